Source: an optimization exercise on an open RTL-to-GDS flow (aim: small area). Production flows keep margins and buffers that such runs may drop. The RTL was checked by simulation tests, not by an equivalence proof against the original design. Order is by start time. A run may have started before the one above it ended, and the first run may already hold edits. Some runs may be left out. An edit can pass the tests and still lose a function that they never use.

File: flow/constraint.sdc
create_clock -name core_clock -period 10.0 [get_ports {CLK}]
set_input_delay 2.0000 -clock core_clock [delete_from_list [all_inputs] [get_ports {CLK}]]
set_output_delay 2.0000 -clock core_clock [all_outputs]
set_load 0.01 [all_outputs]
File: flow/config.mk
export PLATFORM = sky130hd
export DESIGN_NAME = Controller_FIR
export DESIGN_NICKNAME = Controller_FIR
export VERILOG_FILES = /design/flow/design.v
export SDC_FILE = /design/flow/constraint.sdc
export NUM_CORES = 4
export LEC_CHECK = 0
export CAP_MARGIN = 20
export CORE_MARGIN = 2
export CORE_UTILIZATION = 40
export SLEW_MARGIN = 20
File: flow/design.v
module Controller(Vppg, Find_Setting, CLK, rst_n, DC_Comp, PGA_Gain, CLK_Filter, LED_IR, LED_RED, IR_ADC_Value, RED_ADC_Value, LED_Drive);
input 		CLK;							 
input 		rst_n;							 
input 		Find_Setting;					 
input[7:0] 	Vppg;							 
output reg 			LED_IR;					 
output reg 			LED_RED;				 
output reg			CLK_Filter;				 
output reg  [3:0] 	LED_Drive;				 
output reg  [3:0] 	PGA_Gain;				 
output reg  [6:0] 	DC_Comp;				 
output reg  [7:0]   IR_ADC_Value;			 
output reg  [7:0]   RED_ADC_Value;			 
parameter 		 MAX_RAND_VOLTAGE = 250;
parameter 		 MIN_RAND_VOLTAGE = 5;
parameter		 MITTEL_VOLTAGE   = 127;
localparam[2:0]  INITIAL 			    = 3'b001;  
localparam[2:0]  IDLE         		    = 3'b010;  
localparam[2:0]  FIND_SETTING			= 3'b000;
localparam[2:0]  SWEEP_DC_COMP  		= 3'b011;  
localparam[2:0]  INCREASE_PGA_GAIN      = 3'b100;  
localparam[2:0]  OSCILLATE   	     	= 3'b101;  
localparam[2:0]  FIRST_DC_COMP   		= 3'b110;  
reg [9:0]  	counter;						 
reg [3:0] 	gaintemp;						
reg [3:0] 	PGA_Gain_IR;					 
reg [3:0] 	PGA_Gain_RED;					 
reg [2:0]   currentState, nextState;		 
reg [7:0]   DC_left, DC_right, DC_Comp_temp;  
reg [6:0]   DC_Comp_IR;						 
reg [6:0]   DC_Comp_RED; 				     
reg [1:0]	red_on_flag; 					 
reg [9:0]   min_index;						 
reg [9:0]   max_index;						 
reg [7:0]  	temp_min;						 
reg [7:0]  	temp_max;						 
reg [3:0]   gaintemp_max;
reg [3:0]   gaintemp_min;
reg 		start;
always@(posedge CLK or negedge rst_n) begin
	if(~rst_n)begin
		currentState  <= INITIAL;	
	end
    else begin 
		currentState  <= nextState;
	end
end
always@(posedge CLK) begin
	if(counter == 999) begin
			counter <= 0;
		end
		else if(counter >= 0) begin
		counter <= counter + 1;
		end
	 case(currentState)
		INITIAL: begin  
			nextState          <= FIND_SETTING;
			counter		       <= 0;
			PGA_Gain_RED 	   <= 0;
			PGA_Gain_IR		   <= 0;
			DC_Comp_temp	   <= 0;
			DC_Comp_IR 	       <= 0;
			DC_Comp_RED        <= 0; 
			red_on_flag        <= 1;  
			temp_min		   <= 255;
			temp_max           <= 0;
			min_index		   <= 0;
			max_index 		   <= 0;
			LED_IR			   <= 0;
			LED_RED			   <= 1;
			PGA_Gain		   <= 4'd0;
			gaintemp  		   <= 15;
			LED_Drive 	       <= 8;
			CLK_Filter         <= 0;
			gaintemp_max       <= 0;
			gaintemp_min       <= 0;
			start <= 0;
			DC_Comp            <= 0;
			IR_ADC_Value       <= 0;
			RED_ADC_Value      <= 0;
		end
		FIND_SETTING: begin  
		if(Find_Setting) begin
			nextState <= IDLE;
			end
		end
		IDLE: begin  
			DC_left	  <= 0;
			DC_right  <= MITTEL_VOLTAGE; 
            case(red_on_flag)   
                0: begin   
					nextState <= FIRST_DC_COMP;
		   		    LED_IR    <= 1;
		            LED_RED   <= 0;
                    DC_Comp   <= 0;
					temp_min  <= 255;
					temp_max  <= 0;
				end
				1: begin   
					nextState <= FIRST_DC_COMP;
		   			LED_IR    <= 0;
		   		    LED_RED   <= 1;
                    DC_Comp   <= 0; 	
					temp_min  <= 255;
					temp_max  <= 0;
				end 
				2: begin   
					if (Vppg < temp_min && LED_RED == 1) begin
		 				temp_min  <= Vppg;
		 				min_index <= counter;  
		 				nextState <= IDLE;
					end
					if (Vppg > temp_max && LED_RED == 1) begin
		 				temp_max  <= Vppg;
		 				max_index <= counter;  
						nextState <= IDLE;
					end
					if (counter == 999 && LED_RED == 1)begin  
						nextState <= SWEEP_DC_COMP;  
					end	
					if(LED_IR == 1) begin
						nextState <= SWEEP_DC_COMP;
					end				    
				end
                default:;
            endcase
		end 
		FIRST_DC_COMP:begin	 
			if ((DC_right - DC_left) > 1)begin 
				if(Vppg < MITTEL_VOLTAGE)begin
					DC_right 	    <= 	DC_Comp;
					DC_Comp_temp	<=  DC_Comp + DC_left;
					DC_Comp  		<=  DC_Comp_temp >>1;
				end else if(Vppg > MITTEL_VOLTAGE)begin
					DC_left 	    <=	DC_Comp;
					DC_Comp_temp 	<=  DC_Comp + DC_right;
					DC_Comp 	    <=  DC_Comp_temp >> 1;
				end else begin
					DC_left			<=	DC_Comp;
					DC_right		<=	DC_Comp;
				end	
			end else begin
				red_on_flag     	<=	 2;
				nextState			<= 	IDLE;					
			end
	    end
		SWEEP_DC_COMP: begin   
				if (counter < (((min_index +max_index) >> 1) + 7) && counter >= (((min_index + max_index) >> 1) - 7))begin 
					if(Vppg < MITTEL_VOLTAGE)begin
						DC_right 	    <= 	DC_Comp;
						DC_Comp_temp	<=  DC_Comp + DC_left;
						DC_Comp  		<=  DC_Comp_temp >>1;
					end else if(Vppg > MITTEL_VOLTAGE)begin
						DC_left 	    <=	DC_Comp;
						DC_Comp_temp    <=  DC_Comp + DC_right;
						DC_Comp 	    <=  DC_Comp_temp >> 1;
					end else begin
						DC_left			<=	DC_Comp;
						DC_right		<=	DC_Comp;
						nextState 		<= INCREASE_PGA_GAIN;
					end	
				end else if (counter >= (((min_index +max_index) >> 1) + 7)) begin 
					nextState	    <= INCREASE_PGA_GAIN;
				end         
		end
		INCREASE_PGA_GAIN: begin  
			if((counter >= max_index) && counter <= (max_index + 4'd15)) begin  
				if(Vppg < MAX_RAND_VOLTAGE) begin
					PGA_Gain <= PGA_Gain + 4'd1;
				end
				else begin
					gaintemp_max <= PGA_Gain;   
				end
				if(counter == (max_index + 4'd15)) begin   
					PGA_Gain <= 4'd0;
					start <= 1;
				end
			end
			if(start) begin
				start <= 0;
				if(2000 < gaintemp_max) begin
					red_on_flag    <= 0 ;
					counter    	   <= 0;  
					if(LED_IR) begin					 
						DC_Comp_IR    <= DC_Comp;		 
						PGA_Gain_IR   <= gaintemp_min; 	 
						nextState     <= OSCILLATE;
						PGA_Gain      <= 4'd0;  
						gaintemp      <= 15;
						gaintemp_max  <= 0;
						gaintemp_min  <= 0;
					end
					if(LED_RED) begin
						DC_Comp_RED   <= DC_Comp;		 
						PGA_Gain_RED  <= gaintemp_min;   
						nextState  	  <= IDLE; 			 
						PGA_Gain   	  <= 4'd0; 			 
						gaintemp      <= 15;
						gaintemp_max  <= 0;
						gaintemp_min  <= 0;
						LED_RED	      <= 0;
						LED_IR	      <= 1;
					end
				end
				else begin	
					red_on_flag 	  <= 0 ;
					counter    	      <= 0;  
					if(LED_IR) begin
						DC_Comp_IR    <= DC_Comp;		     
						PGA_Gain_IR   <= gaintemp_max; 		 
						nextState     <= OSCILLATE;			 
						PGA_Gain      <= 4'd0;  
						gaintemp      <= 15;
						gaintemp_max  <= 0;
						gaintemp_min  <= 0;
						LED_RED	      <= 1;
						LED_IR	      <= 0;
					end
					if(LED_RED) begin
						DC_Comp_RED   <= DC_Comp;			 
						PGA_Gain_RED  <= gaintemp_max;		 
						nextState     <= IDLE; 				 
						PGA_Gain      <= 4'd0; 				 
						gaintemp      <= 15;
						gaintemp_max  <= 0;
						gaintemp_min  <= 0;
						LED_RED	  	  <= 0;
						LED_IR	      <= 1;
					end
				end
			end
		end 
		OSCILLATE: begin  
			CLK_Filter <=~CLK_Filter;  
			if(counter == 9) begin	  
				LED_RED <= ~LED_RED; 
				LED_IR  <= ~LED_IR;
				counter <= 0;  
				if(LED_IR) begin
					DC_Comp  	  <= DC_Comp_RED;
					PGA_Gain 	  <= PGA_Gain_RED;
					IR_ADC_Value  <= Vppg;  
				end
				if(LED_RED) begin
					DC_Comp 	  <= DC_Comp_IR;
					PGA_Gain 	  <= PGA_Gain_IR;
					RED_ADC_Value <= Vppg;  
				end
			end	
		end
		default: nextState <= IDLE;
	endcase
end
endmodule
module FIR_Filter(
    input wire CLK,                  
    input wire CLK_Filter,           
    input wire [7:0] input_data,     
    input wire rst_n,                
    output reg [19:0] output_data    
);
parameter NUM_SHI_REGS = 22;	 
parameter NUM_ADD_REGS = 11;     
reg     [7:0]   shift_regs   [NUM_SHI_REGS-1:0];   
reg     [8:0]   add_regs     [NUM_ADD_REGS-1:0];   
reg 	[16:0]  order[NUM_ADD_REGS-1:0];  
wire    [7:0]   COEFFICIENTS [NUM_ADD_REGS-1:0];   
assign COEFFICIENTS[0]  =    8'd2;
assign COEFFICIENTS[1]  =    8'd10;
assign COEFFICIENTS[2]  =    8'd16;
assign COEFFICIENTS[3]  =    8'd28;
assign COEFFICIENTS[4]  =    8'd43;
assign COEFFICIENTS[5]  =    8'd60;
assign COEFFICIENTS[6]  =    8'd78;
assign COEFFICIENTS[7]  =    8'd95;
assign COEFFICIENTS[8]  =    8'd111;
assign COEFFICIENTS[9]  =    8'd122;
assign COEFFICIENTS[10] =    8'd128;
always @(posedge CLK or negedge rst_n) begin
    if (!rst_n) begin
        shift_regs[0]  <= 8'b0;
        shift_regs[1]  <= 8'b0;
        shift_regs[2]  <= 8'b0;
        shift_regs[3]  <= 8'b0;
        shift_regs[4]  <= 8'b0;
        shift_regs[5]  <= 8'b0;
        shift_regs[6]  <= 8'b0;
        shift_regs[7]  <= 8'b0;
        shift_regs[8]  <= 8'b0;
        shift_regs[9]  <= 8'b0;
        shift_regs[10] <= 8'b0;
        shift_regs[11] <= 8'b0;
        shift_regs[12] <= 8'b0;
        shift_regs[13] <= 8'b0;
        shift_regs[14] <= 8'b0;
        shift_regs[15] <= 8'b0;
        shift_regs[16] <= 8'b0;
        shift_regs[17] <= 8'b0;
        shift_regs[18] <= 8'b0;
        shift_regs[19] <= 8'b0;
        shift_regs[20] <= 8'b0;
        shift_regs[21] <= 8'b0;
        add_regs[0]  <= 9'b0;
        add_regs[1]  <= 9'b0;
        add_regs[2]  <= 9'b0;
        add_regs[3]  <= 9'b0;
        add_regs[4]  <= 9'b0;
        add_regs[5]  <= 9'b0;
        add_regs[6]  <= 9'b0;
        add_regs[7]  <= 9'b0;
        add_regs[8]  <= 9'b0;
        add_regs[9]  <= 9'b0;
        add_regs[10] <= 9'b0;
        order[0]  <= 17'b0;
        order[1]  <= 17'b0;
        order[2]  <= 17'b0;
        order[3]  <= 17'b0;
        order[4]  <= 17'b0;
        order[5]  <= 17'b0;
        order[6]  <= 17'b0;
        order[7]  <= 17'b0;
        order[8]  <= 17'b0;
        order[9]  <= 17'b0;
        order[10] <= 17'b0;
        output_data <= 20'd0;
    end else if (CLK_Filter) begin
        shift_regs[0]  <= input_data;
        shift_regs[1]  <= shift_regs[0];
        shift_regs[2]  <= shift_regs[1];
        shift_regs[3]  <= shift_regs[2];
        shift_regs[4]  <= shift_regs[3];
        shift_regs[5]  <= shift_regs[4];
        shift_regs[6]  <= shift_regs[5];
        shift_regs[7]  <= shift_regs[6];
        shift_regs[8]  <= shift_regs[7];
        shift_regs[9]  <= shift_regs[8];
        shift_regs[10] <= shift_regs[9];
        shift_regs[11] <= shift_regs[10];
        shift_regs[12] <= shift_regs[11];
        shift_regs[13] <= shift_regs[12];
        shift_regs[14] <= shift_regs[13];
        shift_regs[15] <= shift_regs[14];
        shift_regs[16] <= shift_regs[15];
        shift_regs[17] <= shift_regs[16];
        shift_regs[18] <= shift_regs[17];
        shift_regs[19] <= shift_regs[18];
        shift_regs[20] <= shift_regs[19];
        shift_regs[21] <= shift_regs[20];
        add_regs[0]     <= shift_regs[0] + shift_regs[21];
        add_regs[1]     <= shift_regs[1] + shift_regs[20];
        add_regs[2]     <= shift_regs[2] + shift_regs[19];
        add_regs[3]     <= shift_regs[3] + shift_regs[18];
        add_regs[4]     <= shift_regs[4] + shift_regs[17];
        add_regs[5]     <= shift_regs[5] + shift_regs[16];
        add_regs[6]     <= shift_regs[6] + shift_regs[15];
        add_regs[7]     <= shift_regs[7] + shift_regs[14];
        add_regs[8]     <= shift_regs[8] + shift_regs[13];
        add_regs[9]     <= shift_regs[9] + shift_regs[12];
        add_regs[10]    <= shift_regs[10] + shift_regs[11];
        order[0]    <= COEFFICIENTS[0] * add_regs[0];
        order[1]    <= COEFFICIENTS[1] * add_regs[1];
        order[2]    <= COEFFICIENTS[2] * add_regs[2];
        order[3]    <= COEFFICIENTS[3] * add_regs[3];
        order[4]    <= COEFFICIENTS[4] * add_regs[4];
        order[5]    <= COEFFICIENTS[5] * add_regs[5];
        order[6]    <= COEFFICIENTS[6] * add_regs[6];
        order[7]    <= COEFFICIENTS[7] * add_regs[7];
        order[8]    <= COEFFICIENTS[8] * add_regs[8];
        order[9]    <= COEFFICIENTS[9] * add_regs[9];
        order[10]   <= COEFFICIENTS[10] * add_regs[10];
	    output_data <=   order[0] + order[1] + order[2] + order[3] 
                       + order[4] + order[5] + order[6] + order[7] 
                       + order[8] + order[9] + order[10];
    end
end
endmodule
module Controller_FIR (
	input	[7:0] 	VPPG,             
	input 		  	Find_Setting,     
	input 		  	CLK,              
	input 		  	rst_n,            
	output 	[6:0] 	DC_Comp,          
	output 	[3:0] 	pga_Gain,         
	output 		  	LED_IR,           
	output 		  	LED_RED,          
	output  [19:0] 	Out_RED_Filtered, 
	output  [19:0] 	Out_IR_Filtered,  
	output  [3:0] 	LED_Drive         
);
	wire [7:0] IR_ADC_Value, RED_ADC_Value;
	wire 	   CLK_Filter;
	reg        CLK_Filter_q;    
	wire       Filter_En;       
	always @(posedge CLK or negedge rst_n) begin
		if (!rst_n) CLK_Filter_q <= 1'b0;
		else        CLK_Filter_q <= CLK_Filter;
	end
	assign Filter_En = CLK_Filter & ~CLK_Filter_q;
    Controller ct(  .Vppg(VPPG), 
                    .Find_Setting(Find_Setting), 
                    .CLK(CLK), 
                    .rst_n(rst_n), 
                    .DC_Comp(DC_Comp), 
                    .PGA_Gain(pga_Gain), 
                    .CLK_Filter(CLK_Filter), 
                    .LED_IR(LED_IR), 
                    .LED_RED(LED_RED),
                    .IR_ADC_Value(IR_ADC_Value), 
                    .RED_ADC_Value(RED_ADC_Value), 
                    .LED_Drive(LED_Drive)); 
	FIR_Filter red( .CLK(CLK),
                    .CLK_Filter(Filter_En), 
                    .input_data(RED_ADC_Value),
                    .rst_n(rst_n),  
                    .output_data(Out_RED_Filtered));
	FIR_Filter ir(  .CLK(CLK),
                    .CLK_Filter(Filter_En), 
                    .input_data(IR_ADC_Value),
                    .rst_n(rst_n),  
                    .output_data(Out_IR_Filtered));
endmodule
File: flow/run.sh
#!/bin/bash
# synth_recipe.tcl (not shown) runs the flow's synth.tcl, then flattens the netlist and writes it again
# the make line also repeats each setting of config.mk as NAME=value (left out here)
make -C /OpenROAD-flow-scripts/flow DESIGN_CONFIG=/design/flow/config.mk WORK_HOME=/design/flow/orfs CLKGATE_MAP_FILE= SYNTH_SCRIPT=/design/flow/synth_recipe.tcl finish
==> reports/qor.csv, run 1 <==
stage;metric;value;unit
run_status;status;timing/DRC/antenna clean;
yosys;synth-edff-count;121;
grt;antenna_found_initial;1;
final_layout;drive_gt1_frac;0.03756;
cts;clock_sinks;1007;
critical_path;cp.required;10620;ps
grt;track_usage;0.1869;
critical_path;crit_path_top_delay_cell;o41ai_1;
drt;first_pass_iters;5;
critical_path;r2r_end;red.output_data[18]$_DFFE_PN0P_;
cts;cts_hold_buf;0;
hold_path;whs_path_depth;0;
job;maxCapViolCount;0;
yosys;netlist_area;0.06798;sq mm
timing;relSlewSlack;0.2870;
hold_path;hp-start;ct.nextState[2]$_DFFE_PP_;
drt;wl_met3;5916;microns
floorplanning;pin_count;68;
yosys;syn_inst;7069;
yosys;synth_common_cells;nand2_1, dfrtp_1, inv_1, ha_1, o21ai_0;
grt;grt_pass1_vias;47163;
final_layout;syn_to_final_growth;10.31;%
drt;drc;0;
critical_path;crit_path_max_incr_delay;560;ps
yosys;yosysMostFrequentCell;nand2_1;
yosys;synth_flop_cell;dfrtp_1;
timing;skew;53.68;ps
timing;slew_viol_final;0;
floorplanning;initial_core_util;0.4020;
placed_design;dp_cells;9164;
yosys;synth_area_leaders;dfrtp_1, fa_1, ha_1, nand2_1, edfxtp_1;
floorplanning;core_area;0.1691;sq mm
timing;rsz0062_at_grt;false;
final_layout;antenna-diode-count;0;
critical_path;reg2reg_setup_slack;3090;ps
timing;fin_crit;6912;ps
hold_path;worstHoldEndpoint;ct.currentState[2]$_DFF_PN0_;
critical_path;crit_family;adder cells;
placed_design;io_buffer_count;63;
floorplanning;rows;151;
cts;clk_latency;770;ps
yosys;ys_ff_latch;1007;
critical_path;cp.buffers_inverters;5;
drt;route.detailed.wl_per_inst;16.79;microns
placed_design;place.gp.congestion;0.8717;
drt;num_vias;46248;
critical_path;critPathArrivalTime;7540;ps
critical_path;critPathKind;reg2reg;
critical_path;path_depth;30;
cts;post_cts_resized;0;
critical_path;crit_path_start_kind;flop;
grt;grt_max_degree;239;
timing;final_hold_viol_count;0;
timing;fmax;0.1447;GHz
yosys;yosysSeqAreaShare;0.3789;
cts;cts_buffers;116;
drt;viasPerCell;4.931;
yosys;synth_top_area_share;0.3221;
timing;tightest_slew;1062;ps
critical_path;r2r_start;red.order[1][1]$_DFFE_PN0P_;
floorplanning;fp.dieH;416.3;microns
cts;clockRootBuffer;clkbuf_16;
cts;clkTransAtPathRegs;60;ps
timing;fin_setup_tns;0;ps
critical_path;endpoint_kind;flop;
drt;dr_wl_met2;69860;microns
timing;setup_viol;0;
grt;grt_pass1_wl;260200;microns
yosys;async_flop_share;0.8699;
hold_path;hold_path.class;reg2reg;
cts;cts_tree;yes;
drt;ant_nets;0;
grt;gr-total-overflow;0;
drt;routedLengthMet1;78970;microns
floorplanning;fp.dieW;416.3;microns
timing;post-route-period-util;0.6912;
placed_design;dp_hpwl;119600;microns
drt;dr.max_layer_used;met5;
drt;wirelength;157500;microns
yosys;yosysTopAreaCell;dfrtp_1;
cts;h-tree-depth;3;
critical_path;crit_top_cell;fa_1;
yosys;netlist-cell-type-count;80;
critical_path;crit_fanout;3;
cts;clock_path_buffers;3;
yosys;yosys_warnings;6;
final_layout;fin_cells;9379;
yosys;syn_avg_cell_area;9.617;sq um
final_layout;nets;8298;
cts;post_cts_buffers;0;
drt;drt_iter0_drc;2434;
critical_path;reg2regPathDepth;30;
floorplanning;die_area;0.1733;sq mm
[area by class of cell]
class                      count  area (sq um)
multi-input combinational   5001         38260
clock buffer                 159          3267
inverter                     843          3164
timing repair buffer          95         950.9
fill                       16068         94100
clock inverter                56         812.0
sequential                  1007         25760
tap                         2218          2775
[placed cells by master (no fill, tap or decap), types with 19 or more instances in the layout]
cell	count
a21oi_1	315
and3_1	21
nand2_1	1810
a21o_1	113
o21bai_1	144
clkdlybuf4s50_1	62
nand2b_1	25
clkinv_2	19
ha_1	751
nor3_1	33
buf_4	26
mux2i_1	21
fa_1	472
dfrtp_1	875
clkbuf_16	118
clkbuf_1	25
xor2_1	131
nand3_1	31
nor2_1	111
o21ai_0	502
nor2b_1	29
edfxtp_1	121
and2_1	36
inv_1	843
xnor2_1	232
[registers in the layout, summed over array words and instances (netlist names), 8 cells and up]
register,count
red.shift_regs,176
ct.temp_max,8
ct.min_index,10
red.order,141
ir.add_regs,99
ct.IR_ADC_Value,8
red.output_data,20
red.add_regs,99
ct.counter,10
ir.output_data,20
ir.shift_regs,176
ct.RED_ADC_Value,8
ct.DC_right,8
ct.max_index,10
ct.temp_min,8
ir.order,141
ct.DC_left,8
[how the worst max path moves through the flow]
stage | startpoint | end | slack [ps]
final | red.order[1][1]$_DFFE_PN0P_ | red.output_data[18]$_DFFE_PN0P_ | 3090
after floorplan | red.order[1][1]$_DFFE_PN0P_ | red.output_data[18]$_DFFE_PN0P_ | 3710
after global routing | red.order[1][1]$_DFFE_PN0P_ | red.output_data[18]$_DFFE_PN0P_ | 2530
after detailed placement | red.order[1][1]$_DFFE_PN0P_ | red.output_data[18]$_DFFE_PN0P_ | 3110
after CTS | red.order[1][1]$_DFFE_PN0P_ | red.output_data[18]$_DFFE_PN0P_ | 3100
after global placement | red.order[1][1]$_DFFE_PN0P_ | red.output_data[18]$_DFFE_PN0P_ | 3120
[cell families after synthesis]
| kind of cell | synth area share |
|---|---|
| AOI/OAI and AO/OA | 0.1059 |
| xor gates and xnor gates | 0.04725 |
| adders and majority gates | 0.2772 |
| buffers and inverters | 0.05892 |
| DFF | 0.3789 |
| muxes | 0.003755 |
| other | 0.0001105 |
| and+or+nand+nor | 0.1280 |
[through the flow]
step / area [sq um] / util / setup slack, ps / hold slack [ps]
3_3_place_gp: 70890 / 0.4193 / 3121 / 333.8
2_1_floorplan: 67990 / - / 3714 / 330.6
4_1_cts: 74980 / 0.4434 / 3099 / 346.1
6_report: 74990 / 0.4435 / 3088 / 345.8
5_1_grt: 74990 / 0.4435 / 2534 / 359.7
3_5_place_dp: 70900 / 0.4193 / 3106 / 337.4
[layer usage]
layer  vias to the layer above  GRT usage
met5                         -          0
met4                         2    0.04197
met3                       196    0.02582
met2                       596     0.2885
met1                     22592     0.2782
li1                      22862          -
Power of run 1 is not shown: default switching activity piles up to over one toggle a cycle in this logic, so the estimate is an artifact.
==> inputs of run 2 (changes only) <==
==> flow/design.v (replaced) <==
module Controller(Vppg, Find_Setting, CLK, rst_n, DC_Comp, PGA_Gain, LED_RED, osc, cnt);
input        CLK;
input        rst_n;
input        Find_Setting;
input  [7:0] Vppg;
output reg       LED_RED;        
output reg [3:0] PGA_Gain;
output reg [6:0] DC_Comp;
output           osc;            
output     [3:0] cnt;            
localparam [2:0] INITIAL           = 3'b001;
localparam [2:0] IDLE              = 3'b010;
localparam [2:0] FIND_SETTING      = 3'b000;
localparam [2:0] SWEEP_DC_COMP     = 3'b011;
localparam [2:0] INCREASE_PGA_GAIN = 3'b100;
localparam [2:0] OSCILLATE         = 3'b101;
localparam [2:0] FIRST_DC_COMP     = 3'b110;
reg [9:0] counter;
reg [3:0] PGA_Gain_IR, PGA_Gain_RED;
reg [2:0] currentState, nextState;
reg [6:0] DC_left, DC_right;
reg [6:0] DC_half;               
reg [6:0] DC_Comp_IR, DC_Comp_RED;
reg [1:0] red_on_flag;
reg [9:0] min_index, max_index;
reg [7:0] temp_min, temp_max;
reg [3:0] gaintemp_max;
reg       start;
wire LED_IR = ~LED_RED;
assign osc = (currentState == OSCILLATE);
assign cnt = counter[3:0];
always @(posedge CLK or negedge rst_n) begin
    if (~rst_n) currentState <= INITIAL;
    else        currentState <= nextState;
end
wire [9:0]  idx_s;
wire        idx_co;
rc_add #(10) add_mid(.a(min_index), .b(max_index), .ci(1'b0), .s(idx_s), .co(idx_co));
wire [9:0]  mid = {idx_co, idx_s[9:1]};
wire [9:0]  e_s;
wire        e_co;
rc_add #(10) sub_e(.a(counter), .b(~mid), .ci(1'b1), .s(e_s), .co(e_co));
wire [10:0] e = {~e_co, e_s};
wire        e_ge7  = ~e[10] & ((|e[9:3]) | (&e[2:0]));
wire        e_gem7 = ~e[10] | ((&e[9:3]) & (|e[2:0]));
wire        mid_ge7 = (|mid[9:3]) | (&mid[2:0]);
wire        sw_in   = ~e_ge7 & e_gem7 & mid_ge7;
wire        sw_past = e_ge7;
wire [9:0]  f_s;
wire        f_co;
rc_add #(10) sub_f(.a(counter), .b(~max_index), .ci(1'b1), .s(f_s), .co(f_co));
wire        pg_in  = f_co & ~(|f_s[9:4]);
wire        pg_end = pg_in & (&f_s[3:0]);
wire [6:0]  dd_s;
wire        dd_co;
rc_add #(7) sub_dd(.a(DC_right), .b(~DC_left), .ci(1'b1), .s(dd_s), .co(dd_co));
wire        dc_go = ~dd_co | (|dd_s[6:1]);
wire        v_hi  = Vppg[7];
wire        v_lo  = ~Vppg[7] & ~(&Vppg[6:0]);
wire [6:0]  dcs_s;
wire        dcs_co;
rc_add #(7) add_dcs(.a(DC_Comp), .b(v_lo ? DC_left : DC_right), .ci(1'b0), .s(dcs_s), .co(dcs_co));
wire [7:0]  dc_sum = {dcs_co, dcs_s};
wire [7:0]  tmin_s, tmax_s;
wire        tmin_co, tmax_co;
rc_add #(8) cmp_min(.a(Vppg), .b(~temp_min), .ci(1'b1), .s(tmin_s), .co(tmin_co));   
rc_add #(8) cmp_max(.a(temp_max), .b(~Vppg), .ci(1'b1), .s(tmax_s), .co(tmax_co));   
wire        lt_min = ~tmin_co;
wire        gt_max = ~tmax_co;
wire [9:0]  cnt_inc;
wire        cnt_co;
rc_add #(10) inc_cnt(.a(counter), .b(10'd0), .ci(1'b1), .s(cnt_inc), .co(cnt_co));
wire [3:0]  pga_inc;
wire        pga_co;
rc_add #(4) inc_pga(.a(PGA_Gain), .b(4'd0), .ci(1'b1), .s(pga_inc), .co(pga_co));
wire        v_lt250 = ~(&Vppg[7:3] & (Vppg[2:1] != 2'b00));
always @(posedge CLK) begin
    if (counter == 10'd999) counter <= 10'd0;
    else                    counter <= cnt_inc;
    case (currentState)
    INITIAL: begin
        nextState    <= FIND_SETTING;
        counter      <= 10'd0;
        PGA_Gain_RED <= 4'd0;
        PGA_Gain_IR  <= 4'd0;
        DC_half      <= 7'd0;
        DC_Comp_IR   <= 7'd0;
        DC_Comp_RED  <= 7'd0;
        red_on_flag  <= 2'd1;
        temp_min     <= 8'd255;
        temp_max     <= 8'd0;
        min_index    <= 10'd0;
        max_index    <= 10'd0;
        LED_RED      <= 1'b1;
        PGA_Gain     <= 4'd0;
        gaintemp_max <= 4'd0;
        start        <= 1'b0;
        DC_Comp      <= 7'd0;
    end
    FIND_SETTING: begin
        if (Find_Setting) nextState <= IDLE;
    end
    IDLE: begin
        DC_left  <= 7'd0;
        DC_right <= 7'd127;
        case (red_on_flag)
        2'd0: begin
            nextState <= FIRST_DC_COMP;
            LED_RED   <= 1'b0;
            DC_Comp   <= 7'd0;
            temp_min  <= 8'd255;
            temp_max  <= 8'd0;
        end
        2'd1: begin
            nextState <= FIRST_DC_COMP;
            LED_RED   <= 1'b1;
            DC_Comp   <= 7'd0;
            temp_min  <= 8'd255;
            temp_max  <= 8'd0;
        end
        2'd2: begin
            if (lt_min && LED_RED) begin
                temp_min  <= Vppg;
                min_index <= counter;
                nextState <= IDLE;
            end
            if (gt_max && LED_RED) begin
                temp_max  <= Vppg;
                max_index <= counter;
                nextState <= IDLE;
            end
            if (counter == 10'd999 && LED_RED) nextState <= SWEEP_DC_COMP;
            if (LED_IR) nextState <= SWEEP_DC_COMP;
        end
        default: ;
        endcase
    end
    FIRST_DC_COMP: begin
        if (dc_go) begin
            if (v_lo) begin
                DC_right <= DC_Comp;
                DC_half  <= dc_sum[7:1];
                DC_Comp  <= DC_half;
            end else if (v_hi) begin
                DC_left  <= DC_Comp;
                DC_half  <= dc_sum[7:1];
                DC_Comp  <= DC_half;
            end else begin
                DC_left  <= DC_Comp;
                DC_right <= DC_Comp;
            end
        end else begin
            red_on_flag <= 2'd2;
            nextState   <= IDLE;
        end
    end
    SWEEP_DC_COMP: begin
        if (sw_in) begin
            if (v_lo) begin
                DC_right <= DC_Comp;
                DC_half  <= dc_sum[7:1];
                DC_Comp  <= DC_half;
            end else if (v_hi) begin
                DC_left  <= DC_Comp;
                DC_half  <= dc_sum[7:1];
                DC_Comp  <= DC_half;
            end else begin
                DC_left   <= DC_Comp;
                DC_right  <= DC_Comp;
                nextState <= INCREASE_PGA_GAIN;
            end
        end else if (sw_past) begin
            nextState <= INCREASE_PGA_GAIN;
        end
    end
    INCREASE_PGA_GAIN: begin
        if (pg_in) begin
            if (v_lt250) PGA_Gain <= pga_inc;
            else               gaintemp_max <= PGA_Gain;
            if (pg_end) begin
                PGA_Gain <= 4'd0;
                start    <= 1'b1;
            end
        end
        if (start) begin
            start        <= 1'b0;
            red_on_flag  <= 2'd0;
            counter      <= 10'd0;
            PGA_Gain     <= 4'd0;
            gaintemp_max <= 4'd0;
            if (LED_IR) begin
                DC_Comp_IR  <= DC_Comp;
                PGA_Gain_IR <= gaintemp_max;
                nextState   <= OSCILLATE;
                LED_RED     <= 1'b1;
            end else begin
                DC_Comp_RED  <= DC_Comp;
                PGA_Gain_RED <= gaintemp_max;
                nextState    <= IDLE;
                LED_RED      <= 1'b0;
            end
        end
    end
    OSCILLATE: begin
        if (counter == 10'd9) begin
            LED_RED <= ~LED_RED;
            counter <= 10'd0;
            if (LED_IR) begin
                DC_Comp  <= DC_Comp_RED;
                PGA_Gain <= PGA_Gain_RED;
            end else begin
                DC_Comp  <= DC_Comp_IR;
                PGA_Gain <= PGA_Gain_IR;
            end
        end
    end
    default: nextState <= IDLE;
    endcase
end
endmodule
module rc_add #(parameter W = 8) (
    input  [W-1:0] a,
    input  [W-1:0] b,
    input          ci,
    output [W-1:0] s,
    output         co
);
    wire [W:0] c;
    assign c[0] = ci;
    genvar i;
    generate
        for (i = 0; i < W; i = i + 1) begin : bit_
            assign s[i]   = a[i] ^ b[i] ^ c[i];
            assign c[i+1] = (a[i] & b[i]) | (c[i] & (a[i] ^ b[i]));
        end
    endgenerate
    assign co = c[W];
endmodule
module FIR_Filter(CLK, rst_n, osc, own, cnt, vin, out);
input         CLK;
input         rst_n;
input         osc;      
input         own;      
input  [3:0]  cnt;      
input  [7:0]  vin;      
output [19:0] out;
reg [18:0] y;
reg [15:0] dl;         
reg [7:0]  R;          
reg [8:0]  a, b, c;    
wire latch = osc & own & (cnt == 4'd9);
wire odd   = cnt[0];
wire       u_b = ~own & ~cnt[3] & ~(cnt[2] & cnt[1]);    
wire       v_b = own | cnt[3];                           
wire [9:0] u   = u_b ? {b[8], b} : {a[8], a};
wire [9:0] v   = v_b ? {b[8], b} : {c[8], c};
wire [9:0] w;
wire       w_co;
rc_add #(10) sub_w(.a(u), .b(~v), .ci(1'b1), .s(w), .co(w_co));
wire [15:0] w1  = {{6{w[9]}}, w};
wire [15:0] w2  = {{5{w[9]}}, w, 1'b0};
wire [15:0] w4  = {{4{w[9]}}, w, 2'b0};
wire [15:0] w8  = {{3{w[9]}}, w, 3'b0};
wire [15:0] w16 = {{2{w[9]}}, w, 4'b0};
wire [15:0] a1  = {{7{a[8]}}, a};
wire [15:0] a2  = {{6{a[8]}}, a, 1'b0};
wire [15:0] b1  = {{7{b[8]}}, b};
wire [15:0] c1  = {{7{c[8]}}, c};
wire [15:0] c2  = {{6{c[8]}}, c, 1'b0};
reg [15:0] X, Y;
reg        neg;
always @* begin
    X = 16'd0; Y = 16'd0; neg = 1'b0;
    case ({own, cnt})
    5'h10: begin X = w8;  Y = w4; end
    5'h12: begin X = w16;         end
    5'h14: begin X = w16; Y = w1; end
    5'h16: begin X = w16; Y = w2; end
    5'h18: begin X = w16; Y = w1; end
    5'h00: begin X = w16;         end
    5'h02: begin X = w8;  Y = w4; end
    5'h04: begin X = w4;  Y = w2; end
    5'h06: begin X = w8;          end
    5'h08: begin X = w4;  Y = w2; end
    5'h11: begin X = b1;            end
    5'h13: begin X = ~a1; neg = 1'b1; end
    5'h01: begin X = c1;            end
    5'h03: begin X = ~b1; neg = 1'b1; end
    5'h05: begin X = a2;            end
    5'h09: begin X = ~c2; neg = 1'b1; end
    default: ;
    endcase
end
wire [15:0] cs_s = dl ^ X ^ Y;
wire [15:0] cs_c = (dl & X) | (dl & Y) | (X & Y);
wire [15:0] dl_n;
wire        dl_co;
rc_add #(16) add_dl(.a(cs_s), .b({cs_c[14:0], neg}), .ci(1'b0), .s(dl_n), .co(dl_co));
wire [18:0] yin = odd ? 19'd0 : {{3{dl[15]}}, dl};
wire [18:0] y_n;
wire        y_co;
rc_add #(19) add_y(.a(y), .b(yin), .ci(1'b0), .s(y_n), .co(y_co));
wire [8:0] d_n;
wire       d_co;
rc_add #(9) sub_d(.a({1'b0, vin}), .b(~{1'b0, R}), .ci(1'b1), .s(d_n), .co(d_co));
always @(posedge CLK or negedge rst_n) begin
    if (!rst_n) begin
        y  <= 19'd0;
        dl <= 16'd0;
        R  <= 8'd0;
        a  <= 9'd0;
        b  <= 9'd0;
        c  <= 9'd0;
    end else begin
        y  <= y_n;
        dl <= dl_n;
        if (latch) begin
            R <= vin;
            a <= d_n;
            b <= a;
            c <= b;
        end
    end
end
assign out = {1'b0, y};
endmodule
module Controller_FIR (
    input  [7:0]  VPPG,
    input         Find_Setting,
    input         CLK,
    input         rst_n,
    output [6:0]  DC_Comp,
    output [3:0]  pga_Gain,
    output        LED_IR,
    output        LED_RED,
    output [19:0] Out_RED_Filtered,
    output [19:0] Out_IR_Filtered,
    output [3:0]  LED_Drive
);
    wire       osc;
    wire [3:0] cnt;
    assign LED_IR    = ~LED_RED;
    assign LED_Drive = 4'd8;
    Controller ct(.Vppg(VPPG), .Find_Setting(Find_Setting), .CLK(CLK), .rst_n(rst_n),
                  .DC_Comp(DC_Comp), .PGA_Gain(pga_Gain), .LED_RED(LED_RED),
                  .osc(osc), .cnt(cnt));
    FIR_Filter red(.CLK(CLK), .rst_n(rst_n), .osc(osc), .own(LED_RED), .cnt(cnt),
                   .vin(VPPG), .out(Out_RED_Filtered));
    FIR_Filter ir (.CLK(CLK), .rst_n(rst_n), .osc(osc), .own(LED_IR), .cnt(cnt),
                   .vin(VPPG), .out(Out_IR_Filtered));
endmodule
==> reports/qor.csv, run 2 <==
stage;metric;value;unit;change
run_status;status;timing/DRC/antenna clean;;
grt;track_usage;0.1705;;-0.01642
timing;fin_setup_tns;0;ps;unchanged
critical_path;critPathKind;reg2reg;;
timing;relSlewSlack;0.3272;;+0.04015
timing;setup_viol;0;;unchanged
yosys;yosysSeqAreaShare;0.4263;;+0.04742
timing;post-route-period-util;0.9407;;+0.2495
final_layout;syn_to_final_growth;13.92;%;
timing;slew_viol_final;0;;unchanged
timing;finalWorstSetupSlack;593.0;ps;-2495 ps
final_layout;antenna-diode-count;0;;unchanged
drt;wirelength;34220;microns;-78%
timing;rsz0062_at_grt;false;;
cts;post_cts_buffers;0;;unchanged
hold_path;whs_path_depth;0;;unchanged
floorplanning;core_area;0.03955;sq mm;-77%
drt;route.detailed.wl_per_inst;17.13;microns;+2.0%
critical_path;cp.buffers_inverters;5;;unchanged
grt;grt_max_degree;74;;-69%
critical_path;crit_path_top_delay_cell;fa_1;;
yosys;syn_inst;1395;;-80%
final_layout;reg_top3;ir.y: 19 flops, red.y: 19 flops;;
yosys;synth_common_cells;inv_1, fa_1, dfrtp_1, nor2_1, edfxtp_1;;
grt;grt_pass1_vias;10444;;-78%
yosys;syn_avg_cell_area;11.46;sq um;+19%
yosys;async_flop_share;0.5630;;-0.3069
hold_path;hold_path.class;reg2reg;;
drt;ant_nets;0;;unchanged
floorplanning;pin_count;68;;unchanged
hold_path;hp-start;ct.nextState[0]$_DFFE_PP_;;
critical_path;crit_fanout;20;;+17
timing;fin_crit;9407;ps;+2495 ps
critical_path;endpoint_kind;flop;;
drt;num_vias;10261;;-78%
cts;h-tree-depth;1;;-2
cts;clockRootBuffer;clkbuf_16;;
critical_path;reg2regPathDepth;30;;unchanged
cts;clkTransAtPathRegs;60;ps;about the same
grt;antenna_found_initial;0;;-1
critical_path;crit_path_start_kind;flop;;
drt;drc;0;;unchanged
final_layout;drive_gt1_frac;0.08152;;+0.04396
drt;first_pass_iters;5;;unchanged
floorplanning;initial_core_util;0.4041;;+0.002066
critical_path;r2r_end;ir.dl[15]$_DFF_PN0_;;
floorplanning;fp.dieH;203.9;microns;-51%
critical_path;crit_path_max_incr_delay;510;ps;-50 ps
critical_path;crit_top_cell;fa_1;;
placed_design;place.gp.congestion;0.8789;;+0.83%
cts;cts_hold_buf;0;;unchanged
cts;cts_buffers;29;;-75%
yosys;synth_top_area_share;0.2223;;-0.09975
yosys;yosysMostFrequentCell;inv_1;;
yosys;synth_area_leaders;dfrtp_1, fa_1, edfxtp_1, inv_1, mux2_1;;
cts;cts_tree;yes;;
cts;post_cts_resized;0;;unchanged
job;maxCapViolCount;0;;unchanged
critical_path;reg2reg_setup_slack;590;ps;-2490 ps
yosys;ys_ff_latch;254;;-75%
final_layout;nets;1660;;-80%
drt;viasPerCell;5.138;;+4.2%
cts;clock_path_buffers;3;;unchanged
final_layout;layout_commonest_cell;inv_1;;
final_layout;multi_input_area;0.008202;sq mm;-79%
grt;gr-total-overflow;0;;unchanged
yosys;yosys_warnings;2;;-4
yosys;synth_flop_cell;dfrtp_1;;
floorplanning;die_area;0.04157;sq mm;-76%
cts;clk_latency;580;ps;-190 ps
placed_design;dp_hpwl;25720;microns;-78%
cts;clock_sinks;254;;-75%
floorplanning;fp.dieW;203.9;microns;-51%
yosys;yosysTopAreaCell;dfrtp_1;;
timing;fmax;0.1063;GHz;-27%
final_layout;final_cell_mix;inv_1, fa_1, dfrtp_1, nor2_1, edfxtp_1;;
hold_path;worstHoldEndpoint;ct.currentState[0]$_DFF_PN1_;;
yosys;synth-edff-count;101;;-17%
drt;drt_iter0_drc;756;;-69%
grt;grt_pass1_wl;56150;microns;-78%
timing;skew;9.810;ps;-43.87 ps
critical_path;cp.required;10490;ps;-130 ps
yosys;netlist-cell-type-count;85;;+6.3%
final_layout;nFillCells;3664;;-77%
critical_path;r2r_start;ct.LED_RED$_DFFE_PP_;;
floorplanning;rows;73;;-52%
critical_path;crit_family;adder cells;;
timing;final_hold_viol_count;0;;unchanged
yosys;netlist_area;0.01598;sq mm;-76%
final_layout;regArea;0.006813;sq mm;-74%
critical_path;critPathArrivalTime;9900;ps;+2360 ps
timing;tightest_slew;983.8;ps;-78.53 ps
placed_design;dp_slack;607.6;ps;-2499 ps
placed_design;io_buffer_count;61;;-3.2%
[run 2: routing by layer]
metal	vias up	routed length, microns	GRT usage
met4	0	1014	0.04692
met2	236	16330	0.2849
met3	61	1433	0.02392
li1	4850	-	-
met5	-	0	0
met1	5114	15440	0.2330
[run 2: logic make-up (layout without fill, tap and decap cells)]
kind of cell,after synthesis,after routing,synth area share
AND/OR/NAND/NOR,363,363,0.1106
flip-flops,254,254,0.4263
buffers and inverters,242,315,0.06255
AO/OA/AOI/OAI,213,213,0.08831
adder cells (fa/ha/maj),198,198,0.2306
multiplexers,111,111,0.07453
XOR/XNOR,12,12,0.006577
other,2,6,0.0004699
[run 2: how the worst max path moves through the flow]
stage	startpoint	to	slack [ps]	cells past startpoint
final	ct.LED_RED$_DFFE_PP_	ir.dl[15]$_DFF_PN0_	590	30
after global placement	ct.LED_RED$_DFFE_PP_	ir.dl[15]$_DFF_PN0_	700	30
after floorplan	ct.LED_RED$_DFFE_PP_	red.dl[15]$_DFF_PN0_	960	29
after CTS	ct.LED_RED$_DFFE_PP_	ir.dl[15]$_DFF_PN0_	580	30
after detailed placement	ct.LED_RED$_DFFE_PP_	ir.dl[15]$_DFF_PN0_	610	30
after global routing	ct.LED_RED$_DFFE_PP_	ir.dl[15]$_DFF_PN0_	180	30
[run 2: cell type report]
type	count	share of cell area
clock inverters	20	0.01725
repair buffers	88	0.04543
inverters	175	0.03608
flip-flops and latches	254	0.3742
multi-input cells	903	0.4505
well taps	525	0.03608
clock buffers	32	0.04048
[run 2: per-stage QoR]
step,utilization,instance area (sq um),std cells,hold WS [ps]
after floorplan,-,16000,1399,330.6
after global placement,0.4331,17130,1944,333.5
after detailed placement,0.4331,17130,1944,336.8
after CTS,0.4597,18180,1996,352.4
after global routing,0.4603,18210,1997,350.7
final,0.4603,18210,1997,350.4
Power of run 2 is not shown: the default activity estimate is doubtful for this run.
==> inputs of run 3 (changes only) <==
--- a/flow/design.v
+++ b/flow/design.v
@@ -236,93 +236,99 @@
     endgenerate
     assign co = c[W];
 endmodule
-module FIR_Filter(CLK, rst_n, osc, own, cnt, vin, out);
+module FIR_Filter(CLK, rst_n, osc, led_red, cnt, vin, out_red, out_ir);
 input         CLK;
 input         rst_n;
-input         osc;      
-input         own;      
-input  [3:0]  cnt;      
-input  [7:0]  vin;      
-output [19:0] out;
-reg [18:0] y;
-reg [15:0] dl;         
-reg [7:0]  R;          
-reg [8:0]  a, b, c;    
-wire latch = osc & own & (cnt == 4'd9);
+input         osc;       
+input         led_red;   
+input  [3:0]  cnt;       
+input  [7:0]  vin;       
+output [19:0] out_red;
+output [19:0] out_ir;
+reg [18:0] y_red, y_ir;
+reg [15:0] d0, d1;                
+reg [7:0]  s1, s2;
+reg [8:0]  a1, a2, b1, b2, c0;    
+wire latch = osc & (cnt == 4'd9);
 wire odd   = cnt[0];
-wire       u_b = ~own & ~cnt[3] & ~(cnt[2] & cnt[1]);    
-wire       v_b = own | cnt[3];                           
-wire [9:0] u   = u_b ? {b[8], b} : {a[8], a};
-wire [9:0] v   = v_b ? {b[8], b} : {c[8], c};
+wire own   = led_red ^ odd;       
+wire [2:0] p = cnt[3:1];
+wire [8:0] u = own ? a2 : ((p[2] | (p[1] & p[0])) ? a1 : b1);
+wire [8:0] v = own ? b2 : ((p == 3'd4) ? b1 : c0);
 wire [9:0] w;
 wire       w_co;
-rc_add #(10) sub_w(.a(u), .b(~v), .ci(1'b1), .s(w), .co(w_co));
+rc_add #(10) sub_w(.a({u[8], u}), .b(~{v[8], v}), .ci(1'b1), .s(w), .co(w_co));
 wire [15:0] w1  = {{6{w[9]}}, w};
 wire [15:0] w2  = {{5{w[9]}}, w, 1'b0};
 wire [15:0] w4  = {{4{w[9]}}, w, 2'b0};
 wire [15:0] w8  = {{3{w[9]}}, w, 3'b0};
 wire [15:0] w16 = {{2{w[9]}}, w, 4'b0};
-wire [15:0] a1  = {{7{a[8]}}, a};
-wire [15:0] a2  = {{6{a[8]}}, a, 1'b0};
-wire [15:0] b1  = {{7{b[8]}}, b};
-wire [15:0] c1  = {{7{c[8]}}, c};
-wire [15:0] c2  = {{6{c[8]}}, c, 1'b0};
-reg [15:0] X, Y;
+reg [15:0] X, Y, Z;
 reg        neg;
 always @* begin
-    X = 16'd0; Y = 16'd0; neg = 1'b0;
-    case ({own, cnt})
-    5'h10: begin X = w8;  Y = w4; end
-    5'h12: begin X = w16;         end
-    5'h14: begin X = w16; Y = w1; end
-    5'h16: begin X = w16; Y = w2; end
-    5'h18: begin X = w16; Y = w1; end
-    5'h00: begin X = w16;         end
-    5'h02: begin X = w8;  Y = w4; end
-    5'h04: begin X = w4;  Y = w2; end
-    5'h06: begin X = w8;          end
-    5'h08: begin X = w4;  Y = w2; end
-    5'h11: begin X = b1;            end
-    5'h13: begin X = ~a1; neg = 1'b1; end
-    5'h01: begin X = c1;            end
-    5'h03: begin X = ~b1; neg = 1'b1; end
-    5'h05: begin X = a2;            end
-    5'h09: begin X = ~c2; neg = 1'b1; end
+    X = 16'd0; Y = 16'd0; Z = 16'd0; neg = 1'b0;
+    case ({own, p})
+    4'b1_000: begin X = w8;  Y = w4; Z = {{7{b2[8]}}, b2}; end
+    4'b1_001: begin X = w16;         Z = ~{{7{a2[8]}}, a2}; neg = 1'b1; end
+    4'b1_010: begin X = w16; Y = w1; end
+    4'b1_011: begin X = w16; Y = w2; end
+    4'b1_100: begin X = w16; Y = w1; end
+    4'b0_000: begin X = w16;         Z = {{7{c0[8]}}, c0}; end
+    4'b0_001: begin X = w8;  Y = w4; Z = ~{{7{b1[8]}}, b1}; neg = 1'b1; end
+    4'b0_010: begin X = w4;  Y = w2; Z = {{6{a1[8]}}, a1, 1'b0}; end
+    4'b0_011: begin X = w8;          end
+    4'b0_100: begin X = w4;  Y = w2; Z = ~{{6{c0[8]}}, c0, 1'b0}; neg = 1'b1; end
     default: ;
     endcase
 end
-wire [15:0] cs_s = dl ^ X ^ Y;
-wire [15:0] cs_c = (dl & X) | (dl & Y) | (X & Y);
-wire [15:0] dl_n;
-wire        dl_co;
-rc_add #(16) add_dl(.a(cs_s), .b({cs_c[14:0], neg}), .ci(1'b0), .s(dl_n), .co(dl_co));
-wire [18:0] yin = odd ? 19'd0 : {{3{dl[15]}}, dl};
-wire [18:0] y_n;
-wire        y_co;
-rc_add #(19) add_y(.a(y), .b(yin), .ci(1'b0), .s(y_n), .co(y_co));
-wire [8:0] d_n;
-wire       d_co;
-rc_add #(9) sub_d(.a({1'b0, vin}), .b(~{1'b0, R}), .ci(1'b1), .s(d_n), .co(d_co));
+wire [15:0] s_1 = d0 ^ X ^ Y;
+wire [15:0] c_1 = (d0 & X) | (d0 & Y) | (X & Y);
+wire [15:0] c_1s = {c_1[14:0], neg};
+wire [15:0] s_2 = s_1 ^ c_1s ^ Z;
+wire [15:0] c_2 = (s_1 & c_1s) | (s_1 & Z) | (c_1s & Z);
+wire [15:0] d_n;
+wire        d_co;
+rc_add #(16) add_d(.a(s_2), .b({c_2[14:0], 1'b0}), .ci(1'b0), .s(d_n), .co(d_co));
+wire [18:0] yr_in = odd ? 19'd0 : {{3{d0[15]}}, d0};
+wire [18:0] yi_in = odd ? 19'd0 : {{3{d1[15]}}, d1};
+wire [18:0] yr_n, yi_n;
+wire        yr_co, yi_co;
+rc_add #(19) add_yr(.a(y_red), .b(yr_in), .ci(1'b0), .s(yr_n), .co(yr_co));
+rc_add #(19) add_yi(.a(y_ir),  .b(yi_in), .ci(1'b0), .s(yi_n), .co(yi_co));
+wire [8:0] e_n;
+wire       e_co;
+rc_add #(9) sub_e(.a({1'b0, vin}), .b(~{1'b0, s2}), .ci(1'b1), .s(e_n), .co(e_co));
 always @(posedge CLK or negedge rst_n) begin
     if (!rst_n) begin
-        y  <= 19'd0;
-        dl <= 16'd0;
-        R  <= 8'd0;
-        a  <= 9'd0;
-        b  <= 9'd0;
-        c  <= 9'd0;
+        y_red <= 19'd0;
+        y_ir  <= 19'd0;
+        d0    <= 16'd0;
+        d1    <= 16'd0;
+        s1    <= 8'd0;
+        s2    <= 8'd0;
+        a1    <= 9'd0;
+        a2    <= 9'd0;
+        b1    <= 9'd0;
+        b2    <= 9'd0;
+        c0    <= 9'd0;
     end else begin
-        y  <= y_n;
-        dl <= dl_n;
+        y_red <= yr_n;
+        y_ir  <= yi_n;
+        d0    <= d1;
+        d1    <= d_n;
         if (latch) begin
-            R <= vin;
-            a <= d_n;
-            b <= a;
-            c <= b;
+            s1 <= vin;
+            s2 <= s1;
+            a1 <= e_n;
+            a2 <= a1;
+            b1 <= a2;
+            b2 <= b1;
+            c0 <= b2;
         end
     end
 end
-assign out = {1'b0, y};
+assign out_red = {1'b0, y_red};
+assign out_ir  = {1'b0, y_ir};
 endmodule
 module Controller_FIR (
     input  [7:0]  VPPG,
@@ -344,8 +350,6 @@
     Controller ct(.Vppg(VPPG), .Find_Setting(Find_Setting), .CLK(CLK), .rst_n(rst_n),
                   .DC_Comp(DC_Comp), .PGA_Gain(pga_Gain), .LED_RED(LED_RED),
                   .osc(osc), .cnt(cnt));
-    FIR_Filter red(.CLK(CLK), .rst_n(rst_n), .osc(osc), .own(LED_RED), .cnt(cnt),
-                   .vin(VPPG), .out(Out_RED_Filtered));
-    FIR_Filter ir (.CLK(CLK), .rst_n(rst_n), .osc(osc), .own(LED_IR), .cnt(cnt),
-                   .vin(VPPG), .out(Out_IR_Filtered));
+    FIR_Filter fir(.CLK(CLK), .rst_n(rst_n), .osc(osc), .led_red(LED_RED), .cnt(cnt),
+                   .vin(VPPG), .out_red(Out_RED_Filtered), .out_ir(Out_IR_Filtered));
 endmodule
==> reports/qor.csv, run 3 <==
stage;metric;value;unit;change
drt;route.detailed.wl_per_inst;16.39;microns;-4.4%
yosys;netlist-cell-type-count;64;;-25%
timing;skew;12.10;ps;+2.292 ps
grt;gr-total-overflow;0;;unchanged
run_status;status;timing/DRC/antenna clean;;
cts;clock_path_buffers;3;;unchanged
yosys;syn_inst;1256;;-10%
yosys;synth_top_area_share;0.2369;;+0.01458
placed_design;io_buffer_count;61;;unchanged
cts;clock_sinks;245;;-3.5%
final_layout;nets;1497;;-9.8%
cts;clk_latency;550;ps;-30 ps
final_layout;nFillCells;3214;;-12%
critical_path;crit_path_top_delay_cell;fa_2;;
critical_path;critPathKind;reg2reg;;
grt;grt_pass1_vias;9362;;-10%
timing;fmax;0.1048;GHz;-1.4%
yosys;netlist_area;0.01405;sq mm;-12%
floorplanning;die_area;0.03663;sq mm;-12%
critical_path;crit_path_start_kind;flop;;
grt;track_usage;0.1691;;-0.001400
final_layout;fin_cells;1799;;-9.9%
cts;clkTransAtPathRegs;60;ps;about the same
grt;antenna_found_initial;1;;+1
drt;ant_nets;0;;unchanged
yosys;synth_flop_cell;dfrtp_1;;
final_layout;final_util;0.4680;;+0.007636
floorplanning;initial_core_util;0.4067;;+0.002564
critical_path;crit_path_max_incr_delay;590;ps;+80 ps
cts;clockRootBuffer;clkbuf_16;;
hold_path;whs_path_depth;0;;unchanged
timing;relSlewSlack;0.3463;;+0.01915
final_layout;layout_commonest_cell;nand2_1;;
critical_path;reg2reg_setup_slack;460;ps;-130 ps
drt;num_vias;9091;;-11%
critical_path;endpoint_kind;flop;;
hold_path;hold_path.class;reg2reg;;
drt;wirelength;29480;microns;-14%
drt;drc;0;;unchanged
critical_path;startpoint;ct.counter[3]$_DFF_P_;;
hold_path;worstHoldEndpoint;ct.currentState[1]$_DFF_PN0_;;
cts;cts_buffers;27;;-6.9%
placed_design;place.gp.congestion;0.9224;;+4.9%
critical_path;r2r_start;ct.counter[3]$_DFF_P_;;
grt;grt_max_degree;72;;-2.7%
yosys;ys_ff_latch;245;;-3.5%
critical_path;r2r_end;fir.d1[15]$_DFF_PN0_;;
yosys;yosysMostFrequentCell;nand2_1;;
placed_design;dp_cells;1749;;-10%
cts;cts_tree;yes;;
hold_path;hp-start;ct.nextState[1]$_DFFE_PP_;;
timing;setup_viol;0;;unchanged
timing;rsz0062_at_grt;false;;
yosys;async_flop_share;0.5469;;-0.01605
timing;slew_viol_final;0;;unchanged
final_layout;antenna-diode-count;0;;unchanged
yosys;yosysSeqAreaShare;0.4690;;+0.04267
critical_path;crit_family;adder cells;;
cts;h-tree-depth;1;;unchanged
final_layout;design_area;0.01617;sq mm;-11%
yosys;synth_common_cells;nand2_1, inv_1, dfrtp_1, fa_1, edfxtp_1;;
critical_path;cp.buffers_inverters;3;;-2
floorplanning;fp.dieW;191.4;microns;-6.1%
floorplanning;pin_count;68;;unchanged
timing;final_hold_viol_count;0;;unchanged
final_layout;final_cell_mix;nand2_1, inv_1, dfrtp_1, fa_1, edfxtp_1;;
critical_path;crit_fanout;8;;-60%
floorplanning;core_area;0.03454;sq mm;-13%
yosys;yosysTopAreaCell;dfrtp_1;;
final_layout;syn_to_final_growth;15.08;%;
drt;drt_iter0_drc;610;;-19%
final_layout;drive_gt1_frac;0.06920;;-0.01233
yosys;synth_area_leaders;dfrtp_1, edfxtp_1, fa_1, nand2_1, inv_1;;
critical_path;reg2regPathDepth;29;;-3.3%
critical_path;cp.required;10460;ps;-30 ps
placed_design;postPlaceCellArea;0.01521;sq mm;-11%
yosys;syn_avg_cell_area;11.18;sq um;-2.4%
yosys;synth-edff-count;101;;unchanged
floorplanning;fp.dieH;191.4;microns;-6.1%
timing;fin_crit;9541;ps;+133.6 ps
cts;post_cts_buffers;0;;unchanged
timing;post-route-period-util;0.9541;;+0.01336
grt;grt_pass1_wl;49420;microns;-12%
yosys;yosys_warnings;2;;unchanged
timing;tightest_slew;973.0;ps;-10.77 ps
final_layout;reg_top3;fir.y_ir: 19 flops, fir.y_red: 19 flops;;
floorplanning;rows;68;;-6.8%
timing;fin_setup_tns;0;ps;unchanged
placed_design;dp_hpwl;21820;microns;-15%
drt;viasPerCell;5.053;;-1.7%
drt;first_pass_iters;5;;unchanged
critical_path;critPathArrivalTime;10000;ps;+100 ps
critical_path;crit_top_cell;fa_1;;
job;maxCapViolCount;0;;unchanged
## run 3: cell count changes after synthesis, moves of 20 or more
cell / before / now
buf_2: 25 / 5
fa_1: 161 / 129
inv_1: 171 / 149
mux2_1: 45 / 0
nand2_1: 91 / 188
nor2_1: 132 / 72
nor2b_1: 10 / 37
o21ai_0: 33 / 63
o21ai_1: 24 / 4
o22ai_1: 37 / 14
## run 3: layout make-up
class	instances	area (sq um)	area share
Multi-Input combinational cell	809	6695	0.4142
Timing Repair Buffer	87	807.0	0.04992
Tap cell	455	569.3	0.03522
Clock buffer	39	792.0	0.04899
Clock inverter	11	137.6	0.008514
Inverter	153	574.3	0.03553
Sequential cell	245	6590	0.4077
## run 3: repair_timing
item | CTS | global route
gates resized for setup | 0 | 7
endpoints found under the setup margin | 0 | 1
hold endpoints to repair | 0 | 0
hold buffers | 0 | 0
## run 3: logic make-up after synthesis
| logic type | synth area share |
|---|---|
| simple gates | 0.1202 |
| xor+xnor | 0.01185 |
| mux | 0.03955 |
| buf+inv | 0.05736 |
| other cells | 0.0005346 |
| fa+ha+maj | 0.2141 |
| flops | 0.4690 |
| compound gates | 0.08747 |
## run 3: stage by stage
| stage | hold slack (ps) | setup slack [ps] |
|---|---|---|
| finish | 359.2 | 459.4 |
| global route | 361.1 | 7.602 |
| CTS | 359.9 | 253.4 |
| detailed placement | 340.3 | 257.4 |
| global placement | 334.6 | 440.4 |
| floorplan | 330.6 | 252.6 |
## run 3: how the worst max path moves through the flow
stage	endpoint	depth (start not counted)
4_1_cts	fir.d1[15]$_DFF_PN0_	29
2_1_floorplan	fir.d1[15]$_DFF_PN0_	31
5_1_grt	fir.d1[15]$_DFF_PN0_	29
6_report	fir.d1[15]$_DFF_PN0_	29
3_3_place_gp	fir.d1[15]$_DFF_PN0_	29
3_5_place_dp	fir.d1[15]$_DFF_PN0_	29
## run 3: worst register-to-register path, delay by kind of cell, from the launching register on
kind / cells / cell delay (ps)
AND/OR/NAND/NOR: 1 / 280
AO/OA/AOI/OAI: 2 / 280
buffers and inverters: 3 / 310
multiplexers: 1 / 180
flip-flops: 1 / 390
adder cells (fa/ha/maj): 17 / 7200
XOR/XNOR: 5 / 820
## run 3: per-layer routing
layer,GRT usage,vias to the layer above,wire length [microns]
li1,-,4314,-
met1,0.2283,4537,13060
met2,0.2855,191,14460
met3,0.02332,49,1172
met4,0.04704,0,785
met5,0,-,0
Power of run 3 is not shown: the default activity estimate is doubtful for this run.
==> inputs of run 4 (changes only) <==
--- a/flow/config.mk
+++ b/flow/config.mk
@@ -7,5 +7,8 @@
 export LEC_CHECK = 0
 export CAP_MARGIN = 20
 export CORE_MARGIN = 2
-export CORE_UTILIZATION = 40
+export CORE_UTILIZATION = 50
+export CTS_BUF_LIST = sky130_fd_sc_hd__clkbuf_8
+export CTS_CLUSTER_DIAMETER = 60
+export CTS_CLUSTER_SIZE = 30
 export SLEW_MARGIN = 20
==> reports/qor.csv, run 4 <==
stage;metric;value;unit;change
yosys;synth-edff-count;101;;unchanged
yosys;synth_flop_cell;dfrtp_1;;
final_layout;final_cell_mix;nand2_1, inv_1, dfrtp_1, fa_1, edfxtp_1;;
yosys;yosysMostFrequentCell;nand2_1;;
final_layout;drive_gt1_frac;0.06796;;-0.001235
final_layout;reg_top3;fir.y_ir: 19 flops, fir.y_red: 19 flops;;
critical_path;reg2reg_setup_slack;420;ps;-30 ps
placed_design;place.gp.congestion;0.8678;;-5.9%
final_layout;layout_commonest_cell;nand2_1;;
timing;fin_setup_tns;0;ps;unchanged
cts;post_cts_resized;0;;unchanged
yosys;netlist-cell-type-count;64;;unchanged
timing;fin_crit;9575;ps;+34.56 ps
floorplanning;initial_core_util;0.5070;;+0.1004
timing;setup_viol;0;;unchanged
critical_path;reg2regPathDepth;29;;unchanged
cts;h-tree-depth;1;;unchanged
critical_path;crit_path_start_kind;flop;;
timing;final_hold_viol_count;0;;unchanged
drt;wirelength;29290;microns;-0.65%
critical_path;r2r_start;ct.LED_RED$_DFFE_PP_;;
yosys;syn_avg_cell_area;11.18;sq um;unchanged
grt;grt_pass1_vias;9010;;-3.8%
critical_path;critPathKind;reg2reg;;
final_layout;antenna-diode-count;0;;unchanged
hold_path;whs_path_depth;0;;unchanged
timing;relSlewSlack;0.3667;;+0.02033
cts;cts_hold_buf;0;;unchanged
critical_path;critPathArrivalTime;10030;ps;+30 ps
critical_path;cp.required;10450;ps;about the same
placed_design;dp_hpwl;21390;microns;-2.0%
critical_path;endpoint_kind;flop;;
placed_design;io_buffer_count;61;;unchanged
cts;clock_sinks;245;;unchanged
floorplanning;core_area;0.02771;sq mm;-20%
drt;drc;0;;unchanged
yosys;yosysSeqAreaShare;0.4690;;unchanged
timing;rsz0062_at_grt;false;;
yosys;async_flop_share;0.5469;;unchanged
yosys;ys_ff_latch;245;;unchanged
job;maxCapViolCount;0;;unchanged
cts;cts_buffers;25;;-7.4%
yosys;yosys_warnings;2;;unchanged
yosys;yosysTopAreaCell;dfrtp_1;;
grt;gr-total-overflow;0;;unchanged
grt;antenna_found_initial;0;;-1
critical_path;crit_path_top_delay_cell;fa_2;;
hold_path;hold_path.class;reg2reg;;
drt;num_vias;9059;;-0.35%
yosys;synth_common_cells;nand2_1, inv_1, dfrtp_1, fa_1, edfxtp_1;;
timing;tightest_slew;942.8;ps;-30.26 ps
drt;drt_iter0_drc;700;;+15%
critical_path;crit_path_max_incr_delay;610;ps;+20 ps
timing;skew;22.93;ps;+10.83 ps
grt;grt_max_degree;72;;unchanged
final_layout;syn_to_final_growth;11.95;%;
run_status;status;timing/DRC/antenna clean;;
cts;clkTransAtPathRegs;100;ps;+40 ps
critical_path;r2r_end;fir.d1[15]$_DFF_PN0_;;
cts;clk_latency;570;ps;+20 ps
drt;first_pass_iters;7;;+2
yosys;syn_inst;1256;;unchanged
cts;clock_path_buffers;3;;unchanged
grt;track_usage;0.2102;;+0.04111
drt;viasPerCell;5.276;;+4.4%
floorplanning;fp.dieH;171.6;microns;-10%
floorplanning;die_area;0.02945;sq mm;-20%
timing;post-route-period-util;0.9575;;+0.003456
yosys;netlist_area;0.01405;sq mm;unchanged
floorplanning;rows;61;;-10%
final_layout;nets;1494;;-0.20%
drt;route.detailed.wl_per_inst;17.06;microns;+4.1%
timing;fmax;0.1044;GHz;-0.36%
floorplanning;fp.dieW;171.6;microns;-10%
floorplanning;pin_count;68;;unchanged
critical_path;crit_fanout;20;;+12
hold_path;hp-start;ct.nextState[2]$_DFFE_PP_;;
cts;cts_tree;yes;;
cts;clockRootBuffer;clkbuf_8;;
critical_path;startpoint;ct.LED_RED$_DFFE_PP_;;
yosys;synth_top_area_share;0.2369;;unchanged
grt;grt_pass1_wl;48710;microns;-1.4%
timing;slew_viol_final;0;;unchanged
cts;post_cts_buffers;0;;unchanged
drt;ant_nets;0;;unchanged
critical_path;crit_top_cell;fa_1;;
hold_path;worstHoldEndpoint;ct.currentState[2]$_DFF_PN0_;;
yosys;synth_area_leaders;dfrtp_1, edfxtp_1, fa_1, nand2_1, inv_1;;
[run 4: final cells by class]
cell class	instances	area, sq um
multi-input combinational	809	6700
timing repair buffer	86	799.5
clock buffer	25	344.1
sequential	245	6589
fill	2403	11980
clock inverter	21	246.5
tap	378	473.0
inverter	153	574.3
[run 4: per-layer routing]
layer / GRT usage / part of all wire / vias to the layer above
met4: 0.05416 / 0.025 / 0
met3: 0.02462 / 0.036 / 43
met1: 0.3094 / 0.46 / 4535
met2: 0.3340 / 0.48 / 186
li1: - / - / 4295
met5: 0 / 0 / -
[run 4: kinds of logic after synthesis]
family	count (synthesis)	share of synthesized area
fa+ha+maj	163	0.2141
other cells	2	0.0005346
buf+inv	206	0.05736
mux	54	0.03955
flops	245	0.4690
compound gates	193	0.08747
xor+xnor	16	0.01185
simple gates	377	0.1202
[run 4: through the flow]
stage / hold WS [ps] / utilization / instances / area (sq um) / setup WS (ps)
after global routing: 364.0 / 0.5676 / 1717 / 15730 / 18.79
after detailed placement: 336.2 / 0.5455 / 1671 / 15110 / 289.8
after floorplan: 330.6 / - / 1260 / 14060 / 252.6
after global placement: 332.7 / 0.5454 / 1671 / 15110 / 533.2
after CTS: 358.1 / 0.5669 / 1717 / 15710 / 306.4
final: 356.7 / 0.5676 / 1717 / 15730 / 424.8
[run 4: worst max path at each step]
stage | slack [ps] | to | cells past startpoint
after detailed placement | 290 | fir.d1[15]$_DFF_PN0_ | 29
final | 420 | fir.d1[15]$_DFF_PN0_ | 29
after floorplan | 250 | fir.d1[15]$_DFF_PN0_ | 31
after global routing | 20 | fir.d1[15]$_DFF_PN0_ | 29
after CTS | 310 | fir.d1[15]$_DFF_PN0_ | 29
after global placement | 530 | fir.d1[15]$_DFF_PN0_ | 29
[run 4: critical path, delay by kind of cell (launching register included)]
family	cells	cell delay, ps
xor+xnor	6	980
buf+inv	3	320
compound gates	2	210
simple gates	1	120
fa+ha+maj	17	7300
flops	1	530
Power of run 4 is not shown: the default activity estimate is doubtful for this run.
==> inputs of run 5 (changes only) <==
--- a/flow/config.mk
+++ b/flow/config.mk
@@ -7,8 +7,6 @@
 export LEC_CHECK = 0
 export CAP_MARGIN = 20
 export CORE_MARGIN = 2
-export CORE_UTILIZATION = 50
-export CTS_BUF_LIST = sky130_fd_sc_hd__clkbuf_8
-export CTS_CLUSTER_DIAMETER = 60
-export CTS_CLUSTER_SIZE = 30
+export CORE_UTILIZATION = 40
+export CTS_BUF_LIST = sky130_fd_sc_hd__clkbuf_4
 export SLEW_MARGIN = 20
==> reports/qor.csv, run 5 <==
stage;metric;value;unit;change
timing;slew_viol_final;0;;unchanged
critical_path;crit_fanout;21;;+5.0%
timing;post-route-period-util;0.9553;;-0.002168
placed_design;place.gp.congestion;0.9224;;+6.3%
floorplanning;rows;68;;+11%
drt;drc;0;;unchanged
floorplanning;core_area;0.03454;sq mm;+25%
yosys;netlist_area;0.01405;sq mm;unchanged
floorplanning;fp.dieW;191.4;microns;+12%
final_layout;layout_commonest_cell;nand2_1;;
floorplanning;pin_count;68;;unchanged
final_layout;drive_gt1_frac;0.1086;;+0.04063
timing;setup_viol;0;;unchanged
critical_path;critPathKind;reg2reg;;
yosys;yosysSeqAreaShare;0.4690;;unchanged
yosys;yosysTopAreaCell;dfrtp_1;;
final_layout;nets;1540;;+3.1%
critical_path;crit_path_max_incr_delay;590;ps;-20 ps
critical_path;crit_path_start_kind;flop;;
yosys;netlist-cell-type-count;64;;unchanged
cts;clk_latency;740;ps;+170 ps
drt;num_vias;9346;;+3.2%
final_layout;multi_input_area;0.006695;sq mm;about the same
yosys;yosys_warnings;2;;unchanged
final_layout;design_area;0.01617;sq mm;+2.8%
timing;fmax;0.1047;GHz;+0.23%
cts;clockRootBuffer;clkbuf_4;;
yosys;synth_common_cells;nand2_1, inv_1, dfrtp_1, fa_1, edfxtp_1;;
critical_path;cp.required;10600;ps;+150 ps
grt;grt_pass1_vias;9787;;+8.6%
final_layout;nFillCells;3263;;+36%
drt;drt_iter0_drc;550;;-21%
final_layout;syn_to_final_growth;15.09;%;
final_layout;reg_top3;fir.y_ir: 19 flops, fir.y_red: 19 flops;;
run_status;status;timing/DRC/antenna clean;;
cts;post_cts_buffers;0;;unchanged
cts;cts_tree;yes;;
yosys;synth-edff-count;101;;unchanged
drt;wirelength;30010;microns;+2.4%
yosys;syn_inst;1256;;unchanged
cts;h-tree-depth;3;;+2
grt;track_usage;0.1745;;-0.03568
final_layout;regArea;0.006591;sq mm;about the same
final_layout;final_cell_mix;nand2_1, inv_1, dfrtp_1, fa_1, edfxtp_1;;
drt;first_pass_iters;5;;-2
floorplanning;initial_core_util;0.4067;;-0.1004
timing;final_hold_viol_count;0;;unchanged
drt;ant_nets;0;;unchanged
yosys;async_flop_share;0.5469;;unchanged
grt;grt_max_degree;72;;unchanged
yosys;syn_avg_cell_area;11.18;sq um;unchanged
timing;rsz0062_at_grt;false;;
yosys;synth_area_leaders;dfrtp_1, edfxtp_1, fa_1, nand2_1, inv_1;;
yosys;synth_flop_cell;dfrtp_1;;
critical_path;crit_path_top_delay_cell;fa_2;;
floorplanning;fp.dieH;191.4;microns;+12%
critical_path;reg2reg_setup_slack;450;ps;+20 ps
placed_design;postPlaceCellArea;0.01521;sq mm;+0.66%
cts;clock_path_buffers;3;;unchanged
timing;tightest_slew;957.1;ps;+14.36 ps
yosys;synth_top_area_share;0.2369;;unchanged
grt;gr-total-overflow;0;;unchanged
job;maxCapViolCount;0;;unchanged
timing;fin_crit;9553;ps;-21.68 ps
yosys;ys_ff_latch;245;;unchanged
drt;viasPerCell;5.011;;-5.0%
floorplanning;die_area;0.03663;sq mm;+24%
cts;post_cts_resized;0;;unchanged
placed_design;dp_hpwl;21820;microns;+2.0%
cts;clock_sinks;245;;unchanged
timing;relSlewSlack;0.3570;;-0.009645
cts;cts_hold_buf;0;;unchanged
timing;skew;54.76;ps;+31.83 ps
cts;clkTransAtPathRegs;70;ps;-30 ps
grt;grt_pass1_wl;50250;microns;+3.2%
critical_path;crit_top_cell;fa_1;;
critical_path;endpoint_kind;flop;;
yosys;yosysMostFrequentCell;nand2_1;;
grt;antenna_found_initial;2;;+2
timing;fin_setup_tns;0;ps;unchanged
placed_design;io_buffer_count;61;;unchanged
drt;route.detailed.wl_per_inst;16.09;microns;-5.7%
cts;cts_buffers;70;;+180%
critical_path;critPathArrivalTime;10160;ps;+130 ps
hold_path;hold_path.class;reg2reg;;
run 5: path summary, 6_finish.rpt:
check	from	end	cells after the start
min in group asynchronous	rst_n	fir.c0[0]$_DFFE_PN0P_	1
setup / recovery	ct.LED_RED$_DFFE_PP_	fir.d1[15]$_DFF_PN0_	29
hold / removal	ct.nextState[2]$_DFFE_PP_	ct.currentState[2]$_DFF_PN0_	0
max in group asynchronous	rst_n	fir.a1[2]$_DFFE_PN0P_	2
setup reg to reg	ct.LED_RED$_DFFE_PP_	fir.d1[15]$_DFF_PN0_	29
hold reg to reg	ct.nextState[2]$_DFFE_PP_	ct.currentState[2]$_DFF_PN0_	0
run 5: final cells by class:
| class | count | share of cell area |
|---|---|---|
| Inverter | 153 | 0.03552 |
| Timing Repair Buffer | 87 | 0.05015 |
| Antenna cell | 1 | 0.0001548 |
| Tap cell | 455 | 0.03521 |
| Multi-Input combinational cell | 809 | 0.4141 |
| Sequential cell | 245 | 0.4077 |
| Clock buffer | 94 | 0.04365 |
| Clock inverter | 21 | 0.01347 |
run 5: kinds of logic (layout without fill, tap and decap cells):
family | count (synthesis) | in the layout | share of synthesized area
other | 2 | 7 | 0.0005346
DFF | 245 | 245 | 0.4690
AOI/OAI and AO/OA | 193 | 193 | 0.08747
muxes | 54 | 54 | 0.03955
buffers and inverters | 206 | 355 | 0.05736
adders and majority gates | 163 | 163 | 0.2141
and+or+nand+nor | 377 | 377 | 0.1202
xor gates and xnor gates | 16 | 16 | 0.01185
run 5: per-layer routing:
| layer | GRT usage | routed length, microns |
|---|---|---|
| met1 | 0.2252 | 13120 |
| met2 | 0.2824 | 14500 |
| met3 | 0.03562 | 1328 |
| met4 | 0.08166 | 1057 |
| met5 | 0 | 0 |
run 5: metrics by stage:
| step | hold WS, ps | utilization | instances | worst slack, ps |
|---|---|---|---|---|
| after floorplan | 330.6 | - | 1260 | 252.6 |
| after global placement | 334.6 | 0.4405 | 1749 | 440.4 |
| after detailed placement | 340.3 | 0.4405 | 1749 | 257.4 |
| after CTS | 353.0 | 0.4672 | 1864 | 244.5 |
| after global routing | 355.1 | 0.4680 | 1865 | 26.36 |
| final | 352.5 | 0.4680 | 1865 | 446.5 |
run 5: worst max-delay path, delay by kind of cell (launching register included):
kind / cells / cell delay (ps)
xor+xnor: 6 / 1050
buf+inv: 3 / 310
compound gates: 2 / 270
fa+ha+maj: 17 / 7200
simple gates: 1 / 80
flops: 1 / 520
Power of run 5 is not shown: the default activity estimate is doubtful for this run.
==> inputs of run 6 (changes only) <==
==> flow/design.v (replaced) <==
module Controller(Vppg, Find_Setting, CLK, rst_n, DC_Comp, PGA_Gain, LED_RED, osc, cnt, smp, dnew, hist);
input        CLK;
input        rst_n;
input        Find_Setting;
input  [7:0] Vppg;
output reg       LED_RED;        
output reg [3:0] PGA_Gain;
output reg [6:0] DC_Comp;
output           osc;            
output     [3:0] cnt;            
output     [7:0] smp;            
input      [8:0] dnew;           
output    [44:0] hist;           
localparam [2:0] INITIAL           = 3'b001;
localparam [2:0] IDLE              = 3'b010;
localparam [2:0] FIND_SETTING      = 3'b000;
localparam [2:0] SWEEP_DC_COMP     = 3'b011;
localparam [2:0] INCREASE_PGA_GAIN = 3'b100;
localparam [2:0] OSCILLATE         = 3'b101;
localparam [2:0] FIRST_DC_COMP     = 3'b110;
reg [9:0] counter;
reg [3:0] PGA_Gain_IR, PGA_Gain_RED;
reg [2:0] currentState, nextState;
reg [6:0] DC_Comp_RED;           
reg [1:0] red_on_flag;
reg [7:0] temp_min, temp_max;    
reg [8:0] h0, h1, h2, h3, h4;    
reg       min9, max9;
wire [6:0] DC_left      = h0[6:0];
wire       start        = h0[7];
wire [6:0] DC_right     = h1[6:0];
wire [6:0] DC_half      = h2[6:0];    
wire [3:0] gaintemp_max = {h2[8:7], h1[8:7]};
wire [9:0] min_index    = {min9, h3};
wire [9:0] max_index    = {max9, h4};
reg [9:0] counter_n;
reg [3:0] PGA_Gain_IR_n;
reg [3:0] PGA_Gain_RED_n;
reg [2:0] nextState_n;
reg [6:0] DC_left_n;
reg [6:0] DC_right_n;
reg [6:0] DC_half_n;
reg [6:0] DC_Comp_RED_n;
reg [1:0] red_on_flag_n;
reg [9:0] min_index_n;
reg [9:0] max_index_n;
reg [7:0] temp_min_n;
reg [7:0] temp_max_n;
reg [3:0] gaintemp_max_n;
reg [0:0] start_n;
reg [0:0] LED_RED_n;
reg [3:0] PGA_Gain_n;
reg [6:0] DC_Comp_n;
wire LED_IR = ~LED_RED;
assign osc = (currentState == OSCILLATE);
assign cnt = counter[3:0];
assign smp = temp_min;
assign hist = {h4, h3, h2, h1, h0};
always @(posedge CLK or negedge rst_n) begin
    if (~rst_n) currentState <= INITIAL;
    else        currentState <= nextState;
end
wire [9:0]  idx_s;
wire        idx_co;
rc_add #(10) add_mid(.a(min_index), .b(max_index), .ci(1'b0), .s(idx_s), .co(idx_co));
wire [9:0]  mid = {idx_co, idx_s[9:1]};
wire [9:0]  e_s;
wire        e_co;
rc_add #(10) sub_e(.a(counter), .b(~mid), .ci(1'b1), .s(e_s), .co(e_co));
wire [10:0] e = {~e_co, e_s};
wire        e_ge7  = ~e[10] & ((|e[9:3]) | (&e[2:0]));
wire        e_gem7 = ~e[10] | ((&e[9:3]) & (|e[2:0]));
wire        mid_ge7 = (|mid[9:3]) | (&mid[2:0]);
wire        sw_in   = ~e_ge7 & e_gem7 & mid_ge7;
wire        sw_past = e_ge7;
wire [9:0]  f_s;
wire        f_co;
rc_add #(10) sub_f(.a(counter), .b(~max_index), .ci(1'b1), .s(f_s), .co(f_co));
wire        pg_in  = f_co & ~(|f_s[9:4]);
wire        pg_end = pg_in & (&f_s[3:0]);
wire [6:0]  dd_s;
wire        dd_co;
rc_add #(7) sub_dd(.a(DC_right), .b(~DC_left), .ci(1'b1), .s(dd_s), .co(dd_co));
wire        dc_go = ~dd_co | (|dd_s[6:1]);
wire        v_hi  = Vppg[7];
wire        v_lo  = ~Vppg[7] & ~(&Vppg[6:0]);
wire [6:0]  dcs_s;
wire        dcs_co;
rc_add #(7) add_dcs(.a(DC_Comp), .b(v_lo ? DC_left : DC_right), .ci(1'b0), .s(dcs_s), .co(dcs_co));
wire [7:0]  dc_sum = {dcs_co, dcs_s};
wire [7:0]  tmin_s, tmax_s;
wire        tmin_co, tmax_co;
rc_add #(8) cmp_min(.a(Vppg), .b(~temp_min), .ci(1'b1), .s(tmin_s), .co(tmin_co));   
rc_add #(8) cmp_max(.a(temp_max), .b(~Vppg), .ci(1'b1), .s(tmax_s), .co(tmax_co));   
wire        lt_min = ~tmin_co;
wire        gt_max = ~tmax_co;
wire [9:0]  cnt_inc;
wire        cnt_co;
rc_add #(10) inc_cnt(.a(counter), .b(10'd0), .ci(1'b1), .s(cnt_inc), .co(cnt_co));
wire [3:0]  pga_inc;
wire        pga_co;
rc_add #(4) inc_pga(.a(PGA_Gain), .b(4'd0), .ci(1'b1), .s(pga_inc), .co(pga_co));
wire        v_lt250 = ~(&Vppg[7:3] & (Vppg[2:1] != 2'b00));
always @* begin
    counter_n = counter;
    PGA_Gain_IR_n = PGA_Gain_IR;
    PGA_Gain_RED_n = PGA_Gain_RED;
    nextState_n = nextState;
    DC_left_n = DC_left;
    DC_right_n = DC_right;
    DC_half_n = DC_half;
    DC_Comp_RED_n = DC_Comp_RED;
    red_on_flag_n = red_on_flag;
    min_index_n = min_index;
    max_index_n = max_index;
    temp_min_n = temp_min;
    temp_max_n = temp_max;
    gaintemp_max_n = gaintemp_max;
    start_n = start;
    LED_RED_n = LED_RED;
    PGA_Gain_n = PGA_Gain;
    DC_Comp_n = DC_Comp;
    if (counter == 10'd999) counter_n = 10'd0;
    else                    counter_n = cnt_inc;
    case (currentState)
    INITIAL: begin
        nextState_n    = FIND_SETTING;
        counter_n      = 10'd0;
        PGA_Gain_RED_n = 4'd0;
        PGA_Gain_IR_n  = 4'd0;
        DC_half_n      = 7'd0;
        DC_Comp_RED_n  = 7'd0;
        red_on_flag_n  = 2'd1;
        temp_min_n     = 8'd255;
        temp_max_n     = 8'd0;
        min_index_n    = 10'd0;
        max_index_n    = 10'd0;
        LED_RED_n      = 1'b1;
        PGA_Gain_n     = 4'd0;
        gaintemp_max_n = 4'd0;
        start_n        = 1'b0;
        DC_Comp_n      = 7'd0;
    end
    FIND_SETTING: begin
        if (Find_Setting) nextState_n = IDLE;
    end
    IDLE: begin
        DC_left_n  = 7'd0;
        DC_right_n = 7'd127;
        case (red_on_flag)
        2'd0: begin
            nextState_n = FIRST_DC_COMP;
            LED_RED_n   = 1'b0;
            DC_Comp_n   = 7'd0;
            temp_min_n  = 8'd0;
            temp_max_n  = 8'd0;
        end
        2'd1: begin
            nextState_n = FIRST_DC_COMP;
            LED_RED_n   = 1'b1;
            DC_Comp_n   = 7'd0;
            temp_min_n  = 8'd255;
            temp_max_n  = 8'd0;
        end
        2'd2: begin
            if (lt_min && LED_RED) begin
                temp_min_n  = Vppg;
                min_index_n = counter;
                nextState_n = IDLE;
            end
            if (gt_max && LED_RED) begin
                temp_max_n  = Vppg;
                max_index_n = counter;
                nextState_n = IDLE;
            end
            if (counter == 10'd999 && LED_RED) nextState_n = SWEEP_DC_COMP;
            if (LED_IR) nextState_n = SWEEP_DC_COMP;
        end
        default: ;
        endcase
    end
    FIRST_DC_COMP: begin
        if (dc_go) begin
            if (v_lo) begin
                DC_right_n = DC_Comp;
                DC_half_n  = dc_sum[7:1];
                DC_Comp_n  = DC_half;
            end else if (v_hi) begin
                DC_left_n  = DC_Comp;
                DC_half_n  = dc_sum[7:1];
                DC_Comp_n  = DC_half;
            end else begin
                DC_left_n  = DC_Comp;
                DC_right_n = DC_Comp;
            end
        end else begin
            red_on_flag_n = 2'd2;
            nextState_n   = IDLE;
        end
    end
    SWEEP_DC_COMP: begin
        if (sw_in) begin
            if (v_lo) begin
                DC_right_n = DC_Comp;
                DC_half_n  = dc_sum[7:1];
                DC_Comp_n  = DC_half;
            end else if (v_hi) begin
                DC_left_n  = DC_Comp;
                DC_half_n  = dc_sum[7:1];
                DC_Comp_n  = DC_half;
            end else begin
                DC_left_n   = DC_Comp;
                DC_right_n  = DC_Comp;
                nextState_n = INCREASE_PGA_GAIN;
            end
        end else if (sw_past) begin
            nextState_n = INCREASE_PGA_GAIN;
        end
    end
    INCREASE_PGA_GAIN: begin
        if (pg_in) begin
            if (v_lt250) PGA_Gain_n = pga_inc;
            else               gaintemp_max_n = PGA_Gain;
            if (pg_end) begin
                PGA_Gain_n = 4'd0;
                start_n    = 1'b1;
            end
        end
        if (start) begin
            start_n        = 1'b0;
            counter_n      = 10'd0;
            PGA_Gain_n     = 4'd0;
            gaintemp_max_n = 4'd0;
            if (LED_IR) begin
                red_on_flag_n = 2'd3;      
                PGA_Gain_IR_n = gaintemp_max;
                nextState_n   = OSCILLATE;
                LED_RED_n     = 1'b1;
            end else begin
                red_on_flag_n  = 2'd0;
                DC_Comp_RED_n  = DC_Comp;
                PGA_Gain_RED_n = gaintemp_max;
                nextState_n    = IDLE;
                LED_RED_n      = 1'b0;
            end
        end
    end
    OSCILLATE: begin
        if (counter == 10'd9) begin
            LED_RED_n  = ~LED_RED;
            counter_n  = 10'd0;
            temp_max_n = Vppg;
            temp_min_n = temp_max;
            if (LED_RED & red_on_flag[0]) begin
                red_on_flag_n = 2'd0;
            end else begin
                DC_Comp_n     = DC_Comp_RED;
                DC_Comp_RED_n = DC_Comp;
            end
            if (LED_IR) PGA_Gain_n = PGA_Gain_RED;
            else        PGA_Gain_n = PGA_Gain_IR;
        end
    end
    default: nextState_n = IDLE;
    endcase
end
wire latch = osc & (counter == 10'd9);
wire clr   = (currentState == INCREASE_PGA_GAIN) & (red_on_flag == 2'd3);
always @(posedge CLK) begin
    counter      <= counter_n;
    PGA_Gain_IR  <= PGA_Gain_IR_n;
    PGA_Gain_RED <= PGA_Gain_RED_n;
    nextState    <= nextState_n;
    DC_Comp_RED  <= DC_Comp_RED_n;
    red_on_flag  <= red_on_flag_n;
    temp_min     <= temp_min_n;
    temp_max     <= temp_max_n;
    LED_RED      <= LED_RED_n;
    PGA_Gain     <= PGA_Gain_n;
    DC_Comp      <= DC_Comp_n;
    min9         <= min_index_n[9];
    max9         <= max_index_n[9];
    if (osc) begin
        if (latch) begin
            h0 <= dnew;
            h1 <= h0;
            h2 <= h1;
            h3 <= h2;
            h4 <= h3;
        end
    end else if (clr) begin
        h0 <= 9'd0;
        h1 <= 9'd0;
        h2 <= 9'd0;
        h3 <= 9'd0;
        h4 <= 9'd0;
    end else begin
        h0 <= {h0[8], start_n, DC_left_n};
        h1 <= {gaintemp_max_n[1:0], DC_right_n};
        h2 <= {gaintemp_max_n[3:2], DC_half_n};
        h3 <= min_index_n[8:0];
        h4 <= max_index_n[8:0];
    end
end
endmodule
module rc_add #(parameter W = 8) (
    input  [W-1:0] a,
    input  [W-1:0] b,
    input          ci,
    output [W-1:0] s,
    output         co
);
    wire [W:0] c;
    assign c[0] = ci;
    genvar i;
    generate
        for (i = 0; i < W; i = i + 1) begin : bit_
            assign s[i]   = a[i] ^ b[i] ^ c[i];
            assign c[i+1] = (a[i] & b[i]) | (c[i] & (a[i] ^ b[i]));
        end
    endgenerate
    assign co = c[W];
endmodule
module FIR_Filter(CLK, rst_n, osc, led_red, cnt, vin, smp, hist, dnew, out_red, out_ir);
input         CLK;
input         rst_n;
input         osc;       
input         led_red;   
input  [3:0]  cnt;       
input  [7:0]  vin;       
input  [7:0]  smp;       
input  [44:0] hist;      
output [8:0]  dnew;      
output [19:0] out_red;
output [19:0] out_ir;
reg [18:0] y_red, y_ir;
reg [15:0] d0, d1;                
wire [8:0] a1 = hist[8:0];
wire [8:0] a2 = hist[17:9];
wire [8:0] b1 = hist[26:18];
wire [8:0] b2 = hist[35:27];
wire [8:0] c0 = hist[44:36];
wire odd   = cnt[0];
wire own   = led_red ^ odd;       
wire [2:0] p = cnt[3:1];
wire [8:0] u = own ? a2 : ((p[2] | (p[1] & p[0])) ? a1 : b1);
wire [8:0] v = own ? b2 : ((p == 3'd4) ? b1 : c0);
wire [9:0] w;
wire       w_co;
rc_add #(10) sub_w(.a({u[8], u}), .b(~{v[8], v}), .ci(1'b1), .s(w), .co(w_co));
wire [15:0] w1  = {{6{w[9]}}, w};
wire [15:0] w2  = {{5{w[9]}}, w, 1'b0};
wire [15:0] w4  = {{4{w[9]}}, w, 2'b0};
wire [15:0] w8  = {{3{w[9]}}, w, 3'b0};
wire [15:0] w16 = {{2{w[9]}}, w, 4'b0};
reg [15:0] X, Y, Z;
reg        neg;
always @* begin
    X = 16'd0; Y = 16'd0; Z = 16'd0; neg = 1'b0;
    case ({own, p})
    4'b1_000: begin X = w8;  Y = w4; Z = {{7{b2[8]}}, b2}; end
    4'b1_001: begin X = w16;         Z = ~{{7{a2[8]}}, a2}; neg = 1'b1; end
    4'b1_010: begin X = w16; Y = w1; end
    4'b1_011: begin X = w16; Y = w2; end
    4'b1_100: begin X = w16; Y = w1; end
    4'b0_000: begin X = w16;         Z = {{7{c0[8]}}, c0}; end
    4'b0_001: begin X = w8;  Y = w4; Z = ~{{7{b1[8]}}, b1}; neg = 1'b1; end
    4'b0_010: begin X = w4;  Y = w2; Z = {{6{a1[8]}}, a1, 1'b0}; end
    4'b0_011: begin X = w8;          end
    4'b0_100: begin X = w4;  Y = w2; Z = ~{{6{c0[8]}}, c0, 1'b0}; neg = 1'b1; end
    default: ;
    endcase
end
wire [15:0] s_1 = d0 ^ X ^ Y;
wire [15:0] c_1 = (d0 & X) | (d0 & Y) | (X & Y);
wire [15:0] c_1s = {c_1[14:0], neg};
wire [15:0] s_2 = s_1 ^ c_1s ^ Z;
wire [15:0] c_2 = (s_1 & c_1s) | (s_1 & Z) | (c_1s & Z);
wire [15:0] d_n;
wire        d_co;
rc_add #(16) add_d(.a(s_2), .b({c_2[14:0], 1'b0}), .ci(1'b0), .s(d_n), .co(d_co));
wire [18:0] yr_in = odd ? 19'd0 : {{3{d0[15]}}, d0};
wire [18:0] yi_in = odd ? 19'd0 : {{3{d1[15]}}, d1};
wire [18:0] yr_n, yi_n;
wire        yr_co, yi_co;
rc_add #(19) add_yr(.a(y_red), .b(yr_in), .ci(1'b0), .s(yr_n), .co(yr_co));
rc_add #(19) add_yi(.a(y_ir),  .b(yi_in), .ci(1'b0), .s(yi_n), .co(yi_co));
wire [8:0] e_n;
wire       e_co;
rc_add #(9) sub_e(.a({1'b0, vin}), .b(~{1'b0, smp}), .ci(1'b1), .s(e_n), .co(e_co));
assign dnew = e_n;
always @(posedge CLK or negedge rst_n) begin
    if (!rst_n) begin
        y_red <= 19'd0;
        y_ir  <= 19'd0;
    end else begin
        y_red <= yr_n;
        y_ir  <= yi_n;
    end
end
always @(posedge CLK) begin
    d0 <= d1;
    d1 <= osc ? d_n : 16'd0;
end
assign out_red = {1'b0, y_red};
assign out_ir  = {1'b0, y_ir};
endmodule
module Controller_FIR (
    input  [7:0]  VPPG,
    input         Find_Setting,
    input         CLK,
    input         rst_n,
    output [6:0]  DC_Comp,
    output [3:0]  pga_Gain,
    output        LED_IR,
    output        LED_RED,
    output [19:0] Out_RED_Filtered,
    output [19:0] Out_IR_Filtered,
    output [3:0]  LED_Drive
);
    wire       osc;
    wire [3:0] cnt;
    wire [7:0] smp;
    wire [8:0] dnew;
    wire [44:0] hist;
    assign LED_IR    = ~LED_RED;
    assign LED_Drive = 4'd8;
    Controller ct(.Vppg(VPPG), .Find_Setting(Find_Setting), .CLK(CLK), .rst_n(rst_n),
                  .DC_Comp(DC_Comp), .PGA_Gain(pga_Gain), .LED_RED(LED_RED),
                  .osc(osc), .cnt(cnt), .smp(smp), .dnew(dnew), .hist(hist));
    FIR_Filter fir(.CLK(CLK), .rst_n(rst_n), .osc(osc), .led_red(LED_RED), .cnt(cnt),
                   .vin(VPPG), .smp(smp), .hist(hist), .dnew(dnew), .out_red(Out_RED_Filtered), .out_ir(Out_IR_Filtered));
endmodule
--- a/flow/config.mk
+++ b/flow/config.mk
@@ -7,6 +7,8 @@
 export LEC_CHECK = 0
 export CAP_MARGIN = 20
 export CORE_MARGIN = 2
-export CORE_UTILIZATION = 40
-export CTS_BUF_LIST = sky130_fd_sc_hd__clkbuf_4
+export CORE_UTILIZATION = 50
+export CTS_BUF_LIST = sky130_fd_sc_hd__clkbuf_8
+export CTS_CLUSTER_DIAMETER = 60
+export CTS_CLUSTER_SIZE = 30
 export SLEW_MARGIN = 20
==> reports/qor.csv, run 6 <==
stage;metric;value;unit;change
run_status;status;timing/DRC/antenna clean;;
final_layout;nFillCells;2040;;-37%
floorplanning;fp.dieW;157.0;microns;-18%
cts;clockRootBuffer;clkbuf_8;;
timing;post-route-period-util;0.9630;;+0.007690
critical_path;crit_path_max_incr_delay;600;ps;about the same
critical_path;crit_fanout;6;;-71%
floorplanning;rows;55;;-19%
grt;grt_max_degree;44;;-39%
drt;drt_iter0_drc;797;;+45%
cts;cts_tree;yes;;
grt;antenna_found_initial;0;;-2
critical_path;critPathArrivalTime;10060;ps;-100 ps
yosys;ys_ff_latch;178;;-27%
critical_path;crit_path_start_kind;flop;;
floorplanning;die_area;0.02464;sq mm;-33%
cts;cts_hold_buf;0;;unchanged
timing;fin_setup_tns;0;ps;unchanged
drt;route.detailed.wl_per_inst;20.61;microns;+28%
cts;clkTransAtPathRegs;110;ps;+40 ps
yosys;synth_flop_cell;edfxtp_1;;
drt;viasPerCell;5.658;;+13%
critical_path;endpoint_kind;flop;;
timing;tightest_slew;1020;ps;+62.68 ps
yosys;synth_top_area_share;0.2438;;+0.006869
floorplanning;core_area;0.02278;sq mm;-34%
floorplanning;initial_core_util;0.5137;;+0.1070
critical_path;critPathKind;reg2reg;;
cts;cts_buffers;17;;-76%
drt;num_vias;8363;;-11%
timing;fmax;0.1038;GHz;-0.80%
placed_design;place.gp.congestion;0.9417;;+2.1%
cts;clk_latency;490;ps;-250 ps
grt;grt_pass1_vias;8513;;-13%
timing;fin_crit;9630;ps;+76.90 ps
yosys;yosysTopAreaCell;edfxtp_1;;
yosys;synth_area_leaders;edfxtp_1, fa_1, dfrtp_1, dfxtp_1, inv_1;;
yosys;syn_avg_cell_area;10.61;sq um;-5.1%
yosys;async_flop_share;0.2303;;-0.3166
yosys;synth_common_cells;fa_1, inv_1, nor2_1, edfxtp_1, nand2_1;;
final_layout;antenna-diode-count;0;;-1
cts;h-tree-depth;4;;+1
timing;relSlewSlack;0.3156;;-0.04144
final_layout;final_cell_mix;inv_1, fa_1, nor2_1, edfxtp_1, nand2_1;;
final_layout;regArea;0.004722;sq mm;-28%
yosys;netlist_area;0.01170;sq mm;-17%
yosys;yosys_warnings;2;;unchanged
floorplanning;pin_count;68;;unchanged
drt;first_pass_iters;5;;unchanged
yosys;yosysSeqAreaShare;0.4034;;-0.06552
drt;ant_nets;0;;unchanged
timing;slew_viol_final;0;;unchanged
timing;rsz0062_at_grt;false;;
timing;holdWs;338.3;ps;-14.13 ps
yosys;syn_inst;1103;;-12%
grt;grt_pass1_wl;48350;microns;-3.8%
final_layout;layout_commonest_cell;inv_1;;
final_layout;multi_input_area;0.006299;sq mm;-5.9%
critical_path;crit_path_top_delay_cell;fa_2;;
critical_path;cp.required;10430;ps;-170 ps
timing;setup_viol;0;;unchanged
drt;drc;0;;unchanged
job;maxCapViolCount;0;;unchanged
critical_path;crit_top_cell;fa_1;;
yosys;synth-edff-count;95;;-5.9%
final_layout;syn_to_final_growth;12.02;%;
yosys;netlist-cell-type-count;62;;-3.1%
drt;wirelength;30460;microns;+1.5%
hold_path;hold_path.class;reg2reg;;
placed_design;dp_hpwl;23420;microns;+7.3%
floorplanning;fp.dieH;157.0;microns;-18%
final_layout;drive_gt1_frac;0.06266;;-0.04593
placed_design;io_buffer_count;61;;unchanged
cts;clock_path_buffers;2;;-1
final_layout;nets;1323;;-14%
cts;clock_sinks;178;;-27%
grt;gr-total-overflow;0;;unchanged
final_layout;reg_top3;fir.y_ir: 19 flops, fir.y_red: 19 flops;;
timing;skew;22.31;ps;-32.45 ps
timing;final_hold_viol_count;0;;unchanged
grt;track_usage;0.2638;;+0.08929
run 6: cell types whose count changed in the layout (fill, tap and decap cells not counted), moves of 20 or more:
cell	delta
mux2i_1	-41
nor2_1	+31
nand2_1	-101
dfxtp_1	+34
clkbuf_4	-94
dfrtp_1	-93
inv_1	-20
run 6: logic make-up (layout without fill, tap and decap cells):
group	count (synthesis)	count (layout)	share of synthesized area
flip-flops	178	178	0.4034
AND/OR/NAND/NOR	322	322	0.1302
buffers and inverters	185	243	0.06277
other	2	6	0.0006418
AO/OA/AOI/OAI	232	232	0.1270
multiplexers	11	11	0.01048
adder cells (fa/ha/maj)	160	160	0.2538
XOR/XNOR	13	13	0.01155
run 6: through the flow:
stage	setup slack (ps)	cell area, sq um	utilization	cells
4_1_cts	162.5	13070	0.5736	1477
3_3_place_gp	308.4	12620	0.5539	1445
6_report	369.6	13110	0.5754	1478
2_1_floorplan	12.98	11720	-	1107
3_5_place_dp	185.2	12620	0.5539	1445
5_1_grt	16.40	13110	0.5754	1478
run 6: layout make-up:
class / count / share of cell area
Tap cell: 313 / 0.02988
Inverter: 130 / 0.03723
Timing Repair Buffer: 81 / 0.05785
Clock buffer: 17 / 0.01785
Clock inverter: 15 / 0.01642
Sequential cell: 178 / 0.3603
Multi-Input combinational cell: 744 / 0.4805
run 6: worst max-delay path, delay by kind of cell, from the launching register on:
kind            cells  cell delay [ps]
buf+inv             2              100
flops               1              460
xor+xnor            4              720
compound gates      3              360
simple gates        3              320
fa+ha+maj          18             7390
mux                 1              190
run 6: final timing paths:
kind	slack, ps	cells past startpoint	endpoint	startpoint
max	370	31	fir.d1[15]$_SDFF_PN0_	ct.counter[2]$_DFF_P_
min	340	0	fir.d0[8]$_DFF_P_	fir.d1[8]$_SDFF_PN0_
max reg2reg	370	31	fir.d1[15]$_SDFF_PN0_	ct.counter[2]$_DFF_P_
min reg2reg	340	0	fir.d0[8]$_DFF_P_	fir.d1[8]$_SDFF_PN0_
max in group asynchronous	8080	1	fir.y_red[11]$_DFF_PN0_	rst_n
min in group asynchronous	1490	1	fir.y_ir[1]$_DFF_PN0_	rst_n
run 6: layer usage:
metal / part of all wire / wire, microns / vias to the layer above / global-route usage
met2: 0.47 / 14370 / 285 / 0.4221
met5: 0 / 0 / - / 0
met1: 0.44 / 13330 / 4214 / 0.3666
met4: 0.033 / 998 / 0 / 0.09830
met3: 0.058 / 1760 / 55 / 0.04020
li1: - / - / 3809 / -
run 6: timing repair:
| item | CTS | global route |
|---|---|---|
| endpoints found under the setup margin | 0 | 1 |
| buffers inserted | 0 | 1 |
| hold endpoints to repair | 0 | 0 |
| gates resized for setup | 0 | 9 |
Power of run 6 is not shown: default switching activity piles up to over one toggle a cycle in this logic, so the estimate is an artifact.
==> inputs of run 7 (changes only) <==
--- a/flow/design.v
+++ b/flow/design.v
@@ -64,20 +64,18 @@
 wire        idx_co;
 rc_add #(10) add_mid(.a(min_index), .b(max_index), .ci(1'b0), .s(idx_s), .co(idx_co));
 wire [9:0]  mid = {idx_co, idx_s[9:1]};
+wire [9:0]  e_b = currentState[2] ? max_index : mid;
 wire [9:0]  e_s;
 wire        e_co;
-rc_add #(10) sub_e(.a(counter), .b(~mid), .ci(1'b1), .s(e_s), .co(e_co));
+rc_add #(10) sub_e(.a(counter), .b(~e_b), .ci(1'b1), .s(e_s), .co(e_co));
 wire [10:0] e = {~e_co, e_s};
 wire        e_ge7  = ~e[10] & ((|e[9:3]) | (&e[2:0]));
 wire        e_gem7 = ~e[10] | ((&e[9:3]) & (|e[2:0]));
 wire        mid_ge7 = (|mid[9:3]) | (&mid[2:0]);
 wire        sw_in   = ~e_ge7 & e_gem7 & mid_ge7;
 wire        sw_past = e_ge7;
-wire [9:0]  f_s;
-wire        f_co;
-rc_add #(10) sub_f(.a(counter), .b(~max_index), .ci(1'b1), .s(f_s), .co(f_co));
-wire        pg_in  = f_co & ~(|f_s[9:4]);
-wire        pg_end = pg_in & (&f_s[3:0]);
+wire        pg_in  = e_co & ~(|e_s[9:4]);
+wire        pg_end = pg_in & (&e_s[3:0]);
 wire [6:0]  dd_s;
 wire        dd_co;
 rc_add #(7) sub_dd(.a(DC_right), .b(~DC_left), .ci(1'b1), .s(dd_s), .co(dd_co));
==> flow/flow/run.sh (new file) <==
#!/bin/bash
# Standard layout, with the smallest plain buffer (buf_1) for the port buffers.
set -euo pipefail
export BUFFER_PORTS_ARGS="-buffer_cell sky130_fd_sc_hd__buf_1"
bash standard.sh finish > flow_make.log 2>&1
==> flow/standard.sh (new file) <==
#!/bin/bash
# synth_recipe.tcl (not shown) runs the flow's synth.tcl, then flattens the netlist and writes it again
# the make line also repeats each setting of config.mk as NAME=value (left out here)
make -C /OpenROAD-flow-scripts/flow DESIGN_CONFIG=/design/flow/config.mk WORK_HOME=/design/flow/orfs CLKGATE_MAP_FILE= SYNTH_SCRIPT=/design/flow/synth_recipe.tcl "${@:-finish}"
removed: flow/run.sh
==> reports/qor.csv, run 7 <==
stage;metric;value;unit;change
run_status;status;timing/DRC/antenna clean;;
drt;drc;0;;unchanged
timing;fin_setup_tns;0;ps;unchanged
timing;tightest_slew;1103;ps;+83.21 ps
yosys;async_flop_share;0.2303;;unchanged
yosys;syn_inst;1099;;-0.36%
critical_path;cp.required;10360;ps;-70 ps
timing;final_hold_viol_count;0;;unchanged
timing;skew;24.90;ps;+2.587 ps
placed_design;io_buffer_count;61;;unchanged
yosys;syn_avg_cell_area;10.58;sq um;-0.30%
cts;clockRootBuffer;clkbuf_8;;
yosys;yosysTopAreaCell;edfxtp_1;;
critical_path;crit_path_start_kind;flop;;
critical_path;crit_fanout;12;;+6
timing;relSlewSlack;0.2620;;-0.05363
hold_path;hold_path.class;reg2reg;;
yosys;yosys_warnings;2;;unchanged
cts;clock_sinks;178;;unchanged
yosys;synth_common_cells;inv_1, fa_1, edfxtp_1, nor2_1, nand2_1;;
timing;slew_viol_final;0;;unchanged
grt;use_met3;0.05040;;+0.01020
final_layout;antenna-diode-count;0;;unchanged
grt;grt_pass1_wl;47310;microns;-2.1%
floorplanning;fp.dieW;156.5;microns;-0.32%
critical_path;crit_path_max_incr_delay;530;ps;-70 ps
cts;cts_hold_buf;0;;unchanged
grt;track_usage;0.2573;;-0.006421
cts;clkTransAtPathRegs;110;ps;about the same
final_layout;final_cell_mix;inv_1, fa_1, edfxtp_1, nor2_1, nand2_1;;
critical_path;reg2reg_setup_slack;420;ps;+50 ps
floorplanning;rows;55;;unchanged
floorplanning;fp.dieH;156.5;microns;-0.32%
yosys;synth_flop_cell;edfxtp_1;;
placed_design;dp_hpwl;22680;microns;-3.1%
yosys;netlist_area;0.01162;sq mm;-0.66%
yosys;synth_area_leaders;edfxtp_1, fa_1, dfrtp_1, dfxtp_1, inv_1;;
floorplanning;die_area;0.02448;sq mm;-0.65%
grt;grt_max_degree;48;;+9.1%
critical_path;cp.buffers_inverters;3;;+1
grt;grtUsageMet1;0.3715;;+0.004925
timing;rsz0062_at_grt;false;;
critical_path;endpoint_kind;flop;;
drt;ant_nets;0;;unchanged
cts;clk_latency;480;ps;about the same
drt;first_pass_iters;8;;+3
drt;route.detailed.wl_per_inst;20.46;microns;-0.71%
final_layout;drive_gt1_frac;0.06443;;+0.001772
cts;clock_path_buffers;2;;unchanged
critical_path;crit_family;adder cells;;
yosys;synth_top_area_share;0.2454;;+0.001627
cts;cts_tree;yes;;
yosys;yosysSeqAreaShare;0.4061;;+0.002693
critical_path;crit_path_top_delay_cell;fa_1;;
timing;fin_crit;9585;ps;-45.53 ps
yosys;ys_ff_latch;178;;unchanged
final_layout;reg_top3;fir.y_ir: 19 flops, fir.y_red: 19 flops;;
cts;cts_buffers;17;;unchanged
floorplanning;pin_count;68;;unchanged
critical_path;critPathKind;reg2reg;;
timing;holdWs;336.8;ps;-1.489 ps
grt;antenna_found_initial;0;;unchanged
floorplanning;core_area;0.02271;sq mm;-0.30%
placed_design;place.gp.congestion;0.9199;;-2.3%
timing;fmax;0.1043;GHz;+0.47%
yosys;synth-edff-count;95;;unchanged
cts;h-tree-depth;4;;unchanged
timing;post-route-period-util;0.9585;;-0.004553
drt;wirelength;29650;microns;-2.7%
grt;use_met2;0.3971;;-0.02499
yosys;netlist-cell-type-count;61;;-1.6%
critical_path;crit_top_cell;fa_1;;
grt;grt-busiest-layer;met2;;
grt;gr-total-overflow;0;;unchanged
critical_path;critPathArrivalTime;9940;ps;-120 ps
timing;setup_viol;0;;unchanged
grt;grt_pass1_vias;8210;;-3.6%
floorplanning;initial_core_util;0.5118;;-0.001859
drt;viasPerCell;5.778;;+2.1%
drt;drt_iter0_drc;948;;+19%
final_layout;layout_commonest_cell;inv_1;;
yosys;yosysMostFrequentCell;inv_1;;
drt;num_vias;8373;;+0.12%
final_layout;syn_to_final_growth;8.912;%;
job;maxCapViolCount;0;;unchanged
final_layout;nets;1312;;-0.83%
==> run 7: cell types whose count changed in the layout (fill, tap and decap cells not counted), sizes merged, moves of 9 or more <==
cell,delta
buf,+65
clkdlybuf4s50,-60
nor2,-12
a21oi,+19
mux2i,+11
o21ai,-12
fa,-9
==> run 7: per-stage QoR <==
stage | instance area [sq um] | std cells | utilization | setup slack (ps)
floorplan | 11650 | 1103 | - | 130.9
global placement | 12180 | 1416 | 0.5364 | 349.7
detailed placement | 12180 | 1416 | 0.5364 | 203.4
CTS | 12620 | 1448 | 0.5558 | 213.9
global route | 12660 | 1449 | 0.5575 | 29.52
finish | 12660 | 1449 | 0.5575 | 415.1
==> run 7: kinds of logic after synthesis <==
kind of cell	Yosys count	synth area share
AND/OR/NAND/NOR	302	0.1236
AO/OA/AOI/OAI	244	0.1363
buffers and inverters	186	0.06308
flip-flops	178	0.4061
adder cells (fa/ha/maj)	150	0.2390
multiplexers	22	0.02002
XOR/XNOR	15	0.01130
other	2	0.0006461
==> run 7: final timing paths <==
kind	startpoint	endpoint	depth (start not counted)
max	ct.LED_RED$_DFFE_PP_	fir.d1[15]$_SDFF_PN0_	31
min	fir.d1[7]$_SDFF_PN0_	fir.d0[7]$_DFF_P_	0
max reg2reg	ct.LED_RED$_DFFE_PP_	fir.d1[15]$_SDFF_PN0_	31
min reg2reg	fir.d1[7]$_SDFF_PN0_	fir.d0[7]$_DFF_P_	0
max in group asynchronous	rst_n	fir.y_ir[9]$_DFF_PN0_	2
min in group asynchronous	rst_n	ct.currentState[2]$_DFF_PN0_	2
==> run 7: final cells by class <==
type	instances	area (sq um)
Clock inverter	15	207.7
Tap cell	285	356.6
Multi-Input combinational cell	739	6232
Inverter	128	480.5
Fill cell	2037	10050
Sequential cell	178	4723
Timing Repair Buffer	87	425.4
Clock buffer	17	234.0
==> run 7: per-layer routing <==
| metal | routed length [microns] | vias up |
|---|---|---|
| met5 | 0 | - |
| li1 | - | 3845 |
| met1 | 13390 | 4191 |
| met2 | 13630 | 297 |
| met4 | 765 | 0 |
| met3 | 1863 | 40 |
==> run 7: what timing repair did <==
item                                    in CTS  in global routing
endpoints found under the setup margin       0                  1
resized for setup                            0                  5
setup buffers                                0                  1
Power of run 7 is left out for the same reason.
==> inputs of run 8 (changes only) <==
==> flow/flow/run.sh (replaced) <==
#!/bin/bash
# Standard layout with two changes: the smallest plain buffer (buf_1) for the
# port buffers, and clock tree synthesis without dummy loads.
set -euo pipefail
export BUFFER_PORTS_ARGS="-buffer_cell sky130_fd_sc_hd__buf_1"
export CTS_ARGS="-sink_clustering_enable -repair_clock_nets -sink_clustering_size 24 -sink_clustering_max_diameter 50 -buf_list sky130_fd_sc_hd__clkbuf_8 -dont_use_dummy_load"
bash standard.sh finish > flow_make.log 2>&1
--- a/flow/config.mk
+++ b/flow/config.mk
@@ -8,7 +8,5 @@
 export CAP_MARGIN = 20
 export CORE_MARGIN = 2
 export CORE_UTILIZATION = 50
-export CTS_BUF_LIST = sky130_fd_sc_hd__clkbuf_8
-export CTS_CLUSTER_DIAMETER = 60
-export CTS_CLUSTER_SIZE = 30
+export GPL_TIMING_DRIVEN = 0
 export SLEW_MARGIN = 20
==> reports/qor.csv, run 8 <==
stage;metric;value;unit;change
timing;relSlewSlack;0.2677;;+0.005726
yosys;muxShareOfSynthArea;0.02002;;unchanged
cts;cts_hold_buf;0;;unchanged
final_layout;layout_commonest_cell;inv_1;;
critical_path;crit_path_max_incr_delay;520;ps;about the same
yosys;synthAdderAreaFrac;0.2390;;unchanged
drt;viasPerCell;5.918;;+2.4%
hold_path;hold_path.class;reg2reg;;
yosys;synth_common_cells;inv_1, fa_1, edfxtp_1, nor2_1, nand2_1;;
yosys;netlist_area;0.01162;sq mm;unchanged
critical_path;r2r_end;fir.d1[15]$_SDFF_PN0_;;
cts;cts_tree;yes;;
floorplanning;fp.dieW;156.5;microns;unchanged
critical_path;critPathKind;reg2reg;;
timing;slew_viol_final;0;;unchanged
grt;grt_max_degree;32;;-33%
critical_path;crit_path_top_delay_cell;fa_1;;
timing;finalWorstSetupSlack;392.3;ps;-22.87 ps
yosys;netlist-cell-type-count;61;;unchanged
yosys;syn_avg_cell_area;10.58;sq um;unchanged
placed_design;place.gp.congestion;0.9554;;+3.9%
final_layout;drive_gt1_frac;0.06218;;-0.002248
yosys;synth_area_leaders;edfxtp_1, fa_1, dfrtp_1, dfxtp_1, inv_1;;
critical_path;critPathArrivalTime;9970;ps;+30 ps
grt;track_usage;0.2795;;+0.02216
floorplanning;pin_count;68;;unchanged
grt;grt_pass1_wl;50700;microns;+7.2%
placed_design;dp_slack;-1097;ps;-1300 ps
yosys;syn_inst;1099;;unchanged
cts;clock_path_buffers;2;;unchanged
floorplanning;die_area;0.02448;sq mm;unchanged
drt;num_vias;8729;;+4.3%
cts;clock_sinks;178;;unchanged
placed_design;io_buffer_count;61;;unchanged
final_layout;design_area;0.01269;sq mm;+0.27%
critical_path;reg2regPathDepth;33;;+6.5%
timing;post-route-period-util;0.9608;;+0.002287
drt;drt_iter0_drc;829;;-13%
yosys;async_flop_share;0.2303;;unchanged
timing;skew;52.86;ps;+27.96 ps
drt;drc;0;;unchanged
final_layout;antenna-diode-count;0;;unchanged
floorplanning;initial_core_util;0.5118;;unchanged
yosys;yosys_warnings;2;;unchanged
yosys;synthSimpleGateAreaFrac;0.1236;;unchanged
critical_path;crit_fanout;10;;-2
yosys;yosysTopAreaCell;edfxtp_1;;
drt;ant_nets;0;;unchanged
floorplanning;fp.dieH;156.5;microns;unchanged
grt;grt_pass1_vias;8671;;+5.6%
final_layout;syn_to_final_growth;9.203;%;
cts;clockRootBuffer;clkbuf_8;;
critical_path;r2r_start;ct.LED_RED$_DFFE_PP_;;
placed_design;postPlaceCellArea;0.01227;sq mm;+0.77%
drt;first_pass_iters;7;;-1
hold_path;whs_path_depth;0;;unchanged
grt;antenna_found_initial;0;;unchanged
final_layout;nFillCells;2075;;+1.9%
yosys;synth_flop_cell;edfxtp_1;;
final_layout;final_cell_mix;inv_1, fa_1, edfxtp_1, nor2_1, nand2_1;;
yosys;synth_top_area_share;0.2454;;unchanged
critical_path;endpoint_kind;flop;;
yosys;synth_top_family_by_area;adder cells;;
hold_path;worstHoldEndpoint;fir.d0[10]$_DFF_P_;;
drt;route.detailed.wl_per_inst;21.82;microns;+6.6%
yosys;synth_compound_area_frac;0.1363;;unchanged
timing;fin_setup_tns;0;ps;unchanged
yosys;yosysSeqAreaShare;0.4061;;unchanged
job;maxCapViolCount;0;;unchanged
cts;clkTransAtPathRegs;120;ps;about the same
timing;final_hold_viol_count;0;;unchanged
floorplanning;core_area;0.02271;sq mm;unchanged
yosys;post_synth_xor_area_fraction;0.01130;;unchanged
timing;fmax;0.1041;GHz;-0.24%
run_status;status;timing/DRC/antenna clean;;
timing;setup_viol;0;;unchanged
hold_path;hp-start;fir.d1[10]$_SDFF_PN0_;;
cts;cts_buffers;17;;unchanged
yosys;yosysMostFrequentCell;inv_1;;
drt;wirelength;32180;microns;+8.5%
final_layout;nets;1353;;+3.1%
yosys;ys_ff_latch;178;;unchanged
final_layout;reg_top3;fir.y_ir: 19 flops, fir.y_red: 19 flops;;
timing;tightest_slew;1098;ps;-4.515 ps
yosys;synth-edff-count;95;;unchanged
timing;fin_crit;9608;ps;+22.87 ps
critical_path;reg2reg_setup_slack;390;ps;-20 ps
cts;h-tree-depth;4;;unchanged
critical_path;cp.required;10370;ps;about the same
critical_path;crit_top_cell;fa_2;;
cts;clk_latency;490;ps;about the same
critical_path;crit_path_start_kind;flop;;
grt;gr-total-overflow;0;;unchanged
timing;rsz0062_at_grt;false;;
placed_design;dp_hpwl;25340;microns;+12%
floorplanning;rows;55;;unchanged
run 8: cell counts after synthesis:
Identical to the previous run, type by type.
run 8: final cells by class:
| cell class | instances | area, sq um | area share |
|---|---|---|---|
| Clock buffer | 17 | 234.0 | 0.01843 |
| Tap cell | 285 | 356.6 | 0.02809 |
| Multi-Input combinational cell | 739 | 6266 | 0.4936 |
| Inverter | 128 | 480.5 | 0.03785 |
| Buffer | 57 | 314.1 | 0.02474 |
| Sequential cell | 178 | 4726 | 0.3723 |
| Timing Repair Buffer | 71 | 316.6 | 0.02494 |
run 8: routing by layer:
| metal | track usage | routed length [microns] | vias to the layer above |
|---|---|---|---|
| met5 | 0 | 0 | - |
| met4 | 0.1040 | 1047 | 0 |
| met3 | 0.04154 | 2459 | 54 |
| met2 | 0.4309 | 14520 | 433 |
| met1 | 0.4034 | 14150 | 4333 |
| li1 | - | - | 3909 |
run 8: worst max path at each step:
stage               depth (start not counted)                   from                     to  slack, ps
floorplan                                  34   ct.LED_RED$_DFFE_PP_  fir.d1[15]$_SDFF_PN0_        130
global placement                           33  ct.counter[0]$_DFF_P_  fir.d1[15]$_SDFF_PN0_      -1100
detailed placement                         33  ct.counter[0]$_DFF_P_  fir.d1[15]$_SDFF_PN0_      -1100
CTS                                        33   ct.LED_RED$_DFFE_PP_  fir.d1[15]$_SDFF_PN0_          2
global route                               34   ct.LED_RED$_DFFE_PP_  fir.d1[15]$_SDFF_PN0_         40
finish                                     33   ct.LED_RED$_DFFE_PP_  fir.d1[15]$_SDFF_PN0_        390
run 8: logic make-up after synthesis:
| kind of cell | after synthesis |
|---|---|
| AO/OA/AOI/OAI | 244 |
| XOR/XNOR | 15 |
| adder cells (fa/ha/maj) | 150 |
| buffers and inverters | 186 |
| flip-flops | 178 |
| multiplexers | 22 |
| other | 2 |
| AND/OR/NAND/NOR | 302 |
run 8: through the flow:
stage	cells	util	hold slack [ps]
floorplan	1103	-	323.5
global placement	1449	0.5386	326.3
detailed placement	1452	0.5405	329.7
CTS	1475	0.5567	327.1
global route	1475	0.5590	347.5
finish	1475	0.5590	323.0
run 8: timing repair:
| item | in CTS | in global routing |
|---|---|---|
| resized for setup | 27 | 20 |
| pin swaps | 5 | 3 |
| setup buffers | 7 | 0 |
| endpoints found under the setup margin | 3 | 1 |
run 8: critical path, delay by kind of cell, from the launching register on:
family                     cells  cell delay [ps]
adders and majority gates     18             6770
buffers and inverters          6              650
xor gates and xnor gates       6             1070
AOI/OAI and AO/OA              2              490
and+or+nand+nor                1               60
DFF                            1              410
Power of run 8 is left out for the same reason.
==> inputs of run 9 (changes only) <==
--- a/flow/config.mk
+++ b/flow/config.mk
@@ -8,5 +8,4 @@
 export CAP_MARGIN = 20
 export CORE_MARGIN = 2
 export CORE_UTILIZATION = 50
-export GPL_TIMING_DRIVEN = 0
 export SLEW_MARGIN = 20
==> reports/qor.csv, run 9 <==
stage;metric;value;unit;change
yosys;syn_inst;1099;;unchanged
grt;grt_max_degree;48;;+50%
yosys;yosysTopAreaCell;edfxtp_1;;
drt;first_pass_iters;7;;unchanged
timing;post-route-period-util;0.9638;;+0.003040
yosys;ys_ff_latch;178;;unchanged
cts;clockRootBuffer;clkbuf_8;;
yosys;synth_common_cells;inv_1, fa_1, edfxtp_1, nor2_1, nand2_1;;
yosys;syn_avg_cell_area;10.58;sq um;unchanged
timing;skew;45.84;ps;-7.021 ps
timing;relSlewSlack;0.2780;;+0.01033
yosys;netlist-cell-type-count;61;;unchanged
drt;viasPerCell;5.807;;-1.9%
cts;cts_hold_buf;0;;unchanged
timing;tightest_slew;1079;ps;-19.48 ps
yosys;netlist_area;0.01162;sq mm;unchanged
drt;num_vias;8327;;-4.6%
grt;grt_pass1_vias;8158;;-5.9%
critical_path;crit_path_start_kind;flop;;
timing;setup_viol;0;;unchanged
placed_design;io_buffer_count;61;;unchanged
drt;drt_iter0_drc;920;;+11%
yosys;synth-edff-count;95;;unchanged
hold_path;worstHoldEndpoint;fir.d0[7]$_DFF_P_;;
yosys;async_flop_share;0.2303;;unchanged
grt;antenna_found_initial;0;;unchanged
timing;slew_viol_final;0;;unchanged
grt;grt_pass1_wl;47010;microns;-7.3%
final_layout;nets;1312;;-3.0%
floorplanning;die_area;0.02448;sq mm;unchanged
drt;drc;0;;unchanged
hold_path;whs_path_depth;0;;unchanged
placed_design;dp_hpwl;22680;microns;-10%
critical_path;cp.required;10330;ps;-40 ps
yosys;yosysSeqAreaShare;0.4061;;unchanged
grt;track_usage;0.2562;;-0.02332
critical_path;crit_path_max_incr_delay;530;ps;about the same
critical_path;r2r_end;fir.d1[15]$_SDFF_PN0_;;
drt;route.detailed.wl_per_inst;20.62;microns;-5.5%
critical_path;crit_fanout;6;;-4
cts;cts_buffers;17;;unchanged
floorplanning;core_area;0.02271;sq mm;unchanged
critical_path;crit_top_cell;fa_1;;
cts;clock_sinks;178;;unchanged
critical_path;r2r_start;ct.counter[3]$_DFF_P_;;
final_layout;reg_top3;fir.y_ir: 19 flops, fir.y_red: 19 flops;;
timing;fmax;0.1038;GHz;-0.32%
critical_path;critPathArrivalTime;9970;ps;about the same
timing;fin_crit;9638;ps;+30.40 ps
critical_path;reg2regPathDepth;33;;unchanged
cts;clock_path_buffers;2;;unchanged
critical_path;endpoint_kind;flop;;
job;maxCapViolCount;0;;unchanged
critical_path;critPathKind;reg2reg;;
final_layout;layout_commonest_cell;inv_1;;
floorplanning;initial_core_util;0.5118;;unchanged
yosys;yosys_warnings;2;;unchanged
final_layout;final_cell_mix;inv_1, fa_1, edfxtp_1, nor2_1, nand2_1;;
yosys;yosysMostFrequentCell;inv_1;;
run_status;status;timing/DRC/antenna clean;;
floorplanning;fp.dieW;156.5;microns;unchanged
hold_path;hold_path.class;reg2reg;;
floorplanning;rows;55;;unchanged
grt;gr-total-overflow;0;;unchanged
cts;cts_tree;yes;;
yosys;synth_top_area_share;0.2454;;unchanged
drt;wirelength;29560;microns;-8.1%
final_layout;antenna-diode-count;0;;unchanged
critical_path;reg2reg_setup_slack;360;ps;-30 ps
hold_path;hp-start;fir.d1[7]$_SDFF_PN0_;;
final_layout;final_util;0.5483;;-0.01069
drt;ant_nets;0;;unchanged
cts;clk_latency;470;ps;-20 ps
placed_design;place.gp.congestion;0.9199;;-3.7%
floorplanning;fp.dieH;156.5;microns;unchanged
final_layout;syn_to_final_growth;7.115;%;
cts;clkTransAtPathRegs;90;ps;-30 ps
yosys;synth_flop_cell;edfxtp_1;;
floorplanning;pin_count;68;;unchanged
final_layout;drive_gt1_frac;0.05135;;-0.01084
cts;h-tree-depth;4;;unchanged
timing;final_hold_viol_count;0;;unchanged
critical_path;crit_path_top_delay_cell;fa_1;;
yosys;synth_area_leaders;edfxtp_1, fa_1, dfrtp_1, dfxtp_1, inv_1;;
==> run 9: cell counts after synthesis <==
No cell type changed its count.
==> run 9: worst max path at each step <==
stage | startpoint | to | cells after the start
detailed placement | ct.LED_RED$_DFFE_PP_ | fir.d1[15]$_SDFF_PN0_ | 31
CTS | ct.LED_RED$_DFFE_PP_ | fir.d1[15]$_SDFF_PN0_ | 31
floorplan | ct.LED_RED$_DFFE_PP_ | fir.d1[15]$_SDFF_PN0_ | 34
global route | ct.counter[3]$_DFF_P_ | fir.d1[15]$_SDFF_PN0_ | 33
global placement | ct.counter[3]$_DFF_P_ | fir.d1[15]$_SDFF_PN0_ | 33
finish | ct.counter[3]$_DFF_P_ | fir.d1[15]$_SDFF_PN0_ | 33
==> run 9: per-stage QoR <==
stage	instances	hold slack, ps	area (sq um)	TNS [ps]	worst slack [ps]
2_1_floorplan	1103	323.5	11650	0	130.9
3_3_place_gp	1416	327.7	12180	0	349.7
3_5_place_dp	1416	328.0	12180	0	203.4
4_1_cts	1433	311.1	12410	0	235.0
5_1_grt	1434	334.6	12450	-7.183	-7.183
6_report	1434	311.3	12450	0	361.9
==> run 9: critical path: cells and delay by family, from the launching register on <==
kind	cells	cell delay, ps
AO/OA/AOI/OAI	3	330
XOR/XNOR	5	790
adder cells (fa/ha/maj)	18	7240
buffers and inverters	3	170
flip-flops	1	430
AND/OR/NAND/NOR	4	550
==> run 9: cell families (layout without fill, tap and decap cells) <==
group,count (synthesis),after routing,synth area share
multiplexers,22,22,0.02002
XOR/XNOR,15,15,0.01130
buffers and inverters,186,232,0.06308
flip-flops,178,178,0.4061
other,2,6,0.0006461
AO/OA/AOI/OAI,244,244,0.1363
adder cells (fa/ha/maj),150,150,0.2390
AND/OR/NAND/NOR,302,302,0.1236
==> run 9: metal layers <==
layer | up-vias | part of all wire | GRT usage
li1 | 3828 | - | -
met1 | 4131 | 0.44 | 0.3701
met2 | 330 | 0.46 | 0.3925
met3 | 38 | 0.074 | 0.05040
met4 | 0 | 0.026 | 0.08038
met5 | - | 0 | 0
==> run 9: area by class of cell <==
class,count,area (sq um)
clock buffer,17,234.0
fill,2056,10260
inverter,128,480.5
multi-input combinational,739,6232
sequential,178,4722
tap,285,356.6
timing repair buffer,87,425.4
==> run 9: timing repair <==
item,CTS,global route
setup endpoints to repair,0,1
setup buffers,0,1
resized for setup,0,4
Power of run 9 is left out for the same reason.
==> inputs of run 10 (changes only) <==
--- a/flow/config.mk
+++ b/flow/config.mk
@@ -5,7 +5,8 @@
 export SDC_FILE = /design/flow/constraint.sdc
 export NUM_CORES = 4
 export LEC_CHECK = 0
+export ABC_AREA = 1
 export CAP_MARGIN = 20
 export CORE_MARGIN = 2
-export CORE_UTILIZATION = 50
+export CORE_UTILIZATION = 65
 export SLEW_MARGIN = 20
==> reports/qor.csv, run 10 <==
stage;metric;value;unit;change
run_status;status;timing/DRC/antenna clean;;
grt;grt_pass1_wl;44060;microns;-6.3%
critical_path;cp.required;10350;ps;+20 ps
yosys;netlist-cell-type-count;52;;-15%
placed_design;dp_hpwl;20800;microns;-8.3%
critical_path;r2r_start;ct.counter[1]$_DFF_P_;;
critical_path;crit_path_max_incr_delay;520;ps;about the same
yosys;synth_common_cells;inv_1, nand2_1, fa_1, nor2_1, edfxtp_1;;
grt;gr-total-overflow;0;;unchanged
grt;antenna_found_initial;0;;unchanged
yosys;synth_area_leaders;edfxtp_1, fa_1, dfrtp_1, inv_1, dfxtp_1;;
drt;drc;0;;unchanged
drt;num_vias;8437;;+1.3%
critical_path;crit_path_start_kind;flop;;
timing;relSlewSlack;0.2664;;-0.01159
yosys;synth_flop_cell;edfxtp_1;;
timing;fin_crit;9567;ps;-70.91 ps
yosys;ys_ff_latch;178;;unchanged
cts;clockRootBuffer;clkbuf_8;;
critical_path;critPathKind;reg2reg;;
timing;tightest_slew;1096;ps;+17.32 ps
critical_path;critPathArrivalTime;9920;ps;-50 ps
drt;wirelength;26780;microns;-9.4%
timing;skew;37.94;ps;-7.897 ps
yosys;syn_avg_cell_area;9.844;sq um;-6.9%
placed_design;io_buffer_count;61;;unchanged
timing;post-route-period-util;0.9567;;-0.007091
yosys;yosysSeqAreaShare;0.4116;;+0.005494
yosys;syn_inst;1165;;+6.0%
final_layout;drive_gt1_frac;0.06199;;+0.01064
drt;route.detailed.wl_per_inst;18.46;microns;-10%
timing;slew_viol_final;0;;unchanged
timing;final_hold_viol_count;0;;unchanged
critical_path;crit_top_cell;fa_1;;
hold_path;hp-start;fir.d1[11]$_SDFF_PN0_;;
critical_path;crit_fanout;12;;+6
yosys;synth-edff-count;95;;unchanged
cts;clkTransAtPathRegs;90;ps;about the same
floorplanning;fp.dieW;136.8;microns;-13%
grt;track_usage;0.3112;;+0.05497
yosys;async_flop_share;0.2303;;unchanged
floorplanning;fp.dieH;136.8;microns;-13%
floorplanning;die_area;0.01872;sq mm;-24%
timing;setup_viol;0;;unchanged
floorplanning;pin_count;68;;unchanged
timing;fmax;0.1045;GHz;+0.74%
critical_path;endpoint_kind;flop;;
drt;viasPerCell;5.815;;+0.13%
cts;cts_tree;yes;;
timing;fin_setup_tns;0;ps;unchanged
yosys;yosysMostFrequentCell;inv_1;;
final_layout;final_cell_mix;inv_1, nand2_1, nor2_1, fa_1, edfxtp_1;;
cts;clk_latency;480;ps;about the same
final_layout;regArea;0.004723;sq mm;about the same
final_layout;syn_to_final_growth;6.219;%;
yosys;synth_top_area_share;0.2487;;+0.003320
cts;h-tree-depth;4;;unchanged
job;maxCapViolCount;0;;unchanged
cts;clock_sinks;178;;unchanged
critical_path;startpoint;ct.counter[1]$_DFF_P_;;
grt;grt_pass1_vias;8623;;+5.7%
final_layout;nFillCells;1354;;-34%
cts;cts_buffers;17;;unchanged
placed_design;place.gp.congestion;0.9654;;+4.9%
drt;first_pass_iters;6;;-1
floorplanning;rows;48;;-13%
drt;drt_iter0_drc;808;;-12%
timing;rsz0062_at_grt;false;;
grt;grt_max_degree;71;;+48%
floorplanning;initial_core_util;0.6630;;+0.1512
yosys;yosys_warnings;2;;unchanged
final_layout;layout_commonest_cell;inv_1;;
final_layout;multi_input_area;0.005654;sq mm;-9.3%
final_layout;nets;1389;;+5.9%
yosys;netlist_area;0.01147;sq mm;-1.3%
final_layout;antenna-diode-count;0;;unchanged
floorplanning;core_area;0.01730;sq mm;-24%
critical_path;crit_path_top_delay_cell;fa_1;;
final_layout;reg_top3;fir.y_ir: 19 flops, fir.y_red: 19 flops;;
hold_path;hold_path.class;reg2reg;;
drt;ant_nets;0;;unchanged
cts;clock_path_buffers;2;;unchanged
yosys;yosysTopAreaCell;edfxtp_1;;
## run 10: changes by cell type after synthesis, sizes merged, moves of 13 or more
cell,before,now
nor2b,33,0
a21o,13,0
o211ai,4,17
a22o,25,1
clkbuf,39,25
a21oi,77,15
nor2,91,128
o22ai,18,60
and2,17,0
and3,18,0
mux2i,21,0
o21ai,54,84
inv,125,248
nand2,88,144
## run 10: worst paths after layout
path	endpoint	slack, ps	cells after the start
worst max-delay path	fir.d1[15]$_SDFF_PN0_	430	34
worst min-delay path	fir.d0[11]$_DFF_P_	340	0
worst max register to register	fir.d1[15]$_SDFF_PN0_	430	34
worst min register to register	fir.d0[11]$_DFF_P_	340	0
max in group asynchronous	fir.y_red[13]$_DFF_PN0_	7710	1
min in group asynchronous	fir.y_ir[1]$_DFF_PN0_	1660	1
## run 10: timing repair
| item | in CTS | in global routing |
|---|---|---|
| buffers inserted | 0 | 0 |
| endpoints found under the hold margin | 0 | 0 |
| resized for setup | 0 | 3 |
| setup endpoints to repair | 0 | 1 |
| hold buffers | 0 | 0 |
## run 10: critical path: cells and delay by family (launching register included)
kind	cells	cell delay (ps)
adder cells (fa/ha/maj)	18	7290
AND/OR/NAND/NOR	5	340
AO/OA/AOI/OAI	3	430
XOR/XNOR	2	390
flip-flops	1	440
buffers and inverters	6	570
## run 10: logic make-up (layout without fill, tap and decap cells)
| group | after synthesis | in the layout | share of synthesized area |
|---|---|---|---|
| AND/OR/NAND/NOR | 327 | 327 | 0.1263 |
| buffers and inverters | 288 | 345 | 0.09721 |
| AO/OA/AOI/OAI | 209 | 209 | 0.1129 |
| flip-flops | 178 | 178 | 0.4116 |
| adder cells (fa/ha/maj) | 150 | 150 | 0.2422 |
| XOR/XNOR | 11 | 11 | 0.009055 |
| other | 2 | 6 | 0.0006548 |
## run 10: stage by stage
stage                     setup slack, ps  std cells    util  cell area [sq um]  hold slack, ps
after global placement              398.0       1434  0.6902              11940           334.1
after CTS                           271.2       1451  0.7038              12170           346.1
after detailed placement            240.6       1434  0.6902              11940           338.7
after global routing                19.41       1451  0.7043              12180           345.5
final                               432.8       1451  0.7043              12180           343.7
after floorplan                     472.3       1169       -              11480           330.6
## run 10: cell type report
type                    instances  share of cell area
multi-input cells             703              0.4642
flip-flops and latches        178              0.3877
inverters                     253             0.07827
repair buffers                 75             0.02753
well taps                     225             0.02311
clock buffers                  17             0.01921
## run 10: layer usage
metal | vias up | global-route usage | share of wire
met3 | 71 | 0.05296 | 0.069
met5 | - | 0 | 0
met4 | 0 | 0.1163 | 0.031
li1 | 3882 | - | -
met2 | 367 | 0.5242 | 0.50
met1 | 4117 | 0.4073 | 0.40
Power of run 10 is left out for the same reason.
==> inputs of run 11 (changes only) <==
--- a/flow/config.mk
+++ b/flow/config.mk
@@ -8,5 +8,5 @@
 export ABC_AREA = 1
 export CAP_MARGIN = 20
 export CORE_MARGIN = 2
-export CORE_UTILIZATION = 65
+export CORE_UTILIZATION = 50
 export SLEW_MARGIN = 20
==> reports/qor.csv, run 11 <==
stage;metric;value;unit;change
final_layout;drive_gt1_frac;0.06046;;-0.001533
critical_path;crit_path_start_kind;flop;;
final_layout;final_cell_mix;inv_1, nand2_1, nor2_1, fa_1, edfxtp_1;;
timing;relSlewSlack;0.3619;;+0.09544
drt;num_vias;8178;;-3.1%
yosys;synth_compound_area_frac;0.1129;;unchanged
critical_path;crit_top_cell;fa_1;;
critical_path;crit_family;adder cells;;
yosys;yosysSeqAreaShare;0.4116;;unchanged
yosys;synthAdderAreaFrac;0.2422;;unchanged
final_layout;layout_commonest_cell;inv_1;;
yosys;post_synth_xor_area_fraction;0.009055;;unchanged
yosys;synthSimpleGateAreaFrac;0.1263;;unchanged
cts;clockRootBuffer;clkbuf_8;;
yosys;syn_inst;1165;;unchanged
hold_path;hp-start;fir.d1[2]$_SDFF_PN0_;;
timing;post-route-period-util;0.9475;;-0.009219
final_layout;antenna-diode-count;0;;unchanged
critical_path;critPathKind;reg2reg;;
floorplanning;core_area;0.02257;sq mm;+30%
final_layout;nets;1387;;-0.14%
yosys;ys_ff_latch;178;;unchanged
yosys;async_flop_share;0.2303;;unchanged
timing;tightest_slew;957.2;ps;-139.1 ps
critical_path;cp.buffers_inverters;3;;-3
critical_path;reg2reg_setup_slack;520;ps;+90 ps
critical_path;r2r_start;ct.counter[1]$_DFF_P_;;
cts;clock_sinks;178;;unchanged
placed_design;dp_slack;318.3;ps;+77.69 ps
hold_path;whs_path_depth;0;;unchanged
floorplanning;fp.dieH;155.5;microns;+14%
grt;grt_max_degree;71;;unchanged
timing;finalWorstSetupSlack;525.0;ps;+92.19 ps
grt;gr-total-overflow;0;;unchanged
hold_path;hold_path.class;reg2reg;;
job;maxCapViolCount;0;;unchanged
placed_design;dp_hpwl;21680;microns;+4.2%
timing;fin_setup_tns;0;ps;unchanged
critical_path;reg2regPathDepth;32;;-5.9%
drt;first_pass_iters;7;;+1
cts;cts_hold_buf;0;;unchanged
drt;drt_iter0_drc;591;;-27%
run_status;status;timing/DRC/antenna clean;;
timing;final_hold_viol_count;0;;unchanged
critical_path;cp.required;10360;ps;about the same
cts;clock_path_buffers;2;;unchanged
yosys;muxShareOfSynthArea;0;;unchanged
critical_path;crit_path_top_delay_cell;fa_1;;
drt;wirelength;27720;microns;+3.5%
critical_path;crit_fanout;7;;-5
critical_path;endpoint_kind;flop;;
floorplanning;pin_count;68;;unchanged
cts;clkTransAtPathRegs;90;ps;about the same
yosys;yosys_warnings;2;;unchanged
grt;grt_pass1_wl;45590;microns;+3.5%
timing;skew;38.88;ps;+0.9424 ps
cts;h-tree-depth;4;;unchanged
final_layout;reg_top3;fir.y_ir: 19 flops, fir.y_red: 19 flops;;
cts;cts_buffers;17;;unchanged
yosys;synth_common_cells;inv_1, nand2_1, fa_1, nor2_1, edfxtp_1;;
floorplanning;rows;55;;+15%
floorplanning;initial_core_util;0.5081;;-0.1550
yosys;synth_top_family_by_area;adder cells;;
timing;fmax;0.1055;GHz;+0.97%
grt;track_usage;0.2474;;-0.06377
yosys;yosysMostFrequentCell;inv_1;;
drt;route.detailed.wl_per_inst;18.37;microns;-0.46%
critical_path;critPathArrivalTime;9830;ps;-90 ps
yosys;synth_flop_cell;edfxtp_1;;
yosys;netlist_area;0.01147;sq mm;unchanged
cts;cts_tree;yes;;
timing;fin_crit;9475;ps;-92.19 ps
yosys;synth-edff-count;95;;unchanged
yosys;syn_avg_cell_area;9.844;sq um;unchanged
placed_design;place.gp.congestion;0.9336;;-3.3%
drt;ant_nets;0;;unchanged
placed_design;io_buffer_count;61;;unchanged
timing;rsz0062_at_grt;false;;
timing;setup_viol;0;;unchanged
critical_path;r2r_end;fir.d1[15]$_SDFF_PN0_;;
hold_path;worstHoldEndpoint;fir.d0[2]$_DFF_P_;;
final_layout;syn_to_final_growth;6.731;%;
floorplanning;fp.dieW;155.5;microns;+14%
yosys;synth_top_area_share;0.2487;;unchanged
yosys;yosysTopAreaCell;edfxtp_1;;
timing;slew_viol_final;0;;unchanged
grt;grt_pass1_vias;8351;;-3.2%
critical_path;crit_path_max_incr_delay;560;ps;+40 ps
timing;holdWs;330.8;ps;-12.89 ps
yosys;netlist-cell-type-count;52;;unchanged
drt;viasPerCell;5.419;;-6.8%
floorplanning;die_area;0.02416;sq mm;+29%
yosys;synth_area_leaders;edfxtp_1, fa_1, dfrtp_1, inv_1, dfxtp_1;;
drt;drc;0;;unchanged
cts;clk_latency;480;ps;about the same
grt;antenna_found_initial;0;;unchanged
-- run 11: cell counts after synthesis --
No cell type changed its count.
-- run 11: cells by family after synthesis --
logic type | Yosys count
AND/OR/NAND/NOR | 327
adder cells (fa/ha/maj) | 150
AO/OA/AOI/OAI | 209
buffers and inverters | 288
XOR/XNOR | 11
flip-flops | 178
other | 2
-- run 11: worst register-to-register path, delay by kind of cell, from the launching register on --
kind,cells,cell delay (ps)
compound gates,3,580
xor+xnor,2,380
fa+ha+maj,18,7260
buf+inv,3,240
flops,1,380
simple gates,6,580
-- run 11: worst max-delay path by stage --
stage,from,endpoint,slack [ps],depth (start not counted)
finish,ct.counter[1]$_DFF_P_,fir.d1[15]$_SDFF_PN0_,520,32
floorplan,ct.counter[2]$_DFF_P_,fir.d1[15]$_SDFF_PN0_,470,34
global placement,ct.counter[1]$_DFF_P_,fir.d1[15]$_SDFF_PN0_,480,31
detailed placement,ct.counter[1]$_DFF_P_,fir.d1[15]$_SDFF_PN0_,320,31
CTS,ct.counter[1]$_DFF_P_,fir.d1[15]$_SDFF_PN0_,340,31
global route,ct.counter[1]$_DFF_P_,fir.d1[15]$_SDFF_PN0_,10,31
-- run 11: per-layer routing --
layer / up-vias / part of all wire / track usage
li1: 3870 / - / -
met1: 3992 / 0.43 / 0.3348
met2: 273 / 0.49 / 0.4069
met3: 43 / 0.057 / 0.04735
met4: 0 / 0.021 / 0.07645
met5: - / 0 / 0
-- run 11: timing repair --
item,4_1_cts,5_1_grt
buffers inserted,0,0
resized for setup,0,2
endpoints found under the setup margin,0,1
-- run 11: area by class of cell --
class	count	area, sq um
inverters	253	953.4
fillers	2104	10330
multi-input cells	703	5653
well taps	285	356.6
repair buffers	73	320.3
clock buffers	17	234.0
flip-flops and latches	178	4723
-- run 11: per-stage QoR --
step | cells | utilization | cell area, sq um
after floorplan | 1169 | - | 11480
after global placement | 1492 | 0.5316 | 12000
after detailed placement | 1492 | 0.5318 | 12000
after CTS | 1509 | 0.5422 | 12240
after global routing | 1509 | 0.5423 | 12240
final | 1509 | 0.5423 | 12240
Power of run 11 is left out for the same reason.
==> inputs of run 12 (changes only) <==
--- a/flow/design.v
+++ b/flow/design.v
@@ -1,4 +1,4 @@
-module Controller(Vppg, Find_Setting, CLK, rst_n, DC_Comp, PGA_Gain, LED_RED, osc, cnt, smp, dnew, hist);
+module Controller(Vppg, Find_Setting, CLK, rst_n, DC_Comp, PGA_Gain, LED_RED, osc, cnt, smp, dnew, hist, dc_go);
 input        CLK;
 input        rst_n;
 input        Find_Setting;
@@ -10,6 +10,7 @@
 output     [3:0] cnt;            
 output     [7:0] smp;            
 input      [8:0] dnew;           
+input            dc_go;          
 output    [44:0] hist;           
 localparam [2:0] INITIAL           = 3'b001;
 localparam [2:0] IDLE              = 3'b010;
@@ -26,12 +27,12 @@
 reg [7:0] temp_min, temp_max;    
 reg [8:0] h0, h1, h2, h3, h4;    
 reg       min9, max9;
-wire [6:0] DC_left      = h0[6:0];
-wire       start        = h0[7];
+wire [6:0] DC_left      = h3[6:0];
+wire       start        = h3[7];
 wire [6:0] DC_right     = h1[6:0];
 wire [6:0] DC_half      = h2[6:0];    
 wire [3:0] gaintemp_max = {h2[8:7], h1[8:7]};
-wire [9:0] min_index    = {min9, h3};
+wire [9:0] min_index    = {min9, h0};
 wire [9:0] max_index    = {max9, h4};
 reg [9:0] counter_n;
 reg [3:0] PGA_Gain_IR_n;
@@ -76,10 +77,6 @@
 wire        sw_past = e_ge7;
 wire        pg_in  = e_co & ~(|e_s[9:4]);
 wire        pg_end = pg_in & (&e_s[3:0]);
-wire [6:0]  dd_s;
-wire        dd_co;
-rc_add #(7) sub_dd(.a(DC_right), .b(~DC_left), .ci(1'b1), .s(dd_s), .co(dd_co));
-wire        dc_go = ~dd_co | (|dd_s[6:1]);
 wire        v_hi  = Vppg[7];
 wire        v_lo  = ~Vppg[7] & ~(&Vppg[6:0]);
 wire [6:0]  dcs_s;
@@ -293,10 +290,10 @@
         h3 <= 9'd0;
         h4 <= 9'd0;
     end else begin
-        h0 <= {h0[8], start_n, DC_left_n};
+        h0 <= min_index_n[8:0];
         h1 <= {gaintemp_max_n[1:0], DC_right_n};
         h2 <= {gaintemp_max_n[3:2], DC_half_n};
-        h3 <= min_index_n[8:0];
+        h3 <= {h3[8], start_n, DC_left_n};
         h4 <= max_index_n[8:0];
     end
 end
@@ -306,9 +303,11 @@
     input  [W-1:0] b,
     input          ci,
     output [W-1:0] s,
-    output         co
+    output         co,
+    output [W:0]   cv        
 );
     wire [W:0] c;
+    assign cv = c;
     assign c[0] = ci;
     genvar i;
     generate
@@ -319,7 +318,7 @@
     endgenerate
     assign co = c[W];
 endmodule
-module FIR_Filter(CLK, rst_n, osc, led_red, cnt, vin, smp, hist, dnew, out_red, out_ir);
+module FIR_Filter(CLK, rst_n, osc, led_red, cnt, vin, smp, hist, dnew, dc_go, out_red, out_ir);
 input         CLK;
 input         rst_n;
 input         osc;       
@@ -329,6 +328,7 @@
 input  [7:0]  smp;       
 input  [44:0] hist;      
 output [8:0]  dnew;      
+output        dc_go;     
 output [19:0] out_red;
 output [19:0] out_ir;
 reg [18:0] y_red, y_ir;
@@ -341,11 +341,14 @@
 wire odd   = cnt[0];
 wire own   = led_red ^ odd;       
 wire [2:0] p = cnt[3:1];
-wire [8:0] u = own ? a2 : ((p[2] | (p[1] & p[0])) ? a1 : b1);
-wire [8:0] v = own ? b2 : ((p == 3'd4) ? b1 : c0);
+wire       sel2 = own | ~osc;    
+wire [8:0] u = sel2 ? a2 : ((p[2] | (p[1] & p[0])) ? a1 : b1);
+wire [8:0] v = sel2 ? b2 : ((p == 3'd4) ? b1 : c0);
 wire [9:0] w;
 wire       w_co;
-rc_add #(10) sub_w(.a({u[8], u}), .b(~{v[8], v}), .ci(1'b1), .s(w), .co(w_co));
+wire [10:0] w_cv;
+rc_add #(10) sub_w(.a({u[8], u}), .b(~{v[8], v}), .ci(1'b1), .s(w), .co(w_co), .cv(w_cv));
+assign dc_go = ~w_cv[7] | (|w[6:1]);
 wire [15:0] w1  = {{6{w[9]}}, w};
 wire [15:0] w2  = {{5{w[9]}}, w, 1'b0};
 wire [15:0] w4  = {{4{w[9]}}, w, 2'b0};
@@ -421,11 +424,12 @@
     wire [7:0] smp;
     wire [8:0] dnew;
     wire [44:0] hist;
+    wire        dc_go;
     assign LED_IR    = ~LED_RED;
     assign LED_Drive = 4'd8;
     Controller ct(.Vppg(VPPG), .Find_Setting(Find_Setting), .CLK(CLK), .rst_n(rst_n),
                   .DC_Comp(DC_Comp), .PGA_Gain(pga_Gain), .LED_RED(LED_RED),
-                  .osc(osc), .cnt(cnt), .smp(smp), .dnew(dnew), .hist(hist));
+                  .osc(osc), .cnt(cnt), .smp(smp), .dnew(dnew), .hist(hist), .dc_go(dc_go));
     FIR_Filter fir(.CLK(CLK), .rst_n(rst_n), .osc(osc), .led_red(LED_RED), .cnt(cnt),
-                   .vin(VPPG), .smp(smp), .hist(hist), .dnew(dnew), .out_red(Out_RED_Filtered), .out_ir(Out_IR_Filtered));
+                   .vin(VPPG), .smp(smp), .hist(hist), .dnew(dnew), .dc_go(dc_go), .out_red(Out_RED_Filtered), .out_ir(Out_IR_Filtered));
 endmodule
==> reports/qor.csv, run 12 <==
stage;metric;value;unit;change
run_status;status;timing/DRC/antenna clean;;
final_layout;layout_commonest_cell;inv_1;;
critical_path;cp.buffers_inverters;6;;+3
final_layout;final_cell_mix;inv_1, nand2_1, nor2_1, fa_1, edfxtp_1;;
drt;drt_iter0_drc;598;;+1.2%
critical_path;crit_path_start_kind;flop;;
floorplanning;pin_count;68;;unchanged
timing;final_hold_viol_count;0;;unchanged
yosys;synth_common_cells;inv_1, nand2_1, nor2_1, fa_1;;
yosys;netlist-cell-type-count;51;;-1.9%
critical_path;r2r_start;ct.currentState[0]$_DFF_PN1_;;
yosys;synth_flop_cell;edfxtp_1;;
cts;clockRootBuffer;clkbuf_8;;
critical_path;endpoint_kind;flop;;
critical_path;crit_top_cell;fa_1;;
floorplanning;core_area;0.02196;sq mm;-2.7%
final_layout;reg_top3;fir.y_ir: 19 flops, fir.y_red: 19 flops;;
yosys;synth-edff-count;95;;unchanged
timing;fmax;0.1053;GHz;-0.21%
yosys;async_flop_share;0.2303;;unchanged
timing;tightest_slew;1075;ps;+117.5 ps
floorplanning;initial_core_util;0.5124;;+0.004329
grt;grt_pass1_vias;8278;;-0.87%
critical_path;crit_path_max_incr_delay;580;ps;+20 ps
hold_path;hold_path.class;reg2reg;;
timing;fin_crit;9495;ps;+20.14 ps
yosys;netlist_area;0.01125;sq mm;-1.9%
final_layout;fin_cells;1501;;-0.53%
cts;h-tree-depth;4;;unchanged
final_layout;final_util;0.5502;;+0.007904
drt;first_pass_iters;5;;-2
grt;grt_max_degree;66;;-7.0%
drt;drc;0;;unchanged
critical_path;critPathArrivalTime;9840;ps;about the same
yosys;synth_top_area_share;0.2535;;+0.004785
yosys;ys_ff_latch;178;;unchanged
drt;wirelength;28190;microns;+1.7%
critical_path;cp.required;10350;ps;about the same
grt;antenna_found_initial;0;;unchanged
timing;post-route-period-util;0.9495;;+0.002014
hold_path;hp-start;fir.d1[11]$_SDFF_PP0_;;
critical_path;crit_family;adder cells;;
critical_path;crit_fanout;12;;+5
floorplanning;die_area;0.02372;sq mm;-1.8%
critical_path;startpoint;ct.currentState[0]$_DFF_PN1_;;
cts;clkTransAtPathRegs;80;ps;about the same
job;maxCapViolCount;0;;unchanged
yosys;syn_inst;1157;;-0.69%
yosys;yosysTopAreaCell;edfxtp_1;;
drt;route.detailed.wl_per_inst;18.78;microns;+2.2%
final_layout;nets;1378;;-0.65%
timing;slew_viol_final;0;;unchanged
placed_design;io_buffer_count;61;;unchanged
timing;relSlewSlack;0.2780;;-0.08387
placed_design;place.gp.congestion;1.010;;+8.2%
placed_design;dp_cells;1483;;-0.60%
yosys;synth_area_leaders;edfxtp_1, fa_1, dfrtp_1, dfxtp_1, inv_1;;
final_layout;antenna-diode-count;0;;unchanged
grt;gr-total-overflow;0;;unchanged
cts;cts_tree;yes;;
placed_design;dp_hpwl;22510;microns;+3.8%
floorplanning;rows;54;;-1.8%
cts;clock_path_buffers;2;;unchanged
timing;skew;45.65;ps;+6.761 ps
yosys;yosysMostFrequentCell;inv_1;;
cts;clk_latency;470;ps;about the same
timing;setup_viol;0;;unchanged
yosys;yosys_warnings;2;;unchanged
drt;num_vias;8274;;+1.2%
floorplanning;fp.dieH;154.0;microns;-0.92%
final_layout;drive_gt1_frac;0.05815;;-0.002308
drt;ant_nets;0;;unchanged
grt;track_usage;0.2526;;+0.005262
final_layout;syn_to_final_growth;7.373;%;
yosys;syn_avg_cell_area;9.725;sq um;-1.2%
drt;viasPerCell;5.512;;+1.7%
critical_path;critPathKind;reg2reg;;
cts;cts_hold_buf;0;;unchanged
critical_path;crit_path_top_delay_cell;dfstp_2;;
floorplanning;fp.dieW;154.0;microns;-0.92%
timing;fin_setup_tns;0;ps;unchanged
yosys;yosysSeqAreaShare;0.4195;;+0.007919
cts;cts_buffers;17;;unchanged
cts;clock_sinks;178;;unchanged
critical_path;reg2reg_setup_slack;500;ps;-20 ps
grt;grt_pass1_wl;45780;microns;+0.42%
[run 12: cell types whose count changed in the layout (fill, tap and decap cells not counted), sizes merged, moves of 4 or more]
cell,previous run,this run
buf,73,79
o211ai,17,1
o21ai,84,95
a21oi,15,22
inv,248,233
a22oi,7,13
fa,120,114
o221ai,15,11
[run 12: final timing paths]
| check | end | cells after the start |
|---|---|---|
| max in group asynchronous | fir.y_red[14]$_DFF_PN0_ | 2 |
| hold reg to reg | fir.d0[11]$_DFF_P_ | 0 |
| min in group asynchronous | fir.y_red[0]$_DFF_PN0_ | 2 |
| setup reg to reg | fir.d1[15]$_SDFF_PP0_ | 35 |
| setup / recovery | fir.d1[15]$_SDFF_PP0_ | 35 |
| hold / removal | fir.d0[11]$_DFF_P_ | 0 |
[run 12: final cells by class]
type,instances,area [sq um]
Clock buffer,17,234.0
Fill cell,1974,9877
Inverter,237,889.6
Multi-Input combinational cell,709,5510
Sequential cell,178,4725
Tap cell,280,350.3
Timing Repair Buffer,80,372.9
[run 12: cell families (layout without fill, tap and decap cells)]
family                     Yosys count  count (layout)  synth area share
AOI/OAI and AO/OA                  219             219            0.1161
buffers and inverters              274             334           0.09441
other                                2               6         0.0006674
and+or+nand+nor                    330             330            0.1253
xor gates and xnor gates            10              10          0.007783
adders and majority gates          144             144            0.2362
DFF                                178             178            0.4195
[run 12: worst register-to-register path: cells and delay by family (launching register included)]
kind / cells / cell delay [ps]
compound gates: 3 / 500
xor+xnor: 2 / 320
fa+ha+maj: 18 / 7120
buf+inv: 6 / 340
flops: 1 / 580
simple gates: 6 / 510
[run 12: layer usage]
layer | global-route usage | share of wire | vias up
li1 | - | - | 3877
met1 | 0.3390 | 0.42 | 4039
met2 | 0.4209 | 0.49 | 305
met3 | 0.03523 | 0.055 | 53
met4 | 0.09524 | 0.033 | 0
met5 | 0 | 0 | -
[run 12: stage by stage]
| step | setup WS (ps) | hold WS (ps) | cell area [sq um] |
|---|---|---|---|
| after floorplan | 375.4 | 330.6 | 11270 |
| after global placement | 182.2 | 334.6 | 11810 |
| after detailed placement | 110.7 | 335.3 | 11810 |
| after CTS | 89.01 | 329.1 | 12040 |
| after global routing | -1.352 | 336.2 | 12080 |
| final | 504.8 | 328.0 | 12080 |
[run 12: repair_timing]
item	CTS	global route
endpoints found under the setup margin	0	2
buffers inserted	0	1
hold endpoints to repair	0	0
gates resized for setup	0	14
Power of run 12 is left out for the same reason.
==> inputs of run 13 (changes only) <==
==> flow/flow/run.sh (replaced) <==
#!/bin/bash
# Standard layout with two changes: the smallest plain buffer (buf_1) for the
# port buffers, and clock tree synthesis without dummy loads.
set -euo pipefail
export BUFFER_PORTS_ARGS="-buffer_cell sky130_fd_sc_hd__buf_1"
export CTS_ARGS="-sink_clustering_enable -repair_clock_nets -sink_clustering_size 30 -sink_clustering_max_diameter 60 -buf_list sky130_fd_sc_hd__clkbuf_8 -dont_use_dummy_load"
bash standard.sh finish > flow_make.log 2>&1
==> reports/qor.csv, run 13 <==
stage;metric;value;unit;change
run_status;status;timing/DRC/antenna clean;;
timing;fin_crit;9495;ps;unchanged
yosys;synth_area_leaders;edfxtp_1, fa_1, dfrtp_1, dfxtp_1, inv_1;;
critical_path;endpoint_kind;flop;;
hold_path;hp-start;fir.d1[11]$_SDFF_PP0_;;
job;maxCapViolCount;0;;unchanged
floorplanning;fp.dieW;154.0;microns;unchanged
yosys;yosysSeqAreaShare;0.4195;;unchanged
critical_path;reg2reg_setup_slack;500;ps;about the same
yosys;syn_avg_cell_area;9.725;sq um;unchanged
timing;finalWorstSetupSlack;504.8;ps;unchanged
final_layout;nFillCells;1974;;unchanged
cts;clkTransAtPathRegs;80;ps;about the same
drt;drt_iter0_drc;598;;unchanged
final_layout;syn_to_final_growth;7.373;%;unchanged
drt;wirelength;28190;microns;unchanged
placed_design;dp_cells;1483;;unchanged
final_layout;final_cell_mix;inv_1, nand2_1, nor2_1, fa_1, edfxtp_1;;
cts;cts_buffers;17;;unchanged
critical_path;critPathArrivalTime;9840;ps;about the same
final_layout;nets;1378;;unchanged
floorplanning;core_area;0.02196;sq mm;unchanged
critical_path;crit_path_top_delay_cell;dfstp_2;;
placed_design;dp_slack;110.7;ps;unchanged
yosys;synth_top_area_share;0.2535;;unchanged
drt;viasPerCell;5.512;;unchanged
final_layout;drive_gt1_frac;0.05815;;unchanged
drt;drc;0;;unchanged
yosys;syn_inst;1157;;unchanged
cts;clock_sinks;178;;unchanged
placed_design;dp_hpwl;22510;microns;unchanged
floorplanning;rows;54;;unchanged
critical_path;cp.required;10350;ps;about the same
cts;clockRootBuffer;clkbuf_8;;
yosys;synth-edff-count;95;;unchanged
critical_path;crit_path_start_kind;flop;;
critical_path;crit_top_cell;fa_1;;
final_layout;antenna-diode-count;0;;unchanged
grt;track_usage;0.2526;;unchanged
final_layout;reg_top3;fir.y_ir: 19 flops, fir.y_red: 19 flops;;
placed_design;io_buffer_count;61;;unchanged
timing;slew_viol_final;0;;unchanged
drt;ant_nets;0;;unchanged
critical_path;crit_path_max_incr_delay;580;ps;about the same
critical_path;r2r_start;ct.currentState[0]$_DFF_PN1_;;
yosys;async_flop_share;0.2303;;unchanged
floorplanning;die_area;0.02372;sq mm;unchanged
grt;grt_pass1_wl;45780;microns;unchanged
final_layout;final_util;0.5502;;unchanged
critical_path;critPathKind;reg2reg;;
yosys;yosysMostFrequentCell;inv_1;;
yosys;yosysTopAreaCell;edfxtp_1;;
timing;fmax;0.1053;GHz;unchanged
grt;gr-total-overflow;0;;unchanged
timing;final_hold_viol_count;0;;unchanged
timing;relSlewSlack;0.2780;;unchanged
grt;grt_pass1_vias;8278;;unchanged
drt;route.detailed.wl_per_inst;18.78;microns;unchanged
cts;h-tree-depth;4;;unchanged
timing;skew;45.65;ps;unchanged
timing;fin_setup_tns;0;ps;unchanged
drt;num_vias;8274;;unchanged
cts;cts_hold_buf;0;;unchanged
critical_path;r2r_end;fir.d1[15]$_SDFF_PP0_;;
floorplanning;pin_count;68;;unchanged
hold_path;hold_path.class;reg2reg;;
hold_path;whs_path_depth;0;;unchanged
timing;tightest_slew;1075;ps;unchanged
timing;setup_viol;0;;unchanged
grt;grt_max_degree;66;;unchanged
cts;clock_path_buffers;2;;unchanged
cts;clk_latency;470;ps;about the same
timing;post-route-period-util;0.9495;;unchanged
critical_path;reg2regPathDepth;35;;unchanged
yosys;synth_flop_cell;edfxtp_1;;
yosys;yosys_warnings;2;;unchanged
final_layout;layout_commonest_cell;inv_1;;
hold_path;worstHoldEndpoint;fir.d0[11]$_DFF_P_;;
floorplanning;fp.dieH;154.0;microns;unchanged
yosys;synth_common_cells;inv_1, nand2_1, nor2_1, fa_1;;
critical_path;crit_fanout;12;;unchanged
cts;cts_tree;yes;;
final_layout;fin_cells;1501;;unchanged
grt;antenna_found_initial;0;;unchanged
floorplanning;initial_core_util;0.5124;;unchanged
drt;first_pass_iters;5;;unchanged
yosys;ys_ff_latch;178;;unchanged
placed_design;place.gp.congestion;1.010;;unchanged
yosys;netlist_area;0.01125;sq mm;unchanged
yosys;netlist-cell-type-count;51;;unchanged
## run 13: cell counts in the layout (fill, tap and decap cells not counted)
Identical to the previous run, type by type.
## run 13: cell families (layout without fill, tap and decap cells)
group | count (synthesis) | after routing | share of synthesized area
simple gates | 330 | 330 | 0.1253
other cells | 2 | 6 | 0.0006674
fa+ha+maj | 144 | 144 | 0.2362
flops | 178 | 178 | 0.4195
compound gates | 219 | 219 | 0.1161
buf+inv | 274 | 334 | 0.09441
xor+xnor | 10 | 10 | 0.007783
## run 13: routing by layer
metal  vias to the layer above  track usage  share of wire
li1                       3877            -              -
met4                         0      0.09524          0.033
met3                        53      0.03523          0.055
met5                         -            0              0
met2                       305       0.4209           0.49
met1                      4039       0.3390           0.42
## run 13: worst max-delay path by stage
stage | slack (ps) | cells after the start | start | endpoint
after floorplan | 380 | 36 | ct.currentState[0]$_DFF_PN1_ | fir.d1[15]$_SDFF_PP0_
after global placement | 180 | 35 | ct.currentState[0]$_DFF_PN1_ | fir.d1[15]$_SDFF_PP0_
after detailed placement | 110 | 35 | ct.currentState[0]$_DFF_PN1_ | fir.d1[15]$_SDFF_PP0_
after CTS | 90 | 35 | ct.currentState[0]$_DFF_PN1_ | fir.d1[15]$_SDFF_PP0_
after global routing | -1 | 34 | ct.currentState[0]$_DFF_PN1_ | fir.d1[15]$_SDFF_PP0_
final | 500 | 35 | ct.currentState[0]$_DFF_PN1_ | fir.d1[15]$_SDFF_PP0_
## run 13: per-stage QoR
step | cell area [sq um] | hold slack [ps]
2_1_floorplan | 11270 | 330.6
3_3_place_gp | 11810 | 334.6
3_5_place_dp | 11810 | 335.3
4_1_cts | 12040 | 329.1
5_1_grt | 12080 | 336.2
6_report | 12080 | 328.0
## run 13: timing repair
| action | 4_1_cts | 5_1_grt |
|---|---|---|
| hold endpoints to repair | 0 | 0 |
| buffers inserted | 0 | 1 |
| setup endpoints to repair | 0 | 2 |
| resized for setup | 0 | 14 |
## run 13: worst max-delay path, delay by kind of cell, from the launching register on
kind                     cells  cell delay, ps
adder cells (fa/ha/maj)     18            7120
flip-flops                   1             580
buffers and inverters        6             340
AO/OA/AOI/OAI                3             500
AND/OR/NAND/NOR              6             510
XOR/XNOR                     2             320
## run 13: final cells by class
cell class / count / area (sq um) / area share
multi-input cells: 709 / 5510 / 0.4561
clock buffers: 17 / 234.0 / 0.01937
inverters: 237 / 889.6 / 0.07363
flip-flops and latches: 178 / 4725 / 0.3911
repair buffers: 80 / 372.9 / 0.03086
well taps: 280 / 350.3 / 0.02900
Power of run 13 is left out for the same reason.
==> inputs of run 14 (changes only) <==
--- a/flow/design.v
+++ b/flow/design.v
@@ -332,7 +332,9 @@
 output [19:0] out_red;
 output [19:0] out_ir;
 reg [18:0] y_red, y_ir;
-reg [15:0] d0, d1;                
+reg [15:0] d0n, d1n;              
+wire [15:0] d0 = ~d0n;
+wire [15:0] d1 = ~d1n;
 wire [8:0] a1 = hist[8:0];
 wire [8:0] a2 = hist[17:9];
 wire [8:0] b1 = hist[26:18];
@@ -400,8 +402,8 @@
     end
 end
 always @(posedge CLK) begin
-    d0 <= d1;
-    d1 <= osc ? d_n : 16'd0;
+    d0n <= d1n;
+    d1n <= ~(osc ? d_n : 16'd0);
 end
 assign out_red = {1'b0, y_red};
 assign out_ir  = {1'b0, y_ir};
==> flow/flow/run.sh (replaced) <==
#!/bin/bash
# Standard layout with two changes: the smallest plain buffer (buf_1) for the
# port buffers, and clock tree synthesis without dummy loads.
set -euo pipefail
export BUFFER_PORTS_ARGS="-buffer_cell sky130_fd_sc_hd__buf_1"
export CTS_ARGS="-sink_clustering_enable -repair_clock_nets -sink_clustering_size 24 -sink_clustering_max_diameter 50 -buf_list sky130_fd_sc_hd__clkbuf_8 -dont_use_dummy_load"
bash standard.sh finish > flow_make.log 2>&1
==> reports/qor.csv, run 14 <==
stage;metric;value;unit;change
run_status;status;timing/DRC/antenna clean;;
critical_path;critPathArrivalTime;9910;ps;+70 ps
yosys;synth_flop_cell;edfxtp_1;;
timing;slew_viol_final;0;;unchanged
yosys;yosys_warnings;2;;unchanged
final_layout;drive_gt1_frac;0.06164;;+0.003495
grt;track_usage;0.2521;;-0.0005384
timing;fmax;0.1049;GHz;-0.37%
grt;gr-total-overflow;0;;unchanged
final_layout;antenna-diode-count;0;;unchanged
final_layout;layout_commonest_cell;inv_1;;
drt;drt_iter0_drc;599;;+0.17%
timing;fin_setup_tns;0;ps;unchanged
timing;post-route-period-util;0.9530;;+0.003482
grt;grt_pass1_vias;8095;;-2.2%
drt;num_vias;8068;;-2.5%
yosys;synth_area_leaders;edfxtp_1, fa_1, dfrtp_1, dfxtp_1, inv_1;;
drt;wirelength;28310;microns;+0.41%
placed_design;dp_hpwl;22500;microns;about the same
job;maxCapViolCount;0;;unchanged
grt;grtUsageMet1;0.3442;;+0.005273
placed_design;io_buffer_count;61;;unchanged
critical_path;crit_top_cell;fa_1;;
cts;h-tree-depth;4;;unchanged
yosys;synth-edff-count;95;;unchanged
grt;grt-busiest-layer;met2;;
yosys;syn_avg_cell_area;10.04;sq um;+3.2%
critical_path;crit_path_max_incr_delay;570;ps;about the same
final_layout;syn_to_final_growth;7.070;%;
floorplanning;fp.dieH;153.3;microns;-0.44%
floorplanning;rows;54;;unchanged
critical_path;critPathKind;reg2reg;;
drt;route.detailed.wl_per_inst;19.55;microns;+4.1%
cts;clkTransAtPathRegs;90;ps;about the same
cts;clockRootBuffer;clkbuf_8;;
final_layout;fin_cells;1448;;-3.5%
floorplanning;fp.dieW;153.3;microns;-0.44%
drt;drc;0;;unchanged
hold_path;hold_path.class;reg2reg;;
grt;use_met2;0.4137;;-0.007194
floorplanning;die_area;0.02351;sq mm;-0.88%
cts;cts_tree;yes;;
cts;cts_buffers;17;;unchanged
timing;tightest_slew;1000;ps;-74.76 ps
timing;final_hold_viol_count;0;;unchanged
final_layout;final_cell_mix;inv_1, nand2_1, nor2_1, fa_1, edfxtp_1;;
timing;fin_crit;9530;ps;+34.82 ps
timing;skew;44.26;ps;-1.387 ps
yosys;yosysMostFrequentCell;inv_1;;
placed_design;place.gp.congestion;0.9449;;-6.4%
critical_path;reg2reg_setup_slack;470;ps;-30 ps
critical_path;crit_fanout;12;;unchanged
timing;setup_viol;0;;unchanged
floorplanning;core_area;0.02182;sq mm;-0.62%
critical_path;crit_path_top_delay_cell;dfstp_2;;
cts;cts_hold_buf;0;;unchanged
floorplanning;pin_count;68;;unchanged
yosys;netlist_area;0.01115;sq mm;-0.90%
yosys;netlist-cell-type-count;55;;+7.8%
critical_path;crit_path_start_kind;flop;;
cts;clock_sinks;178;;unchanged
timing;relSlewSlack;0.3326;;+0.05462
yosys;ys_ff_latch;178;;unchanged
cts;clk_latency;480;ps;about the same
yosys;synth_top_area_share;0.2558;;+0.002304
timing;rsz0062_at_grt;false;;
floorplanning;initial_core_util;0.5110;;-0.001471
critical_path;endpoint_kind;flop;;
final_layout;nets;1326;;-3.8%
grt;use_met3;0.04905;;+0.01382
grt;antenna_found_initial;0;;unchanged
yosys;syn_inst;1111;;-4.0%
drt;first_pass_iters;7;;+2
yosys;synth_common_cells;inv_1, nand2_1, nor2_1, fa_1, edfxtp_1;;
placed_design;dp_cells;1428;;-3.7%
drt;ant_nets;0;;unchanged
drt;viasPerCell;5.572;;+1.1%
critical_path;cp.required;10380;ps;+30 ps
yosys;yosysTopAreaCell;edfxtp_1;;
yosys;async_flop_share;0.2303;;unchanged
yosys;yosysSeqAreaShare;0.4234;;+0.003813
grt;grt_max_degree;56;;-15%
cts;clock_path_buffers;2;;unchanged
final_layout;nFillCells;2036;;+3.1%
final_layout;reg_top3;fir.y_ir: 19 flops, fir.y_red: 19 flops;;
grt;grt_pass1_wl;45400;microns;-0.84%
[run 14: cell types whose count changed after synthesis, moves of 4 or more]
cell,change
a211oi_1,+4
nor4_1,+4
inv_1,-32
o21ai_0,-13
nor2_1,-9
a22oi_1,-4
o22ai_1,+11
nor3_1,-4
o221ai_1,-4
a21oi_1,+11
nand3_1,-7
nand2_1,-8
[run 14: metrics by stage]
step	hold WS, ps	instance area, sq um	utilization	setup slack [ps]
2_1_floorplan	323.1	11170	-	541.6
3_5_place_dp	337.6	11640	0.5334	178.6
4_1_cts	327.7	11870	0.5441	143.5
5_1_grt	329.4	11940	0.5471	3.215
3_3_place_gp	331.1	11640	0.5334	331.7
6_report	326.4	11940	0.5471	470.0
[run 14: area by class of cell]
class | count | area, sq um | area share
Timing Repair Buffer | 74 | 327.8 | 0.02746
Multi-Input combinational cell | 694 | 5534 | 0.4635
Clock buffer | 17 | 234.0 | 0.01960
Sequential cell | 178 | 4721 | 0.3954
Tap cell | 280 | 350.3 | 0.02934
Inverter | 205 | 772.0 | 0.06466
[run 14: worst max-delay path: cells and delay by family (launching register included)]
| family | cells | cell delay [ps] |
|---|---|---|
| xor+xnor | 3 | 560 |
| simple gates | 3 | 280 |
| compound gates | 5 | 710 |
| fa+ha+maj | 17 | 6850 |
| flops | 1 | 570 |
| buf+inv | 6 | 460 |
[run 14: what timing repair did]
action | 4_1_cts | 5_1_grt
resized for setup | 0 | 13
buffers inserted | 0 | 3
endpoints found under the setup margin | 0 | 2
[run 14: worst paths after layout]
kind / startpoint / to / cells after the start
worst max register to register: ct.currentState[0]$_DFF_PN1_ / fir.d1n[15]$_DFF_P_ / 34
worst max-delay path: ct.currentState[0]$_DFF_PN1_ / fir.d1n[15]$_DFF_P_ / 34
worst min-delay path: fir.d1n[3]$_DFF_P_ / fir.d0n[3]$_DFF_P_ / 0
worst min register to register: fir.d1n[3]$_DFF_P_ / fir.d0n[3]$_DFF_P_ / 0
max in group asynchronous: rst_n / ct.currentState[0]$_DFF_PN1_ / 2
min in group asynchronous: rst_n / fir.y_red[0]$_DFF_PN0_ / 2
[run 14: kinds of logic after synthesis]
family | synth area share
compound gates | 0.1214
buf+inv | 0.08573
other cells | 0.0006735
xor+xnor | 0.01156
simple gates | 0.1171
flops | 0.4234
fa+ha+maj | 0.2401
[run 14: routing by layer]
layer,share of wire,vias to the layer above
met1,0.43,4002
met4,0.021,0
li1,-,3750
met2,0.49,280
met3,0.061,36
met5,0,-
Power of run 14 is left out for the same reason.
==> inputs of run 15 (changes only) <==
--- a/flow/design.v
+++ b/flow/design.v
@@ -332,9 +332,7 @@
 output [19:0] out_red;
 output [19:0] out_ir;
 reg [18:0] y_red, y_ir;
-reg [15:0] d0n, d1n;              
-wire [15:0] d0 = ~d0n;
-wire [15:0] d1 = ~d1n;
+reg [15:0] d0, d1;                
 wire [8:0] a1 = hist[8:0];
 wire [8:0] a2 = hist[17:9];
 wire [8:0] b1 = hist[26:18];
@@ -402,8 +400,8 @@
     end
 end
 always @(posedge CLK) begin
-    d0n <= d1n;
-    d1n <= ~(osc ? d_n : 16'd0);
+    d0 <= d1;
+    d1 <= osc ? d_n : 16'd0;
 end
 assign out_red = {1'b0, y_red};
 assign out_ir  = {1'b0, y_ir};
==> flow/flow/run.sh (replaced) <==
#!/bin/bash
# Standard layout with two changes: the smallest plain buffer (buf_1) for the
# port buffers, and clock tree synthesis without dummy loads.
set -euo pipefail
export BUFFER_PORTS_ARGS="-buffer_cell sky130_fd_sc_hd__buf_1"
export CTS_ARGS="-sink_clustering_enable -repair_clock_nets -sink_clustering_size 24 -sink_clustering_max_diameter 50 -buf_list \"sky130_fd_sc_hd__clkbuf_4 sky130_fd_sc_hd__clkbuf_8\" -dont_use_dummy_load"
bash standard.sh finish > flow_make.log 2>&1
==> reports/qor.csv, run 15 <==
stage;metric;value;unit;change
timing;tightest_slew;1075;ps;+74.76 ps
yosys;muxShareOfSynthArea;0;;unchanged
drt;wirelength;28190;microns;-0.41%
critical_path;crit_path_max_incr_delay;580;ps;about the same
grt;grt_pass1_wl;45780;microns;+0.85%
drt;ant_nets;0;;unchanged
yosys;synth_top_family_by_area;adder cells;;
hold_path;hp-start;fir.d1[11]$_SDFF_PP0_;;
critical_path;crit_path_start_kind;flop;;
timing;fmax;0.1053;GHz;+0.37%
yosys;synth_compound_area_frac;0.1161;;-0.005319
floorplanning;fp.dieW;154.0;microns;+0.44%
yosys;synth_common_cells;inv_1, nand2_1, nor2_1, fa_1;;
floorplanning;rows;54;;unchanged
yosys;synth_flop_cell;edfxtp_1;;
timing;skew;45.65;ps;+1.387 ps
final_layout;syn_to_final_growth;7.373;%;
yosys;syn_avg_cell_area;9.725;sq um;-3.1%
floorplanning;pin_count;68;;unchanged
critical_path;reg2reg_setup_slack;500;ps;+30 ps
critical_path;crit_fanout;12;;unchanged
grt;antenna_found_initial;0;;unchanged
final_layout;nFillCells;1974;;-3.0%
cts;clockRootBuffer;clkbuf_8;;
drt;route.detailed.wl_per_inst;18.78;microns;-3.9%
yosys;ys_ff_latch;178;;unchanged
critical_path;critPathArrivalTime;9840;ps;-70 ps
timing;relSlewSlack;0.2780;;-0.05462
drt;drc;0;;unchanged
cts;clk_latency;470;ps;about the same
hold_path;worstHoldEndpoint;fir.d0[11]$_DFF_P_;;
grt;grt_max_degree;66;;+18%
critical_path;cp.buffers_inverters;6;;unchanged
floorplanning;fp.dieH;154.0;microns;+0.44%
floorplanning;initial_core_util;0.5124;;+0.001471
run_status;status;timing/DRC/antenna clean;;
critical_path;r2r_start;ct.currentState[0]$_DFF_PN1_;;
yosys;yosys_warnings;2;;unchanged
placed_design;place.gp.congestion;1.010;;+6.9%
yosys;synth_top_area_share;0.2535;;-0.002304
placed_design;dp_slack;110.7;ps;-67.85 ps
critical_path;crit_top_cell;fa_1;;
yosys;synth-edff-count;95;;unchanged
critical_path;critPathKind;reg2reg;;
drt;viasPerCell;5.512;;-1.1%
placed_design;io_buffer_count;61;;unchanged
final_layout;final_cell_mix;inv_1, nand2_1, nor2_1, fa_1, edfxtp_1;;
timing;fin_crit;9495;ps;-34.82 ps
critical_path;r2r_end;fir.d1[15]$_SDFF_PP0_;;
grt;gr-total-overflow;0;;unchanged
yosys;async_flop_share;0.2303;;unchanged
floorplanning;die_area;0.02372;sq mm;+0.89%
critical_path;cp.required;10350;ps;-30 ps
yosys;synthSimpleGateAreaFrac;0.1253;;+0.008174
timing;slew_viol_final;0;;unchanged
final_layout;reg_top3;fir.y_ir: 19 flops, fir.y_red: 19 flops;;
cts;cts_tree;yes;;
grt;track_usage;0.2526;;+0.0005384
yosys;syn_inst;1157;;+4.1%
critical_path;crit_path_top_delay_cell;dfstp_2;;
timing;setup_viol;0;;unchanged
drt;num_vias;8274;;+2.6%
cts;clock_sinks;178;;unchanged
floorplanning;core_area;0.02196;sq mm;+0.62%
drt;first_pass_iters;5;;-2
yosys;netlist_area;0.01125;sq mm;+0.91%
timing;final_hold_viol_count;0;;unchanged
cts;cts_hold_buf;0;;unchanged
yosys;netlist-cell-type-count;51;;-7.3%
critical_path;reg2regPathDepth;35;;+2.9%
yosys;synthAdderAreaFrac;0.2362;;-0.003942
timing;fin_setup_tns;0;ps;unchanged
yosys;post_synth_xor_area_fraction;0.007784;;-0.003774
final_layout;drive_gt1_frac;0.05815;;-0.003495
final_layout;layout_commonest_cell;inv_1;;
yosys;yosysSeqAreaShare;0.4195;;-0.003813
drt;drt_iter0_drc;598;;-0.17%
yosys;synth_area_leaders;edfxtp_1, fa_1, dfrtp_1, dfxtp_1, inv_1;;
cts;clock_path_buffers;2;;unchanged
cts;clkTransAtPathRegs;80;ps;about the same
final_layout;nets;1378;;+3.9%
final_layout;antenna-diode-count;0;;unchanged
job;maxCapViolCount;0;;unchanged
grt;grt_pass1_vias;8278;;+2.3%
yosys;yosysMostFrequentCell;inv_1;;
hold_path;hold_path.class;reg2reg;;
timing;finalWorstSetupSlack;504.8;ps;+34.82 ps
placed_design;dp_hpwl;22510;microns;about the same
timing;post-route-period-util;0.9495;;-0.003482
critical_path;crit_family;adder cells;;
critical_path;startpoint;ct.currentState[0]$_DFF_PN1_;;
hold_path;whs_path_depth;0;;unchanged
cts;cts_buffers;17;;unchanged
critical_path;endpoint_kind;flop;;
cts;h-tree-depth;4;;unchanged
yosys;yosysTopAreaCell;edfxtp_1;;
==> run 15: changes by cell type after synthesis, sizes merged, moves of 6 or more <==
cell,change
o22ai,-12
o21ai,+11
nor2,+8
a21oi,-12
nand2,+11
inv,+32
nand3,+6
==> run 15: logic make-up after synthesis <==
group	Yosys count
adders and majority gates	144
xor gates and xnor gates	10
DFF	178
AOI/OAI and AO/OA	219
other	2
and+or+nand+nor	330
buffers and inverters	274
==> run 15: area by class of cell <==
cell class,count,area (sq um),area share
Clock buffer,17,234.0,0.01937
Multi-Input combinational cell,709,5510,0.4561
Inverter,237,889.6,0.07363
Tap cell,280,350.3,0.02900
Sequential cell,178,4725,0.3911
Timing Repair Buffer,80,372.9,0.03086
==> run 15: metal layers <==
metal / vias to the layer above / wire, microns / track usage
met5: - / 0 / 0
met4: 0 / 925 / 0.09524
met3: 53 / 1560 / 0.03523
met2: 305 / 13730 / 0.4209
met1: 4039 / 11980 / 0.3390
li1: 3877 / - / -
==> run 15: how the worst max path moves through the flow <==
stage	endpoint	cells after the start	slack, ps
after detailed placement	fir.d1[15]$_SDFF_PP0_	35	110
after floorplan	fir.d1[15]$_SDFF_PP0_	36	380
final	fir.d1[15]$_SDFF_PP0_	35	500
after CTS	fir.d1[15]$_SDFF_PP0_	35	90
after global placement	fir.d1[15]$_SDFF_PP0_	35	180
after global routing	fir.d1[15]$_SDFF_PP0_	34	-1
==> run 15: worst reg2reg max path, delay by kind of cell (launching register included) <==
family,cells,cell delay [ps]
AND/OR/NAND/NOR,6,510
adder cells (fa/ha/maj),18,7120
AO/OA/AOI/OAI,3,500
buffers and inverters,6,340
XOR/XNOR,2,320
flip-flops,1,580
==> run 15: stage by stage <==
step	hold slack, ps	util	cells	area, sq um
2_1_floorplan	330.6	-	1161	11270
3_3_place_gp	334.6	0.5378	1483	11810
3_5_place_dp	335.3	0.5378	1483	11810
4_1_cts	329.1	0.5485	1500	12040
5_1_grt	336.2	0.5502	1501	12080
6_report	328.0	0.5502	1501	12080
==> run 15: timing repair <==
action                     in CTS  in global routing
gates resized for setup         0                 14
setup buffers                   0                  1
setup endpoints to repair       0                  2
Power of run 15 is left out for the same reason.
==> inputs of run 16 (changes only) <==
--- a/flow/design.v
+++ b/flow/design.v
@@ -332,7 +332,9 @@
 output [19:0] out_red;
 output [19:0] out_ir;
 reg [18:0] y_red, y_ir;
-reg [15:0] d0, d1;                
+reg [15:0] d0n, d1n;              
+wire [15:0] d0 = ~d0n;
+wire [15:0] d1 = ~d1n;
 wire [8:0] a1 = hist[8:0];
 wire [8:0] a2 = hist[17:9];
 wire [8:0] b1 = hist[26:18];
@@ -400,8 +402,8 @@
     end
 end
 always @(posedge CLK) begin
-    d0 <= d1;
-    d1 <= osc ? d_n : 16'd0;
+    d0n <= d1n;
+    d1n <= ~(osc ? d_n : 16'd0);
 end
 assign out_red = {1'b0, y_red};
 assign out_ir  = {1'b0, y_ir};
==> flow/flow/run.sh (replaced) <==
#!/bin/bash
# Standard layout with two changes: the smallest plain buffer (buf_1) for the
# port buffers, and clock tree synthesis without dummy loads.
set -euo pipefail
export BUFFER_PORTS_ARGS="-buffer_cell sky130_fd_sc_hd__buf_1"
export CTS_ARGS="-sink_clustering_enable -repair_clock_nets -sink_clustering_size 45 -sink_clustering_max_diameter 100 -buf_list sky130_fd_sc_hd__clkbuf_16 -dont_use_dummy_load"
bash standard.sh finish > flow_make.log 2>&1
==> reports/qor.csv, run 16 <==
stage;metric;value;unit;change
cts;cts_tree;yes;;
yosys;synth_top_family_by_area;adder cells;;
timing;final_hold_viol_count;0;;unchanged
placed_design;io_buffer_count;61;;unchanged
critical_path;crit_path_top_delay_cell;dfstp_2;;
cts;clock_sinks;178;;unchanged
job;maxCapViolCount;0;;unchanged
yosys;netlist_area;0.01115;sq mm;-0.90%
critical_path;crit_path_max_incr_delay;560;ps;-20 ps
yosys;synth_area_leaders;edfxtp_1, fa_1, dfrtp_1, dfxtp_1, inv_1;;
cts;clkTransAtPathRegs;70;ps;about the same
final_layout;drive_gt1_frac;0.06164;;+0.003495
yosys;syn_avg_cell_area;10.04;sq um;+3.2%
cts;h-tree-depth;4;;unchanged
placed_design;place.gp.congestion;0.9449;;-6.4%
final_layout;final_cell_mix;inv_1, nand2_1, nor2_1, fa_1, edfxtp_1;;
timing;finalWorstSetupSlack;477.6;ps;-27.22 ps
floorplanning;rows;54;;unchanged
grt;grt_max_degree;56;;-15%
critical_path;cp.required;10350;ps;about the same
timing;fin_setup_tns;0;ps;unchanged
final_layout;syn_to_final_growth;8.786;%;
yosys;synthAdderAreaFrac;0.2401;;+0.003942
yosys;syn_inst;1111;;-4.0%
timing;skew;28.59;ps;-17.05 ps
final_layout;multi_input_area;0.005534;sq mm;+0.43%
yosys;yosysMostFrequentCell;inv_1;;
hold_path;hold_path.class;reg2reg;;
placed_design;dp_slack;178.6;ps;+67.85 ps
yosys;yosysSeqAreaShare;0.4234;;+0.003813
critical_path;critPathArrivalTime;9870;ps;+30 ps
cts;clock_path_buffers;2;;unchanged
yosys;synthSimpleGateAreaFrac;0.1171;;-0.008174
floorplanning;fp.dieH;153.3;microns;-0.44%
yosys;yosys_warnings;2;;unchanged
floorplanning;core_area;0.02182;sq mm;-0.62%
critical_path;crit_path_start_kind;flop;;
timing;post-route-period-util;0.9522;;+0.002722
final_layout;regArea;0.004721;sq mm;about the same
drt;wirelength;28330;microns;+0.49%
grt;grt_pass1_wl;45510;microns;-0.60%
drt;route.detailed.wl_per_inst;19.56;microns;+4.2%
floorplanning;initial_core_util;0.5110;;-0.001471
cts;cts_hold_buf;0;;unchanged
timing;relSlewSlack;0.3392;;+0.06120
critical_path;crit_top_cell;fa_1;;
final_layout;reg_top3;fir.y_ir: 19 flops, fir.y_red: 19 flops;;
grt;track_usage;0.2523;;-0.0003542
yosys;synth_common_cells;inv_1, nand2_1, nor2_1, fa_1, edfxtp_1;;
yosys;netlist-cell-type-count;55;;+7.8%
cts;cts_buffers;17;;unchanged
drt;drt_iter0_drc;690;;+15%
yosys;post_synth_xor_area_fraction;0.01156;;+0.003774
critical_path;critPathKind;reg2reg;;
yosys;synth_compound_area_frac;0.1214;;+0.005319
timing;setup_viol;0;;unchanged
timing;fmax;0.1050;GHz;-0.29%
final_layout;layout_commonest_cell;inv_1;;
timing;tightest_slew;990.1;ps;-84.62 ps
critical_path;crit_fanout;12;;unchanged
placed_design;dp_hpwl;22500;microns;about the same
drt;num_vias;8087;;-2.3%
yosys;async_flop_share;0.2303;;unchanged
run_status;status;timing/DRC/antenna clean;;
grt;grt_pass1_vias;8096;;-2.2%
final_layout;nets;1326;;-3.8%
final_layout;nFillCells;2001;;+1.4%
yosys;synth_top_area_share;0.2558;;+0.002304
yosys;yosysTopAreaCell;edfxtp_1;;
yosys;muxShareOfSynthArea;0;;unchanged
cts;clk_latency;440;ps;-30 ps
floorplanning;fp.dieW;153.3;microns;-0.44%
drt;viasPerCell;5.585;;+1.3%
yosys;ys_ff_latch;178;;unchanged
drt;ant_nets;0;;unchanged
grt;gr-total-overflow;0;;unchanged
cts;clockRootBuffer;clkbuf_16;;
critical_path;endpoint_kind;flop;;
drt;drc;0;;unchanged
grt;antenna_found_initial;0;;unchanged
yosys;synth-edff-count;95;;unchanged
final_layout;antenna-diode-count;0;;unchanged
floorplanning;pin_count;68;;unchanged
yosys;synth_flop_cell;edfxtp_1;;
floorplanning;die_area;0.02351;sq mm;-0.88%
timing;rsz0062_at_grt;false;;
drt;first_pass_iters;6;;+1
timing;slew_viol_final;0;;unchanged
timing;fin_crit;9522;ps;+27.22 ps
## run 16: worst paths after layout
kind	depth (start not counted)	slack (ps)	startpoint	to
setup / recovery	34	480	ct.currentState[0]$_DFF_PN1_	fir.d1n[15]$_DFF_P_
hold / removal	0	330	fir.d1n[3]$_DFF_P_	fir.d0n[3]$_DFF_P_
setup reg to reg	34	480	ct.currentState[0]$_DFF_PN1_	fir.d1n[15]$_DFF_P_
hold reg to reg	0	330	fir.d1n[3]$_DFF_P_	fir.d0n[3]$_DFF_P_
max in group asynchronous	2	7950	rst_n	ct.currentState[0]$_DFF_PN1_
min in group asynchronous	2	1630	rst_n	fir.y_ir[0]$_DFF_PN0_
## run 16: repair_timing
action                                  CTS  global route
buffers inserted                          0             3
endpoints found under the setup margin    0             2
endpoints found under the hold margin     0             0
gates resized for setup                   0            13
## run 16: layout make-up
cell class / instances / share of cell area
inverters: 205 / 0.06364
multi-input cells: 694 / 0.4562
well taps: 280 / 0.02888
repair buffers: 74 / 0.02702
clock buffers: 17 / 0.03507
flip-flops and latches: 178 / 0.3892
## run 16: cell families after synthesis
logic type | Yosys count
other cells | 2
buf+inv | 243
fa+ha+maj | 145
compound gates | 225
xor+xnor | 13
simple gates | 305
flops | 178
## run 16: metrics by stage
stage / instances / cell area, sq um / utilization / hold WS [ps]
floorplan: 1115 / 11170 / - / 323.1
global placement: 1428 / 11640 / 0.5334 / 331.1
detailed placement: 1428 / 11640 / 0.5334 / 337.6
CTS: 1445 / 12070 / 0.5529 / 336.6
global route: 1448 / 12130 / 0.5558 / 340.9
finish: 1448 / 12130 / 0.5558 / 333.3
## run 16: metal layers
metal	global-route usage	vias to the layer above	wire length (microns)	share of wire
met4	0.07034	0	582	0.021
met2	0.4196	291	13950	0.49
met3	0.03913	43	1706	0.060
met5	0	-	0	0
li1	-	3754	-	-
met1	0.3475	3999	12090	0.43
## run 16: critical path, delay by kind of cell, from the launching register on
| kind | cells | cell delay [ps] |
|---|---|---|
| xor+xnor | 3 | 570 |
| compound gates | 6 | 790 |
| flops | 1 | 560 |
| fa+ha+maj | 17 | 6850 |
| simple gates | 3 | 280 |
| buf+inv | 5 | 360 |
Power of run 16 is left out for the same reason.
==> inputs of run 17 (changes only) <==
==> flow/flow/run.sh (replaced) <==
#!/bin/bash
# Standard layout with two changes: the smallest plain buffer (buf_1) for the
# port buffers, and clock tree synthesis without dummy loads.
set -euo pipefail
export BUFFER_PORTS_ARGS="-buffer_cell sky130_fd_sc_hd__buf_1"
export CTS_ARGS="-sink_clustering_enable -repair_clock_nets -sink_clustering_size 36 -sink_clustering_max_diameter 80 -buf_list sky130_fd_sc_hd__clkbuf_8 -dont_use_dummy_load"
bash standard.sh finish > flow_make.log 2>&1
==> reports/qor.csv, run 17 <==
stage;metric;value;unit;change
yosys;syn_inst;1111;;unchanged
job;maxCapViolCount;0;;unchanged
timing;fin_setup_tns;0;ps;unchanged
grt;grt_pass1_vias;8095;;-0.012%
yosys;ys_ff_latch;178;;unchanged
cts;h-tree-depth;4;;unchanged
drt;wirelength;28310;microns;about the same
grt;gr-total-overflow;0;;unchanged
final_layout;antenna-diode-count;0;;unchanged
yosys;synth_area_leaders;edfxtp_1, fa_1, dfrtp_1, dfxtp_1, inv_1;;
cts;clk_latency;480;ps;+40 ps
critical_path;reg2reg_setup_slack;470;ps;about the same
timing;slew_viol_final;0;;unchanged
final_layout;syn_to_final_growth;7.070;%;
yosys;synth_top_family_by_area;adder cells;;
yosys;synth_top_area_share;0.2558;;unchanged
placed_design;place.gp.congestion;0.9449;;unchanged
yosys;yosysMostFrequentCell;inv_1;;
final_layout;nFillCells;2036;;+1.7%
cts;cts_buffers;17;;unchanged
drt;ant_nets;0;;unchanged
hold_path;hp-start;fir.d1n[3]$_DFF_P_;;
critical_path;cp.required;10380;ps;+30 ps
cts;clockRootBuffer;clkbuf_8;;
timing;skew;44.26;ps;+15.66 ps
floorplanning;core_area;0.02182;sq mm;unchanged
grt;track_usage;0.2521;;about the same
final_layout;drive_gt1_frac;0.06164;;unchanged
final_layout;final_util;0.5471;;-0.008772
final_layout;nets;1326;;unchanged
yosys;yosysTopAreaCell;edfxtp_1;;
drt;drc;0;;unchanged
final_layout;multi_input_area;0.005534;sq mm;unchanged
drt;first_pass_iters;7;;+1
final_layout;final_cell_mix;inv_1, nand2_1, nor2_1, fa_1, edfxtp_1;;
yosys;synthAdderAreaFrac;0.2401;;unchanged
timing;tightest_slew;1000;ps;+9.859 ps
critical_path;r2r_start;ct.currentState[0]$_DFF_PN1_;;
yosys;async_flop_share;0.2303;;unchanged
drt;viasPerCell;5.572;;-0.23%
timing;relSlewSlack;0.3326;;-0.006580
run_status;status;timing/DRC/antenna clean;;
final_layout;regArea;0.004721;sq mm;unchanged
yosys;yosysSeqAreaShare;0.4234;;unchanged
timing;fmax;0.1049;GHz;about the same
floorplanning;die_area;0.02351;sq mm;unchanged
critical_path;crit_path_top_delay_cell;dfstp_2;;
drt;num_vias;8068;;-0.23%
drt;drt_iter0_drc;599;;-13%
cts;clock_path_buffers;2;;unchanged
yosys;synth-edff-count;95;;unchanged
critical_path;crit_path_max_incr_delay;570;ps;about the same
final_layout;reg_top3;fir.y_ir: 19 flops, fir.y_red: 19 flops;;
cts;clkTransAtPathRegs;90;ps;+20 ps
grt;grt_pass1_wl;45400;microns;-0.24%
critical_path;critPathArrivalTime;9910;ps;+40 ps
floorplanning;pin_count;68;;unchanged
drt;route.detailed.wl_per_inst;19.55;microns;about the same
cts;clock_sinks;178;;unchanged
placed_design;io_buffer_count;61;;unchanged
yosys;synth_flop_cell;edfxtp_1;;
timing;holdWs;326.4;ps;-6.865 ps
yosys;synth_compound_area_frac;0.1214;;unchanged
yosys;synthSimpleGateAreaFrac;0.1171;;unchanged
timing;setup_viol;0;;unchanged
hold_path;whs_path_depth;0;;unchanged
critical_path;path_depth;34;;unchanged
critical_path;r2r_end;fir.d1n[15]$_DFF_P_;;
grt;antenna_found_initial;0;;unchanged
timing;fin_crit;9530;ps;+7.600 ps
floorplanning;initial_core_util;0.5110;;unchanged
critical_path;endpoint_kind;flop;;
critical_path;cp.buffers_inverters;6;;+1
timing;rsz0062_at_grt;false;;
floorplanning;fp.dieW;153.3;microns;unchanged
floorplanning;fp.dieH;153.3;microns;unchanged
grt;grt_max_degree;56;;unchanged
timing;final_hold_viol_count;0;;unchanged
placed_design;dp_hpwl;22500;microns;unchanged
critical_path;crit_fanout;12;;unchanged
yosys;netlist-cell-type-count;55;;unchanged
floorplanning;rows;54;;unchanged
yosys;syn_avg_cell_area;10.04;sq um;unchanged
critical_path;crit_path_start_kind;flop;;
timing;post-route-period-util;0.9530;;about the same
hold_path;worstHoldEndpoint;fir.d0n[3]$_DFF_P_;;
critical_path;critPathKind;reg2reg;;
yosys;synth_common_cells;inv_1, nand2_1, nor2_1, fa_1, edfxtp_1;;
critical_path;reg2regPathDepth;34;;unchanged
critical_path;crit_top_cell;fa_1;;
hold_path;hold_path.class;reg2reg;;
yosys;yosys_warnings;2;;unchanged
cts;cts_tree;yes;;
yosys;muxShareOfSynthArea;0;;unchanged
yosys;netlist_area;0.01115;sq mm;unchanged
critical_path;crit_family;adder cells;;
yosys;post_synth_xor_area_fraction;0.01156;;unchanged
final_layout;layout_commonest_cell;inv_1;;
## run 17: cell counts after synthesis
Identical to the previous run, type by type.
## run 17: kinds of logic (layout without fill, tap and decap cells)
group | count (synthesis) | count (layout)
and+or+nand+nor | 305 | 305
other | 2 | 6
DFF | 178 | 178
xor gates and xnor gates | 13 | 13
adders and majority gates | 145 | 145
AOI/OAI and AO/OA | 225 | 225
buffers and inverters | 243 | 296
## run 17: layout make-up
| cell class | instances | share of cell area |
|---|---|---|
| Timing Repair Buffer | 74 | 0.02746 |
| Tap cell | 280 | 0.02934 |
| Inverter | 205 | 0.06466 |
| Sequential cell | 178 | 0.3954 |
| Clock buffer | 17 | 0.01960 |
| Multi-Input combinational cell | 694 | 0.4635 |
## run 17: worst max-delay path by stage
stage	to	start
finish	fir.d1n[15]$_DFF_P_	ct.currentState[0]$_DFF_PN1_
detailed placement	fir.d1n[15]$_DFF_P_	ct.currentState[0]$_DFF_PN1_
global placement	fir.d1n[15]$_DFF_P_	ct.currentState[0]$_DFF_PN1_
global route	fir.d1n[15]$_DFF_P_	ct.currentState[0]$_DFF_PN1_
CTS	fir.d1n[15]$_DFF_P_	ct.currentState[0]$_DFF_PN1_
floorplan	fir.d1n[15]$_DFF_P_	ct.currentState[0]$_DFF_PN1_
## run 17: layer usage
layer  vias to the layer above  track usage  wire length (microns)
met1                      4002       0.3442                  12130
met3                        36      0.04905                   1733
met5                         -            0                      0
met4                         0      0.07339                    603
met2                       280       0.4137                  13840
li1                       3750            -                      -
## run 17: metrics by stage
| step | instances | setup WS, ps | cell area [sq um] |
|---|---|---|---|
| 5_1_grt | 1448 | 3.215 | 11940 |
| 3_5_place_dp | 1428 | 178.6 | 11640 |
| 3_3_place_gp | 1428 | 331.7 | 11640 |
| 2_1_floorplan | 1115 | 541.6 | 11170 |
| 6_report | 1448 | 470.0 | 11940 |
| 4_1_cts | 1445 | 143.5 | 11870 |
## run 17: what timing repair did
item                       in CTS  in global routing
setup buffers                   0                  3
setup endpoints to repair       0                  2
hold buffers                    0                  0
gates resized for setup         0                 13
Power of run 17 is left out for the same reason.
==> inputs of run 18 (changes only) <==
==> flow/run.sh (new file) <==
#!/bin/bash
# synth_recipe.tcl (not shown) runs the flow's synth.tcl, then flattens the netlist and writes it again
# the make line also repeats each setting of config.mk as NAME=value (left out here)
make -C /OpenROAD-flow-scripts/flow DESIGN_CONFIG=/design/flow/config.mk WORK_HOME=/design/flow/orfs CLKGATE_MAP_FILE= SYNTH_SCRIPT=/design/flow/synth_recipe.tcl finish
--- a/flow/config.mk
+++ b/flow/config.mk
@@ -9,4 +9,7 @@
 export CAP_MARGIN = 20
 export CORE_MARGIN = 2
 export CORE_UTILIZATION = 50
+export CTS_BUF_LIST = sky130_fd_sc_hd__clkbuf_8
+export CTS_CLUSTER_DIAMETER = 50
+export CTS_CLUSTER_SIZE = 24
 export SLEW_MARGIN = 20
removed: flow/flow/run.sh
removed: flow/standard.sh
==> reports/qor.csv, run 18 <==
stage;metric;value;unit;change
run_status;status;timing/DRC/antenna clean;;
yosys;synth_top_area_share;0.2558;;unchanged
timing;relSlewSlack;0.3260;;-0.006605
timing;fin_crit;9537;ps;+6.697 ps
yosys;synth_flop_cell;edfxtp_1;;
yosys;yosysSeqAreaShare;0.4234;;unchanged
timing;final_hold_viol_count;0;;unchanged
timing;rsz0062_at_grt;false;;
final_layout;drive_gt1_frac;0.06762;;+0.005981
yosys;syn_avg_cell_area;10.04;sq um;unchanged
yosys;yosys_warnings;2;;unchanged
yosys;netlist_area;0.01115;sq mm;unchanged
cts;clk_latency;490;ps;about the same
timing;tightest_slew;1000;ps;+0.07457 ps
timing;fmax;0.1049;GHz;about the same
cts;h-tree-depth;4;;unchanged
floorplanning;pin_count;68;;unchanged
final_layout;reg_top3;fir.y_ir: 19 flops, fir.y_red: 19 flops;;
drt;first_pass_iters;5;;-2
placed_design;dp_hpwl;22610;microns;+0.46%
critical_path;crit_path_start_kind;flop;;
floorplanning;die_area;0.02351;sq mm;unchanged
cts;cts_tree;yes;;
drt;num_vias;8098;;+0.37%
critical_path;crit_path_top_delay_cell;dfstp_2;;
floorplanning;core_area;0.02182;sq mm;unchanged
grt;grt_pass1_vias;8285;;+2.3%
drt;wirelength;28790;microns;+1.7%
cts;clockRootBuffer;clkbuf_8;;
final_layout;syn_to_final_growth;11.91;%;
cts;cts_hold_buf;0;;unchanged
final_layout;antenna-diode-count;0;;unchanged
grt;grt_max_degree;56;;unchanged
cts;cts_buffers;17;;unchanged
timing;skew;20.43;ps;-23.83 ps
cts;clock_sinks;178;;unchanged
yosys;synth_area_leaders;edfxtp_1, fa_1, dfrtp_1, dfxtp_1, inv_1;;
critical_path;cp.required;10420;ps;+40 ps
yosys;yosysMostFrequentCell;inv_1;;
critical_path;endpoint_kind;flop;;
grt;antenna_found_initial;0;;unchanged
yosys;synth-edff-count;95;;unchanged
drt;drc;0;;unchanged
final_layout;nets;1326;;unchanged
floorplanning;fp.dieH;153.3;microns;unchanged
grt;grt_pass1_wl;46210;microns;+1.8%
drt;drt_iter0_drc;686;;+15%
yosys;ys_ff_latch;178;;unchanged
timing;setup_viol;0;;unchanged
grt;gr-total-overflow;0;;unchanged
floorplanning;initial_core_util;0.5110;;unchanged
critical_path;crit_path_max_incr_delay;580;ps;about the same
critical_path;crit_top_cell;fa_1;;
hold_path;hold_path.class;reg2reg;;
placed_design;io_buffer_count;61;;unchanged
floorplanning;rows;54;;unchanged
hold_path;whs_path_depth;0;;unchanged
yosys;async_flop_share;0.2303;;unchanged
timing;post-route-period-util;0.9537;;about the same
timing;slew_viol_final;0;;unchanged
critical_path;crit_fanout;10;;-2
cts;clock_path_buffers;2;;unchanged
yosys;yosysTopAreaCell;edfxtp_1;;
placed_design;place.gp.congestion;0.9774;;+3.4%
grt;track_usage;0.2563;;+0.004161
critical_path;critPathKind;reg2reg;;
yosys;syn_inst;1111;;unchanged
drt;viasPerCell;5.535;;-0.66%
final_layout;layout_commonest_cell;inv_1;;
critical_path;reg2regPathDepth;35;;+2.9%
timing;fin_setup_tns;0;ps;unchanged
critical_path;reg2reg_setup_slack;460;ps;about the same
yosys;netlist-cell-type-count;55;;unchanged
job;maxCapViolCount;0;;unchanged
floorplanning;fp.dieW;153.3;microns;unchanged
drt;route.detailed.wl_per_inst;19.68;microns;+0.65%
cts;clkTransAtPathRegs;110;ps;+20 ps
critical_path;critPathArrivalTime;9950;ps;+40 ps
final_layout;final_cell_mix;inv_1, nand2_1, nor2_1, fa_1, edfxtp_1;;
drt;ant_nets;0;;unchanged
yosys;synth_common_cells;inv_1, nand2_1, nor2_1, fa_1, edfxtp_1;;
run 18: critical path, delay by kind of cell (launching register included):
kind / cells / cell delay [ps]
XOR/XNOR: 3 / 560
flip-flops: 1 / 580
adder cells (fa/ha/maj): 18 / 6970
AND/OR/NAND/NOR: 3 / 310
buffers and inverters: 6 / 420
AO/OA/AOI/OAI: 5 / 610
run 18: cell type report:
cell class | count | area (sq um)
repair buffers | 74 | 705.7
fillers | 1966 | 9345
clock buffers | 17 | 234.0
clock inverters | 15 | 177.7
inverters | 205 | 772.0
well taps | 280 | 350.3
multi-input cells | 694 | 5518
flip-flops and latches | 178 | 4721
run 18: path summary, 6_finish.rpt:
check | startpoint | end
max | ct.currentState[0]$_DFF_PN1_ | fir.d1n[15]$_DFF_P_
min | fir.d1n[9]$_DFF_P_ | fir.d0n[9]$_DFF_P_
max reg2reg | ct.currentState[0]$_DFF_PN1_ | fir.d1n[15]$_DFF_P_
min reg2reg | fir.d1n[9]$_DFF_P_ | fir.d0n[9]$_DFF_P_
max in group asynchronous | rst_n | fir.y_red[16]$_DFF_PN0_
min in group asynchronous | rst_n | fir.y_red[0]$_DFF_PN0_
run 18: stage by stage:
step	util	setup slack, ps	area [sq um]	hold slack (ps)	std cells
2_1_floorplan	-	541.6	11170	323.1	1115
3_3_place_gp	0.5501	370.6	12010	330.9	1427
3_5_place_dp	0.5501	260.5	12010	336.3	1427
4_1_cts	0.5690	239.2	12420	340.9	1459
5_1_grt	0.5718	13.21	12480	350.3	1463
6_report	0.5718	463.3	12480	340.2	1463
run 18: logic make-up after synthesis:
family                   after synthesis  synth area share
AO/OA/AOI/OAI                        225            0.1214
AND/OR/NAND/NOR                      305            0.1171
XOR/XNOR                              13           0.01156
other                                  2         0.0006735
adder cells (fa/ha/maj)              145            0.2401
buffers and inverters                243           0.08573
flip-flops                           178            0.4234
run 18: what timing repair did:
| action | CTS | global route |
|---|---|---|
| resized for setup | 0 | 7 |
| setup endpoints to repair | 0 | 2 |
| setup buffers | 0 | 4 |
run 18: metal layers:
layer / GRT usage / part of all wire / vias up
li1: - / - / 3764
met1: 0.3496 / 0.44 / 4036
met2: 0.4250 / 0.49 / 250
met3: 0.03913 / 0.049 / 48
met4: 0.08301 / 0.025 / 0
met5: 0 / 0 / -
Power of run 18 is left out for the same reason.
==> inputs of run 19 (changes only) <==
==> flow/flow/run.sh (new file) <==
#!/bin/bash
# Standard layout with two changes: the smallest plain buffer (buf_1) for the
# port buffers, and clock tree synthesis without dummy loads.
set -euo pipefail
export BUFFER_PORTS_ARGS="-buffer_cell sky130_fd_sc_hd__buf_1"
export CTS_ARGS="-sink_clustering_enable -repair_clock_nets -sink_clustering_size 24 -sink_clustering_max_diameter 50 -buf_list sky130_fd_sc_hd__clkbuf_8 -dont_use_dummy_load"
bash standard.sh finish > flow_make.log 2>&1
==> flow/standard.sh (new file) <==
#!/bin/bash
# synth_recipe.tcl (not shown) runs the flow's synth.tcl, then flattens the netlist and writes it again
# the make line also repeats each setting of config.mk as NAME=value (left out here)
make -C /OpenROAD-flow-scripts/flow DESIGN_CONFIG=/design/flow/config.mk WORK_HOME=/design/flow/orfs CLKGATE_MAP_FILE= SYNTH_SCRIPT=/design/flow/synth_recipe.tcl "${@:-finish}"
==> flow/config.mk (replaced) <==
export PLATFORM = sky130hd
export DESIGN_NAME = Controller_FIR
export DESIGN_NICKNAME = Controller_FIR
export VERILOG_FILES = /design/flow/design.v
export SDC_FILE = /design/flow/constraint.sdc
export NUM_CORES = 4
export LEC_CHECK = 0
export ABC_AREA = 1
export CAP_MARGIN = 5
export CORE_MARGIN = 2
export CORE_UTILIZATION = 50
export SLEW_MARGIN = 5
removed: flow/run.sh
==> reports/qor.csv, run 19 <==
stage;metric;value;unit;change
final_layout;final_cell_mix;inv_1, nand2_1, nor2_1, fa_1, edfxtp_1;;
timing;skew;45.05;ps;+24.61 ps
yosys;synth_area_leaders;edfxtp_1, fa_1, dfrtp_1, dfxtp_1, inv_1;;
cts;cts_buffers;17;;unchanged
grt;use_met2;0.4137;;-0.01127
run_status;status;timing/DRC/antenna clean;;
grt;antenna_found_initial;0;;unchanged
critical_path;crit_path_top_delay_cell;dfstp_2;;
final_layout;antenna-diode-count;0;;unchanged
cts;clock_path_buffers;2;;unchanged
yosys;synth-edff-count;95;;unchanged
job;maxCapViolCount;0;;unchanged
grt;track_usage;0.2521;;-0.004161
drt;wirelength;28270;microns;-1.8%
grt;grt_max_degree;56;;unchanged
yosys;yosysTopAreaCell;edfxtp_1;;
floorplanning;rows;54;;unchanged
critical_path;critPathKind;reg2reg;;
drt;drc;0;;unchanged
critical_path;critPathArrivalTime;9900;ps;-50 ps
final_layout;nets;1326;;unchanged
drt;first_pass_iters;5;;unchanged
critical_path;crit_fanout;12;;+2
yosys;post_synth_xor_area_fraction;0.01156;;unchanged
cts;clockRootBuffer;clkbuf_8;;
cts;clk_latency;480;ps;about the same
yosys;syn_avg_cell_area;10.04;sq um;unchanged
floorplanning;die_area;0.02351;sq mm;unchanged
timing;post-route-period-util;0.9528;;about the same
timing;slew_viol_final;0;;unchanged
yosys;ys_ff_latch;178;;unchanged
timing;relSlewSlack;0.2876;;-0.03841
floorplanning;core_area;0.02182;sq mm;unchanged
yosys;yosysSeqAreaShare;0.4234;;unchanged
final_layout;layout_commonest_cell;inv_1;;
yosys;yosys_warnings;2;;unchanged
final_layout;reg_top3;fir.y_ir: 19 flops, fir.y_red: 19 flops;;
yosys;synth_compound_area_frac;0.1214;;unchanged
yosys;yosysMostFrequentCell;inv_1;;
placed_design;io_buffer_count;61;;unchanged
timing;tightest_slew;1060;ps;+60.39 ps
critical_path;endpoint_kind;flop;;
floorplanning;fp.dieH;153.3;microns;unchanged
yosys;synthAdderAreaFrac;0.2401;;unchanged
cts;clock_sinks;178;;unchanged
cts;cts_tree;yes;;
drt;route.detailed.wl_per_inst;19.53;microns;-0.77%
cts;clkTransAtPathRegs;90;ps;-20 ps
yosys;muxShareOfSynthArea;0;;unchanged
yosys;synth_common_cells;inv_1, nand2_1, nor2_1, fa_1, edfxtp_1;;
final_layout;drive_gt1_frac;0.06079;;-0.006837
critical_path;crit_path_start_kind;flop;;
critical_path;crit_top_cell;fa_1;;
yosys;synthSimpleGateAreaFrac;0.1171;;unchanged
yosys;synth_top_area_share;0.2558;;unchanged
yosys;async_flop_share;0.2303;;unchanged
yosys;syn_inst;1111;;unchanged
placed_design;place.gp.congestion;0.9449;;-3.3%
drt;drt_iter0_drc;606;;-12%
grt;grtUsageMet1;0.3442;;-0.005308
floorplanning;fp.dieW;153.3;microns;unchanged
timing;fin_crit;9528;ps;-8.983 ps
timing;rsz0062_at_grt;false;;
grt;grt_pass1_vias;8095;;-2.3%
drt;num_vias;8046;;-0.64%
yosys;synth_flop_cell;edfxtp_1;;
yosys;synth_top_family_by_area;adder cells;;
grt;use_met3;0.04905;;+0.009923
grt;grt-busiest-layer;met2;;
yosys;netlist-cell-type-count;55;;unchanged
floorplanning;pin_count;68;;unchanged
drt;viasPerCell;5.557;;+0.39%
yosys;netlist_area;0.01115;sq mm;unchanged
hold_path;hold_path.class;reg2reg;;
drt;ant_nets;0;;unchanged
cts;cts_hold_buf;0;;unchanged
placed_design;dp_hpwl;22500;microns;-0.46%
grt;grt_pass1_wl;45400;microns;-1.8%
timing;setup_viol;0;;unchanged
timing;fin_setup_tns;0;ps;unchanged
floorplanning;initial_core_util;0.5110;;unchanged
timing;fmax;0.1050;GHz;about the same
final_layout;syn_to_final_growth;7.024;%;
critical_path;crit_path_max_incr_delay;570;ps;about the same
grt;gr-total-overflow;0;;unchanged
cts;h-tree-depth;4;;unchanged
timing;final_hold_viol_count;0;;unchanged
critical_path;cp.required;10370;ps;-50 ps
## run 19: cell counts after synthesis
Identical to the previous run, type by type.
## run 19: worst paths after layout
path | startpoint | end | slack [ps] | cells after the start
setup / recovery | ct.currentState[0]$_DFF_PN1_ | fir.d1n[15]$_DFF_P_ | 470 | 34
hold / removal | fir.d1n[3]$_DFF_P_ | fir.d0n[3]$_DFF_P_ | 330 | 0
setup reg to reg | ct.currentState[0]$_DFF_PN1_ | fir.d1n[15]$_DFF_P_ | 470 | 34
hold reg to reg | fir.d1n[3]$_DFF_P_ | fir.d0n[3]$_DFF_P_ | 330 | 0
max in group asynchronous | rst_n | ct.currentState[0]$_DFF_PN1_ | 7980 | 2
min in group asynchronous | rst_n | fir.y_red[0]$_DFF_PN0_ | 1600 | 2
## run 19: area by class of cell
| cell class | instances | area [sq um] |
|---|---|---|
| fillers | 2038 | 9889 |
| multi-input cells | 694 | 5529 |
| flip-flops and latches | 178 | 4721 |
| inverters | 205 | 772.0 |
| well taps | 280 | 350.3 |
| repair buffers | 74 | 327.8 |
| clock buffers | 17 | 234.0 |
## run 19: metal layers
layer | vias up | routed length [microns]
met1 | 3985 | 12130
met5 | - | 0
li1 | 3747 | -
met4 | 0 | 686
met2 | 270 | 13700
met3 | 44 | 1759
## run 19: kinds of logic (layout without fill, tap and decap cells)
| family | after synthesis | in the layout |
|---|---|---|
| AOI/OAI and AO/OA | 225 | 225 |
| xor gates and xnor gates | 13 | 13 |
| adders and majority gates | 145 | 145 |
| buffers and inverters | 243 | 296 |
| DFF | 178 | 178 |
| other | 2 | 6 |
| and+or+nand+nor | 305 | 305 |
## run 19: stage by stage
| stage | hold WS (ps) | worst slack [ps] | instances | utilization | area (sq um) |
|---|---|---|---|---|---|
| 2_1_floorplan | 323.1 | 541.6 | 1115 | - | 11170 |
| 6_report | 327.0 | 472.3 | 1448 | 0.5468 | 11930 |
| 3_5_place_dp | 337.6 | 178.6 | 1428 | 0.5334 | 11640 |
| 5_1_grt | 329.4 | 3.215 | 1448 | 0.5468 | 11930 |
| 3_3_place_gp | 331.1 | 331.7 | 1428 | 0.5334 | 11640 |
| 4_1_cts | 327.7 | 143.5 | 1445 | 0.5441 | 11870 |
## run 19: timing repair
item | in CTS | in global routing
setup endpoints to repair | 0 | 2
resized for setup | 0 | 13
setup buffers | 0 | 3
## run 19: critical path: cells and delay by family (launching register included)
family / cells / cell delay [ps]
buf+inv: 6 / 460
compound gates: 5 / 710
flops: 1 / 570
simple gates: 3 / 280
xor+xnor: 3 / 570
fa+ha+maj: 17 / 6850
Power of run 19 is left out for the same reason.

==> afterwards: timing with drivers on the ports <==
The results above use ideal ports. As a check the final layouts listed here were re-extracted and re-timed, cells and wires unchanged.
Step 1, drivers: a clkbuf_16 drives CLK and a buf_2 each remaining input, both assumed.
Step 2 adds t to the input delays and takes it off the output delays; t is the mean of the earliest and latest rising clock arrival at the registers after step 1. Input paths then give back, and output paths get back, about the clock's delay inside the block.
Slacks: ideal ports / drivers / drivers and shift; pairs: ideal ports / drivers.
run	t (ns)	setup slack, ns	hold slack, ns	slew at the worst register clock pin (ns)	worst slew at a driven data input, ns
run 1	0.829	3.088 / 3.088 / 3.088	0.346 / 0.346 / 0.346	0.07 / 0.07	0.05
run 2	0.625	0.593 / 0.593 / 0.593	0.350 / 0.350 / 0.350	0.07 / 0.07	0.07
run 3	0.593	0.459 / 0.459 / 0.459	0.359 / 0.359 / 0.359	0.06 / 0.06	0.04
run 4	0.611	0.425 / 0.425 / 0.425	0.357 / 0.357 / 0.357	0.11 / 0.11	0.04
run 5	0.754	0.447 / 0.447 / 0.447	0.352 / 0.352 / 0.352	0.07 / 0.07	0.04
run 6	0.524	0.370 / 0.370 / 0.370	0.338 / 0.338 / 0.338	0.12 / 0.12	0.03
run 7	0.512	0.415 / 0.415 / 0.415	0.337 / 0.337 / 0.337	0.12 / 0.12	0.03
run 8	0.514	0.392 / 0.392 / 0.392	0.323 / 0.323 / 0.323	0.12 / 0.12	0.03
run 9	0.487	0.362 / 0.362 / 0.362	0.311 / 0.311 / 0.311	0.11 / 0.11	0.03
run 10	0.502	0.433 / 0.433 / 0.433	0.344 / 0.344 / 0.344	0.10 / 0.10	0.04
run 11	0.504	0.525 / 0.525 / 0.525	0.331 / 0.331 / 0.331	0.11 / 0.11	0.03
run 12	0.496	0.505 / 0.505 / 0.505	0.328 / 0.328 / 0.328	0.12 / 0.12	0.03
run 13	0.496	0.505 / 0.505 / 0.505	0.328 / 0.328 / 0.328	0.12 / 0.12	0.03
run 14	0.502	0.470 / 0.470 / 0.470	0.326 / 0.326 / 0.326	0.11 / 0.11	0.03
run 15	0.496	0.505 / 0.505 / 0.505	0.328 / 0.328 / 0.328	0.12 / 0.12	0.03
run 16	0.472	0.478 / 0.478 / 0.478	0.333 / 0.333 / 0.333	0.08 / 0.08	0.03
run 17	0.502	0.470 / 0.470 / 0.470	0.326 / 0.326 / 0.326	0.11 / 0.11	0.03
run 18	0.522	0.463 / 0.463 / 0.463	0.340 / 0.340 / 0.340	0.12 / 0.12	0.04
run 19	0.497	0.472 / 0.472 / 0.472	0.327 / 0.327 / 0.327	0.11 / 0.11	0.03
After both steps every run listed still meets setup and hold.
